What follows belongs to an exercise in optimizing a design on an open flow for small area, a short achievable clock period and few clock cycles per item; a production flow would make more cautious choices.
At most, simulation tests tie the RTL to the original design; equivalence was not proved.
Runs are listed by start time; runs that overlapped did not see each other's results, and the first one shown may already differ from the original design.
Some runs may be left out. An edit can pass the tests and still lose a function that they never use.
Function not checked in runs 9 and 14: the RTL went through the layout flow alone.

[flow/run.sh]
#!/bin/bash
# synth_recipe.tcl (not shown) runs the flow's synth.tcl, then flattens the netlist and writes it again
# the make line also repeats each setting of config.mk as NAME=value (left out here)
make -C /OpenROAD-flow-scripts/flow DESIGN_CONFIG=/design/flow/config.mk WORK_HOME=/design/flow/orfs CLKGATE_MAP_FILE= SYNTH_SCRIPT=/design/flow/synth_recipe.tcl finish
[flow/config.mk]
export PLATFORM = sky130hd
export DESIGN_NAME = muldiv_top
export DESIGN_NICKNAME = muldiv_top
export VERILOG_FILES = /design/flow/design.v
export SDC_FILE = /design/flow/constraint.sdc
export NUM_CORES = 4
export LEC_CHECK = 0
export CAP_MARGIN = 20
export CORE_MARGIN = 2
export CORE_UTILIZATION = 40
export PLACE_DENSITY = 0.6
export SLEW_MARGIN = 20
[flow/constraint.sdc]
create_clock -name core_clock -period 14.0 [get_ports {clk}]
set_input_delay 2.8000 -clock core_clock [delete_from_list [all_inputs] [get_ports {clk}]]
set_output_delay 2.8000 -clock core_clock [all_outputs]
set_load 0.01 [all_outputs]
[flow/design.v]
typedef enum logic [16-1:0] {
    MTIME_LOW_R     = 16'hbff8,
    MTIME_HIGH_R    = 16'hbffc,
    MTIMECMP_LOW_R  = 16'h4000,
    MTIMECMP_HIGH_R = 16'h4004
} type_mtime_regs_e;
localparam int unsigned CSR_MTVEC_BASE_ALIGN_VECTOR = 6;
localparam int unsigned CSR_MTVEC_BASE_ALIGN_DIRECT = 2;
localparam int unsigned MODE_BIT = 0;
localparam int unsigned CSR_STVEC_BASE_ALIGN_VECTOR = 6;
localparam int unsigned CSR_STVEC_BASE_ALIGN_DIRECT = 2;
typedef enum logic [11:0] {
    CSR_ADDR_MVENDORID  = 12'hF11,
    CSR_ADDR_MARCHID    = 12'hF12,
    CSR_ADDR_MIMPID     = 12'hF13,
    CSR_ADDR_MHARTID    = 12'hF14,
    CSR_ADDR_MSTATUS    = 12'h300,   
    CSR_ADDR_MISA       = 12'h301,   
    CSR_ADDR_MEDELEG    = 12'h302,   
    CSR_ADDR_MIDELEG    = 12'h303,   
    CSR_ADDR_MIE        = 12'h304,   
    CSR_ADDR_MTVEC      = 12'h305,   
    CSR_ADDR_MCOUNTEREN = 12'h306,   
    CSR_ADDR_MSTATUSH   = 12'h310,   
    CSR_ADDR_MSCRATCH   = 12'h340,   
    CSR_ADDR_MEPC       = 12'h341,   
    CSR_ADDR_MCAUSE     = 12'h342,   
    CSR_ADDR_MTVAL      = 12'h343,   
    CSR_ADDR_MIP        = 12'h344,   
    CSR_ADDR_SSTATUS    = 12'h100,
    CSR_ADDR_SIE        = 12'h104,
    CSR_ADDR_STVEC      = 12'h105,
    CSR_ADDR_SCOUNTEREN = 12'h106,
    CSR_ADDR_SSCRATCH   = 12'h140,
    CSR_ADDR_SEPC       = 12'h141,
    CSR_ADDR_SCAUSE     = 12'h142,
    CSR_ADDR_STVAL      = 12'h143,
    CSR_ADDR_SIP        = 12'h144,
    CSR_ADDR_SATP       = 12'h180,
    CSR_ADDR_PMPCFG0   = 12'h3A0,
    CSR_ADDR_PMPADDR0  = 12'h3B0,
    CSR_ADDR_PMPADDR1  = 12'h3B1,
    CSR_ADDR_PMPADDR2  = 12'h3B2,
    CSR_ADDR_PMPADDR3  = 12'h3B3,
    CSR_ADDR_MCYCLE        = 12'hB00,
    CSR_ADDR_MCYCLEH       = 12'hB80,
    CSR_ADDR_MINSTRET      = 12'hB02,
    CSR_ADDR_MINSTRETH     = 12'hB82,
    CSR_ADDR_MHPMCOUNTER3  = 12'hB03,
    CSR_ADDR_MHPMCOUNTER3H = 12'hB83,
    CSR_ADDR_MCOUNTINHIBIT = 12'h320,
    CSR_ADDR_CYCLE         = 12'hC00,
    CSR_ADDR_TIME          = 12'hC01,
    CSR_ADDR_INSTRET       = 12'hC02,
    CSR_ADDR_CYCLEH        = 12'hC80,
    CSR_ADDR_TIMEH         = 12'hC81,
    CSR_ADDR_INSTRETH      = 12'hC82
} type_csr_addr_e;
localparam int unsigned EXC_CODE_WIDTH = 4;
typedef enum logic [EXC_CODE_WIDTH-1:0] {
    EXC_CODE_INSTR_MISALIGN        = 4'd0,      
    EXC_CODE_INSTR_ACCESS_FAULT    = 4'd1,      
    EXC_CODE_ILLEGAL_INSTR         = 4'd2,      
    EXC_CODE_BREAKPOINT            = 4'd3,      
    EXC_CODE_LD_ADDR_MISALIGN      = 4'd4,      
    EXC_CODE_LD_ACCESS_FAULT       = 4'd5,      
    EXC_CODE_ST_ADDR_MISALIGN      = 4'd6,      
    EXC_CODE_ST_ACCESS_FAULT       = 4'd7,      
    EXC_CODE_ECALL_UMODE           = 4'd8,      
    EXC_CODE_ECALL_SMODE           = 4'd9,      
    EXC_CODE_ECALL_MMODE           = 4'd11,     
    EXC_CODE_INST_PAGE_FAULT       = 4'd12,     
    EXC_CODE_LD_PAGE_FAULT         = 4'd13,     
    EXC_CODE_ST_PAGE_FAULT         = 4'd15,     
    EXC_CODE_NO_EXCEPTION          = 4'd14      
} type_exc_code_e;
localparam int unsigned S_SOFT_INT_IDX  = 1;
localparam int unsigned M_SOFT_INT_IDX  = 3;
localparam int unsigned S_TIMER_INT_IDX = 5;
localparam int unsigned M_TIMER_INT_IDX = 7;
localparam int unsigned S_EXT_INT_IDX   = 9;
localparam int unsigned M_EXT_INT_IDX   = 11;
localparam logic [32-1:0] MIE_SSIP = 1 << S_SOFT_INT_IDX;
localparam logic [32-1:0] MIE_MSIP = 1 << M_SOFT_INT_IDX;
localparam logic [32-1:0] MIE_STIP = 1 << S_TIMER_INT_IDX;
localparam logic [32-1:0] MIE_MTIP = 1 << M_TIMER_INT_IDX;
localparam logic [32-1:0] MIE_SEIP = 1 << S_EXT_INT_IDX;
localparam logic [32-1:0] MIE_MEIP = 1 << M_EXT_INT_IDX;
localparam logic [32-1:0] MIE_MASK = MIE_SSIP | MIE_STIP | MIE_SEIP | MIE_MSIP | MIE_MTIP | MIE_MEIP;
localparam logic [32-1:0] MIP_MASK = MIE_MASK;
localparam logic [32-1:0] SIE_MASK = MIE_SSIP | MIE_STIP | MIE_SEIP;
localparam logic [32-1:0] SIP_MASK = SIE_MASK;
localparam logic [32-1:0] SIE_SSIP = MIE_SSIP;
localparam logic [32-1:0] SIP_SSIP = SIE_SSIP;
localparam int unsigned IRQ_CODE_WIDTH = 4;
typedef enum logic [IRQ_CODE_WIDTH-1:0] {
    IRQ_CODE_NONE       = 4'd0,
    IRQ_CODE_S_SOFTWARE = 4'd1,      
    IRQ_CODE_M_SOFTWARE = 4'd3,      
    IRQ_CODE_S_TIMER    = 4'd5,      
    IRQ_CODE_M_TIMER    = 4'd7,      
    IRQ_CODE_S_EXTERNAL = 4'd9,      
    IRQ_CODE_M_EXTERNAL = 4'd11      
} type_irq_code_e;
typedef enum logic[1:0] {
    PRIV_MODE_M = 2'b11,
    PRIV_MODE_S = 2'b01,
    PRIV_MODE_U = 2'b00
} type_priv_mode_e;
 typedef struct packed {
    logic              sd;      
    logic [7:0]        wpri3;   
    logic              tsr;     
    logic              tw;      
    logic              tvm;     
    logic              mxr;     
    logic              sum;     
    logic              mprv;    
    logic [1:0]        xs;      
    logic [1:0]        fs;      
    type_priv_mode_e   mpp;     
    logic [1:0]        vs;      
    logic              spp;     
    logic              mpie;    
    logic              ube;     
    logic              spie;    
    logic              wpri2;   
    logic              mie;     
    logic              wpri1;   
    logic              sie;     
    logic              wpri0;   
} type_status_reg_s;
localparam logic [32-1:0] STATUS_SIE  = 'h00000002;
localparam logic [32-1:0] STATUS_SPIE = 'h00000020;
localparam logic [32-1:0] STATUS_UBE  = 'h00000040;
localparam logic [32-1:0] STATUS_SPP  = 'h00000100;
localparam logic [32-1:0] STATUS_VS   = 'h00000600;
localparam logic [32-1:0] STATUS_FS   = 'h00006000;
localparam logic [32-1:0] STATUS_XS   = 'h00018000;
localparam logic [32-1:0] STATUS_SUM  = 'h00040000;
localparam logic [32-1:0] STATUS_MXR  = 'h00080000;
localparam logic [32-1:0] STATUS_SD   = 'h80000000;
localparam logic [32-1:0] SSTATUS_READ_MASK  = STATUS_SIE | STATUS_SPIE
                                                | STATUS_UBE | STATUS_SPP
                                                | STATUS_VS  | STATUS_FS
                                                | STATUS_XS  | STATUS_SUM
                                                | STATUS_MXR | STATUS_SD;
localparam logic [32-1:0] SSTATUS_WRITE_MASK = STATUS_SIE | STATUS_SPIE
                                                | STATUS_SPP | STATUS_FS
                                                | STATUS_SUM | STATUS_MXR;
localparam logic [32-1:0] SATP_ASID_MASK  = 'h803FFFFF;
localparam SATP_MODE_WIDTH = 1;
localparam SATP_ASID_WIDTH = 9;
localparam SATP_PPN_WIDTH  = 22;
localparam MODE_SV32       = 1;
typedef struct packed {
    logic [SATP_MODE_WIDTH-1:0] mode;
    logic [SATP_ASID_WIDTH-1:0] asid;
    logic [SATP_PPN_WIDTH-1:0]  ppn;
} type_satp_reg_s;
localparam TVEC_MODE_WIDTH = 2;
localparam TVEC_BASE_WIDTH = 30;
typedef struct packed {
    logic [TVEC_BASE_WIDTH-1:0] base;
    logic [TVEC_MODE_WIDTH-1:0] mode;
} type_tvec_reg_s;
typedef struct packed {
    logic [14:0]                warl7;    
    logic                       uart;
    logic [3:0]                 warl6;
    logic                       meie;     
    logic                       warl5;
    logic                       seie;     
    logic                       warl4;
    logic                       mtie;     
    logic                       warl3;
    logic                       stie;     
    logic                       warl2;
    logic                       msie;     
    logic                       warl1;
    logic                       ssie;     
    logic                       warl0;
} type_mie_reg_s;
typedef struct packed {
    logic [14:0]                warl7;    
    logic                       uart;
    logic [3:0]                 warl6;
    logic                       meip;     
    logic                       warl5;
    logic                       seip;     
    logic                       warl4;
    logic                       mtip;     
    logic                       warl3;
    logic                       stip;     
    logic                       warl2;
    logic                       msip;     
    logic                       warl1;
    logic                       ssip;     
    logic                       warl0;
} type_mip_reg_s;
typedef struct packed {
    logic [14:0]                warl10;    
    logic                       uart;
    logic [3:0]                 warl9;
    logic                       warl8;   
    logic                       warl7;
    logic                       seie;     
    logic                       warl6;
    logic                       warl5;    
    logic                       warl4;
    logic                       stie;     
    logic                       warl3;
    logic                       warl2;    
    logic                       warl1;
    logic                       ssie;     
    logic                       warl0;
} type_sie_reg_s;
typedef struct packed {
    logic [14:0]                warl10;    
    logic                       uart;
    logic [3:0]                 warl9;
    logic                       warl8;   
    logic                       warl7;
    logic                       seip;     
    logic                       warl6;
    logic                       warl5;    
    logic                       warl4;
    logic                       stip;     
    logic                       warl3;
    logic                       warl2;    
    logic                       warl1;
    logic                       ssip;     
    logic                       warl0;
} type_sip_reg_s;
typedef struct packed {
    logic [27:0]               warl1;
    logic                       hpm3;
    logic                       ir;
    logic                       warl0;
    logic                       cy;
} type_mcountinhibit_reg_s;
 typedef enum logic [3:0] {
    AMO_OPS_NONE = '0,
    AMO_OPS_LR,
    AMO_OPS_SC,
    AMO_OPS_SWAP,
    AMO_OPS_ADD,
    AMO_OPS_XOR,
    AMO_OPS_AND,
    AMO_OPS_OR,
    AMO_OPS_MIN,
    AMO_OPS_MAX,
    AMO_OPS_MINU,
    AMO_OPS_MAXU
} type_amo_ops_e;
typedef enum logic [2:0] {
    AMO_IDLE  = 3'h0,
    AMO_LOAD  = 3'h1,
    AMO_OP    = 3'h2,
    AMO_ST    = 3'h3,
    AMO_DONE  = 3'h4
} type_amo_states_e;
typedef struct packed {                            
    type_amo_ops_e                   amo_ops;              
    logic                            is_amo; 
    logic                            amo_flush; 
    logic                            ack;  
} type_lsu2amo_ctrl_s;
typedef struct packed {                            
    logic [32-1:0]                lsu_addr;
    logic [32-1:0]                rs2_operand;
    logic [32-1:0]                r_data; 
} type_lsu2amo_data_s;
typedef struct packed {                      
    logic                            amo_done;      
    logic                            ld_req;     
    logic                            st_req; 
    logic                            rd_wr_req;
} type_amo2lsu_ctrl_s;
typedef struct packed {                            
    logic [32-1:0]                w_data; 
    logic [32-1:0]                amo_wrb_data; 
} type_amo2lsu_data_s;
typedef enum logic [4:0] {
    OPCODE_LOAD_INST      = 5'b00000,
    OPCODE_STORE_INST     = 5'b01000,
    OPCODE_MEM_FENCE_INST = 5'b00011,
    OPCODE_IMM_INST       = 5'b00100,
    OPCODE_AUIPC_INST     = 5'b00101,
    OPCODE_ARITH_INST     = 5'b01100,
    OPCODE_LUI_INST       = 5'b01101,
    OPCODE_BRANCH_INST    = 5'b11000,
    OPCODE_JALR_INST      = 5'b11001,
    OPCODE_JAL_INST       = 5'b11011,
    OPCODE_AMO_INST       = 5'b01011,
    OPCODE_SYSTEM_INST    = 5'b11100
} type_rv_opcode_e;
typedef enum logic {
    ALU_OPR1_PC = '0,        
    ALU_OPR1_REG             
} type_alu_opr1_sel_e;
typedef enum logic {
    ALU_OPR2_IMM = '0,      
    ALU_OPR2_REG            
} type_alu_opr2_sel_e;
typedef enum logic {
    ALU_CMP_OPR2_IMM = '0,  
    ALU_CMP_OPR2_REG        
} type_alu_cmp_opr2_sel_e;
typedef enum logic [3:0] {
    ALU_I_OPS_NONE = '0,    
    ALU_I_OPS_ADD,           
    ALU_I_OPS_SUB,           
    ALU_I_OPS_AND,           
    ALU_I_OPS_OR,            
    ALU_I_OPS_XOR,           
    ALU_I_OPS_SLT,           
    ALU_I_OPS_SLTU,          
    ALU_I_OPS_SLL,           
    ALU_I_OPS_SRL,           
    ALU_I_OPS_SRA,           
    ALU_I_OPS_COPY_OPR1,     
    ALU_I_OPS_COPY_OPR2      
} type_alu_i_ops_e;
typedef enum logic [3:0] {
    ALU_M_OPS_NONE = '0,    
    ALU_M_OPS_MUL    =  4'b0100,         
    ALU_M_OPS_MULH   =  4'b0101,         
    ALU_M_OPS_MULHSU =  4'b0110,         
    ALU_M_OPS_MULHU  =  4'b0111,         
    ALU_M_OPS_DIV    =  4'b1000,           
    ALU_M_OPS_DIVU   =  4'b1001,          
    ALU_M_OPS_REM    =  4'b1010,           
    ALU_M_OPS_REMU   =  4'b1011           
} type_alu_m_ops_e;
typedef enum logic [2:0] {
    BR_OPS_NONE = '0,   
    BR_OPS_EQ,           
    BR_OPS_NE,           
    BR_OPS_GE,           
    BR_OPS_GEU,          
    BR_OPS_LT,           
    BR_OPS_LTU           
} type_br_ops_e;
typedef enum logic [2:0] {
    LD_OPS_NONE = '0,
    LD_OPS_LB,
    LD_OPS_LBU,
    LD_OPS_LH,
    LD_OPS_LHU,
    LD_OPS_LW
} type_ld_ops_e;
typedef enum logic [1:0] {
    ST_OPS_NONE = '0,
    ST_OPS_SB,
    ST_OPS_SH,
    ST_OPS_SW
} type_st_ops_e;
typedef enum logic [2:0] {
    RD_WRB_NONE = '0,
    RD_WRB_ALU,                            
    RD_WRB_INC_PC,                         
    RD_WRB_DMEM,                           
    RD_WRB_CSR,                            
    RD_WRB_M_ALU                           
} type_rd_wrb_sel_e;
 typedef enum logic [2:0] {
    SYS_OPS_NONE = '0,
    SYS_OPS_SFENCE_VMA,
    SYS_OPS_SRET,
    SYS_OPS_MRET,
    SYS_OPS_WFI 
} type_sys_ops_e;
 typedef enum logic [1:0] {
    CSR_OPS_NONE = '0,
    CSR_OPS_WRITE,
    CSR_OPS_SET,
    CSR_OPS_CLEAR
} type_csr_ops_e;
typedef enum logic {
    CSR_OPR_REG = '0,        
    CSR_OPR_IMM              
} type_csr_opr_sel_e;
typedef struct packed {                            
    logic [32-1:0]                addr;
    logic                            req; 
} type_if2imem_s;
typedef struct packed {                            
    logic [32-1:0]                r_data;
    logic                            ack;  
} type_imem2if_s;
typedef struct packed {
    logic [32-1:0]                instr;
} type_pf2if_data_s;
typedef struct packed {
    logic       [1:0]               fifo_valid;
    logic                           stall;
    logic                           ack;
} type_pf2if_ctrl_s;
typedef struct packed {
    logic [32-1:0]               pc_ff;
    logic                           instr_req;
    logic                           is_comp;
    logic                           clear;
} type_if2pf_s;
typedef struct packed {                            
    logic [32-1:0]                instr;
    logic [32-1:0]                pc;
    logic [32-1:0]                pc_next;
    type_exc_code_e                  exc_code;
    logic                            instr_flushed;
} type_if2id_data_s;
typedef struct packed {                            
    logic                            exc_req;
} type_if2id_ctrl_s;
typedef struct packed {                            
    logic [32-1:0]                rs1_data;     
    logic [32-1:0]                rs2_data;
    logic [32-1:0]                instr;
    logic [32-1:0]                pc;
    logic [32-1:0]                pc_next;
    logic [32-1:0]                imm;  
    type_exc_code_e                  exc_code;
    logic                            instr_flushed;   
} type_id2exe_data_s;
typedef struct packed {                           
    type_alu_i_ops_e                 alu_i_ops;
    type_alu_m_ops_e                 alu_m_ops;
    type_ld_ops_e                    ld_ops;
    type_st_ops_e                    st_ops;
    type_br_ops_e                    branch_ops;
    type_csr_ops_e                   csr_ops;
    type_amo_ops_e                   amo_ops;
    type_sys_ops_e                   sys_ops;
    type_alu_opr1_sel_e              alu_opr1_sel;
    type_alu_opr2_sel_e              alu_opr2_sel;
    type_alu_cmp_opr2_sel_e          alu_cmp_opr2_sel;
    type_csr_opr_sel_e               csr_opr_sel;
    type_rd_wrb_sel_e                rd_wrb_sel;
    logic                            exc_req;
    logic                            rd_wr_req;
    logic                            jump_req;
    logic                            branch_req;
    logic                            fence_i_req;
    logic                            fence_req;
} type_id2exe_ctrl_s;
typedef struct packed {                            
    logic [32-1:0]                alu_result;
    logic [32-1:0]                pc_next;
    logic [32-1:0]                rs2_data;
} type_exe2lsu_data_s;
typedef struct packed {  
    logic [4:0]                      rd_addr;                         
    type_rd_wrb_sel_e                rd_wrb_sel;
    type_ld_ops_e                    ld_ops;
    type_st_ops_e                    st_ops;
    type_amo_ops_e                   amo_ops;
    logic                            rd_wr_req;
    logic                            jump_req;
    logic                            branch_req;
    logic                            fence_req;
} type_exe2lsu_ctrl_s;
typedef struct packed {                            
    logic [11:0]                     csr_addr;
    logic [32-1:0]                pc;
    logic [32-1:0]                instr;
    logic [32-1:0]                csr_wdata;  
    type_exc_code_e                  exc_code; 
    logic                            instr_flushed;     
} type_exe2csr_data_s;
typedef struct packed {                           
    type_csr_ops_e                   csr_ops;
    type_sys_ops_e                   sys_ops;
    logic                            exc_req;
    logic                            csr_rd_req;
    logic                            csr_wr_req;
    logic                            fence_i_req;
} type_exe2csr_ctrl_s;
typedef struct packed {                           
    type_ld_ops_e                    ld_ops;
    type_st_ops_e                    st_ops;
    logic                            ld_page_fault;
    logic                            st_page_fault;
    logic                            dcache_flush_ack;  
} type_lsu2csr_ctrl_s;
typedef struct packed {                            
    logic [32-1:0]                dbus_addr;
    logic [32-1:0]                pc_next; 
} type_lsu2csr_data_s;
typedef struct packed {                            
    logic [32-1:0]                csr_rdata;     
} type_csr2wrb_data_s;
typedef struct packed { 
    logic [32-1:0]                csr_mhartid;                           
    logic [1:0]                      ext_irq;   
    logic                            timer_irq;   
    logic                            soft_irq; 
    logic                            uart_irq;    
} type_pipe2csr_s;
typedef struct packed {                            
    logic [32-1:0]                alu_result;
    logic [32-1:0]                pc_next;
    logic [32-1:0]                r_data;  
    logic [5-1:0]           rd_addr; 
} type_lsu2wrb_data_s;
typedef struct packed {                           
    type_rd_wrb_sel_e                rd_wrb_sel;
    logic                            rd_wr_req;
} type_lsu2wrb_ctrl_s;
typedef struct packed {                            
    logic [32-1:0]                addr;
    logic [32-1:0]                w_data;
    type_st_ops_e                    st_ops;
    logic                            ld_req;  
    logic                            st_req;  
} type_lsu2dbus_s;
typedef struct packed {                            
    logic [32-1:0]                r_data;
    logic                            ack;  
} type_dbus2lsu_s;
typedef struct packed {                            
    logic [32-1:0]                addr;
    logic [32-1:0]                w_data;
    logic [3:0]                      sel_byte;  
    logic                            w_en;  
    logic                            req;
} type_dbus2peri_s;
typedef struct packed {                            
    logic [32-1:0]                r_data;
    logic                            ack;  
} type_peri2dbus_s;
typedef struct packed {                            
    logic [32-1:0]                pc_new;
} type_exe2if_fb_s;
typedef struct packed {                            
    logic [32-1:0]                pc_new;
    logic                            icache_flush;  
} type_csr2if_fb_s;
typedef struct packed {                            
    type_priv_mode_e                 priv_mode;
} type_csr2id_fb_s;
typedef struct packed {                            
    logic [32-1:0]                rd_data;
    logic [5-1:0]           rd_addr;
    logic                            rd_wr_req;  
} type_wrb2id_fb_s;
typedef struct packed {                        
    logic [5-1:0]           rd_addr;
    logic                            rd_wr_req;  
    logic                            lsu_req;
    logic                            lsu_ack;   
} type_lsu2fwd_s;
typedef struct packed {                            
    logic [5-1:0]           rd_addr;
    logic                            rd_wr_req;    
} type_wrb2fwd_s;
typedef struct packed {                            
    logic [5-1:0]           rs1_addr;
    logic [5-1:0]           rs2_addr;
    logic                            new_pc_req;  
    logic                            use_rs1;
    logic                            use_rs2; 
} type_exe2fwd_s;
typedef struct packed {                            
    logic                            new_pc_req; 
    logic                            irq_flush_lsu;
    logic                            wfi_req; 
    logic                            csr_read_req;
} type_csr2fwd_s;
typedef struct packed {  
    logic                            exe_new_pc_req;                            
    logic                            csr_new_pc_req;
    logic                            wfi_req; 
    logic                            if_stall;
} type_fwd2if_s;
typedef struct packed {                            
    logic                            fwd_wrb_rs1;
    logic                            fwd_wrb_rs2; 
    logic                            fwd_lsu_rs1;
    logic                            fwd_lsu_rs2; 
} type_fwd2exe_s;
typedef struct packed {  
    logic                            if2id_pipe_flush; 
    logic                            if2id_pipe_stall;
    logic                            id2exe_pipe_flush;  
    logic                            id2exe_pipe_stall; 
    logic                            exe2lsu_pipe_stall;
    logic                            exe2lsu_pipe_flush;
    logic                            lsu2wrb_pipe_flush; 
    logic                            pipe_fwd_wrb_rs1; 
    logic                            pipe_fwd_wrb_rs2;                          
} type_fwd2ptop_s;
typedef struct packed {  
    logic                            pipe_stall; 
    logic                            irq_stall;                           
} type_fwd2csr_s;
typedef struct packed {  
    logic                            lsu_flush;                           
} type_fwd2lsu_s;
typedef struct packed {                            
    logic [22-1:0]           satp_ppn;  
    logic                            en_vaddr;
    logic                            en_ld_st_vaddr;
    logic                            mxr; 
    logic                            lsu_flush;  
    logic                            tlb_flush;
    logic                            dcache_flush;
} type_csr2lsu_data_s;
typedef struct packed {                            
    logic [32-1:0]                timer_val;  
    logic                            flag;
} type_clint2csr_s;
typedef struct packed {                            
    logic [32-1:0]                reg_data;
    logic [5-1:0]           reg_addr;
    logic                            reg_wr_req;  
} type_debug_port_s;
typedef struct packed {                            
    logic [32-1:0]                alu_operand_1;     
    logic [32-1:0]                alu_operand_2; 
    type_alu_m_ops_e                 alu_m_ops;
} type_exe2mul_s;
typedef struct packed {                            
    logic                            mul_req;
    logic                            mul_ack;
} type_mul2fwd_s;
typedef struct packed {                            
    logic  [32-1:0]                alu_m_result;   
} type_mul2wrb_s;
typedef enum logic [1:0] {
    MULDIV_IDLE  = 2'h0,
    MULDIV_START = 2'h1,
    MULDIV_DONE  = 2'h2
} type_muldiv_states_e;
module divider (     
    input wire logic                        clk,      
    input wire logic                        rst,      
    input wire logic                        start_i,  
    input wire logic [32-1:0]            opr1_i,   
    input wire logic [32-1:0]            opr2_i,   
    output     logic                        done_o,   
    output     logic [32-1:0]            quo_o,    
    output     logic [32-1:0]            rem_o     
);
    logic                       busy_ff;
    logic                       done_ff;
    logic [32-1:0]           opr2_ff;              
    logic [32-1:0]           quo_ff, quo_next;     
    logic [32:0]             acc_ff, acc_next;     
    logic [32:0]             rem_ff;               
    logic [$clog2(32)-1:0]   counter;              
    always_comb begin
        if (acc_ff >= {1'b0, opr2_ff}) begin
            acc_next = acc_ff - opr2_ff;
            {acc_next, quo_next} = {acc_next[32-1:0], quo_ff, 1'b1};
        end else begin
            {acc_next, quo_next} = {acc_ff, quo_ff} << 1;
        end
    end
    always_ff @(posedge clk) begin
        done_ff <= 0;
        if (!rst) begin
            busy_ff <= 0;
            done_ff <= 0;
            quo_ff  <= 0;
            rem_ff  <= 0;
        end else if (busy_ff) begin
            if (counter == (32-1)) begin                 
                busy_ff <= 0;
                done_ff <= 1;
                quo_ff  <= quo_next;
                rem_ff  <= {1'b0, acc_next[32:1]};     
            end else begin                                
                counter <= counter + 1;
                acc_ff  <= acc_next;
                quo_ff  <= quo_next;
            end
        end else if (start_i) begin
            counter <= 0;
            if (opr2_i == 0) begin                        
                busy_ff <= 0;
                done_ff <= 1;
                quo_ff  <= {32{1'b1}};
                rem_ff  <= {1'b0, opr1_i};
            end else begin
                busy_ff <= 1;
                opr2_ff <= opr2_i;
                {acc_ff, quo_ff} <= {{32{1'b0}}, opr1_i, 1'b0};   
            end
        end
    end
assign rem_o  = rem_ff[32-1:0];
assign quo_o  = quo_ff;
assign done_o = done_ff;
endmodule
module muldiv (
    input   logic                        rst_n,                     
    input   logic                        clk,                       
    input  wire type_exe2mul_s           exe2mul_i,
    input wire                           fwd2mul_stall_i,
    input wire                           fwd2mul_flush_i,
    output type_mul2fwd_s                mul2fwd_o,
    output type_mul2wrb_s                mul2wrb_o
);
type_exe2mul_s                       exe2mul;
type_mul2fwd_s                       mul2fwd;
type_mul2wrb_s                       mul2wrb;
type_alu_m_ops_e                     alu_m_ops, alu_m_ops_next, alu_m_ops_ff;
logic  [32-1:0]                   alu_opr_1, alu_m_opr_1, alu_m_opr1_next, alu_m_opr1_ff;
logic  [32-1:0]                   alu_opr_2, alu_m_opr_2, alu_m_opr2_next, alu_m_opr2_ff;
logic                                alu_m_opr1_sign_next, alu_m_opr1_sign_ff;
logic                                alu_m_opr2_sign_next, alu_m_opr2_sign_ff;
logic                                alu_m_req;
logic                                alu_m_ack_next, alu_m_ack_ff;
logic  [32-1:0]                   alu_m_result_next;
logic  [2*32-1:0]                 mult;
logic  [2*32-1:0]                 mult_ss;
logic  [2*32-1:0]                 mult_su;
logic  [2*32-1:0]                 mult_su_int;
logic  [32-1:0]                   div;
logic  [32-1:0]                   div_u;
logic  [32-1:0]                   rem;
logic  [32-1:0]                   rem_u;
logic                                div_done;
logic                                div_valid;
assign exe2mul = exe2mul_i;
assign alu_m_ops = type_alu_m_ops_e'(exe2mul.alu_m_ops);
assign alu_opr_1 = exe2mul.alu_operand_1;
assign alu_opr_2 = exe2mul.alu_operand_2;
assign alu_m_req = |alu_m_ops_ff;
always_comb begin
    if (alu_m_ops == ALU_M_OPS_DIV || alu_m_ops == ALU_M_OPS_REM || alu_m_ops == ALU_M_OPS_MULHSU) begin
        alu_m_opr_1 = alu_opr_1[32-1] ? (~alu_opr_1 + 1) : alu_opr_1;
    end else begin
        alu_m_opr_1 = alu_opr_1;
    end
end
always_comb begin
    if (alu_m_ops == ALU_M_OPS_DIV || alu_m_ops == ALU_M_OPS_REM) begin
        alu_m_opr_2 = alu_opr_2[32-1] ? (~alu_opr_2+1) : alu_opr_2;
    end else begin
        alu_m_opr_2 = alu_opr_2;
    end
end
always_ff @(negedge rst_n, posedge clk ) begin
    if (~rst_n) begin
        alu_m_ops_ff       <= type_alu_m_ops_e'(0);
        alu_m_opr1_ff      <= '0;
        alu_m_opr2_ff      <= '0;
        alu_m_opr1_sign_ff <= '0;
        alu_m_opr2_sign_ff <= '0;
    end else if (fwd2mul_flush_i) begin
        alu_m_ops_ff       <= type_alu_m_ops_e'(0);
        alu_m_opr1_ff      <= '0;
        alu_m_opr2_ff      <= '0;
        alu_m_opr1_sign_ff <= '0;
        alu_m_opr2_sign_ff <= '0;
    end else begin
        alu_m_ops_ff       <= alu_m_ops_next; 
        alu_m_opr1_ff      <= alu_m_opr1_next;
        alu_m_opr2_ff      <= alu_m_opr2_next;
        alu_m_opr1_sign_ff <= alu_m_opr1_sign_next;
        alu_m_opr2_sign_ff <= alu_m_opr2_sign_next;
    end 
end
always_comb begin
    if (fwd2mul_stall_i) begin
        alu_m_ops_next       = alu_m_ops_ff; 
        alu_m_opr1_next      = alu_m_opr1_ff;
        alu_m_opr2_next      = alu_m_opr2_ff;
        alu_m_opr1_sign_next = alu_m_opr1_sign_ff;
        alu_m_opr2_sign_next = alu_m_opr2_sign_ff;
    end else begin
        alu_m_ops_next       = alu_m_ops;
        alu_m_opr1_next      = alu_m_opr_1;
        alu_m_opr2_next      = alu_m_opr_2;
        alu_m_opr1_sign_next = alu_opr_1[32-1];
        alu_m_opr2_sign_next = alu_opr_2[32-1];
    end
end
always_comb begin
    mult    = alu_m_opr1_ff          * alu_m_opr2_ff;
    mult_ss = $signed(alu_m_opr1_ff) * $signed(alu_m_opr2_ff);
end
always_comb begin
    alu_m_result_next = '0;
    alu_m_ack_next    = '0;
    mult_su_int       = alu_m_opr1_sign_ff ? (~mult + 1) : mult;
    case (alu_m_ops_ff)
        ALU_M_OPS_MUL    : begin
            alu_m_ack_next    = 1'b1;
            alu_m_result_next = mult_ss[31:0];
        end
        ALU_M_OPS_MULH   : begin
            alu_m_ack_next    = 1'b1;
            alu_m_result_next = mult_ss[63:32];
        end
        ALU_M_OPS_MULHSU : begin
            alu_m_ack_next    = 1'b1;
            alu_m_result_next = mult_su_int[63:32];
        end
        ALU_M_OPS_MULHU  : begin
            alu_m_ack_next    = 1'b1;
            alu_m_result_next = mult[63:32];
        end
        ALU_M_OPS_DIV  : begin
            alu_m_ack_next    = div_done; 
            alu_m_result_next = ((alu_m_opr1_sign_ff ^ alu_m_opr2_sign_ff) && ~div_u[32-1]) 
                              ? (~div_u+1): div_u;
        end
        ALU_M_OPS_DIVU  : begin
            alu_m_ack_next    = div_done; 
            alu_m_result_next = div_u;
        end
        ALU_M_OPS_REM  : begin
            alu_m_ack_next    = div_done; 
            alu_m_result_next = ((alu_m_opr1_sign_ff && ~alu_m_opr2_sign_ff) || (alu_m_opr1_sign_ff && alu_m_opr2_sign_ff)) 
                              ? (~rem_u+1): rem_u;
        end
        ALU_M_OPS_REMU  : begin
            alu_m_ack_next    = div_done; 
            alu_m_result_next = rem_u;
        end
        default : begin
            alu_m_ack_next    = 1'b0;
            alu_m_result_next = '0;
        end
    endcase
end
always_ff @(negedge rst_n, posedge clk ) begin
    if (~rst_n) begin
        alu_m_ack_ff <= 1'b0;       
    end else begin
        alu_m_ack_ff <= alu_m_ack_next & ~(~fwd2mul_stall_i & ~fwd2mul_flush_i & alu_m_ops[3]); 
    end
end
assign mul2fwd.mul_req = alu_m_req; 
assign mul2wrb.alu_m_result = alu_m_result_next; 
assign mul2fwd.mul_ack      = alu_m_ack_ff;
assign mul2fwd_o = mul2fwd;
assign mul2wrb_o = mul2wrb;
divider divider_module(                                                         
    .clk                (clk),                                                  
    .rst                (rst_n & ~fwd2mul_flush_i),                             
    .start_i            (alu_m_ops_ff[3] & ~(alu_m_ack_next | alu_m_ack_ff)),   
    .opr1_i             (alu_m_opr1_ff),                                        
    .opr2_i             (alu_m_opr2_ff),                                        
    .done_o             (div_done),                                             
    .quo_o              (div_u),                                                
    .rem_o              (rem_u)                                                 
);
endmodule
module muldiv_top (
    input  logic               clk,
    input  logic               rst_n,
    input  logic [3:0]         op_i,        
    input  logic [32-1:0]   opr1_i,
    input  logic [32-1:0]   opr2_i,
    input  logic               flush_i,
    output logic               busy_o,
    output logic               done_o,
    output logic [32-1:0]   result_o
);
type_exe2mul_s                 exe2mul;
type_mul2fwd_s                 mul2fwd;
type_mul2wrb_s                 mul2wrb;
logic                          mul_stall;
assign exe2mul.alu_operand_1 = opr1_i;
assign exe2mul.alu_operand_2 = opr2_i;
assign exe2mul.alu_m_ops     = type_alu_m_ops_e'(op_i);
assign mul_stall = mul2fwd.mul_req & ~mul2fwd.mul_ack;
muldiv muldiv_module (
    .rst_n           (rst_n),
    .clk             (clk),
    .exe2mul_i       (exe2mul),
    .fwd2mul_stall_i (mul_stall),
    .fwd2mul_flush_i (flush_i),
    .mul2fwd_o       (mul2fwd),
    .mul2wrb_o       (mul2wrb)
);
assign busy_o   = mul_stall;
assign done_o   = mul2fwd.mul_req & mul2fwd.mul_ack;
assign result_o = mul2wrb.alu_m_result;
endmodule
==> flow_summary_export.csv, run 1 <==
group,metric,value,unit
grt,grt_max_degree,81,
min_path,hold_path_startpoint,"muldiv_module.divider_module.rem_ff[12]$_SDFFE_PN0P_",
worst_setup_path,crit_fanout,23,
grt,grtUsageTotal,0.2710,
floorplan,core_region_area,166800,um2
final_layout,ff_latch_area,5293,um2
route,num_vias,52030,
floorplan,die_h,413.3,um
grt,grt_pass1_vias,55560,
sta,fmax,73.11,MHz
final_layout,multi_input_area,54060,um2
flow_run,maxCapViolCount,0,
placement,routabilityCongestion,0.9702,
route,drt_iter0_markers,4440,
worst_setup_path,critical-path-max-stage-delay,610,ps
worst_setup_path,r2r_end,"muldiv_module.divider_module.acc_ff[31]$_SDFFCE_PN0P_",
logic_synthesis,synthTopCellsByArea,"fa_1 44%, inv_1 9.6%, ha_1 8.0%, and2_1 5.2%, nand2_1 4.0%",
logic_synthesis,yosysWarnings,2,
final_layout,final_common_cell,"inv_1",
logic_synthesis,synth_edf_count,70,
grt,antenna_found_initial,9,
sta,hold_violations,0,
grt,grt_pass1_wl,348400,um
floorplan,io_pins,105,
status,outcome,"complete, no violations",
logic_synthesis,yosys.area.top_type,"fa_1",
sta,worst_slew_pin_slew,1085,ps
min_path,min_path_type,"flip-flop to flip-flop",
final_layout,areaGrowthSynthToFinish,7.508,%
logic_synthesis,syn_area_per_cell,8.942,um2
sta,fin_tns_setup,0,ps
worst_setup_path,crit_path_end_kind,"output port",
min_path,hold_depth,2,
cts,cts_made_buffers,29,
worst_setup_path,cp_slowest_cell,"clkdlybuf4s50_1",
floorplan,die_x,413.3,um
logic_synthesis,synth_nets,9470,
worst_setup_path,reg2reg_from,"muldiv_module.divider_module.opr2_ff[10]$_DFFE_PP_",
placement,post-dp-hpwl,190400,um
route,drtAntennaViolNets,0,
sta,slew_violations,0,
cts,cts_tree,"done",
sta,slew_headroom,0.2705,
cts,htreeDepth,1,
cts,cts.path.max_buffers,3,
sta,setup_viol,0,
cts,cts_root_buffer,"clkbuf_16",
cts,cts_num_sinks,207,
floorplan,initial_utilization,0.4017,
logic_synthesis,synth_top_area_share,0.4400,
cts,clkTransAtPathRegs,60,ps
logic_synthesis,ys_ff_latch,207,
logic_synthesis,synth.distinct_cells,101,
floorplan,row_count,150,
route,vias_per_cell,5.390,
worst_setup_path,r2r_slack,9420,ps
logic_synthesis,yosysSeqAreaShare,0.07759,
sta,min_period,13680,ps
worst_setup_path,crit_arrival,10880,ps
floorplan,die_area,170800,um2
sta,finClkSkew,45.22,ps
final_layout,nets,9399,
logic_synthesis,synth_cells,7495,
route,avgRoutedWirePerCell,23.43,um
grt,grt-ovfl-total,0,
min_path,min_to,"muldiv_module.divider_module.rem_ff[12]$_SDFFE_PN0P_",
route,drt-total-wl,226100,um
logic_synthesis,syn-cell-area,67020,um2
route,first_pass_iters,7,
logic_synthesis,async_flop_share,0.3430,
worst_setup_path,crit_path_start_kind,"flip-flop",
final_layout,layout_common_cells,"1715 x inv_1, 1473 x fa_1, 711 x nand2_1",
worst_setup_path,cp.required,11200,ps
route,route.detailed.drc,0,
worst_setup_path,crit_type,"flip-flop to output port",
cts,clock_latency,660,ps
sta,fin_crit_sh,0.9769,
worst_setup_path,crit_top_cell,"fa_1",
final_layout,n_fill_cell,16320,
logic_synthesis,synthFlopType,"dfrtp_1",
final_layout,drive_gt1_frac,0.04713,
cts,holdBufCountCts,0,
worst_setup_path,reg2regPathDepth,16,
placement,io_buffers,104,
per-layer routing:
layer  vias to the layer above  GRT usage  part of all wire
li1                      22830          -                 -
met1                     26870     0.3748              0.42
met2                      1995     0.4284              0.45
met3                       328    0.05602             0.087
met4                         2    0.08069             0.036
met5                         -          0          0.000057
kinds of logic (layout without fill, tap and decap cells):
logic type      after synthesis  after routing  synth area share
compound gates              961            961           0.09370
xor+xnor                    259            259           0.03385
fa+ha+maj                  1904           1904            0.5204
buf+inv                    2099           2051            0.1178
flops                       207            207           0.07759
mux                          36             36          0.005507
other cells                   0              1                 0
simple gates               2029           2029            0.1512
through the flow:
step	setup slack [ps]	util	area [um2]	cells	hold WS, ps
final	322.9	0.4319	72060	9652	512.4
after global routing	-8.598	0.4318	72050	9651	525.1
after CTS	1.997	0.4308	71870	9648	506.3
after detailed placement	335.5	0.4244	70810	9594	502.1
after global placement	329.7	0.4244	70810	9594	476.8
after floorplan	2204	-	67020	7495	423.1
flip-flops by register name, indices dropped and copies added (netlist names):
register and count:
muldiv_module.alu_m_opr1_ff 32, muldiv_module.divider_module.done_ff 1, muldiv_module.alu_m_ops_ff 4, muldiv_module.divider_module.quo_ff 32
muldiv_module.alu_m_opr2_sign_ff 1, muldiv_module.divider_module.acc_ff 33, muldiv_module.alu_m_ack_ff 1, muldiv_module.divider_module.opr2_ff 32
muldiv_module.alu_m_opr1_sign_ff 1, muldiv_module.divider_module.busy_ff 1, muldiv_module.alu_m_opr2_ff 32, muldiv_module.divider_module.rem_ff 32
muldiv_module.divider_module.counter 5
worst max-delay path, delay by kind of cell (launching register included):
| family | cells | cell delay (ps) |
|---|---|---|
| AO/OA/AOI/OAI | 5 | 800 |
| XOR/XNOR | 1 | 240 |
| adder cells (fa/ha/maj) | 9 | 4350 |
| buffers and inverters | 7 | 1350 |
| flip-flops | 1 | 560 |
| AND/OR/NAND/NOR | 9 | 2920 |
timing repair:
| item | CTS | global route |
|---|---|---|
| pin swaps | 1 | 3 |
| setup endpoints to repair | 18 | 23 |
| buffers inserted | 0 | 3 |
| gates cloned | 0 | 0 |
| gates resized for setup | 31 | 53 |
final cells by class:
class                      instances  share of cell area
clock inverter                    22            0.003577
antenna                            1          0.00003473
sequential                       207             0.07345
inverter                        1716             0.08939
multi-input combinational       5189              0.7502
tap                             2204             0.03827
timing repair buffer             281             0.03452
clock buffer                      32             0.01051
worst max path at each step:
stage                                                           start            to  slack, ps  cells past startpoint
after CTS                 muldiv_module.alu_m_opr2_ff[12]$_DFFE_PN0P_  result_o[26]          2                     30
after floorplan           muldiv_module.alu_m_opr2_ff[31]$_DFFE_PN0P_  result_o[26]       2200                     31
after detailed placement   muldiv_module.alu_m_opr2_ff[9]$_DFFE_PN0P_  result_o[26]        340                     29
final                      muldiv_module.alu_m_opr1_ff[5]$_DFFE_PN0P_  result_o[26]        320                     31
after global routing       muldiv_module.alu_m_opr1_ff[5]$_DFFE_PN0P_  result_o[26]         -9                     31
after global placement     muldiv_module.alu_m_opr1_ff[1]$_DFFE_PN0P_  result_o[26]        330                     29
synth_stat cells, drive strengths merged (43+ instances only):
master / n
a211oi: 75
a21o: 116
a21oi: 247
a31oi: 45
and2: 553
clkbuf: 370
dfrtp: 71
dfxtp: 66
edfxtp: 70
fa: 1473
ha: 431
inv: 1715
nand2: 712
nand3: 49
nor2: 308
nor3: 118
o21ai: 215
or3: 43
xnor2: 145
xor2: 114
Testbench counts, summed over its fixed seeds: cycles 42,244, ops 2,400.
Power of run 1 is left out: the tool's default activity adds up to more than one toggle a clock period on the data nets, which glitch-free logic cannot reach.
==> run 2, diff against run 1 <==
--- a/flow/design.v
+++ b/flow/design.v
@@ -632,253 +632,144 @@
     MULDIV_START = 2'h1,
     MULDIV_DONE  = 2'h2
 } type_muldiv_states_e;
-module divider (     
-    input wire logic                        clk,      
-    input wire logic                        rst,      
-    input wire logic                        start_i,  
-    input wire logic [32-1:0]            opr1_i,   
-    input wire logic [32-1:0]            opr2_i,   
-    output     logic                        done_o,   
-    output     logic [32-1:0]            quo_o,    
-    output     logic [32-1:0]            rem_o     
-);
-    logic                       busy_ff;
-    logic                       done_ff;
-    logic [32-1:0]           opr2_ff;              
-    logic [32-1:0]           quo_ff, quo_next;     
-    logic [32:0]             acc_ff, acc_next;     
-    logic [32:0]             rem_ff;               
-    logic [$clog2(32)-1:0]   counter;              
-    always_comb begin
-        if (acc_ff >= {1'b0, opr2_ff}) begin
-            acc_next = acc_ff - opr2_ff;
-            {acc_next, quo_next} = {acc_next[32-1:0], quo_ff, 1'b1};
-        end else begin
-            {acc_next, quo_next} = {acc_ff, quo_ff} << 1;
-        end
-    end
-    always_ff @(posedge clk) begin
-        done_ff <= 0;
-        if (!rst) begin
-            busy_ff <= 0;
-            done_ff <= 0;
-            quo_ff  <= 0;
-            rem_ff  <= 0;
-        end else if (busy_ff) begin
-            if (counter == (32-1)) begin                 
-                busy_ff <= 0;
-                done_ff <= 1;
-                quo_ff  <= quo_next;
-                rem_ff  <= {1'b0, acc_next[32:1]};     
-            end else begin                                
-                counter <= counter + 1;
-                acc_ff  <= acc_next;
-                quo_ff  <= quo_next;
-            end
-        end else if (start_i) begin
-            counter <= 0;
-            if (opr2_i == 0) begin                        
-                busy_ff <= 0;
-                done_ff <= 1;
-                quo_ff  <= {32{1'b1}};
-                rem_ff  <= {1'b0, opr1_i};
-            end else begin
-                busy_ff <= 1;
-                opr2_ff <= opr2_i;
-                {acc_ff, quo_ff} <= {{32{1'b0}}, opr1_i, 1'b0};   
-            end
-        end
-    end
-assign rem_o  = rem_ff[32-1:0];
-assign quo_o  = quo_ff;
-assign done_o = done_ff;
-endmodule
-module muldiv (
-    input   logic                        rst_n,                     
-    input   logic                        clk,                       
-    input  wire type_exe2mul_s           exe2mul_i,
-    input wire                           fwd2mul_stall_i,
-    input wire                           fwd2mul_flush_i,
-    output type_mul2fwd_s                mul2fwd_o,
-    output type_mul2wrb_s                mul2wrb_o
+module muldiv_top (
+    input  logic               clk,
+    input  logic               rst_n,
+    input  logic [3:0]         op_i,
+    input  logic [31:0]        opr1_i,
+    input  logic [31:0]        opr2_i,
+    input  logic               flush_i,
+    output logic               busy_o,
+    output logic               done_o,
+    output logic [31:0]        result_o
 );
-type_exe2mul_s                       exe2mul;
-type_mul2fwd_s                       mul2fwd;
-type_mul2wrb_s                       mul2wrb;
-type_alu_m_ops_e                     alu_m_ops, alu_m_ops_next, alu_m_ops_ff;
-logic  [32-1:0]                   alu_opr_1, alu_m_opr_1, alu_m_opr1_next, alu_m_opr1_ff;
-logic  [32-1:0]                   alu_opr_2, alu_m_opr_2, alu_m_opr2_next, alu_m_opr2_ff;
-logic                                alu_m_opr1_sign_next, alu_m_opr1_sign_ff;
-logic                                alu_m_opr2_sign_next, alu_m_opr2_sign_ff;
-logic                                alu_m_req;
-logic                                alu_m_ack_next, alu_m_ack_ff;
-logic  [32-1:0]                   alu_m_result_next;
-logic  [2*32-1:0]                 mult;
-logic  [2*32-1:0]                 mult_ss;
-logic  [2*32-1:0]                 mult_su;
-logic  [2*32-1:0]                 mult_su_int;
-logic  [32-1:0]                   div;
-logic  [32-1:0]                   div_u;
-logic  [32-1:0]                   rem;
-logic  [32-1:0]                   rem_u;
-logic                                div_done;
-logic                                div_valid;
-assign exe2mul = exe2mul_i;
-assign alu_m_ops = type_alu_m_ops_e'(exe2mul.alu_m_ops);
-assign alu_opr_1 = exe2mul.alu_operand_1;
-assign alu_opr_2 = exe2mul.alu_operand_2;
-assign alu_m_req = |alu_m_ops_ff;
+localparam int S  = 4;            
+localparam int LS = $clog2(S);
+localparam int BW = 32 + S - 1;   
+function automatic logic [5:0] clz32(input logic [31:0] x);
+    logic [5:0] n;
+    n = 6'd32;
+    for (int i = 0; i < 32; i++)
+        if (x[i]) n = 6'(31 - i);
+    clz32 = n;
+endfunction
+logic              mul_q;       
+logic              div_q;       
+logic              sh_q;        
+logic              imm_q;       
+logic              rem_q;       
+logic              bz_q;        
+logic              hi_q;        
+logic [3:0]        cnt_q;       
+logic [5:0]        clza_q, clzb_q;
+logic [32:0]       a_q;         
+logic [BW-1:0]     b_q;         
+logic [31:0]       q_q;         
+logic              done_q;
+logic              neg_q;       
+logic              oneg_q;      
+logic [31:0]       res_q;
+logic        last_iter;
+logic        take;
+logic        is_div;
+logic        sgn_a, sgn_b;      
+logic [31:0] ua, ub;
+logic [5:0]  clza, clzb;
+assign last_iter = ~sh_q & ~imm_q & (cnt_q == 4'd1);
+assign busy_o    = div_q & ~imm_q & ~last_iter;
+assign take      = ~busy_o & ~flush_i & (op_i != 4'b0000);
+assign is_div    = op_i[3];
 always_comb begin
-    if (alu_m_ops == ALU_M_OPS_DIV || alu_m_ops == ALU_M_OPS_REM || alu_m_ops == ALU_M_OPS_MULHSU) begin
-        alu_m_opr_1 = alu_opr_1[32-1] ? (~alu_opr_1 + 1) : alu_opr_1;
+    if (is_div) begin
+        sgn_a = ~op_i[0];
+        sgn_b = ~op_i[0];
     end else begin
-        alu_m_opr_1 = alu_opr_1;
+        sgn_a = (op_i[1:0] == 2'b01) | (op_i[1:0] == 2'b10);
+        sgn_b = (op_i[1:0] == 2'b01);
     end
 end
+assign ua   = (sgn_a & opr1_i[31]) ? (~opr1_i + 32'd1) : opr1_i;
+assign ub   = (sgn_b & opr2_i[31]) ? (~opr2_i + 32'd1) : opr2_i;
+assign clza = clz32(ua);
+assign clzb = clz32(ub);
+logic signed [65:0] prod;
+assign prod = $signed(a_q) * $signed(b_q[32:0]);
+logic [5:0]     dsh;
+logic [BW-1:0]  b_al;
+logic [31:0]    r_it;
+logic [S-1:0]   qb_it;
+assign dsh  = (clzb_q - clza_q) | 6'(S - 1);
+assign b_al = b_q << dsh[4:0];
 always_comb begin
-    if (alu_m_ops == ALU_M_OPS_DIV || alu_m_ops == ALU_M_OPS_REM) begin
-        alu_m_opr_2 = alu_opr_2[32-1] ? (~alu_opr_2+1) : alu_opr_2;
-    end else begin
-        alu_m_opr_2 = alu_opr_2;
+    logic [31:0]   r;
+    logic [BW-1:0] d;
+    logic [BW:0]   diff;
+    r = a_q[31:0];
+    for (int j = 0; j < S; j++) begin
+        d    = b_q >> j;
+        diff = {1'b0, {(BW-32){1'b0}}, r} - {1'b0, d};
+        qb_it[S-1-j] = ~diff[BW];
+        if (~diff[BW]) r = diff[31:0];
     end
+    r_it = r;
 end
-always_ff @(negedge rst_n, posedge clk ) begin
+always_ff @(posedge clk or negedge rst_n) begin
     if (~rst_n) begin
-        alu_m_ops_ff       <= type_alu_m_ops_e'(0);
-        alu_m_opr1_ff      <= '0;
-        alu_m_opr2_ff      <= '0;
-        alu_m_opr1_sign_ff <= '0;
-        alu_m_opr2_sign_ff <= '0;
-    end else if (fwd2mul_flush_i) begin
-        alu_m_ops_ff       <= type_alu_m_ops_e'(0);
-        alu_m_opr1_ff      <= '0;
-        alu_m_opr2_ff      <= '0;
-        alu_m_opr1_sign_ff <= '0;
-        alu_m_opr2_sign_ff <= '0;
-    end else begin
-        alu_m_ops_ff       <= alu_m_ops_next; 
-        alu_m_opr1_ff      <= alu_m_opr1_next;
-        alu_m_opr2_ff      <= alu_m_opr2_next;
-        alu_m_opr1_sign_ff <= alu_m_opr1_sign_next;
-        alu_m_opr2_sign_ff <= alu_m_opr2_sign_next;
-    end 
-end
-always_comb begin
-    if (fwd2mul_stall_i) begin
-        alu_m_ops_next       = alu_m_ops_ff; 
-        alu_m_opr1_next      = alu_m_opr1_ff;
-        alu_m_opr2_next      = alu_m_opr2_ff;
-        alu_m_opr1_sign_next = alu_m_opr1_sign_ff;
-        alu_m_opr2_sign_next = alu_m_opr2_sign_ff;
+        mul_q  <= 1'b0;
+        div_q  <= 1'b0;
+        done_q <= 1'b0;
+    end else if (flush_i) begin
+        mul_q  <= 1'b0;
+        div_q  <= 1'b0;
+        done_q <= 1'b0;
     end else begin
-        alu_m_ops_next       = alu_m_ops;
-        alu_m_opr1_next      = alu_m_opr_1;
-        alu_m_opr2_next      = alu_m_opr_2;
-        alu_m_opr1_sign_next = alu_opr_1[32-1];
-        alu_m_opr2_sign_next = alu_opr_2[32-1];
-    end
-end
-always_comb begin
-    mult    = alu_m_opr1_ff          * alu_m_opr2_ff;
-    mult_ss = $signed(alu_m_opr1_ff) * $signed(alu_m_opr2_ff);
-end
-always_comb begin
-    alu_m_result_next = '0;
-    alu_m_ack_next    = '0;
-    mult_su_int       = alu_m_opr1_sign_ff ? (~mult + 1) : mult;
-    case (alu_m_ops_ff)
-        ALU_M_OPS_MUL    : begin
-            alu_m_ack_next    = 1'b1;
-            alu_m_result_next = mult_ss[31:0];
-        end
-        ALU_M_OPS_MULH   : begin
-            alu_m_ack_next    = 1'b1;
-            alu_m_result_next = mult_ss[63:32];
-        end
-        ALU_M_OPS_MULHSU : begin
-            alu_m_ack_next    = 1'b1;
-            alu_m_result_next = mult_su_int[63:32];
-        end
-        ALU_M_OPS_MULHU  : begin
-            alu_m_ack_next    = 1'b1;
-            alu_m_result_next = mult[63:32];
-        end
-        ALU_M_OPS_DIV  : begin
-            alu_m_ack_next    = div_done; 
-            alu_m_result_next = ((alu_m_opr1_sign_ff ^ alu_m_opr2_sign_ff) && ~div_u[32-1]) 
-                              ? (~div_u+1): div_u;
-        end
-        ALU_M_OPS_DIVU  : begin
-            alu_m_ack_next    = div_done; 
-            alu_m_result_next = div_u;
-        end
-        ALU_M_OPS_REM  : begin
-            alu_m_ack_next    = div_done; 
-            alu_m_result_next = ((alu_m_opr1_sign_ff && ~alu_m_opr2_sign_ff) || (alu_m_opr1_sign_ff && alu_m_opr2_sign_ff)) 
-                              ? (~rem_u+1): rem_u;
-        end
-        ALU_M_OPS_REMU  : begin
-            alu_m_ack_next    = div_done; 
-            alu_m_result_next = rem_u;
-        end
-        default : begin
-            alu_m_ack_next    = 1'b0;
-            alu_m_result_next = '0;
+        done_q <= mul_q | (div_q & (imm_q | last_iter));
+        mul_q  <= take & ~is_div;
+        if (take)
+            div_q <= is_div;
+        else if (imm_q | last_iter)
+            div_q <= 1'b0;
+    end
+end
+always_ff @(posedge clk) begin
+    if (take) begin
+        hi_q   <= (op_i[1:0] != 2'b00);
+        rem_q  <= op_i[1];
+        bz_q   <= (opr2_i == 32'd0);
+        imm_q  <= (opr2_i == 32'd0) | (ua == 32'd0) | (clza > clzb);
+        sh_q   <= 1'b1;
+        clza_q <= clza;
+        clzb_q <= clzb;
+        if (is_div) begin
+            a_q <= {1'b0, ua};
+            b_q <= BW'(ub);
+        end else begin
+            a_q <= {sgn_a & opr1_i[31], opr1_i};
+            b_q <= BW'({sgn_b & opr2_i[31], opr2_i});
         end
-    endcase
-end
-always_ff @(negedge rst_n, posedge clk ) begin
-    if (~rst_n) begin
-        alu_m_ack_ff <= 1'b0;       
-    end else begin
-        alu_m_ack_ff <= alu_m_ack_next & ~(~fwd2mul_stall_i & ~fwd2mul_flush_i & alu_m_ops[3]); 
-    end
+    end else if (div_q & sh_q) begin
+        sh_q  <= 1'b0;
+        b_q   <= b_al;
+        q_q   <= '0;
+        cnt_q <= 4'((clzb_q - clza_q) >> LS) + 4'd1;
+    end else if (div_q & ~imm_q) begin
+        a_q   <= {1'b0, r_it};
+        b_q   <= b_q >> S;
+        q_q   <= {q_q[31-S:0], qb_it};
+        cnt_q <= cnt_q - 4'd1;
+    end
+    if (take)
+        neg_q <= is_div & (op_i[1] ? (sgn_a & opr1_i[31])
+                                   : (sgn_a & (opr1_i[31] ^ opr2_i[31]) & (opr2_i != 32'd0)));
+    if (mul_q | (div_q & (imm_q | last_iter)))
+        oneg_q <= div_q & neg_q;
+    if (mul_q)
+        res_q <= hi_q ? prod[63:32] : prod[31:0];
+    else if (div_q & imm_q)
+        res_q <= rem_q ? a_q[31:0] : {32{bz_q}};
+    else if (last_iter)
+        res_q <= rem_q ? r_it : {q_q[31-S:0], qb_it};
 end
-assign mul2fwd.mul_req = alu_m_req; 
-assign mul2wrb.alu_m_result = alu_m_result_next; 
-assign mul2fwd.mul_ack      = alu_m_ack_ff;
-assign mul2fwd_o = mul2fwd;
-assign mul2wrb_o = mul2wrb;
-divider divider_module(                                                         
-    .clk                (clk),                                                  
-    .rst                (rst_n & ~fwd2mul_flush_i),                             
-    .start_i            (alu_m_ops_ff[3] & ~(alu_m_ack_next | alu_m_ack_ff)),   
-    .opr1_i             (alu_m_opr1_ff),                                        
-    .opr2_i             (alu_m_opr2_ff),                                        
-    .done_o             (div_done),                                             
-    .quo_o              (div_u),                                                
-    .rem_o              (rem_u)                                                 
-);
-endmodule
-module muldiv_top (
-    input  logic               clk,
-    input  logic               rst_n,
-    input  logic [3:0]         op_i,        
-    input  logic [32-1:0]   opr1_i,
-    input  logic [32-1:0]   opr2_i,
-    input  logic               flush_i,
-    output logic               busy_o,
-    output logic               done_o,
-    output logic [32-1:0]   result_o
-);
-type_exe2mul_s                 exe2mul;
-type_mul2fwd_s                 mul2fwd;
-type_mul2wrb_s                 mul2wrb;
-logic                          mul_stall;
-assign exe2mul.alu_operand_1 = opr1_i;
-assign exe2mul.alu_operand_2 = opr2_i;
-assign exe2mul.alu_m_ops     = type_alu_m_ops_e'(op_i);
-assign mul_stall = mul2fwd.mul_req & ~mul2fwd.mul_ack;
-muldiv muldiv_module (
-    .rst_n           (rst_n),
-    .clk             (clk),
-    .exe2mul_i       (exe2mul),
-    .fwd2mul_stall_i (mul_stall),
-    .fwd2mul_flush_i (flush_i),
-    .mul2fwd_o       (mul2fwd),
-    .mul2wrb_o       (mul2wrb)
-);
-assign busy_o   = mul_stall;
-assign done_o   = mul2fwd.mul_req & mul2fwd.mul_ack;
-assign result_o = mul2wrb.alu_m_result;
+assign done_o   = done_q;
+assign result_o = oneg_q ? (~res_q + 32'd1) : res_q;
 endmodule
==> run 2 against run 1 <==
Net effect:
- critical path depth rose by 11
- clock skew fell by 31 ps
- die area fell by 12%
==> flow_summary_export.csv, run 2 <==
group,metric,value,unit
status,outcome,"complete, no violations",
placement,placedInstanceArea,62170,um2
final_layout,largest_registers,"b_q: 35 flops, a_q: 33 flops, res_q: 32 flops",
placement,post-dp-hpwl,174700,um
logic_synthesis,yosysMostFrequentCell,"inv_1",
cts,cts_made_buffers,17,
sta,min_period,13230,ps
worst_setup_path,crit_path_start_kind,"flip-flop",
final_layout,final_common_cell,"inv_1",
final_layout,areaGrowthSynthToFinish,6.212,%
final_layout,nets,8419,
floorplan,core_region_area,147100,um2
floorplan,die_area,150700,um2
grt,grt_max_degree,56,
worst_setup_path,crit_top_cell,"buf_4",
final_layout,layout_common_cells,"1141 x inv_1, 1129 x fa_1, 1048 x nand2_1",
worst_setup_path,crit_arrival,13480,ps
logic_synthesis,synth.distinct_cells,108,
sta,hold_violations,0,
flow_run,maxCapViolCount,0,
cts,holdBufCountCts,0,
grt,grt_pass1_wl,334400,um
worst_setup_path,crit_path_end_kind,"flip-flop",
route,first_pass_iters,8,
final_layout,drive_gt1_frac,0.04326,
sta,slew_violations,0,
route,drtAntennaViolNets,0,
logic_synthesis,ys_ff_latch,154,
cts,cts_tree,"done",
sta,fin_crit_sh,0.9447,
logic_synthesis,yosysWarnings,1,
grt,grt_pass1_vias,51320,
worst_setup_path,critical-path-max-stage-delay,550,ps
grt,grtUsageTotal,0.2973,
logic_synthesis,syn_area_per_cell,8.498,um2
grt,grt-ovfl-total,0,
cts,cts_root_buffer,"clkbuf_16",
cts,cts_num_sinks,154,
route,drt-total-wl,222000,um
floorplan,die_x,388.2,um
logic_synthesis,synthTopCellsByCount,"1141 x inv_1, 1129 x fa_1, 1049 x nand2_1, 390 x ha_1, 378 x nor2_1",
final_layout,regMostFlops,"b_q",
cts,post-cts-setup-buffer-count,0,
worst_setup_path,cp_slowest_cell,"o311ai_0",
cts,clock_latency,500,ps
logic_synthesis,synthFlopType,"edfxtp_1",
placement,routabilityCongestion,1.038,
sta,slew_headroom,0.2017,
logic_synthesis,synth_cells,6950,
floorplan,io_pins,105,
grt,antenna_found_initial,8,
sta,worst_slew_pin_slew,1167,ps
logic_synthesis,synth_edf_count,150,
worst_setup_path,crit_fanout,34,
floorplan,initial_utilization,0.4014,
worst_setup_path,reg2reg_from,"b_q[8]$_DFFE_PP_",
floorplan,die_h,388.2,um
final_layout,design_area,62730,um2
route,num_vias,50380,
min_path,min_path_type,"flip-flop to flip-flop",
route,vias_per_cell,5.741,
sta,setup_viol,0,
cts,cts_resized,0,
placement,io_buffers,104,
logic_synthesis,synthTopCellsByArea,"fa_1 38%, ha_1 8.3%, edfxtp_1 7.6%, inv_1 7.3%, nand2_1 6.7%",
logic_synthesis,syn-cell-area,59060,um2
route,drt_iter0_markers,5123,
logic_synthesis,async_flop_share,0.01948,
logic_synthesis,synth_nets,8540,
sta,fin_tns_setup,0,ps
route,avgRoutedWirePerCell,25.30,um
sta,rsz0062_at_grt,"no",
sta,finClkSkew,14.22,ps
worst_setup_path,r2r_end,"res_q[30]$_DFFE_PP_",
logic_synthesis,synth_top_area_share,0.3827,
logic_synthesis,yosys.area.top_type,"fa_1",
cts,clkTransAtPathRegs,80,ps
final_layout,n_fill_cell,14830,
worst_setup_path,cp.required,14250,ps
worst_setup_path,reg2regPathDepth,42,
route,route.detailed.drc,0,
worst_setup_path,startpoint,"b_q[8]$_DFFE_PP_",
cts,cts.path.max_buffers,2,
final_layout,largest_register_ffs,35,
floorplan,row_count,141,
worst_setup_path,crit_type,"flip-flop to flip-flop",
worst_setup_path,cp-endpoint,"res_q[30]$_DFFE_PP_",
logic_synthesis,yosysSeqAreaShare,0.07788,
worst_setup_path,r2r_slack,770,ps
cts,htreeDepth,4,
sta,fmax,75.61,MHz
## run 2: routing by layer
layer  share of wire  global-route usage  up-vias
met2            0.45              0.4640     2215
met4           0.044              0.1091        8
met3           0.084             0.05185      351
met5         0.00021                   0        -
li1                -                   -    22010
met1            0.43              0.4137    25800
## run 2: cell type report
cell class                 instances  area, um2  share of cell area
multi-input combinational       5256      48690              0.7762
sequential                       154       4599             0.07332
inverter                        1146       4302             0.06858
tap                             1930       2415             0.03850
timing repair buffer             254       2167             0.03455
clock buffer                      18      429.2            0.006842
clock inverter                    14      116.4            0.001855
antenna                            4      10.01           0.0001596
## run 2: how the worst min path moves through the flow
stage | startpoint | to | slack (ps) | cells past startpoint
2_1_floorplan | sh_q$_SDFFE_PP1P_ | sh_q$_SDFFE_PP1P_ | 490 | 2
3_3_place_gp | neg_q$_DFFE_PP_ | oneg_q$_DFFE_PN_ | 530 | 1
3_5_place_dp | q_q[2]$_SDFFCE_PP0P_ | q_q[6]$_SDFFCE_PP0P_ | 540 | 1
4_1_cts | q_q[21]$_SDFFCE_PP0P_ | q_q[25]$_SDFFCE_PP0P_ | 560 | 1
5_1_grt | neg_q$_DFFE_PP_ | oneg_q$_DFFE_PN_ | 570 | 1
6_report | neg_q$_DFFE_PP_ | oneg_q$_DFFE_PN_ | 560 | 1
## run 2: metrics by stage
| step | cells | utilization | setup WS, ps | hold slack, ps |
|---|---|---|---|---|
| floorplan | 6950 | - | 2815 | 486.3 |
| global placement | 8740 | 0.4225 | 1092 | 534.4 |
| detailed placement | 8740 | 0.4225 | 987.0 | 539.3 |
| CTS | 8772 | 0.4263 | 924.3 | 562.8 |
| global route | 8772 | 0.4263 | 174.1 | 569.1 |
| finish | 8776 | 0.4263 | 773.6 | 555.5 |
## run 2: worst max-delay path, delay by kind of cell, from the launching register on
family                   cells  cell delay [ps]
AND/OR/NAND/NOR              9             2510
multiplexers                 3             1040
flip-flops                   1              360
buffers and inverters        7             1480
AO/OA/AOI/OAI               18             5830
adder cells (fa/ha/maj)      5             1670
## run 2: cells by family (layout without fill, tap and decap cells)
| logic type | after synthesis | after routing | share of synthesized area |
|---|---|---|---|
| buf+inv | 1540 | 1432 | 0.09858 |
| simple gates | 2144 | 2144 | 0.1662 |
| other cells | 0 | 4 | 0 |
| compound gates | 1216 | 1216 | 0.1330 |
| flops | 154 | 154 | 0.07788 |
| xor+xnor | 292 | 292 | 0.04330 |
| fa+ha+maj | 1520 | 1520 | 0.4655 |
| mux | 84 | 84 | 0.01553 |
Testbench counts for the RTL of run 2, summed over its fixed seeds: cycles 4,379, ops 2,400.
Power of run 2 is left out for the same reason.
==> run 3, diff against run 2 <==
--- a/flow/design.v
+++ b/flow/design.v
@@ -644,38 +644,65 @@
     output logic [31:0]        result_o
 );
 localparam int S  = 4;            
-localparam int LS = $clog2(S);
-localparam int BW = 32 + S - 1;   
+localparam int BW = 36;           
+localparam int CW = 4;            
 function automatic logic [5:0] clz32(input logic [31:0] x);
-    logic [5:0] n;
-    n = 6'd32;
-    for (int i = 0; i < 32; i++)
-        if (x[i]) n = 6'(31 - i);
-    clz32 = n;
+    logic [15:0]      v1;
+    logic [15:0][0:0] c1;
+    logic [7:0]       v2;
+    logic [7:0][1:0]  c2;
+    logic [3:0]       v3;
+    logic [3:0][2:0]  c3;
+    logic [1:0]       v4;
+    logic [1:0][3:0]  c4;
+    logic             v5;
+    logic [4:0]       c5;
+    for (int k = 0; k < 16; k++) begin
+        v1[k] = x[2*k+1] | x[2*k];
+        c1[k] = ~x[2*k+1];
+    end
+    for (int k = 0; k < 8; k++) begin
+        v2[k] = v1[2*k+1] | v1[2*k];
+        c2[k] = v1[2*k+1] ? {1'b0, c1[2*k+1]} : {1'b1, c1[2*k]};
+    end
+    for (int k = 0; k < 4; k++) begin
+        v3[k] = v2[2*k+1] | v2[2*k];
+        c3[k] = v2[2*k+1] ? {1'b0, c2[2*k+1]} : {1'b1, c2[2*k]};
+    end
+    for (int k = 0; k < 2; k++) begin
+        v4[k] = v3[2*k+1] | v3[2*k];
+        c4[k] = v3[2*k+1] ? {1'b0, c3[2*k+1]} : {1'b1, c3[2*k]};
+    end
+    v5 = v4[1] | v4[0];
+    c5 = v4[1] ? {1'b0, c4[1]} : {1'b1, c4[0]};
+    clz32 = v5 ? {1'b0, c5} : 6'd32;
 endfunction
 logic              mul_q;       
 logic              div_q;       
-logic              sh_q;        
 logic              imm_q;       
 logic              rem_q;       
 logic              bz_q;        
 logic              hi_q;        
-logic [3:0]        cnt_q;       
-logic [5:0]        clza_q, clzb_q;
+logic              neg_q;       
+logic [CW-1:0]     cnt_q;       
 logic [32:0]       a_q;         
 logic [BW-1:0]     b_q;         
 logic [31:0]       q_q;         
 logic              done_q;
-logic              neg_q;       
 logic              oneg_q;      
 logic [31:0]       res_q;
 logic        last_iter;
 logic        take;
 logic        is_div;
 logic        sgn_a, sgn_b;      
+logic        na, nb;            
 logic [31:0] ua, ub;
-logic [5:0]  clza, clzb;
-assign last_iter = ~sh_q & ~imm_q & (cnt_q == 4'd1);
+logic [5:0]  lza, lzb;          
+logic [5:0]  clza, clzb;        
+logic [5:0]  dd;
+logic        bz, imm;
+logic [3:0]  dsh4;              
+assign last_iter = ~imm_q & (cnt_q == CW'(1));
 assign busy_o    = div_q & ~imm_q & ~last_iter;
 assign take      = ~busy_o & ~flush_i & (op_i != 4'b0000);
 assign is_div    = op_i[3];
@@ -688,31 +715,45 @@
         sgn_b = (op_i[1:0] == 2'b01);
     end
 end
-assign ua   = (sgn_a & opr1_i[31]) ? (~opr1_i + 32'd1) : opr1_i;
-assign ub   = (sgn_b & opr2_i[31]) ? (~opr2_i + 32'd1) : opr2_i;
-assign clza = clz32(ua);
-assign clzb = clz32(ub);
-logic signed [65:0] prod;
-assign prod = $signed(a_q) * $signed(b_q[32:0]);
-logic [5:0]     dsh;
-logic [BW-1:0]  b_al;
+assign na   = sgn_a & opr1_i[31];
+assign nb   = sgn_b & opr2_i[31];
+assign ua   = na ? (~opr1_i + 32'd1) : opr1_i;
+assign ub   = nb ? (~opr2_i + 32'd1) : opr2_i;
+assign lza  = clz32(na ? ~opr1_i : opr1_i);
+assign lzb  = clz32(nb ? ~opr2_i : opr2_i);
+assign clza = na ? (lza - 6'd1) : lza;
+assign clzb = lzb;
+assign bz   = (opr2_i == 32'd0);
+assign imm  = bz | (clza > clzb);
+assign dd   = clzb - clza;
+assign dsh4 = dd[5:2];
+logic [63:0] prod;
+booth33 mul_u (.a(a_q), .b(b_q[32:0]), .p(prod));
 logic [31:0]    r_it;
 logic [S-1:0]   qb_it;
-assign dsh  = (clzb_q - clza_q) | 6'(S - 1);
-assign b_al = b_q << dsh[4:0];
-always_comb begin
-    logic [31:0]   r;
-    logic [BW-1:0] d;
-    logic [BW:0]   diff;
-    r = a_q[31:0];
-    for (int j = 0; j < S; j++) begin
-        d    = b_q >> j;
-        diff = {1'b0, {(BW-32){1'b0}}, r} - {1'b0, d};
-        qb_it[S-1-j] = ~diff[BW];
-        if (~diff[BW]) r = diff[31:0];
-    end
-    r_it = r;
+localparam int DW = BW + 2;       
+logic [31:0]    r_k  [3];           
+logic [DW-1:0]  bh_k [2], bf_k [2];
+logic [DW-1:0]  d1_k [2], d2_k [2], d3_k [2];
+logic           ge1_k [2], ge2_k [2], ge3_k [2];
+assign r_k[0] = a_q[31:0];
+for (genvar k = 0; k < 2; k++) begin : g_r4
+    assign bf_k[k] = DW'(b_q >> (2*k));         
+    assign bh_k[k] = DW'(b_q >> (2*k+1));       
+    logic [DW-1:0] cs_s, cs_c;
+    assign cs_s = DW'(r_k[k]) ^ ~bf_k[k] ^ ~bh_k[k];
+    assign cs_c = (DW'(r_k[k]) & ~bf_k[k]) | (DW'(r_k[k]) & ~bh_k[k]) | (~bf_k[k] & ~bh_k[k]);
+    sub_ge #(.W(DW)) s1 (.a(DW'(r_k[k])), .b(bh_k[k]), .d(d1_k[k]), .ge(ge1_k[k]));
+    sub_ge #(.W(DW)) s2 (.a(DW'(r_k[k])), .b(bf_k[k]), .d(d2_k[k]), .ge(ge2_k[k]));
+    add_pf #(.W(DW)) s3 (.a(cs_s), .b({cs_c[DW-2:0], 1'b1}), .s(d3_k[k]));
+    assign ge3_k[k] = ~d3_k[k][DW-1];
+    assign qb_it[3-2*k] = ge2_k[k];
+    assign qb_it[2-2*k] = ge3_k[k] | (ge1_k[k] & ~ge2_k[k]);
+    assign r_k[k+1]     = ge3_k[k] ? d3_k[k][31:0] :
+                          ge2_k[k] ? d2_k[k][31:0] :
+                          ge1_k[k] ? d1_k[k][31:0] : r_k[k];
 end
+assign r_it = r_k[2];
 always_ff @(posedge clk or negedge rst_n) begin
     if (~rst_n) begin
         mul_q  <= 1'b0;
@@ -733,43 +774,106 @@
 end
 always_ff @(posedge clk) begin
     if (take) begin
-        hi_q   <= (op_i[1:0] != 2'b00);
-        rem_q  <= op_i[1];
-        bz_q   <= (opr2_i == 32'd0);
-        imm_q  <= (opr2_i == 32'd0) | (ua == 32'd0) | (clza > clzb);
-        sh_q   <= 1'b1;
-        clza_q <= clza;
-        clzb_q <= clzb;
+        hi_q  <= (op_i[1:0] != 2'b00);
+        rem_q <= op_i[1];
+        bz_q  <= bz;
+        imm_q <= ~is_div | imm;
+        cnt_q <= dsh4 + 4'd1;
+        neg_q <= op_i[1] ? na : ((na ^ nb) & ~bz);
+        q_q   <= '0;
         if (is_div) begin
             a_q <= {1'b0, ua};
-            b_q <= BW'(ub);
+            b_q <= BW'({ub, 3'b000}) << {dsh4, 2'b00};
         end else begin
-            a_q <= {sgn_a & opr1_i[31], opr1_i};
-            b_q <= BW'({sgn_b & opr2_i[31], opr2_i});
+            a_q <= {na, opr1_i};
+            b_q <= BW'({nb, opr2_i});
         end
-    end else if (div_q & sh_q) begin
-        sh_q  <= 1'b0;
-        b_q   <= b_al;
-        q_q   <= '0;
-        cnt_q <= 4'((clzb_q - clza_q) >> LS) + 4'd1;
     end else if (div_q & ~imm_q) begin
         a_q   <= {1'b0, r_it};
         b_q   <= b_q >> S;
         q_q   <= {q_q[31-S:0], qb_it};
-        cnt_q <= cnt_q - 4'd1;
+        cnt_q <= cnt_q - CW'(1);
     end
-    if (take)
-        neg_q <= is_div & (op_i[1] ? (sgn_a & opr1_i[31])
-                                   : (sgn_a & (opr1_i[31] ^ opr2_i[31]) & (opr2_i != 32'd0)));
     if (mul_q | (div_q & (imm_q | last_iter)))
         oneg_q <= div_q & neg_q;
     if (mul_q)
         res_q <= hi_q ? prod[63:32] : prod[31:0];
     else if (div_q & imm_q)
         res_q <= rem_q ? a_q[31:0] : {32{bz_q}};
-    else if (last_iter)
+    else if (div_q & last_iter)
         res_q <= rem_q ? r_it : {q_q[31-S:0], qb_it};
 end
 assign done_o   = done_q;
 assign result_o = oneg_q ? (~res_q + 32'd1) : res_q;
 endmodule
+module booth33 (
+    input  logic [32:0] a,
+    input  logic [32:0] b,
+    output logic [63:0] p
+);
+    logic [35:0] bx;
+    logic [33:0] ax;
+    logic [63:0] rows [17];
+    logic [63:0] negs;
+    logic [63:0] kconst;
+    assign bx = {b[32], b[32], b, 1'b0};
+    assign ax = {a[32], a};
+    always_comb begin
+        logic [33:0] pp;
+        logic        s1, s2, ng;
+        negs   = '0;
+        kconst = '0;
+        for (int i = 0; i < 17; i++) begin
+            s1 = bx[2*i+1] ^ bx[2*i];
+            s2 = (bx[2*i+2] & ~bx[2*i+1] & ~bx[2*i]) | (~bx[2*i+2] & bx[2*i+1] & bx[2*i]);
+            ng = bx[2*i+2];
+            for (int j = 0; j < 34; j++)
+                pp[j] = ((s1 & ax[j]) | (s2 & (j == 0 ? 1'b0 : ax[j-1]))) ^ ng;
+            rows[i]   = 64'({~pp[33], pp[32:0]}) << (2*i);
+            negs[2*i] = ng;
+            kconst    = kconst - (64'd1 << (33 + 2*i));
+        end
+    end
+    always_comb begin
+        p = negs + kconst;
+        for (int i = 0; i < 17; i++)
+            p = p + rows[i];
+    end
+endmodule
+module sub_ge #(parameter int W = 38) (
+    input  logic [W-1:0] a,
+    input  logic [W-1:0] b,
+    output logic [W-1:0] d,
+    output logic         ge
+);
+    localparam int L = $clog2(W);
+    logic [W-1:0] p0;
+    logic [W-1:0] g [L+1];
+    logic [W-1:0] p [L+1];
+    assign p0   = a ^ ~b;
+    assign p[0] = p0;
+    assign g[0] = (a & ~b) | {{(W-1){1'b0}}, p0[0]};
+    for (genvar l = 0; l < L; l++) begin : g_lvl
+        for (genvar i = 0; i < W; i++) begin : g_bit
+            if ((i >> l) & 1) begin : g_m
+                localparam int J = ((i >> l) << l) - 1;
+                assign g[l+1][i] = g[l][i] | (p[l][i] & g[l][J]);
+                assign p[l+1][i] = p[l][i] & p[l][J];
+            end else begin : g_t
+                assign g[l+1][i] = g[l][i];
+                assign p[l+1][i] = p[l][i];
+            end
+        end
+    end
+    assign d  = p0 ^ {g[L][W-2:0], 1'b1};
+    assign ge = g[L][W-1];
+endmodule
+module add_pf #(parameter int W = 38) (
+    input  logic [W-1:0] a,
+    input  logic [W-1:0] b,
+    output logic [W-1:0] s
+);
+    logic [W-1:0] d;
+    logic         ge;
+    sub_ge #(.W(W)) u (.a(a), .b(~b), .d(s), .ge(ge));
+endmodule
==> run 3 against run 2 <==
Net effect:
- via count down 7.1%
- synthesized cell count down 15%
- worst setup slack better by 2600 ps
- final cell count down 16%
- sequential cell count down 12
- critical path type unchanged
- still clean
- clock skew about the same
- die area down 16%
- register-to-register slack better by 2600 ps
- cell area down 16%
==> flow_summary_export.csv, run 3 <==
group,metric,value,unit
sta,min_period,10630,ps
grt,grt-ovfl-total,0,
min_path,min_to,"q_q[0]$_SDFFE_PP0P_",
final_layout,layout_common_cells,"674 x xnor2_1, 621 x inv_1, 543 x fa_1",
worst_setup_path,startpoint,"b_q[7]$_DFFE_PP_",
cts,clock_latency,450,ps
logic_synthesis,yosysSeqAreaShare,0.08032,
logic_synthesis,syn_area_per_cell,8.384,um2
final_layout,n_fill_cell,12300,
cts,holdBufCountCts,0,
logic_synthesis,syn-cell-area,49410,um2
sta,finClkSkew,14.01,ps
cts,cts.path.max_buffers,2,
sta,setup_viol,0,
floorplan,io_pins,105,
logic_synthesis,synth.distinct_cells,94,
cts,cts_resized,0,
worst_setup_path,cp.required,14160,ps
sta,hold_ws,462.0,ps
worst_setup_path,r2r_slack,3370,ps
placement,post-dp-hpwl,154000,um
final_layout,ff_latch_area,3970,um2
worst_setup_path,crit_path_end_kind,"flip-flop",
floorplan,row_count,128,
sta,fmax,94.08,MHz
route,route.detailed.drc,0,
worst_setup_path,cp_slowest_cell,"nor2_1",
grt,grtUsageTotal,0.3305,
final_layout,nets,6743,
final_layout,drive_gt1_frac,0.05228,
sta,fin_crit_sh,0.7592,
route,drt-total-wl,212400,um
route,avgRoutedWirePerCell,28.98,um
logic_synthesis,synth_top_area_share,0.2200,
placement,pre_cts_slack,3807,ps
final_layout,largest_register_ffs,36,
sta,hold_violations,0,
worst_setup_path,crit_top_cell,"a21oi_1",
cts,cts_num_sinks,142,
logic_synthesis,synthFlopType,"edfxtp_1",
worst_setup_path,crit_type,"flip-flop to flip-flop",
floorplan,core_region_area,122200,um2
sta,fin_tns_setup,0,ps
worst_setup_path,crit_path_start_kind,"flip-flop",
grt,grt_pass1_vias,46250,
status,outcome,"complete, no violations",
route,num_vias,46820,
final_layout,regMostFlops,"b_q",
route,first_pass_iters,6,
worst_setup_path,reg2reg_from,"b_q[7]$_DFFE_PP_",
grt,grt_pass1_wl,311500,um
logic_synthesis,synth_edf_count,111,
sta,worst_slew_pin_slew,1079,ps
route,vias_per_cell,6.388,
cts,clkTransAtPathRegs,70,ps
floorplan,initial_utilization,0.4044,
placement,routabilityCongestion,1.064,
route,drtAntennaViolNets,0,
sta,slew_violations,0,
logic_synthesis,yosys.area.top_type,"fa_1",
min_path,min_path_type,"flip-flop to flip-flop",
logic_synthesis,ys_ff_latch,142,
min_path,hold_path_startpoint,"q_q[0]$_SDFFE_PP0P_",
cts,cts_root_buffer,"clkbuf_16",
floorplan,die_x,355.5,um
logic_synthesis,synthTopCellsByCount,"674 x xnor2_1, 623 x inv_1, 543 x fa_1, 508 x a22oi_1, 442 x ha_1",
worst_setup_path,r2r_end,"res_q[15]$_DFFE_PP_",
logic_synthesis,async_flop_share,0.02113,
cts,cts_made_buffers,17,
logic_synthesis,synth_nets,6950,
worst_setup_path,critical-path-max-stage-delay,850,ps
route,drt_iter0_markers,5801,
placement,io_buffers,104,
worst_setup_path,crit_arrival,10790,ps
sta,fin_ws,3371,ps
sta,rsz0062_at_grt,"no",
final_layout,multi_input_area,41290,um2
floorplan,die_area,126400,um2
worst_setup_path,reg2regPathDepth,31,
grt,antenna_found_initial,11,
final_layout,final_common_cell,"xnor2_1",
cts,post-cts-setup-buffer-count,0,
final_layout,largest_registers,"b_q: 36 flops, a_q: 33 flops, res_q: 32 flops",
sta,slew_headroom,0.2778,
cts,cts_tree,"done",
floorplan,die_h,355.5,um
final_layout,areaGrowthSynthToFinish,6.163,%
cts,htreeDepth,4,
logic_synthesis,synth_cells,5894,
logic_synthesis,yosysMostFrequentCell,"xnor2_1",
logic_synthesis,yosysWarnings,19,
logic_synthesis,synthTopCellsByArea,"fa_1 22%, xnor2_1 12%, ha_1 11%, a22oi_1 7.7%, edfxtp_1 6.7%",
flow_run,maxCapViolCount,0,
grt,grt_max_degree,71,
min_path,hold_depth,2,
worst_setup_path,crit_fanout,33,
[run 3: cell types whose count changed in the layout (fill, tap and decap cells not counted), moves of 59 or more]
| cell | before | now |
|---|---|---|
| a22oi_1 | 16 | 507 |
| and2_1 | 269 | 14 |
| fa_1 | 1129 | 543 |
| inv_1 | 1141 | 621 |
| mux2i_1 | 35 | 94 |
| nand2_1 | 1048 | 285 |
| nor2_1 | 377 | 248 |
| xnor2_1 | 191 | 674 |
[run 3: metal layers]
layer / up-vias / GRT usage / routed length (um)
met5: - / 0 / 46
met4: 8 / 0.1839 / 14590
met3: 674 / 0.07186 / 20980
met2: 2775 / 0.5328 / 96550
met1: 23150 / 0.4095 / 80280
li1: 20220 / - / -
[run 3: logic make-up (layout without fill, tap and decap cells)]
family | count (synthesis) | in the layout | share of synthesized area
AOI/OAI and AO/OA | 1741 | 1741 | 0.2394
xor gates and xnor gates | 786 | 786 | 0.1396
adders and majority gates | 985 | 985 | 0.3319
buffers and inverters | 1118 | 924 | 0.08556
DFF | 142 | 142 | 0.08032
muxes | 126 | 126 | 0.02633
other | 0 | 5 | 0
and+or+nand+nor | 996 | 996 | 0.09685
[run 3: final cells by class]
cell class                      instances  share of cell area
Inverter                              634             0.04536
Antenna cell                            5           0.0002385
Sequential cell                       142             0.07568
Clock inverter                          9            0.001813
Multi-Input combinational cell       4634              0.7871
Timing Repair Buffer                  258             0.04188
Tap cell                             1625             0.03876
Clock buffer                           23            0.009135
[run 3: worst max path at each step]
| stage | to | slack (ps) |
|---|---|---|
| after detailed placement | res_q[28]$_DFFE_PP_ | 3810 |
| after global placement | res_q[14]$_DFFE_PP_ | 3950 |
| after CTS | res_q[28]$_DFFE_PP_ | 3750 |
| final | res_q[15]$_DFFE_PP_ | 3370 |
| after global routing | res_q[28]$_DFFE_PP_ | 2860 |
| after floorplan | res_q[24]$_DFFE_PP_ | 4970 |
[run 3: through the flow]
| stage | std cells | area, um2 | utilization |
|---|---|---|---|
| 2_1_floorplan | 5894 | 49410 | - |
| 3_3_place_gp | 7293 | 51870 | 0.4245 |
| 3_5_place_dp | 7293 | 51870 | 0.4245 |
| 4_1_cts | 7325 | 52450 | 0.4292 |
| 5_1_grt | 7325 | 52450 | 0.4292 |
| 6_report | 7330 | 52460 | 0.4293 |
[run 3: critical path: cells and delay by family (launching register included)]
| family | cells | cell delay, ps |
|---|---|---|
| adders and majority gates | 4 | 1320 |
| and+or+nand+nor | 2 | 970 |
| AOI/OAI and AO/OA | 19 | 5910 |
| buffers and inverters | 6 | 1590 |
| DFF | 1 | 360 |
Testbench counts for the RTL of run 3, summed over its fixed seeds: cycles 3,733, ops 2,400.
Power of run 3 is left out for the same reason.
==> run 4, diff against run 3 <==
--- a/flow/config.mk
+++ b/flow/config.mk
@@ -7,6 +7,8 @@
 export LEC_CHECK = 0
 export CAP_MARGIN = 20
 export CORE_MARGIN = 2
-export CORE_UTILIZATION = 40
-export PLACE_DENSITY = 0.6
+export CORE_UTILIZATION = 55
+export PLACE_DENSITY = 0.7
+export SETUP_SLACK_MARGIN = 5
 export SLEW_MARGIN = 20
+export TNS_END_PERCENT = 100
==> run 4 against run 3 <==
Net effect:
- hold slack gained 2.9 ps
- cell area grew 2.9%
- utilization grew 18 points
- largest cell class unchanged
- critical endpoint is now res_q[16]$_DFFE_PP_
==> flow_summary_export.csv, run 4 <==
group,metric,value,unit
placement,routabilityCongestion,1.060,
final_layout,drive_gt1_frac,0.08719,
floorplan,core_region_area,88650,um2
final_layout,nets,6858,
sta,setup_viol,0,
route,route.detailed.drc,0,
worst_setup_path,r2r_end,"res_q[16]$_DFFE_PP_",
floorplan,initial_utilization,0.5574,
logic_synthesis,synthTopCellsByArea,"fa_1 22%, xnor2_1 12%, ha_1 11%, a22oi_1 7.7%, edfxtp_1 6.7%",
grt,busiest_layer,"met2",
grt,grt_pass1_vias,46360,
placement,io_buffers,104,
grt,met2_usage,0.6727,
flow_run,maxCapViolCount,0,
worst_setup_path,crit_fanout,33,
grt,grtUsageTotal,0.4243,
sta,slew_headroom,0.3502,
logic_synthesis,syn_area_per_cell,8.384,um2
grt,antenna_found_initial,5,
worst_setup_path,critical-path-max-stage-delay,560,ps
logic_synthesis,yosys.area.top_type,"fa_1",
logic_synthesis,synth_edf_count,111,
route,avgRoutedWirePerCell,29.22,um
logic_synthesis,synth_nets,6950,
final_layout,layout_common_cells,"672 x xnor2_1, 607 x inv_1, 543 x fa_1",
floorplan,die_x,303.7,um
floorplan,io_pins,105,
cts,cts_num_sinks,142,
cts,clkTransAtPathRegs,70,ps
worst_setup_path,reg2reg_from,"b_q[11]$_DFFE_PP_",
sta,rsz0062_at_grt,"no",
sta,hold_ws,464.9,ps
min_path,hold_path_startpoint,"q_q[0]$_SDFFE_PP0P_",
cts,cts_tree,"done",
worst_setup_path,reg2regPathDepth,32,
worst_setup_path,crit_arrival,9200,ps
sta,fmax,111.2,MHz
logic_synthesis,synthTopCellsByCount,"674 x xnor2_1, 623 x inv_1, 543 x fa_1, 508 x a22oi_1, 442 x ha_1",
status,outcome,"complete, no violations",
sta,min_period,8992,ps
worst_setup_path,cp.required,14210,ps
min_path,min_to,"q_q[0]$_SDFFE_PP0P_",
logic_synthesis,synth_top_area_share,0.2200,
logic_synthesis,ys_ff_latch,142,
route,num_vias,47620,
final_layout,regMostFlops,"b_q",
route,vias_per_cell,6.821,
floorplan,die_area,92260,um2
final_layout,largest_registers,"b_q: 36 flops, a_q: 33 flops, res_q: 32 flops",
cts,cts.path.max_buffers,2,
sta,finClkSkew,16.49,ps
worst_setup_path,crit_top_cell,"fa_1",
route,drt-total-wl,204000,um
logic_synthesis,syn-cell-area,49410,um2
grt,grt_pass1_wl,297600,um
logic_synthesis,yosysMostFrequentCell,"xnor2_1",
worst_setup_path,crit_path_start_kind,"flip-flop",
final_layout,areaGrowthSynthToFinish,9.244,%
min_path,min_path_type,"flip-flop to flip-flop",
floorplan,row_count,109,
logic_synthesis,yosysSeqAreaShare,0.08032,
sta,worst_slew_pin_slew,974.7,ps
logic_synthesis,synth.distinct_cells,94,
worst_setup_path,r2r_slack,5010,ps
floorplan,die_h,303.7,um
cts,clock_latency,440,ps
grt,grt_max_degree,74,
grt,grt-ovfl-total,0,
final_layout,final_common_cell,"xnor2_1",
final_layout,largest_register_ffs,36,
logic_synthesis,yosysWarnings,19,
worst_setup_path,crit_type,"flip-flop to flip-flop",
grt,grt_use_met1,0.5167,
cts,cts_root_buffer,"clkbuf_16",
logic_synthesis,synthFlopType,"edfxtp_1",
grt,grt_use_met3,0.1130,
logic_synthesis,async_flop_share,0.02113,
worst_setup_path,cp_slowest_cell,"fa_1",
cts,holdBufCountCts,0,
route,drt_iter0_markers,6247,
min_path,hold_depth,2,
placement,post-dp-hpwl,148300,um
logic_synthesis,synth_cells,5894,
worst_setup_path,crit_path_end_kind,"flip-flop",
sta,hold_violations,0,
cts,cts_made_buffers,17,
sta,fin_tns_setup,0,ps
route,drtAntennaViolNets,0,
sta,slew_violations,0,
route,first_pass_iters,7,
cts,htreeDepth,4,
sta,fin_crit_sh,0.6423,
## run 4: what timing repair did
item / 4_1_cts / 5_1_grt
pin swaps: 3 / 16
setup endpoints to repair: 101 / 97
setup buffers: 27 / 87
gates cloned: 0 / 8
resized for setup: 115 / 170
## run 4: layer usage
layer	up-vias	routed length, um
met5	-	25
met4	4	15810
met3	780	24030
met2	3149	90460
met1	23230	73640
li1	20450	-
## run 4: cell type report
cell class,instances,area [um2]
repair buffers,372,3695
clock inverters,13,127.6
flip-flops and latches,142,3970
inverters,634,2460
fillers,8050,34660
diodes,1,2.502
multi-input cells,4635,41830
clock buffers,19,442.9
well taps,1165,1458
## run 4: kinds of logic after synthesis
kind of cell    count (synthesis)  synth area share
compound gates               1741            0.2394
xor+xnor                      786            0.1396
fa+ha+maj                     985            0.3319
buf+inv                      1118           0.08556
flops                         142           0.08032
mux                           126           0.02633
simple gates                  996           0.09685
## run 4: worst max-delay path, delay by kind of cell (launching register included)
kind	cells	cell delay (ps)
xor+xnor	2	660
buf+inv	10	1150
compound gates	12	2830
fa+ha+maj	7	3480
flops	1	450
simple gates	1	100
## run 4: through the flow
stage                       util  cells  cell area [um2]  worst slack, ps
final                     0.6090   6981            53980             5008
after global routing      0.6089   6980            53980             4960
after CTS                 0.5921   6885            52490             4978
after detailed placement  0.5783   6826            51260             3122
after global placement    0.5779   6824            51230             3043
after floorplan                -   5894            49420             5129
## run 4: how the worst max path moves through the flow
stage,from,end,slack [ps],cells past startpoint
final,b_q[11]$_DFFE_PP_,res_q[16]$_DFFE_PP_,5010,32
after global routing,b_q[5]$_DFFE_PP_,res_q[28]$_DFFE_PP_,4960,35
after CTS,b_q[5]$_DFFE_PP_,res_q[28]$_DFFE_PP_,4980,33
after detailed placement,b_q[3]$_DFFE_PP_,res_q[28]$_DFFE_PP_,3120,30
after global placement,b_q[3]$_DFFE_PP_,res_q[28]$_DFFE_PP_,3040,26
after floorplan,b_q[27]$_DFFE_PP_,res_q[24]$_DFFE_PP_,5130,33
Power of run 4 is left out for the same reason.
--- run 5: outline of the changes from run 4 ---
flow/design.v: 879 -> 2508 lines; modules unchanged: 2
  mul33: new, 1629 lines, shown in part
  add64: new, 23 lines
  muldiv_top: edited, 174 -> 185 lines
  removed: booth33
==> module mul33 as of run 5, first 39 of 1629 lines <==
module mul33 (
    input  logic [32:0] a,
    input  logic [16:0] sel1,
    input  logic [16:0] sel2,
    input  logic [16:0] neg,
    output logic [63:0] p
);
    logic [33:0] ax;
    assign ax = {a[32], a};
    logic [33:0] pp0;
    logic [33:0] pp1;
    logic [33:0] pp2;
    logic [33:0] pp3;
    logic [33:0] pp4;
    logic [33:0] pp5;
    logic [33:0] pp6;
    logic [33:0] pp7;
    logic [33:0] pp8;
    logic [33:0] pp9;
    logic [33:0] pp10;
    logic [33:0] pp11;
    logic [33:0] pp12;
    logic [33:0] pp13;
    logic [33:0] pp14;
    logic [33:0] pp15;
    logic [33:0] pp16;
    assign pp0 = ({34{sel1[0]}} & ax | {34{sel2[0]}} & {ax[32:0], 1'b0}) ^ {34{neg[0]}};
    assign pp1 = ({34{sel1[1]}} & ax | {34{sel2[1]}} & {ax[32:0], 1'b0}) ^ {34{neg[1]}};
    assign pp2 = ({34{sel1[2]}} & ax | {34{sel2[2]}} & {ax[32:0], 1'b0}) ^ {34{neg[2]}};
    assign pp3 = ({34{sel1[3]}} & ax | {34{sel2[3]}} & {ax[32:0], 1'b0}) ^ {34{neg[3]}};
    assign pp4 = ({34{sel1[4]}} & ax | {34{sel2[4]}} & {ax[32:0], 1'b0}) ^ {34{neg[4]}};
    assign pp5 = ({34{sel1[5]}} & ax | {34{sel2[5]}} & {ax[32:0], 1'b0}) ^ {34{neg[5]}};
    assign pp6 = ({34{sel1[6]}} & ax | {34{sel2[6]}} & {ax[32:0], 1'b0}) ^ {34{neg[6]}};
    assign pp7 = ({34{sel1[7]}} & ax | {34{sel2[7]}} & {ax[32:0], 1'b0}) ^ {34{neg[7]}};
    assign pp8 = ({34{sel1[8]}} & ax | {34{sel2[8]}} & {ax[32:0], 1'b0}) ^ {34{neg[8]}};
    assign pp9 = ({34{sel1[9]}} & ax | {34{sel2[9]}} & {ax[32:0], 1'b0}) ^ {34{neg[9]}};
    assign pp10 = ({34{sel1[10]}} & ax | {34{sel2[10]}} & {ax[32:0], 1'b0}) ^ {34{neg[10]}};
    assign pp11 = ({34{sel1[11]}} & ax | {34{sel2[11]}} & {ax[32:0], 1'b0}) ^ {34{neg[11]}};
    assign pp12 = ({34{sel1[12]}} & ax | {34{sel2[12]}} & {ax[32:0], 1'b0}) ^ {34{neg[12]}};
==> module add64 as of run 5 <==
module add64 (
    input  logic [63:0] a,
    input  logic [63:0] b,
    output logic [63:0] s
);
    logic [63:0] g [7];
    logic [63:0] p [7];
    assign g[0] = a & b;
    assign p[0] = a ^ b;
    for (genvar l = 0; l < 6; l++) begin : g_lvl
        for (genvar i = 0; i < 64; i++) begin : g_bit
            if ((i >> l) & 1) begin : g_m
                localparam int J = ((i >> l) << l) - 1;
                assign g[l+1][i] = g[l][i] | (p[l][i] & g[l][J]);
                assign p[l+1][i] = p[l][i] & p[l][J];
            end else begin : g_t
                assign g[l+1][i] = g[l][i];
                assign p[l+1][i] = p[l][i];
            end
        end
    end
    assign s = p[0] ^ {g[6][62:0], 1'b0};
endmodule
==> module muldiv_top, changes in run 5 <==
@@ -64,11 +64,10 @@
 logic        na, nb;            
 logic [31:0] ua, ub;
 logic [5:0]  lza, lzb;          
-logic [5:0]  clza, clzb;        
-logic [5:0]  dd;
+logic [6:0]  dd;                
 logic        bz, imm;
 logic [3:0]  dsh4;              
-assign last_iter = ~imm_q & (cnt_q == CW'(1));
+assign last_iter = ~imm_q & (cnt_q == CW'(0));
 assign busy_o    = div_q & ~imm_q & ~last_iter;
 assign take      = ~busy_o & ~flush_i & (op_i != 4'b0000);
 assign is_div    = op_i[3];
@@ -87,14 +86,28 @@
 assign ub   = nb ? (~opr2_i + 32'd1) : opr2_i;
 assign lza  = clz32(na ? ~opr1_i : opr1_i);
 assign lzb  = clz32(nb ? ~opr2_i : opr2_i);
-assign clza = na ? (lza - 6'd1) : lza;
-assign clzb = lzb;
 assign bz   = (opr2_i == 32'd0);
-assign imm  = bz | (clza > clzb);
-assign dd   = clzb - clza;
+assign dd   = {1'b0, lzb} - {1'b0, lza} + 7'(na);
+assign imm  = bz | dd[6];
 assign dsh4 = dd[5:2];
+logic [35:0] bx;
+logic [16:0] bsel1, bsel2, bneg;
+logic [16:0] bsel1_q, bsel2_q, bneg_q;
 logic [63:0] prod;
-booth33 mul_u (.a(a_q), .b(b_q[32:0]), .p(prod));
+assign bx = {nb, nb, opr2_i, 1'b0};
+always_comb begin
+    for (int i = 0; i < 17; i++) begin
+        bsel1[i] = bx[2*i+1] ^ bx[2*i];
+        bsel2[i] = (bx[2*i+2] & ~bx[2*i+1] & ~bx[2*i]) | (~bx[2*i+2] & bx[2*i+1] & bx[2*i]);
+        bneg[i]  = bx[2*i+2];
+    end
+end
+always_ff @(posedge clk) begin
+    bsel1_q <= bsel1;
+    bsel2_q <= bsel2;
+    bneg_q  <= bneg;
+end
+mul33 mul_u (.a(a_q), .sel1(bsel1_q), .sel2(bsel2_q), .neg(bneg_q), .p(prod));
 logic [31:0]    r_it;
 logic [S-1:0]   qb_it;
 localparam int DW = BW + 2;       
@@ -144,16 +157,14 @@
         rem_q <= op_i[1];
         bz_q  <= bz;
         imm_q <= ~is_div | imm;
-        cnt_q <= dsh4 + 4'd1;
+        cnt_q <= dsh4;
         neg_q <= op_i[1] ? na : ((na ^ nb) & ~bz);
         q_q   <= '0;
-        if (is_div) begin
+        b_q <= BW'({ub, 3'b000}) << {dsh4, 2'b00};
+        if (is_div)
             a_q <= {1'b0, ua};
-            b_q <= BW'({ub, 3'b000}) << {dsh4, 2'b00};
-        end else begin
+        else
             a_q <= {na, opr1_i};
-            b_q <= BW'({nb, opr2_i});
-        end
     end else if (div_q & ~imm_q) begin
         a_q   <= {1'b0, r_it};
         b_q   <= b_q >> S;
==> run 5 against run 4 <==
Net effect:
- still clean on timing, DRC and antenna
- utilization shrank 2.4 points
- wire length is 1.6% higher
- count of clock-buffer cells in the layout is 2 higher
- critical path depth shrank 7
- die area fell by 0.13%
- hold slack improved by 29 ps
- non-clock buffer count shrank 124
- critical endpoint is now res_q[3]$_DFFE_PP_
==> flow_summary_export.csv, run 5 <==
group,metric,value,unit
final_layout,regMostFlops,"b_q",
logic_synthesis,synth_cells,5879,
grt,grt_pass1_vias,46030,
final_layout,layout_common_cells,"738 x inv_1, 556 x fa_1, 529 x a22oi_1",
cts,cts_root_buffer,"clkbuf_16",
worst_setup_path,r2r_slack,5000,ps
min_path,hold_path_startpoint,"q_q[24]$_SDFFE_PP0P_",
final_layout,drive_gt1_frac,0.05126,
logic_synthesis,synth_fa_ha_area_frac,0.3140,
min_path,min_path_type,"flip-flop to flip-flop",
logic_synthesis,async_flop_share,0.01563,
logic_synthesis,yosys.area_share.simple,0.09819,
grt,grt_pass1_wl,301000,um
worst_setup_path,timing.critical_path.buf_inv,4,
cts,cts.path.max_buffers,2,
route,first_pass_iters,10,
grt,grt_max_degree,62,
logic_synthesis,synth_top_family_by_area,"adder cells",
cts,clkTransAtPathRegs,70,ps
cts,cts_tree,"done",
worst_setup_path,crit_path_end_kind,"flip-flop",
logic_synthesis,yosys.area.top_type,"fa_1",
logic_synthesis,ys_ff_latch,192,
logic_synthesis,synth.distinct_cells,105,
cts,clock_latency,510,ps
placement,post-dp-hpwl,146200,um
worst_setup_path,r2r_end,"res_q[3]$_DFFE_PP_",
sta,finClkSkew,22.15,ps
logic_synthesis,yosysSeqAreaShare,0.1007,
grt,antenna_found_initial,11,
grt,grtUsageTotal,0.4457,
route,route.detailed.drc,0,
sta,slew_headroom,0.2139,
logic_synthesis,syn-cell-area,49350,um2
min_path,min_to,"q_q[24]$_SDFFE_PP0P_",
worst_setup_path,cp_slowest_cell,"edfxtp_1",
sta,setup_viol,0,
final_layout,final_common_cell,"inv_1",
sta,rsz0062_at_grt,"yes",
floorplan,core_region_area,88650,um2
logic_synthesis,synth_top_area_share,0.2255,
sta,worst_slew_pin_slew,1171,ps
sta,fin_tns_setup,0,ps
flow_run,maxCapViolCount,0,
route,avgRoutedWirePerCell,30.18,um
cts,cts_made_buffers,17,
final_layout,nets,6659,
route,drtAntennaViolNets,0,
placement,io_buffers,104,
worst_setup_path,crit_path_start_kind,"flip-flop",
logic_synthesis,synth_nets,6855,
floorplan,die_x,303.6,um
route,drt_iter0_markers,6856,
worst_setup_path,crit_arrival,9160,ps
final_layout,largest_registers,"b_q: 36 flops, a_q: 33 flops, res_q: 32 flops",
worst_setup_path,crit_fanout,24,
worst_setup_path,reg2regPathDepth,25,
worst_setup_path,cp_top_family,"compound AO/OA/AOI/OAI gates",
floorplan,io_pins,105,
final_layout,largest_register_ffs,36,
status,outcome,"complete, no violations",
logic_synthesis,muxShareOfSynthArea,0.01085,
logic_synthesis,synth_compound_area_frac,0.2358,
floorplan,die_area,92140,um2
worst_setup_path,critical-path-max-stage-delay,610,ps
floorplan,row_count,109,
logic_synthesis,yosysMostFrequentCell,"inv_1",
logic_synthesis,synthFlopType,"edfxtp_1",
logic_synthesis,synthTopCellsByArea,"fa_1 23%, ha_1 8.8%, a22oi_1 8.0%, xnor2_1 7.8%, xor2_1 6.8%",
sta,fmax,111.1,MHz
worst_setup_path,cp.required,14160,ps
worst_setup_path,crit_type,"flip-flop to flip-flop",
sta,hold_ws,493.9,ps
route,drt-total-wl,207300,um
sta,min_period,8999,ps
placement,routabilityCongestion,1.047,
final_layout,areaGrowthSynthToFinish,5.121,%
logic_synthesis,synth_edf_count,111,
cts,cts_num_sinks,192,
final_layout,ff_latch_area,4995,um2
logic_synthesis,syn_area_per_cell,8.394,um2
route,num_vias,47500,
logic_synthesis,synth_xor_area_frac,0.1467,
logic_synthesis,synthTopCellsByCount,"744 x inv_1, 556 x fa_1, 529 x a22oi_1, 439 x xnor2_1, 384 x xor2_1",
floorplan,die_h,303.6,um
logic_synthesis,yosysWarnings,20,
floorplan,initial_utilization,0.5567,
grt,grt-ovfl-total,0,
final_layout,multi_input_area,39870,um2
sta,hold_violations,0,
final_layout,n_fill_cell,8192,
cts,htreeDepth,4,
sta,fin_crit_sh,0.6428,
route,vias_per_cell,6.915,
min_path,hold_depth,1,
worst_setup_path,reg2reg_from,"b_q[7]$_DFFE_PP_",
sta,slew_violations,0,
[run 5: area by class of cell]
| cell class | instances | area share |
|---|---|---|
| Antenna cell | 9 | 0.0004341 |
| Clock buffer | 21 | 0.009310 |
| Clock inverter | 11 | 0.001857 |
| Inverter | 748 | 0.05446 |
| Multi-Input combinational cell | 4476 | 0.7686 |
| Sequential cell | 192 | 0.09628 |
| Tap cell | 1165 | 0.02810 |
| Timing Repair Buffer | 248 | 0.04098 |
[run 5: metal layers]
layer  up-vias  global-route usage  routed length, um
met1     22970              0.5829              77910
met5         -            0.006211                256
met3       938              0.1570              29630
met2      3638              0.6423              85390
met4        18              0.2431              14110
li1      19940                   -                  -
[run 5: repair_timing]
item / CTS / global route
hold buffers: 0 / 0
setup buffers: 0 / 15
pin swaps: 0 / 3
gates resized for setup: 1 / 24
endpoints found under the setup margin: 5 / 73
[run 5: how the worst max path moves through the flow]
stage	start	endpoint	cells past startpoint
after floorplan	op_i[1]	b_q[34]$_SDFFCE_PP0P_	24
after global placement	op_i[3]	b_q[4]$_DFFE_PP_	23
after detailed placement	op_i[3]	b_q[10]$_DFFE_PP_	23
after CTS	b_q[5]$_DFFE_PP_	res_q[27]$_DFFE_PP_	26
after global routing	b_q[7]$_DFFE_PP_	res_q[3]$_DFFE_PP_	25
final	b_q[7]$_DFFE_PP_	res_q[3]$_DFFE_PP_	25
[run 5: cells by family after synthesis]
group / after synthesis
simple gates: 1019
flops: 192
mux: 53
buf+inv: 1211
compound gates: 1674
fa+ha+maj: 905
xor+xnor: 825
[run 5: per-stage QoR]
step           setup WS (ps)  utilization  instance area (um2)  instances
2_1_floorplan           6588            -                49350       5879
3_3_place_gp            4539       0.5759                51060       6814
3_5_place_dp            4410       0.5759                51060       6814
4_1_cts                 5137       0.5825                51640       6846
5_1_grt                 4847       0.5850                51860       6862
6_report                5001       0.5852                51880       6870
Testbench counts for the RTL of run 5, summed over its fixed seeds: cycles 3,733, ops 2,400.
Power of run 5 is left out for the same reason.
==> run 6, diff against run 5 <==
==> flow/flow/run.sh (new file) <==
#!/bin/bash
set -euo pipefail
bash standard.sh finish SETUP_SLACK_MARGIN=7 > standard_flow.log 2>&1
==> flow/standard.sh (new file) <==
#!/bin/bash
# synth_recipe.tcl (not shown) runs the flow's synth.tcl, then flattens the netlist and writes it again
# the make line also repeats each setting of config.mk as NAME=value (left out here)
make -C /OpenROAD-flow-scripts/flow DESIGN_CONFIG=/design/flow/config.mk WORK_HOME=/design/flow/orfs CLKGATE_MAP_FILE= SYNTH_SCRIPT=/design/flow/synth_recipe.tcl "${@:-finish}"
--- a/flow/config.mk
+++ b/flow/config.mk
@@ -9,6 +9,5 @@
 export CORE_MARGIN = 2
 export CORE_UTILIZATION = 55
 export PLACE_DENSITY = 0.7
-export SETUP_SLACK_MARGIN = 5
 export SLEW_MARGIN = 20
 export TNS_END_PERCENT = 100
removed: flow/run.sh
==> run 6 against run 5 <==
Net effect:
- still clean on timing, DRC and antenna
- maximum frequency is 11% higher
- sequential cell count stayed put
- critical path depth is 2 higher
- die area stayed put
- global-route usage is 2.8 points higher
- count of clock-buffer cells in the layout is 3 lower
- final cell count is 5.2% higher
- hold slack worse by 19 ps
==> flow_summary_export.csv, run 6 <==
group,metric,value,unit
sta,rsz0062_at_grt,"yes",
sta,setup_viol,0,
route,routed.top_layer,"met5",
route,route.detailed.drc,0,
route,vias_per_cell,7.003,
sta,hold_violations,0,
logic_synthesis,yosysSeqAreaShare,0.1007,
final_layout,ff_latch_area,4991,um2
worst_setup_path,crit_fanout,24,
logic_synthesis,async_flop_share,0.01563,
placement,post-dp-hpwl,148000,um
min_path,hold_path_startpoint,"q_q[2]$_SDFFE_PP0P_",
sta,slew_violations,0,
flow_run,maxCapViolCount,0,
logic_synthesis,syn-cell-area,49350,um2
final_layout,drive_gt1_frac,0.1784,
worst_setup_path,cp_top_family,"compound AO/OA/AOI/OAI gates",
worst_setup_path,crit_path_end_kind,"flip-flop",
logic_synthesis,syn_area_per_cell,8.394,um2
route,num_vias,50610,
cts,cts.path.max_buffers,2,
route,first_pass_iters,9,
grt,grtUsageTotal,0.4742,
status,outcome,"complete, no violations",
worst_setup_path,critical-path-max-stage-delay,1050,ps
logic_synthesis,synth.distinct_cells,105,
final_layout,areaGrowthSynthToFinish,20.46,%
logic_synthesis,synth_top_area_share,0.2255,
logic_synthesis,synth_cells,5879,
final_layout,largest_registers,"b_q: 36 flops, a_q: 33 flops, res_q: 32 flops",
sta,slew_headroom,0.1064,
worst_setup_path,crit_arrival,8320,ps
route,avgRoutedWirePerCell,31.45,um
logic_synthesis,yosysWarnings,20,
worst_setup_path,crit_top_cell,"buf_4",
sta,finClkSkew,20.68,ps
cts,clkTransAtPathRegs,90,ps
grt,grt_max_degree,70,
logic_synthesis,synthTopCellsByCount,"744 x inv_1, 556 x fa_1, 529 x a22oi_1, 439 x xnor2_1, 384 x xor2_1",
final_layout,layout_common_cells,"699 x inv_1, 547 x fa_1, 500 x a22oi_1",
final_layout,nets,7016,
floorplan,initial_utilization,0.5567,
logic_synthesis,synth_edf_count,111,
floorplan,io_pins,105,
cts,cts_num_sinks,192,
logic_synthesis,synth_nets,6855,
logic_synthesis,yosys.area.top_type,"fa_1",
worst_setup_path,crit_path_start_kind,"flip-flop",
worst_setup_path,cp_slowest_cell,"a31oi_1",
final_layout,largest_register_ffs,36,
route,drtAntennaViolNets,0,
final_layout,multi_input_area,42950,um2
floorplan,die_area,92140,um2
grt,grt_pass1_vias,48300,
worst_setup_path,timing.critical_path.buf_inv,7,
grt,grt-ovfl-total,0,
grt,antenna_found_initial,13,
final_layout,final_common_cell,"inv_1",
route,drt-total-wl,227300,um
final_layout,n_fill_cell,7126,
sta,min_period,8094,ps
floorplan,core_region_area,88650,um2
route,drt_iter0_markers,7418,
worst_setup_path,crit_type,"flip-flop to flip-flop",
route,wl_met1,81040,um
logic_synthesis,synthFlopType,"edfxtp_1",
placement,routabilityCongestion,1.064,
logic_synthesis,synthTopCellsByArea,"fa_1 23%, ha_1 8.8%, a22oi_1 8.0%, xnor2_1 7.8%, xor2_1 6.8%",
cts,cts_root_buffer,"clkbuf_16",
placement,io_buffers,104,
cts,cts_made_buffers,17,
final_layout,regMostFlops,"b_q",
cts,htreeDepth,4,
route,met2WireLength,93280,um
min_path,min_path_type,"flip-flop to flip-flop",
cts,cts_tree,"done",
sta,worst_slew_pin_slew,1334,ps
cts,clock_latency,500,ps
sta,fmax,123.6,MHz
logic_synthesis,ys_ff_latch,192,
sta,fin_tns_setup,0,ps
floorplan,row_count,109,
cts,holdBufCountCts,0,
floorplan,die_x,303.6,um
logic_synthesis,yosysMostFrequentCell,"inv_1",
floorplan,die_h,303.6,um
worst_setup_path,reg2reg_from,"a_q[11]$_DFFE_PP_",
worst_setup_path,cp.required,14230,ps
route,wl_met3,35840,um
sta,fin_crit_sh,0.5781,
worst_setup_path,startpoint,"a_q[11]$_DFFE_PP_",
grt,grt_pass1_wl,319600,um
run 6: cell counts after synthesis:
No cell type changed its count.
run 6: kinds of logic after synthesis:
| group | count (synthesis) | share of synthesized area |
|---|---|---|
| DFF | 192 | 0.1007 |
| AOI/OAI and AO/OA | 1674 | 0.2358 |
| muxes | 53 | 0.01085 |
| adders and majority gates | 905 | 0.3140 |
| buffers and inverters | 1211 | 0.09376 |
| and+or+nand+nor | 1019 | 0.09819 |
| xor gates and xnor gates | 825 | 0.1467 |
run 6: final timing paths:
kind / end / slack [ps] / depth (start not counted)
max in group asynchronous: mul_q$_DFF_PN0_ / 10980 / 1
min: q_q[2]$_SDFFE_PP0P_ / 470 / 2
min reg2reg: q_q[2]$_SDFFE_PP0P_ / 470 / 2
max reg2reg: res_q[27]$_DFFE_PP_ / 5910 / 27
min in group asynchronous: done_q$_DFF_PN0_ / 2650 / 1
max: res_q[27]$_DFFE_PP_ / 5910 / 27
run 6: area by class of cell:
type	instances	share of cell area
Timing Repair Buffer	600	0.1099
Sequential cell	192	0.08395
Clock buffer	18	0.007219
Tap cell	1165	0.02452
Antenna cell	9	0.0003788
Clock inverter	14	0.002420
Inverter	748	0.04902
Multi-Input combinational cell	4481	0.7225
run 6: repair_timing:
item | 4_1_cts | 5_1_grt
resized for setup | 508 | 446
setup endpoints to repair | 104 | 100
buffers inserted | 204 | 140
gates cloned | 19 | 13
pin swaps | 118 | 179
run 6: worst reg2reg max path: cells and delay by family (launching register included):
family / cells / cell delay (ps)
adder cells (fa/ha/maj): 3 / 1250
flip-flops: 1 / 680
AND/OR/NAND/NOR: 2 / 520
AO/OA/AOI/OAI: 15 / 4060
buffers and inverters: 7 / 1310
run 6: routing by layer:
metal	vias to the layer above	GRT usage
met5	-	0.02795
met4	20	0.2698
met3	1137	0.1923
met2	4198	0.6720
met1	24570	0.6072
li1	20690	-
run 6: per-stage QoR:
stage	area, um2	hold slack [ps]	instances	utilization	worst slack, ps
after floorplan	49460	435.2	5879	-	6999
after global placement	51090	454.0	6810	0.5763	4443
after detailed placement	51090	458.4	6810	0.5763	4374
after CTS	55990	470.4	7065	0.6316	6890
after global routing	59430	488.3	7219	0.6704	5845
final	59450	474.9	7227	0.6706	5906
Power of run 6 is left out for the same reason.
==> run 7, diff against run 6 <==
==> flow/run.sh (new file) <==
#!/bin/bash
# synth_recipe.tcl (not shown) runs the flow's synth.tcl, then flattens the netlist and writes it again
# the make line also repeats each setting of config.mk as NAME=value (left out here)
make -C /OpenROAD-flow-scripts/flow DESIGN_CONFIG=/design/flow/config.mk WORK_HOME=/design/flow/orfs CLKGATE_MAP_FILE= SYNTH_SCRIPT=/design/flow/synth_recipe.tcl finish
--- a/flow/config.mk
+++ b/flow/config.mk
@@ -9,5 +9,6 @@
 export CORE_MARGIN = 2
 export CORE_UTILIZATION = 55
 export PLACE_DENSITY = 0.7
+export SETUP_SLACK_MARGIN = 5
 export SLEW_MARGIN = 20
-export TNS_END_PERCENT = 100
+export TNS_END_PERCENT = 5
removed: flow/flow/run.sh
removed: flow/standard.sh
==> run 7 against run 6 <==
Net effect:
- area after synthesis unchanged
- maximum frequency down 12%
- utilization fell by 8.7 points
- count of clock-buffer cells in the layout is 3 higher
- clock skew rose by 1.1 ps
- worst setup slack worse by 1100 ps
- final cell count decreased by 5.1%
- non-clock buffer count fell by 365
- global-route usage down 2.8 points
- largest cell class unchanged
==> flow_summary_export.csv, run 7 <==
group,metric,value,unit
route,wl_met1,77160,um
cts,htreeDepth,4,
worst_setup_path,crit_fanout,45,
cts,holdBufCountCts,0,
worst_setup_path,r2r_slack,4830,ps
worst_setup_path,reg2regPathDepth,25,
grt,grtUsageTotal,0.4457,
logic_synthesis,synth_top_area_share,0.2255,
floorplan,initial_utilization,0.5567,
cts,cts_num_sinks,192,
grt,grt_pass1_wl,301000,um
route,met2WireLength,84990,um
sta,rsz0062_at_grt,"yes",
logic_synthesis,synth.distinct_cells,105,
final_layout,final_core_util,0.5833,
cts,clock_latency,510,ps
cts,cts.path.max_buffers,2,
cts,cts_made_buffers,17,
logic_synthesis,synthTopCellsByArea,"fa_1 23%, ha_1 8.8%, a22oi_1 8.0%, xnor2_1 7.8%, xor2_1 6.8%",
min_path,min_path_type,"flip-flop to flip-flop",
route,avgRoutedWirePerCell,30.24,um
final_layout,drive_gt1_frac,0.04716,
sta,fin_ws,4826,ps
logic_synthesis,yosysSeqAreaShare,0.1007,
floorplan,die_h,303.6,um
final_layout,largest_registers,"b_q: 36 flops, a_q: 33 flops, res_q: 32 flops",
logic_synthesis,synth_cells,5879,
logic_synthesis,synth_nets,6855,
logic_synthesis,ys_ff_latch,192,
placement,pre_cts_slack,4410,ps
sta,slew_headroom,0.1679,
final_layout,regMostFlops,"b_q",
cts,clkTransAtPathRegs,80,ps
route,drtAntennaViolNets,0,
grt,antenna_found_initial,11,
sta,hold_violations,0,
logic_synthesis,yosys.area.top_type,"fa_1",
grt,grt_max_degree,62,
cts,cts_tree,"done",
logic_synthesis,yosysMostFrequentCell,"inv_1",
flow_run,maxCapViolCount,0,
worst_setup_path,critical-path-max-stage-delay,720,ps
sta,setup_viol,0,
placement,io_buffers,104,
sta,min_period,9174,ps
final_layout,areaGrowthSynthToFinish,4.776,%
route,wl_met3,30720,um
final_layout,final_common_cell,"inv_1",
grt,grt_pass1_vias,46030,
floorplan,io_pins,105,
worst_setup_path,crit_top_cell,"inv_1",
sta,hold_ws,491.3,ps
final_layout,layout_common_cells,"742 x inv_1, 556 x fa_1, 529 x a22oi_1",
worst_setup_path,crit_path_start_kind,"flip-flop",
final_layout,nets,6646,
floorplan,die_x,303.6,um
floorplan,row_count,109,
status,outcome,"complete, no violations",
sta,worst_slew_pin_slew,1248,ps
logic_synthesis,async_flop_share,0.01563,
worst_setup_path,cp_slowest_cell,"o211ai_1",
route,route.detailed.drc,0,
cts,cts_root_buffer,"clkbuf_16",
worst_setup_path,crit_arrival,9370,ps
floorplan,core_region_area,88650,um2
placement,routabilityCongestion,1.047,
route,drt_iter0_markers,7033,
sta,fin_crit_sh,0.6553,
sta,slew_violations,0,
min_path,hold_depth,1,
final_layout,largest_register_ffs,36,
worst_setup_path,crit_path_end_kind,"flip-flop",
route,vias_per_cell,6.931,
logic_synthesis,yosysWarnings,20,
route,drt-total-wl,207300,um
route,first_pass_iters,9,
sta,finClkSkew,21.76,ps
logic_synthesis,synthTopCellsByCount,"744 x inv_1, 556 x fa_1, 529 x a22oi_1, 439 x xnor2_1, 384 x xor2_1",
logic_synthesis,synthFlopType,"edfxtp_1",
floorplan,die_area,92140,um2
worst_setup_path,crit_type,"flip-flop to flip-flop",
worst_setup_path,cp.required,14190,ps
logic_synthesis,synth_edf_count,111,
logic_synthesis,syn-cell-area,49350,um2
sta,fmax,109.0,MHz
placement,post-dp-hpwl,146200,um
route,routed.top_layer,"met5",
logic_synthesis,syn_area_per_cell,8.394,um2
sta,fin_tns_setup,0,ps
grt,grt-ovfl-total,0,
route,num_vias,47510,
run 7: metal layers:
metal  global-route usage  up-vias
met5             0.006211        -
met4               0.2431       14
met3               0.1570      944
met2               0.6423     3701
met1               0.5829    22950
li1                     -    19910
run 7: critical path, delay by kind of cell (launching register included):
kind | cells | cell delay (ps)
simple gates | 6 | 990
flops | 1 | 650
compound gates | 11 | 4210
buf+inv | 4 | 1230
fa+ha+maj | 4 | 1700
run 7: timing repair:
item	CTS	global route
pin swaps	0	1
hold endpoints to repair	0	0
setup endpoints to repair	5	73
resized for setup	1	9
cloned	0	0
setup buffers	0	2
run 7: logic make-up after synthesis:
family	synth area share
AOI/OAI and AO/OA	0.2358
buffers and inverters	0.09376
and+or+nand+nor	0.09819
adders and majority gates	0.3140
xor gates and xnor gates	0.1467
DFF	0.1007
muxes	0.01085
run 7: path summary, 6_finish.rpt:
| check | to | start |
|---|---|---|
| setup / recovery | res_q[23]$_DFFE_PP_ | b_q[16]$_DFFE_PP_ |
| hold / removal | q_q[24]$_SDFFE_PP0P_ | q_q[24]$_SDFFE_PP0P_ |
| setup reg to reg | res_q[23]$_DFFE_PP_ | b_q[16]$_DFFE_PP_ |
| hold reg to reg | q_q[24]$_SDFFE_PP0P_ | q_q[24]$_SDFFE_PP0P_ |
| max in group asynchronous | done_q$_DFF_PN0_ | rst_n |
| min in group asynchronous | div_q$_DFFE_PN0P_ | rst_n |
run 7: cell type report:
| cell class | count | area, um2 |
|---|---|---|
| Clock buffer | 21 | 483.0 |
| Clock inverter | 11 | 96.34 |
| Inverter | 748 | 2810 |
| Tap cell | 1165 | 1458 |
| Sequential cell | 192 | 4995 |
| Fill cell | 8202 | 36940 |
| Multi-Input combinational cell | 4476 | 39820 |
| Antenna cell | 7 | 17.52 |
| Timing Repair Buffer | 235 | 2024 |
run 7: metrics by stage:
stage / area, um2 / std cells
detailed placement: 51060 / 6814
global placement: 51060 / 6814
CTS: 51640 / 6846
global route: 51690 / 6849
floorplan: 49350 / 5879
finish: 51710 / 6855
Power of run 7 is left out for the same reason.
==> run 8, diff against run 7 <==
--- a/flow/design.v
+++ b/flow/design.v
@@ -2346,9 +2346,9 @@
 logic        last_iter;
 logic        take;
 logic        is_div;
-logic        sgn_a, sgn_b;      
+logic        nma, nmb;          
 logic        na, nb;            
-logic [31:0] ua, ub;
+logic [31:0] ua, ub;            
 logic [5:0]  lza, lzb;          
 logic [6:0]  dd;                
 logic        bz, imm;
@@ -2357,18 +2357,11 @@
 assign busy_o    = div_q & ~imm_q & ~last_iter;
 assign take      = ~busy_o & ~flush_i & (op_i != 4'b0000);
 assign is_div    = op_i[3];
-always_comb begin
-    if (is_div) begin
-        sgn_a = ~op_i[0];
-        sgn_b = ~op_i[0];
-    end else begin
-        sgn_a = (op_i[1:0] == 2'b01) | (op_i[1:0] == 2'b10);
-        sgn_b = (op_i[1:0] == 2'b01);
-    end
-end
-assign na   = sgn_a & opr1_i[31];
-assign nb   = sgn_b & opr2_i[31];
-assign ua   = na ? (~opr1_i + 32'd1) : opr1_i;
+assign nma  = ((op_i[1:0] == 2'b01) | (op_i[1:0] == 2'b10)) & opr1_i[31];
+assign nmb  = (op_i[1:0] == 2'b01) & opr2_i[31];
+assign na   = ~op_i[0] & opr1_i[31];
+assign nb   = ~op_i[0] & opr2_i[31];
+assign ua   = (na & is_div) ? (~opr1_i + 32'd1) : opr1_i;    
 assign ub   = nb ? (~opr2_i + 32'd1) : opr2_i;
 assign lza  = clz32(na ? ~opr1_i : opr1_i);
 assign lzb  = clz32(nb ? ~opr2_i : opr2_i);
@@ -2380,7 +2373,7 @@
 logic [16:0] bsel1, bsel2, bneg;
 logic [16:0] bsel1_q, bsel2_q, bneg_q;
 logic [63:0] prod;
-assign bx = {nb, nb, opr2_i, 1'b0};
+assign bx = {nmb, nmb, opr2_i, 1'b0};
 always_comb begin
     for (int i = 0; i < 17; i++) begin
         bsel1[i] = bx[2*i+1] ^ bx[2*i];
@@ -2443,27 +2436,27 @@
         rem_q <= op_i[1];
         bz_q  <= bz;
         imm_q <= ~is_div | imm;
-        cnt_q <= dsh4;
         neg_q <= op_i[1] ? na : ((na ^ nb) & ~bz);
+    end
+end
+always_ff @(posedge clk) begin
+    if (take) begin
+        a_q   <= {nma & ~is_div, ua};
+        b_q   <= BW'({ub, 3'b000}) << {dsh4, 2'b00};
         q_q   <= '0;
-        b_q <= BW'({ub, 3'b000}) << {dsh4, 2'b00};
-        if (is_div)
-            a_q <= {1'b0, ua};
-        else
-            a_q <= {na, opr1_i};
-    end else if (div_q & ~imm_q) begin
+        cnt_q <= dsh4;
+    end else begin
         a_q   <= {1'b0, r_it};
         b_q   <= b_q >> S;
         q_q   <= {q_q[31-S:0], qb_it};
         cnt_q <= cnt_q - CW'(1);
     end
-    if (mul_q | (div_q & (imm_q | last_iter)))
-        oneg_q <= div_q & neg_q;
+    oneg_q <= div_q & neg_q;
     if (mul_q)
         res_q <= hi_q ? prod[63:32] : prod[31:0];
-    else if (div_q & imm_q)
+    else if (imm_q)
         res_q <= rem_q ? a_q[31:0] : {32{bz_q}};
-    else if (div_q & last_iter)
+    else
         res_q <= rem_q ? r_it : {q_q[31-S:0], qb_it};
 end
 assign done_o   = done_q;
--- a/flow/config.mk
+++ b/flow/config.mk
@@ -11,4 +11,4 @@
 export PLACE_DENSITY = 0.7
 export SETUP_SLACK_MARGIN = 5
 export SLEW_MARGIN = 20
-export TNS_END_PERCENT = 5
+export TNS_END_PERCENT = 100
==> run 8 against run 7 <==
Net effect:
- global-route usage decreased by 1.2 points
- critical path depth decreased by 1
- cell area decreased by 3.7%
- critical endpoint is now res_q[24]$_DFF_P_
- largest cell class unchanged
- synthesized cell count decreased by 1.8%
- wire length decreased by 5.4%
- hold slack got worse by 22 ps
- die area decreased by 3.7%
- register-to-register slack improved by 400 ps
- final cell count decreased by 2.1%
- count of clock-buffer cells in the layout decreased by 3
- area after synthesis decreased by 3.7%
- maximum frequency increased by 4.5%
==> flow_summary_export.csv, run 8 <==
group,metric,value,unit
logic_synthesis,synth.distinct_cells,111,
final_layout,multi_input_area,39060,um2
final_layout,ff_latch_area,3963,um2
cts,htreeDepth,4,
floorplan,io_pins,105,
logic_synthesis,yosysWarnings,20,
floorplan,die_h,297.9,um
placement,routabilityCongestion,1.107,
logic_synthesis,synthTopCellsByCount,"739 x inv_1, 556 x fa_1, 526 x a22oi_1, 437 x xnor2_1, 414 x xor2_1",
floorplan,die_x,297.9,um
grt,antenna_found_initial,12,
grt,grt_pass1_vias,43720,
flow_run,maxCapViolCount,0,
cts,cts_num_sinks,192,
sta,fin_crit_sh,0.6269,
worst_setup_path,crit_path_start_kind,"flip-flop",
min_path,min_path_type,"flip-flop to flip-flop",
final_layout,regMostFlops,"b_q",
floorplan,core_region_area,85410,um2
floorplan,die_area,88730,um2
worst_setup_path,reg2reg_from,"b_q[5]$_DFF_P_",
worst_setup_path,startpoint,"b_q[5]$_DFF_P_",
worst_setup_path,crit_path_end_kind,"flip-flop",
route,drt_iter0_markers,6110,
worst_setup_path,cp-endpoint,"res_q[24]$_DFF_P_",
final_layout,largest_registers,"b_q: 36 flops, a_q: 33 flops, res_q: 32 flops",
logic_synthesis,synth_nets,6751,
sta,worst_slew_pin_slew,1119,ps
final_layout,largest_register_ffs,36,
worst_setup_path,critical-path-max-stage-delay,620,ps
logic_synthesis,synth_top_area_share,0.2343,
final_layout,layout_common_cells,"739 x inv_1, 556 x fa_1, 526 x a22oi_1",
final_layout,areaGrowthSynthToFinish,4.820,%
grt,grt-ovfl-total,0,
placement,io_buffers,104,
placement,post-dp-hpwl,142700,um
logic_synthesis,async_flop_share,0.01563,
logic_synthesis,yosysSeqAreaShare,0.08229,
worst_setup_path,cp_slowest_cell,"o22ai_1",
final_layout,n_fill_cell,8010,
placement,placedInstanceArea,49100,um2
route,first_pass_iters,7,
logic_synthesis,ys_ff_latch,192,
logic_synthesis,syn_area_per_cell,8.224,um2
route,route.detailed.drc,0,
grt,grt_max_degree,70,
floorplan,initial_utilization,0.5561,
cts,cts_made_buffers,17,
logic_synthesis,synth_cells,5776,
worst_setup_path,cp_cell_sequence,"inv_1 > fa_1 > ha_1 > a21oi_1 > nor3b_2 > a211oi_2 > o21ai_0 > a31o_2 > buf_4 > o21ai_0 > o22ai_1 > inv_1 > ha_1 > o211ai_1 > o211ai_1 > nand4b_1 > nand2_1 > a211o_1 > a21bo_2 > nor2_1 > a221oi_1 > o21ai_1 > nand3_1 > nand2_1",
logic_synthesis,yosysMostFrequentCell,"inv_1",
status,outcome,"complete, no violations",
final_layout,final_common_cell,"inv_1",
worst_setup_path,crit_fanout,39,
logic_synthesis,synth_edf_count,5,
logic_synthesis,syn-cell-area,47500,um2
route,vias_per_cell,6.764,
logic_synthesis,synthFlopType,"dfxtp_1",
floorplan,row_count,107,
worst_setup_path,crit_type,"flip-flop to flip-flop",
placement,placed_cells,6672,
grt,grt_pass1_wl,288100,um
sta,slew_violations,0,
sta,hold_violations,0,
final_layout,nets,6523,
sta,setup_viol,0,
logic_synthesis,synthTopCellsByArea,"fa_1 23%, ha_1 9.2%, a22oi_1 8.3%, xnor2_1 8.1%, dfxtp_1 7.8%",
sta,fin_tns_setup,0,ps
worst_setup_path,crit_arrival,9100,ps
final_layout,drive_gt1_frac,0.05233,
sta,rsz0062_at_grt,"no",
final_layout,fin_cells,6710,
cts,cts.path.max_buffers,2,
final_layout,design_area,49790,um2
worst_setup_path,r2r_end,"res_q[24]$_DFF_P_",
final_layout,final_core_util,0.5829,
cts,cts_tree,"done",
route,avgRoutedWirePerCell,29.23,um
cts,cts_root_buffer,"clkbuf_16",
route,drtAntennaViolNets,0,
cts,clock_latency,490,ps
logic_synthesis,yosys.area.top_type,"fa_1",
worst_setup_path,reg2regPathDepth,24,
cts,clkTransAtPathRegs,90,ps
route,drt-total-wl,196200,um
grt,grtUsageTotal,0.4336,
worst_setup_path,cp.required,14320,ps
cts,post-cts-setup-buffer-count,0,
sta,fmax,113.9,MHz
worst_setup_path,r2r_slack,5220,ps
route,num_vias,45390,
sta,slew_headroom,0.2484,
sta,finClkSkew,22.07,ps
sta,min_period,8777,ps
-- run 8: worst min path at each step --
stage                            start                 end  slack, ps  cells after the start
floorplan           q_q[12]$_SDFF_PP0_  q_q[16]$_SDFF_PP0_        420                      2
global placement     q_q[5]$_SDFF_PP0_   q_q[9]$_SDFF_PP0_        440                      1
CTS                 q_q[17]$_SDFF_PP0_  q_q[21]$_SDFF_PP0_        470                      1
global route        q_q[17]$_SDFF_PP0_  q_q[21]$_SDFF_PP0_        480                      1
finish                cnt_q[0]$_DFF_P_    cnt_q[0]$_DFF_P_        470                      1
detailed placement  q_q[17]$_SDFF_PP0_  q_q[21]$_SDFF_PP0_        430                      1
-- run 8: logic make-up (layout without fill, tap and decap cells) --
family,count (synthesis),count (layout),share of synthesized area
AOI/OAI and AO/OA,1594,1594,0.2314
xor gates and xnor gates,851,851,0.1569
DFF,192,192,0.08229
other,0,5,0
and+or+nand+nor,984,984,0.09678
muxes,44,44,0.009509
buffers and inverters,1207,992,0.09712
adders and majority gates,904,904,0.3260
-- run 8: timing repair --
item | 4_1_cts | 5_1_grt
gates resized for setup | 0 | 8
hold buffers | 0 | 0
setup endpoints to repair | 0 | 36
-- run 8: stage by stage --
stage	setup slack, ps	hold WS, ps
2_1_floorplan	6901	417.1
3_3_place_gp	5280	436.4
3_5_place_dp	5186	432.5
4_1_cts	5123	466.8
5_1_grt	5037	480.2
6_report	5223	469.2
-- run 8: per-layer routing --
| layer | part of all wire | global-route usage | up-vias | wire [um] |
|---|---|---|---|---|
| li1 | - | - | 19170 | - |
| met1 | 0.38 | 0.5741 | 21950 | 74420 |
| met2 | 0.40 | 0.6106 | 3443 | 79010 |
| met3 | 0.15 | 0.1604 | 813 | 29750 |
| met4 | 0.066 | 0.2350 | 12 | 12890 |
| met5 | 0.00044 | 0 | - | 86 |
-- run 8: layout make-up --
type | count | share of cell area
Antenna cell | 5 | 0.0002513
Clock buffer | 18 | 0.008820
Clock inverter | 14 | 0.003694
Inverter | 742 | 0.05594
Multi-Input combinational cell | 4377 | 0.7845
Sequential cell | 192 | 0.07958
Tap cell | 1144 | 0.02875
Timing Repair Buffer | 218 | 0.03847
-- run 8: worst max-delay path: cells and delay by family, from the launching register on --
kind | cells | cell delay [ps]
AO/OA/AOI/OAI | 12 | 4280
flip-flops | 1 | 540
AND/OR/NAND/NOR | 6 | 1590
buffers and inverters | 3 | 900
adder cells (fa/ha/maj) | 3 | 1240
Testbench counts for the RTL of run 8, summed over its fixed seeds: cycles 3,733, ops 2,400.
Power of run 8 is left out for the same reason.
==> run 9, diff against run 8 <==
--- a/flow/design.v
+++ b/flow/design.v
@@ -2339,6 +2339,7 @@
 logic [CW-1:0]     cnt_q;       
 logic [32:0]       a_q;         
 logic [BW-1:0]     b_q;         
+logic [BW+1:0]     b3_q;        
 logic [31:0]       q_q;         
 logic              done_q;
 logic              oneg_q;      
@@ -2349,6 +2350,7 @@
 logic        nma, nmb;          
 logic        na, nb;            
 logic [31:0] ua, ub;            
+logic [33:0] ub3;                
 logic [5:0]  lza, lzb;          
 logic [6:0]  dd;                
 logic        bz, imm;
@@ -2367,6 +2369,7 @@
 assign lzb  = clz32(nb ? ~opr2_i : opr2_i);
 assign bz   = (opr2_i == 32'd0);
 assign dd   = {1'b0, lzb} - {1'b0, lza} + 7'(na);
+assign ub3  = {1'b0, ub, 1'b0} + {2'b00, ub};
 assign imm  = bz | dd[6];
 assign dsh4 = dd[5:2];
 logic [35:0] bx;
@@ -2389,27 +2392,28 @@
 mul33 mul_u (.a(a_q), .sel1(bsel1_q), .sel2(bsel2_q), .neg(bneg_q), .p(prod));
 logic [31:0]    r_it;
 logic [S-1:0]   qb_it;
-localparam int DW = BW + 2;       
 logic [31:0]    r_k  [3];           
-logic [DW-1:0]  bh_k [2], bf_k [2];
-logic [DW-1:0]  d1_k [2], d2_k [2], d3_k [2];
+logic [31:0]    d1_k [2], d2_k [2], d3_k [2];
 logic           ge1_k [2], ge2_k [2], ge3_k [2];
 assign r_k[0] = a_q[31:0];
 for (genvar k = 0; k < 2; k++) begin : g_r4
-    assign bf_k[k] = DW'(b_q >> (2*k));         
-    assign bh_k[k] = DW'(b_q >> (2*k+1));       
-    logic [DW-1:0] cs_s, cs_c;
-    assign cs_s = DW'(r_k[k]) ^ ~bf_k[k] ^ ~bh_k[k];
-    assign cs_c = (DW'(r_k[k]) & ~bf_k[k]) | (DW'(r_k[k]) & ~bh_k[k]) | (~bf_k[k] & ~bh_k[k]);
-    sub_ge #(.W(DW)) s1 (.a(DW'(r_k[k])), .b(bh_k[k]), .d(d1_k[k]), .ge(ge1_k[k]));
-    sub_ge #(.W(DW)) s2 (.a(DW'(r_k[k])), .b(bf_k[k]), .d(d2_k[k]), .ge(ge2_k[k]));
-    add_pf #(.W(DW)) s3 (.a(cs_s), .b({cs_c[DW-2:0], 1'b1}), .s(d3_k[k]));
-    assign ge3_k[k] = ~d3_k[k][DW-1];
+    logic [BW-1:0] bf, bh;              
+    logic [BW+1:0] b3;                  
+    logic          c1, c2, c3;
+    assign bf = b_q >> (2*k);
+    assign bh = b_q >> (2*k+1);
+    assign b3 = b3_q >> (2*k+1);
+    sub_ge #(.W(32)) s1 (.a(r_k[k]), .b(bh[31:0]), .d(d1_k[k]), .ge(c1));
+    sub_ge #(.W(32)) s2 (.a(r_k[k]), .b(bf[31:0]), .d(d2_k[k]), .ge(c2));
+    sub_ge #(.W(32)) s3 (.a(r_k[k]), .b(b3[31:0]), .d(d3_k[k]), .ge(c3));
+    assign ge1_k[k] = c1 & ~|bh[BW-1:32];
+    assign ge2_k[k] = c2 & ~|bf[BW-1:32];
+    assign ge3_k[k] = c3 & ~|b3[BW+1:32];
     assign qb_it[3-2*k] = ge2_k[k];
     assign qb_it[2-2*k] = ge3_k[k] | (ge1_k[k] & ~ge2_k[k]);
-    assign r_k[k+1]     = ge3_k[k] ? d3_k[k][31:0] :
-                          ge2_k[k] ? d2_k[k][31:0] :
-                          ge1_k[k] ? d1_k[k][31:0] : r_k[k];
+    assign r_k[k+1]     = ge3_k[k] ? d3_k[k] :
+                          ge2_k[k] ? d2_k[k] :
+                          ge1_k[k] ? d1_k[k] : r_k[k];
 end
 assign r_it = r_k[2];
 always_ff @(posedge clk or negedge rst_n) begin
@@ -2443,11 +2447,13 @@
     if (take) begin
         a_q   <= {nma & ~is_div, ua};
         b_q   <= BW'({ub, 3'b000}) << {dsh4, 2'b00};
+        b3_q  <= (BW+2)'({ub3, 3'b000}) << {dsh4, 2'b00};
         q_q   <= '0;
         cnt_q <= dsh4;
     end else begin
         a_q   <= {1'b0, r_it};
         b_q   <= b_q >> S;
+        b3_q  <= b3_q >> S;
         q_q   <= {q_q[31-S:0], qb_it};
         cnt_q <= cnt_q - CW'(1);
     end
@@ -2490,12 +2496,3 @@
     assign d  = p0 ^ {g[L][W-2:0], 1'b1};
     assign ge = g[L][W-1];
 endmodule
-module add_pf #(parameter int W = 38) (
-    input  logic [W-1:0] a,
-    input  logic [W-1:0] b,
-    output logic [W-1:0] s
-);
-    logic [W-1:0] d;
-    logic         ge;
-    sub_ge #(.W(W)) u (.a(a), .b(~b), .d(s), .ge(ge));
-endmodule
==> flow/flow/run.sh (new file) <==
#!/bin/bash
# The standard layout (standard.sh, standard synthesis included), with
# the port buffers made from sky130_fd_sc_hd__buf_2 cells instead of the delay
# buffer cells ORFS picks by default.
set -euo pipefail
bash standard.sh finish "BUFFER_PORTS_ARGS=-buffer_cell sky130_fd_sc_hd__buf_2" > standard_flow.log 2>&1
==> flow/standard.sh (new file) <==
#!/bin/bash
# synth_recipe.tcl (not shown) runs the flow's synth.tcl, then flattens the netlist and writes it again
# the make line also repeats each setting of config.mk as NAME=value (left out here)
make -C /OpenROAD-flow-scripts/flow DESIGN_CONFIG=/design/flow/config.mk WORK_HOME=/design/flow/orfs CLKGATE_MAP_FILE= SYNTH_SCRIPT=/design/flow/synth_recipe.tcl "${@:-finish}"
removed: flow/run.sh
==> run 9 against run 8 <==
Net effect:
- non-clock buffer count up 6
- sequential cell count is 37 higher
- register-to-register slack worse by 220 ps
- synthesized cell count is 5.9% higher
==> flow_summary_export.csv, run 9 <==
group,metric,value,unit
worst_setup_path,r2r_slack,5010,ps
final_layout,fin_cells,7069,
grt,grtUsageTotal,0.4310,
route,drt_iter0_markers,7292,
route,vias_per_cell,6.804,
final_layout,drive_gt1_frac,0.06812,
logic_synthesis,yosysMostFrequentCell,"inv_1",
final_layout,n_fill_cell,8174,
sta,setup_viol,0,
cts,post-cts-setup-buffer-count,0,
placement,pre_cts_slack,4012,ps
logic_synthesis,synth_nets,7058,
placement,placed_cells,7016,
route,num_vias,48100,
worst_setup_path,crit_path_end_kind,"flip-flop",
status,outcome,"complete, no violations",
final_layout,largest_registers,"b3_q: 37 flops, b_q: 36 flops, a_q: 33 flops",
logic_synthesis,syn-cell-area,49430,um2
grt,grt_pass1_wl,301500,um
placement,routabilityCongestion,1.031,
final_layout,final_common_cell,"inv_1",
sta,hold_violations,0,
logic_synthesis,synthTopCellsByCount,"705 x inv_1, 524 x a22oi_1, 495 x fa_1, 465 x xnor2_1, 423 x clkbuf_1",
sta,fmax,111.2,MHz
floorplan,io_pins,105,
logic_synthesis,yosysWarnings,18,
min_path,min_path_type,"flip-flop to flip-flop",
cts,holdBufCountCts,0,
final_layout,nets,6819,
logic_synthesis,async_flop_share,0.01310,
final_layout,largest_register_ffs,37,
flow_run,maxCapViolCount,0,
logic_synthesis,ys_ff_latch,229,
worst_setup_path,crit_type,"flip-flop to flip-flop",
sta,slew_violations,0,
floorplan,initial_utilization,0.5567,
worst_setup_path,crit_arrival,9430,ps
final_layout,layout_common_cells,"704 x inv_1, 524 x a22oi_1, 495 x fa_1",
placement,io_buffers,104,
floorplan,core_region_area,88780,um2
sta,finClkSkew,25.58,ps
route,drt-total-wl,204100,um
final_layout,final_core_util,0.5803,
grt,grt_max_degree,69,
cts,cts_num_sinks,229,
sta,worst_slew_pin_slew,1057,ps
route,first_pass_iters,10,
sta,rsz0062_at_grt,"yes",
sta,slew_headroom,0.2867,
worst_setup_path,crit_path_start_kind,"flip-flop",
cts,clock_latency,580,ps
grt,grt-ovfl-total,0,
placement,post-dp-hpwl,144600,um
cts,cts_made_buffers,27,
logic_synthesis,synth.distinct_cells,112,
route,avgRoutedWirePerCell,28.87,um
grt,antenna_found_initial,18,
cts,cts.path.max_buffers,3,
cts,cts_root_buffer,"clkbuf_16",
final_layout,regMostFlops,"b3_q",
logic_synthesis,synthTopCellsByArea,"fa_1 20%, ha_1 9.4%, dfxtp_1 9.0%, xnor2_1 8.2%, a22oi_1 8.0%",
logic_synthesis,synth_top_area_share,0.2005,
worst_setup_path,crit_fanout,30,
sta,fin_tns_setup,0,ps
route,drtAntennaViolNets,0,
cts,cts_tree,"done",
floorplan,row_count,109,
cts,clkTransAtPathRegs,60,ps
logic_synthesis,synthFlopType,"dfxtp_1",
sta,min_period,8993,ps
final_layout,areaGrowthSynthToFinish,4.235,%
logic_synthesis,syn_area_per_cell,8.078,um2
floorplan,die_x,303.8,um
grt,grt_pass1_vias,46930,
floorplan,die_h,303.8,um
cts,htreeDepth,1,
logic_synthesis,yosys.area.top_type,"fa_1",
logic_synthesis,yosysSeqAreaShare,0.09406,
route,route.detailed.drc,0,
sta,fin_ws,5007,ps
logic_synthesis,synth_edf_count,5,
floorplan,die_area,92290,um2
logic_synthesis,synth_cells,6119,
sta,fin_crit_sh,0.6423,
worst_setup_path,cp.required,14440,ps
==> run 9: cell count changes after synthesis, moves of 32 or more <==
cell / previous run / this run
nand2_1: 367 / 399
dfxtp_1: 184 / 221
inv_1: 739 / 705
fa_1: 556 / 495
a21oi_1: 273 / 331
clkbuf_1: 391 / 423
o21ai_0: 220 / 290
==> run 9: final cells by class <==
cell class | instances | area (um2) | share of cell area
Inverter | 707 | 2655 | 0.05153
Timing Repair Buffer | 224 | 1421 | 0.02759
Tap cell | 1165 | 1458 | 0.02829
Clock inverter | 17 | 200.2 | 0.003886
Multi-Input combinational cell | 4691 | 40350 | 0.7832
Antenna cell | 3 | 7.507 | 0.0001457
Sequential cell | 229 | 4691 | 0.09104
Clock buffer | 33 | 739.5 | 0.01435
==> run 9: through the flow <==
stage                     hold slack (ps)  cell area, um2
after global routing                471.8           51520
after floorplan                     420.9           49430
after CTS                           453.8           51500
after global placement              427.8           50540
after detailed placement            440.1           50540
final                               457.2           51520
==> run 9: what timing repair did <==
item | in CTS | in global routing
gates resized for setup | 4 | 6
pin swaps | 0 | 1
endpoints found under the setup margin | 21 | 50
==> run 9: kinds of logic (layout without fill, tap and decap cells) <==
group	after synthesis	in the layout	synth area share
XOR/XNOR	871	871	0.1543
flip-flops	229	229	0.09406
AND/OR/NAND/NOR	1082	1082	0.1026
AO/OA/AOI/OAI	1787	1787	0.2441
buffers and inverters	1199	981	0.09211
other	0	3	0
multiplexers	83	83	0.01787
adder cells (fa/ha/maj)	868	868	0.2949
==> run 9: worst max-delay path, cell delays in order (launching register included) <==
cell and delay [ps]:
dfxtp_2 720, buf_4 660, a22oi_1 170, xnor2_1 210, fa_1 580, inv_1 70, fa_1 530, inv_1 50
fa_1 500, inv_1 50, fa_1 380, fa_1 510, inv_1 50, fa_1 480, ha_1 350, a21o_1 190
a21oi_1 350, o21bai_1 170, a221o_1 360, a21oi_1 350, nand2_1 330, a31oi_1 330, o21ai_0 130, xnor2_1 460
o21ai_0 490, a21o_1 330
==> run 9: worst paths after layout <==
| path | start | end | depth (start not counted) |
|---|---|---|---|
| max | a_q[19]$_DFF_P_ | res_q[27]$_DFF_P_ | 25 |
| min | q_q[11]$_SDFF_PP0_ | q_q[15]$_SDFF_PP0_ | 1 |
| max reg2reg | a_q[19]$_DFF_P_ | res_q[27]$_DFF_P_ | 25 |
| min reg2reg | q_q[11]$_SDFF_PP0_ | q_q[15]$_SDFF_PP0_ | 1 |
| max in group asynchronous | rst_n | div_q$_DFFE_PN0P_ | 1 |
| min in group asynchronous | rst_n | done_q$_DFF_PN0_ | 1 |
==> run 9: layer usage <==
layer  part of all wire  global-route usage  up-vias  wire length, um
li1                   -                   -    20570                -
met3               0.16              0.1637      821            33400
met5            0.00039                   0        -               79
met4              0.059              0.2021       12            12000
met2               0.39              0.6009     3732            80110
met1               0.38              0.5850    22960            78490
Power of run 9 is left out for the same reason.
==> run 10, diff against run 9 <==
--- a/flow/design.v
+++ b/flow/design.v
@@ -2339,7 +2339,6 @@
 logic [CW-1:0]     cnt_q;       
 logic [32:0]       a_q;         
 logic [BW-1:0]     b_q;         
-logic [BW+1:0]     b3_q;        
 logic [31:0]       q_q;         
 logic              done_q;
 logic              oneg_q;      
@@ -2350,7 +2349,6 @@
 logic        nma, nmb;          
 logic        na, nb;            
 logic [31:0] ua, ub;            
-logic [33:0] ub3;                
 logic [5:0]  lza, lzb;          
 logic [6:0]  dd;                
 logic        bz, imm;
@@ -2365,11 +2363,10 @@
 assign nb   = ~op_i[0] & opr2_i[31];
 assign ua   = (na & is_div) ? (~opr1_i + 32'd1) : opr1_i;    
 assign ub   = nb ? (~opr2_i + 32'd1) : opr2_i;
-assign lza  = clz32(na ? ~opr1_i : opr1_i);
+assign lza  = clz32(na ? {~opr1_i[30:0], 1'b1} : opr1_i);
 assign lzb  = clz32(nb ? ~opr2_i : opr2_i);
 assign bz   = (opr2_i == 32'd0);
-assign dd   = {1'b0, lzb} - {1'b0, lza} + 7'(na);
-assign ub3  = {1'b0, ub, 1'b0} + {2'b00, ub};
+assign dd   = {1'b0, lzb} - {1'b0, lza};
 assign imm  = bz | dd[6];
 assign dsh4 = dd[5:2];
 logic [35:0] bx;
@@ -2393,25 +2390,32 @@
 logic [31:0]    r_it;
 logic [S-1:0]   qb_it;
 logic [31:0]    r_k  [3];           
-logic [31:0]    d1_k [2], d2_k [2], d3_k [2];
+logic [31:0]    d1_k [2], d2_k [2];
+logic [33:0]    d3_k [2];
 logic           ge1_k [2], ge2_k [2], ge3_k [2];
 assign r_k[0] = a_q[31:0];
 for (genvar k = 0; k < 2; k++) begin : g_r4
     logic [BW-1:0] bf, bh;              
-    logic [BW+1:0] b3;                  
-    logic          c1, c2, c3;
+    logic          c1, c2, hf, hh;
+    logic [33:0]   x, yf, yh, cs_s, cs_c;
     assign bf = b_q >> (2*k);
     assign bh = b_q >> (2*k+1);
-    assign b3 = b3_q >> (2*k+1);
+    assign hf = |bf[BW-1:32];
+    assign hh = |bh[BW-1:32];
     sub_ge #(.W(32)) s1 (.a(r_k[k]), .b(bh[31:0]), .d(d1_k[k]), .ge(c1));
     sub_ge #(.W(32)) s2 (.a(r_k[k]), .b(bf[31:0]), .d(d2_k[k]), .ge(c2));
-    sub_ge #(.W(32)) s3 (.a(r_k[k]), .b(b3[31:0]), .d(d3_k[k]), .ge(c3));
-    assign ge1_k[k] = c1 & ~|bh[BW-1:32];
-    assign ge2_k[k] = c2 & ~|bf[BW-1:32];
-    assign ge3_k[k] = c3 & ~|b3[BW+1:32];
+    assign x    = {2'b00, r_k[k]};
+    assign yf   = ~{2'b00, bf[31:0]};
+    assign yh   = ~{2'b00, bh[31:0]};
+    assign cs_s = x ^ yf ^ yh;
+    assign cs_c = (x & yf) | (x & yh) | (yf & yh);
+    add_pf #(.W(34)) s3 (.a(cs_s), .b({cs_c[32:0], 1'b1}), .s(d3_k[k]));
+    assign ge1_k[k] = c1 & ~hh;
+    assign ge2_k[k] = c2 & ~hf;
+    assign ge3_k[k] = ~d3_k[k][33] & ~hf & ~hh;
     assign qb_it[3-2*k] = ge2_k[k];
     assign qb_it[2-2*k] = ge3_k[k] | (ge1_k[k] & ~ge2_k[k]);
-    assign r_k[k+1]     = ge3_k[k] ? d3_k[k] :
+    assign r_k[k+1]     = ge3_k[k] ? d3_k[k][31:0] :
                           ge2_k[k] ? d2_k[k] :
                           ge1_k[k] ? d1_k[k] : r_k[k];
 end
@@ -2447,13 +2451,11 @@
     if (take) begin
         a_q   <= {nma & ~is_div, ua};
         b_q   <= BW'({ub, 3'b000}) << {dsh4, 2'b00};
-        b3_q  <= (BW+2)'({ub3, 3'b000}) << {dsh4, 2'b00};
         q_q   <= '0;
         cnt_q <= dsh4;
     end else begin
         a_q   <= {1'b0, r_it};
         b_q   <= b_q >> S;
-        b3_q  <= b3_q >> S;
         q_q   <= {q_q[31-S:0], qb_it};
         cnt_q <= cnt_q - CW'(1);
     end
@@ -2496,3 +2498,12 @@
     assign d  = p0 ^ {g[L][W-2:0], 1'b1};
     assign ge = g[L][W-1];
 endmodule
+module add_pf #(parameter int W = 38) (
+    input  logic [W-1:0] a,
+    input  logic [W-1:0] b,
+    output logic [W-1:0] s
+);
+    logic [W-1:0] d;
+    logic         ge;
+    sub_ge #(.W(W)) u (.a(a), .b(~b), .d(s), .ge(ge));
+endmodule
==> flow/run.sh (new file) <==
#!/bin/bash
# synth_recipe.tcl (not shown) runs the flow's synth.tcl, then flattens the netlist and writes it again
# the make line also repeats each setting of config.mk as NAME=value (left out here)
make -C /OpenROAD-flow-scripts/flow DESIGN_CONFIG=/design/flow/config.mk WORK_HOME=/design/flow/orfs CLKGATE_MAP_FILE= SYNTH_SCRIPT=/design/flow/synth_recipe.tcl finish
removed: flow/flow/run.sh
removed: flow/standard.sh
==> run 10 against run 9 <==
Net effect:
- still clean on timing, DRC and antenna
- hold slack worse by 14 ps
- clock skew is 2.8 ps higher
- die area is 3.7% lower
- maximum frequency is 4.4% higher
- global-route usage hardly changed
==> flow_summary_export.csv, run 10 <==
group,metric,value,unit
worst_setup_path,crit_path_end_kind,"flip-flop",
logic_synthesis,yosys.area.top_type,"fa_1",
placement,post-dp-hpwl,140800,um
cts,clkTransAtPathRegs,100,ps
worst_setup_path,cp.required,14410,ps
logic_synthesis,synth_top_family_by_area,"adder cells",
logic_synthesis,yosys.area_share.simple,0.09978,
sta,finClkSkew,28.37,ps
logic_synthesis,synth_top_area_share,0.2338,
final_layout,nets,6489,
final_layout,fin_cells,6692,
sta,setup_viol,0,
final_layout,final_common_cell,"inv_1",
floorplan,die_h,298.2,um
sta,fmax,116.1,MHz
route,avgRoutedWirePerCell,29.01,um
logic_synthesis,muxShareOfSynthArea,0.01735,
logic_synthesis,synth_nets,6713,
logic_synthesis,ys_ff_latch,192,
logic_synthesis,synth_cells,5750,
route,num_vias,45130,
logic_synthesis,synth_compound_area_frac,0.2269,
grt,grt_max_degree,73,
logic_synthesis,synth_xor_area_frac,0.1549,
final_layout,n_fill_cell,7975,
placement,io_buffers,104,
worst_setup_path,crit_fanout,38,
sta,fin_tns_setup,0,ps
route,vias_per_cell,6.744,
cts,cts_root_buffer,"clkbuf_16",
sta,hold_violations,0,
logic_synthesis,synthTopCellsByCount,"735 x inv_1, 556 x fa_1, 528 x a22oi_1, 420 x xnor2_1, 420 x xor2_1",
status,outcome,"complete, no violations",
logic_synthesis,synth_fa_ha_area_frac,0.3222,
grt,grtUsageTotal,0.4309,
logic_synthesis,yosysWarnings,21,
grt,grt_pass1_wl,287300,um
sta,slew_headroom,0.2071,
sta,min_period,8612,ps
final_layout,ff_latch_area,3964,um2
route,drt_iter0_markers,5681,
route,drtAntennaViolNets,0,
logic_synthesis,syn_area_per_cell,8.278,um2
cts,clock_latency,510,ps
placement,placed_cells,6648,
cts,cts.path.max_buffers,2,
floorplan,io_pins,105,
grt,grt-ovfl-total,0,
worst_setup_path,crit_path_start_kind,"flip-flop",
sta,slew_violations,0,
route,first_pass_iters,13,
final_layout,areaGrowthSynthToFinish,5.102,%
sta,worst_slew_pin_slew,1156,ps
logic_synthesis,synthTopCellsByArea,"fa_1 23%, ha_1 8.8%, a22oi_1 8.3%, dfxtp_1 7.7%, xnor2_1 7.7%",
final_layout,largest_register_ffs,36,
cts,cts_made_buffers,17,
grt,antenna_found_initial,16,
logic_synthesis,synthFlopType,"dfxtp_1",
sta,fin_crit_sh,0.6152,
floorplan,initial_utilization,0.5573,
final_layout,regMostFlops,"b_q",
sta,rsz0062_at_grt,"yes",
final_layout,drive_gt1_frac,0.05434,
floorplan,core_region_area,85410,um2
route,drt-total-wl,194100,um
min_path,min_path_type,"flip-flop to flip-flop",
placement,routabilityCongestion,1.076,
worst_setup_path,crit_type,"flip-flop to flip-flop",
final_layout,largest_registers,"b_q: 36 flops, a_q: 33 flops, res_q: 32 flops",
grt,grt_pass1_vias,44720,
cts,cts_tree,"done",
flow_run,maxCapViolCount,0,
logic_synthesis,synth_edf_count,5,
final_layout,layout_common_cells,"735 x inv_1, 556 x fa_1, 527 x a22oi_1",
logic_synthesis,async_flop_share,0.01563,
floorplan,row_count,107,
final_layout,multi_input_area,39250,um2
logic_synthesis,yosysMostFrequentCell,"inv_1",
logic_synthesis,synth.distinct_cells,103,
cts,cts_num_sinks,192,
cts,htreeDepth,4,
final_layout,final_core_util,0.5857,
worst_setup_path,crit_arrival,9020,ps
route,route.detailed.drc,0,
floorplan,die_area,88910,um2
floorplan,die_x,298.2,um
logic_synthesis,syn-cell-area,47600,um2
logic_synthesis,yosysSeqAreaShare,0.08212,
==> run 10: path summary, 6_finish.rpt <==
path                                         start                 end  slack (ps)  depth (start not counted)
worst max-delay path                a_q[3]$_DFF_P_    res_q[2]$_DFF_P_        5390                         27
worst min-delay path            q_q[19]$_SDFF_PP0_  q_q[23]$_SDFF_PP0_         440                          2
worst max register to register      a_q[3]$_DFF_P_    res_q[2]$_DFF_P_        5390                         27
worst min register to register  q_q[19]$_SDFF_PP0_  q_q[23]$_SDFF_PP0_         440                          2
max in group asynchronous                    rst_n     mul_q$_DFF_PN0_       11380                          1
min in group asynchronous                    rst_n    done_q$_DFF_PN0_        2470                          1
==> run 10: per-layer routing <==
layer | track usage | vias to the layer above | wire length (um)
li1 | - | 19180 | -
met1 | 0.5576 | 21920 | 73740
met2 | 0.6305 | 3237 | 80970
met3 | 0.1537 | 781 | 27700
met4 | 0.2237 | 18 | 11590
met5 | 0 | - | 122
==> run 10: cell type report <==
cell class / instances / area share
repair buffers: 225 / 0.03934
flip-flops and latches: 192 / 0.07923
clock buffers: 17 / 0.008504
inverters: 738 / 0.05537
diodes: 9 / 0.0004502
well taps: 1144 / 0.02861
clock inverters: 15 / 0.003977
multi-input cells: 4352 / 0.7845
==> run 10: metrics by stage <==
stage | setup WS [ps] | cell area [um2] | hold WS, ps
after floorplan | 6119 | 47600 | 416.0
after global placement | 4468 | 49240 | 421.8
after detailed placement | 4403 | 49240 | 429.2
after CTS | 5109 | 49890 | 441.2
after global routing | 4980 | 50010 | 476.8
final | 5388 | 50030 | 443.0
==> run 10: worst max-delay path: stages, from the launching register on <==
cell	delay (ps)
dfxtp_2	320
buf_4	520
fa_1	520
ha_1	350
o211ai_1	110
a21o_1	200
a211o_1	350
a21oi_1	320
o2111a_1	380
a21o_1	300
o31a_1	180
buf_6	310
a211oi_1	140
or2_2	370
fa_1	510
inv_1	50
ha_1	210
or4_1	550
o2111ai_2	300
o31ai_2	150
o211a_1	310
o2111ai_2	310
a21o_1	160
buf_4	370
nand2_1	380
o221ai_1	320
a21oi_1	100
a221o_1	350
==> run 10: what timing repair did <==
| action | CTS | global route |
|---|---|---|
| endpoints found under the setup margin | 48 | 63 |
| gates resized for setup | 7 | 18 |
| setup buffers | 0 | 3 |
| hold buffers | 0 | 0 |
| pin swaps | 0 | 1 |
==> run 10: cells by family (layout without fill, tap and decap cells) <==
kind of cell	Yosys count	in the layout
AOI/OAI and AO/OA	1554	1554
buffers and inverters	1206	995
and+or+nand+nor	985	985
adders and majority gates	892	892
xor gates and xnor gates	841	841
DFF	192	192
muxes	80	80
other	0	9
Testbench counts for the RTL of run 10, summed over its fixed seeds: cycles 3,733, ops 2,400.
Power of run 10 is left out for the same reason.
==> run 11, diff against run 10 <==
==> flow/flow/run.sh (new file) <==
#!/bin/bash
# The standard layout (standard.sh, standard synthesis included), with
# the port buffers made from sky130_fd_sc_hd__buf_2 cells instead of the delay
# buffer cells ORFS picks by default.
set -euo pipefail
bash standard.sh finish "BUFFER_PORTS_ARGS=-buffer_cell sky130_fd_sc_hd__buf_2" > standard_flow.log 2>&1
==> flow/standard.sh (new file) <==
#!/bin/bash
# synth_recipe.tcl (not shown) runs the flow's synth.tcl, then flattens the netlist and writes it again
# the make line also repeats each setting of config.mk as NAME=value (left out here)
make -C /OpenROAD-flow-scripts/flow DESIGN_CONFIG=/design/flow/config.mk WORK_HOME=/design/flow/orfs CLKGATE_MAP_FILE= SYNTH_SCRIPT=/design/flow/synth_recipe.tcl "${@:-finish}"
removed: flow/run.sh
==> run 11 against run 10 <==
Net effect:
- still clean
- final cell count hardly changed
- register-to-register slack worse by 170 ps
- cell area is 1.1% lower
- count of clock-buffer cells in the layout stayed put
- critical endpoint is now res_q[23]$_DFF_P_
- largest cell class unchanged
==> flow_summary_export.csv, run 11 <==
group,metric,value,unit
logic_synthesis,synth_nets,6713,
cts,cts_tree,"done",
sta,finClkSkew,17.97,ps
placement,io_buffers,104,
sta,slew_headroom,0.2326,
placement,post-dp-hpwl,146100,um
worst_setup_path,crit_path_start_kind,"flip-flop",
sta,rsz0062_at_grt,"no",
logic_synthesis,syn_area_per_cell,8.278,um2
status,outcome,"complete, no violations",
floorplan,die_area,88910,um2
sta,worst_slew_pin_slew,1139,ps
floorplan,die_x,298.2,um
sta,min_period,8781,ps
grt,grt_pass1_vias,43820,
floorplan,io_pins,105,
route,vias_per_cell,6.771,
logic_synthesis,synth_top_area_share,0.2338,
placement,routabilityCongestion,1.067,
logic_synthesis,syn-cell-area,47600,um2
final_layout,layout_common_cells,"735 x inv_1, 556 x fa_1, 527 x a22oi_1",
logic_synthesis,synthTopCellsByCount,"735 x inv_1, 556 x fa_1, 528 x a22oi_1, 420 x xnor2_1, 420 x xor2_1",
route,route.detailed.drc,0,
sta,slew_violations,0,
worst_setup_path,critical-path-max-stage-delay,680,ps
logic_synthesis,yosysWarnings,21,
final_layout,n_fill_cell,7936,
final_layout,nets,6488,
worst_setup_path,cp.required,14400,ps
worst_setup_path,crit_path_end_kind,"flip-flop",
logic_synthesis,async_flop_share,0.01563,
cts,cts_root_buffer,"clkbuf_16",
cts,htreeDepth,4,
placement,placedInstanceArea,48710,um2
flow_run,maxCapViolCount,0,
route,drtAntennaViolNets,0,
logic_synthesis,synth_cells,5750,
worst_setup_path,timing.critical_path.buf_inv,5,
grt,grt-ovfl-total,0,
floorplan,core_region_area,85410,um2
floorplan,die_h,298.2,um
sta,fmax,113.9,MHz
logic_synthesis,yosysSeqAreaShare,0.08212,
logic_synthesis,synthTopCellsByArea,"fa_1 23%, ha_1 8.8%, a22oi_1 8.3%, dfxtp_1 7.7%, xnor2_1 7.7%",
sta,setup_viol,0,
floorplan,row_count,107,
logic_synthesis,ys_ff_latch,192,
logic_synthesis,synthFlopType,"dfxtp_1",
grt,grt_pass1_wl,293200,um
worst_setup_path,cp_slowest_cell,"nor3_1",
route,drt-total-wl,201000,um
route,drt_iter0_markers,6199,
route,first_pass_iters,8,
logic_synthesis,yosysMostFrequentCell,"inv_1",
grt,antenna_found_initial,23,
final_layout,design_area,49500,um2
cts,holdBufCountCts,0,
min_path,min_path_type,"flip-flop to flip-flop",
sta,fin_tns_setup,0,ps
floorplan,initial_utilization,0.5573,
sta,hold_violations,0,
worst_setup_path,crit_arrival,9180,ps
final_layout,areaGrowthSynthToFinish,3.996,%
route,avgRoutedWirePerCell,30.04,um
cts,cts_made_buffers,17,
logic_synthesis,synth.distinct_cells,103,
worst_setup_path,cp_top_family,"compound AO/OA/AOI/OAI gates",
logic_synthesis,synth_edf_count,5,
sta,fin_crit_sh,0.6272,
worst_setup_path,crit_fanout,39,
logic_synthesis,yosys.area.top_type,"fa_1",
final_layout,drive_gt1_frac,0.07349,
route,num_vias,45310,
final_layout,largest_register_ffs,36,
cts,cts_num_sinks,192,
grt,grtUsageTotal,0.4447,
cts,cts.path.max_buffers,2,
final_layout,largest_registers,"b_q: 36 flops, a_q: 33 flops, res_q: 32 flops",
final_layout,final_common_cell,"inv_1",
cts,clkTransAtPathRegs,80,ps
cts,clock_latency,510,ps
final_layout,regMostFlops,"b_q",
worst_setup_path,crit_type,"flip-flop to flip-flop",
worst_setup_path,crit_top_cell,"a21o_1",
grt,grt_max_degree,55,
==> run 11: cell counts after synthesis <==
No cell type changed its count.
==> run 11: logic make-up (layout without fill, tap and decap cells) <==
kind of cell	after synthesis	after routing	synth area share
AND/OR/NAND/NOR	985	985	0.09978
XOR/XNOR	841	841	0.1549
flip-flops	192	192	0.08212
other	0	9	0
multiplexers	80	80	0.01735
buffers and inverters	1206	994	0.09674
AO/OA/AOI/OAI	1554	1554	0.2269
adder cells (fa/ha/maj)	892	892	0.3222
==> run 11: timing repair <==
item | 4_1_cts | 5_1_grt
cloned | 0 | 0
pin swaps | 0 | 3
gates resized for setup | 6 | 24
endpoints found under the setup margin | 36 | 63
buffers inserted | 0 | 4
==> run 11: worst reg2reg max path: cells and delay by family (launching register included) <==
family,cells,cell delay [ps]
buf+inv,5,1310
simple gates,6,2120
flops,1,320
compound gates,13,3930
fa+ha+maj,3,970
==> run 11: final cells by class <==
| class | instances | area, um2 | area share |
|---|---|---|---|
| clock buffers | 17 | 425.4 | 0.008594 |
| diodes | 9 | 22.52 | 0.0004550 |
| clock inverters | 15 | 176.4 | 0.003564 |
| flip-flops and latches | 192 | 3968 | 0.08015 |
| multi-input cells | 4352 | 39250 | 0.7929 |
| well taps | 1144 | 1431 | 0.02892 |
| repair buffers | 224 | 1459 | 0.02947 |
| inverters | 738 | 2770 | 0.05596 |
==> run 11: worst paths after layout <==
path,from,end,slack [ps],cells past startpoint
worst max-delay path,a_q[2]$_DFF_P_,res_q[23]$_DFF_P_,5220,27
worst min-delay path,q_q[7]$_SDFF_PP0_,q_q[11]$_SDFF_PP0_,460,1
worst min register to register,q_q[7]$_SDFF_PP0_,q_q[11]$_SDFF_PP0_,460,1
worst max register to register,a_q[2]$_DFF_P_,res_q[23]$_DFF_P_,5220,27
min in group asynchronous,rst_n,done_q$_DFF_PN0_,2090,1
max in group asynchronous,rst_n,mul_q$_DFF_PN0_,11800,1
==> run 11: stage by stage <==
| step | instances | setup slack [ps] | utilization | hold slack, ps |
|---|---|---|---|---|
| after floorplan | 5750 | 6119 | - | 416.0 |
| after global placement | 6645 | 4736 | 0.5702 | 434.9 |
| after detailed placement | 6645 | 4679 | 0.5702 | 435.4 |
| after CTS | 6677 | 4992 | 0.5777 | 455.6 |
| after global routing | 6683 | 5023 | 0.5793 | 473.8 |
| final | 6691 | 5219 | 0.5795 | 457.9 |
==> run 11: metal layers <==
| metal | GRT usage | wire length, um |
|---|---|---|
| met5 | 0 | 109 |
| met4 | 0.2303 | 12240 |
| met3 | 0.1569 | 29610 |
| met2 | 0.6406 | 82880 |
| met1 | 0.5852 | 76160 |
Power of run 11 is left out for the same reason.
==> run 12, diff against run 11 <==
==> flow/flow/run.sh (replaced) <==
#!/bin/bash
# The standard layout (standard.sh, standard synthesis included), with
# the port buffers made from sky130_fd_sc_hd__buf_2 cells instead of the delay
# buffer cells ORFS picks by default, and timing repair aiming for 7 ns of
# setup slack.
set -euo pipefail
bash standard.sh finish "BUFFER_PORTS_ARGS=-buffer_cell sky130_fd_sc_hd__buf_2" SETUP_SLACK_MARGIN=7 > standard_flow.log 2>&1
--- a/flow/config.mk
+++ b/flow/config.mk
@@ -9,6 +9,5 @@
 export CORE_MARGIN = 2
 export CORE_UTILIZATION = 55
 export PLACE_DENSITY = 0.7
-export SETUP_SLACK_MARGIN = 5
 export SLEW_MARGIN = 20
 export TNS_END_PERCENT = 100
==> run 12 against run 11 <==
Net effect:
- synthesized cell count unchanged
- sequential cell count is the same
- sequential share of layout area decreased by 0.76 points
- critical endpoint is now res_q[11]$_DFF_P_
- area after synthesis did not move
- first-iteration DRC count is 18% higher
- highest routed layer unchanged
- global-route usage increased by 3.7 points
- hold slack worse by 12 ps
- cell area up 15%
- maximum frequency up 22%
- wire length increased by 11%
- final cell count rose by 4.8%
- register-to-register slack improved by 1600 ps
==> flow_summary_export.csv, run 12 <==
group,metric,value,unit
logic_synthesis,async_flop_share,0.01563,
route,route.detailed.drc,0,
worst_setup_path,cp.required,14360,ps
cts,holdBufCountCts,0,
placement,post-dp-hpwl,141800,um
logic_synthesis,synthFlopType,"dfxtp_1",
final_layout,regMostFlops,"b_q",
sta,finClkSkew,21.73,ps
logic_synthesis,synth_cells,5750,
sta,rsz0062_at_grt,"yes",
logic_synthesis,syn_area_per_cell,8.278,um2
worst_setup_path,cp_top_family,"compound AO/OA/AOI/OAI gates",
final_layout,nets,6806,
floorplan,core_region_area,85410,um2
logic_synthesis,synth_top_area_share,0.2338,
worst_setup_path,crit_arrival,7560,ps
worst_setup_path,crit_path_end_kind,"flip-flop",
sta,min_period,7206,ps
route,num_vias,48960,
logic_synthesis,synthTopCellsByCount,"735 x inv_1, 556 x fa_1, 528 x a22oi_1, 420 x xnor2_1, 420 x xor2_1",
worst_setup_path,timing.critical_path.buf_inv,5,
worst_setup_path,crit_top_cell,"buf_12",
logic_synthesis,synth_edf_count,5,
route,vias_per_cell,6.979,
cts,cts_root_buffer,"clkbuf_16",
worst_setup_path,crit_path_start_kind,"flip-flop",
worst_setup_path,cp_slowest_cell,"fa_2",
worst_setup_path,crit_type,"flip-flop to flip-flop",
sta,fmax,138.8,MHz
grt,grt_pass1_vias,46670,
logic_synthesis,yosysWarnings,21,
cts,cts_tree,"done",
grt,grt_max_degree,73,
floorplan,row_count,107,
sta,slew_violations,0,
logic_synthesis,ys_ff_latch,192,
placement,routabilityCongestion,1.081,
floorplan,initial_utilization,0.5573,
floorplan,die_area,88910,um2
route,first_pass_iters,9,
logic_synthesis,yosysSeqAreaShare,0.08212,
status,outcome,"complete, no violations",
logic_synthesis,yosysMostFrequentCell,"inv_1",
cts,cts_num_sinks,192,
route,drt_iter0_markers,7338,
logic_synthesis,synthTopCellsByArea,"fa_1 23%, ha_1 8.8%, a22oi_1 8.3%, dfxtp_1 7.7%, xnor2_1 7.7%",
sta,worst_slew_pin_slew,1314,ps
final_layout,areaGrowthSynthToFinish,19.90,%
floorplan,die_h,298.2,um
final_layout,layout_common_cells,"699 x inv_1, 541 x fa_1, 499 x a22oi_1",
cts,htreeDepth,4,
cts,clock_latency,510,ps
cts,cts.path.max_buffers,2,
logic_synthesis,syn-cell-area,47600,um2
sta,setup_viol,0,
worst_setup_path,crit_fanout,7,
grt,grtUsageTotal,0.4814,
sta,fin_tns_setup,0,ps
route,drt-total-wl,224100,um
sta,slew_headroom,0.1241,
logic_synthesis,yosys.area.top_type,"fa_1",
cts,clkTransAtPathRegs,80,ps
logic_synthesis,synth.distinct_cells,103,
floorplan,io_pins,105,
flow_run,maxCapViolCount,0,
final_layout,largest_register_ffs,36,
sta,hold_violations,0,
placement,io_buffers,104,
final_layout,largest_registers,"b_q: 36 flops, a_q: 33 flops, res_q: 32 flops",
route,avgRoutedWirePerCell,31.94,um
grt,grt_pass1_wl,314800,um
final_layout,final_common_cell,"inv_1",
cts,cts_made_buffers,17,
grt,grt-ovfl-total,0,
final_layout,drive_gt1_frac,0.1954,
logic_synthesis,synth_nets,6713,
worst_setup_path,critical-path-max-stage-delay,600,ps
sta,fin_crit_sh,0.5147,
min_path,min_path_type,"flip-flop to flip-flop",
route,drtAntennaViolNets,0,
floorplan,die_x,298.2,um
grt,antenna_found_initial,26,
-- run 12: path summary, 6_finish.rpt --
path / start / to / slack (ps) / cells after the start
hold reg to reg: q_q[19]$_SDFF_PP0_ / q_q[23]$_SDFF_PP0_ / 450 / 2
setup reg to reg: a_q[13]$_DFF_P_ / res_q[11]$_DFF_P_ / 6790 / 27
max in group asynchronous: rst_n / mul_q$_DFF_PN0_ / 11800 / 1
hold / removal: q_q[19]$_SDFF_PP0_ / q_q[23]$_SDFF_PP0_ / 450 / 2
setup / recovery: a_q[13]$_DFF_P_ / res_q[11]$_DFF_P_ / 6790 / 27
min in group asynchronous: rst_n / done_q$_DFF_PN0_ / 2090 / 1
-- run 12: final cells by class --
type	instances	area, um2
Clock buffer	17	425.4
Clock inverter	15	140.1
Antenna cell	15	37.54
Tap cell	1144	1431
Fill cell	7033	28340
Timing Repair Buffer	540	6309
Inverter	738	2865
Sequential cell	192	4143
Multi-Input combinational cell	4354	41720
-- run 12: kinds of logic (layout without fill, tap and decap cells) --
logic type	after synthesis	count (layout)	share of synthesized area
AOI/OAI and AO/OA	1554	1554	0.2269
xor gates and xnor gates	841	841	0.1549
adders and majority gates	892	892	0.3222
buffers and inverters	1206	1310	0.09674
DFF	192	192	0.08212
muxes	80	80	0.01735
other	0	15	0
and+or+nand+nor	985	987	0.09978
-- run 12: what timing repair did --
action / CTS / global route
gates resized for setup: 596 / 322
hold endpoints to repair: 0 / 0
pin swaps: 100 / 123
gates cloned: 43 / 15
endpoints found under the setup margin: 91 / 93
setup buffers: 175 / 92
-- run 12: stage by stage --
stage | area (um2) | worst slack (ps) | std cells | utilization | hold slack (ps)
4_1_cts | 54530 | 6967 | 6893 | 0.6385 | 442.6
2_1_floorplan | 47690 | 7010 | 5750 | - | 416.0
3_3_place_gp | 48710 | 4726 | 6643 | 0.5703 | 421.5
5_1_grt | 57040 | 6669 | 7003 | 0.6678 | 455.1
6_report | 57070 | 6794 | 7015 | 0.6682 | 445.7
3_5_place_dp | 48710 | 4593 | 6643 | 0.5703 | 431.5
-- run 12: tightest hold or removal path, cell delays in order (launching register included) --
cell     delay (ps)
dfxtp_1         300
inv_1            60
nor2_1           40
-- run 12: metal layers --
metal / global-route usage / vias up / part of all wire
met5: 0.005952 / - / 0.0021
met4: 0.3179 / 26 / 0.089
met2: 0.6680 / 4397 / 0.39
li1: - / 19870 / -
met1: 0.6023 / 23350 / 0.35
met3: 0.2099 / 1312 / 0.17
Power of run 12 is left out for the same reason.
==> run 13, diff against run 12 <==
==> flow/flow/run.sh (replaced) <==
#!/bin/bash
# The standard layout (standard.sh, standard synthesis included), with
# the port buffers made from sky130_fd_sc_hd__buf_2 cells instead of the delay
# buffer cells ORFS picks by default, and timing repair aiming for 6 ns of
# setup slack.
set -euo pipefail
bash standard.sh finish "BUFFER_PORTS_ARGS=-buffer_cell sky130_fd_sc_hd__buf_2" SETUP_SLACK_MARGIN=6 > standard_flow.log 2>&1
==> run 13 against run 12 <==
Net effect:
- still clean on timing, DRC and antenna
- critical path type unchanged
- final cell count down 4.1%
- highest routed layer unchanged
- critical path depth is 1 higher
- largest cell class unchanged
- via count is 7.0% lower
==> flow_summary_export.csv, run 13 <==
group,metric,value,unit
floorplan,io_pins,105,
cts,cts.path.max_buffers,2,
worst_setup_path,crit_type,"flip-flop to flip-flop",
sta,rsz0062_at_grt,"yes",
logic_synthesis,synth_compound_area_frac,0.2269,
logic_synthesis,synthTopCellsByCount,"735 x inv_1, 556 x fa_1, 528 x a22oi_1, 420 x xnor2_1, 420 x xor2_1",
grt,grt_max_degree,55,
logic_synthesis,yosysSeqAreaShare,0.08212,
logic_synthesis,muxShareOfSynthArea,0.01735,
cts,clkTransAtPathRegs,90,ps
worst_setup_path,crit_path_end_kind,"flip-flop",
logic_synthesis,yosys.area.top_type,"fa_1",
logic_synthesis,syn_area_per_cell,8.278,um2
logic_synthesis,synthFlopType,"dfxtp_1",
final_layout,final_common_cell,"inv_1",
logic_synthesis,synth_nets,6713,
placement,pre_cts_slack,4679,ps
floorplan,die_area,88910,um2
sta,fin_tns_setup,0,ps
placement,placedInstanceArea,48710,um2
floorplan,core_region_area,85410,um2
cts,cts_num_sinks,192,
final_layout,drive_gt1_frac,0.09026,
logic_synthesis,synth_top_area_share,0.2338,
worst_setup_path,crit_fanout,48,
final_layout,largest_registers,"b_q: 36 flops, a_q: 33 flops, res_q: 32 flops",
route,num_vias,45520,
logic_synthesis,yosysWarnings,21,
route,first_pass_iters,10,
logic_synthesis,yosysMostFrequentCell,"inv_1",
worst_setup_path,cp_slowest_cell,"a2111oi_2",
route,drtAntennaViolNets,0,
final_layout,areaGrowthSynthToFinish,5.936,%
worst_setup_path,crit_arrival,8380,ps
worst_setup_path,crit_top_cell,"buf_4",
logic_synthesis,synthTopCellsByArea,"fa_1 23%, ha_1 8.8%, a22oi_1 8.3%, dfxtp_1 7.7%, xnor2_1 7.7%",
sta,worst_slew_pin_slew,1124,ps
final_layout,design_area,50420,um2
logic_synthesis,synth_edf_count,5,
worst_setup_path,critical-path-max-stage-delay,550,ps
logic_synthesis,synth_cells,5750,
route,vias_per_cell,6.768,
logic_synthesis,synth_top_family_by_area,"adder cells",
final_layout,n_fill_cell,7881,
logic_synthesis,syn-cell-area,47600,um2
cts,cts_made_buffers,17,
floorplan,die_x,298.2,um
sta,fmax,125.5,MHz
floorplan,row_count,107,
cts,clock_latency,510,ps
placement,io_buffers,104,
flow_run,maxCapViolCount,0,
final_layout,nets,6523,
worst_setup_path,crit_path_start_kind,"flip-flop",
logic_synthesis,yosys.area_share.simple,0.09978,
logic_synthesis,ys_ff_latch,192,
route,drt-total-wl,203400,um
logic_synthesis,synth_fa_ha_area_frac,0.3222,
logic_synthesis,async_flop_share,0.01563,
floorplan,die_h,298.2,um
placement,routabilityCongestion,1.067,
grt,grt-ovfl-total,0,
sta,slew_headroom,0.2478,
final_layout,regMostFlops,"b_q",
worst_setup_path,cp.required,14410,ps
route,route.detailed.drc,0,
cts,cts_root_buffer,"clkbuf_16",
sta,hold_violations,0,
cts,cts_tree,"done",
sta,finClkSkew,14.11,ps
grt,grt_pass1_vias,44070,
route,drt_iter0_markers,6408,
sta,slew_violations,0,
sta,setup_viol,0,
floorplan,initial_utilization,0.5573,
placement,post-dp-hpwl,146100,um
grt,antenna_found_initial,20,
cts,htreeDepth,4,
logic_synthesis,synth_xor_area_frac,0.1549,
status,outcome,"complete, no violations",
sta,min_period,7970,ps
final_layout,layout_common_cells,"724 x inv_1, 556 x fa_1, 526 x a22oi_1",
route,avgRoutedWirePerCell,30.24,um
logic_synthesis,synth.distinct_cells,103,
final_layout,largest_register_ffs,36,
sta,fin_crit_sh,0.5693,
min_path,min_path_type,"flip-flop to flip-flop",
sta,fin_ws,6030,ps
grt,grt_pass1_wl,294700,um
grt,grtUsageTotal,0.4470,
## run 13: changes by cell type in the layout (fill, tap and decap cells not counted), sizes merged, moves of 2 or more
cell / change
bufbuf: -34
inv: +9
clkinvlp: -11
bufinv: +2
diode: -6
buf: -233
clkbuf: -14
## run 13: area by class of cell
type	count	area, um2	area share
Multi-Input combinational cell	4352	39490	0.7832
Sequential cell	192	3995	0.07923
Inverter	738	2810	0.05573
Timing Repair Buffer	259	2068	0.04102
Tap cell	1144	1431	0.02839
Clock buffer	17	425.4	0.008437
Clock inverter	15	176.4	0.003499
Antenna cell	9	22.52	0.0004466
## run 13: worst max-delay path: cells and delay by family (launching register included)
kind            cells  cell delay (ps)
compound gates     12             3450
buf+inv             6             1340
simple gates        6             1210
fa+ha+maj           2              860
flops               1              480
mux                 2              450
## run 13: cell families after synthesis
group                      after synthesis
AOI/OAI and AO/OA                     1554
xor gates and xnor gates               841
adders and majority gates              892
buffers and inverters                 1206
DFF                                    192
muxes                                   80
and+or+nand+nor                        985
## run 13: path summary, 6_finish.rpt
check / startpoint / endpoint / slack, ps / cells past startpoint
max in group asynchronous: rst_n / mul_q$_DFF_PN0_ / 11810 / 1
min: q_q[9]$_SDFF_PP0_ / q_q[13]$_SDFF_PP0_ / 460 / 1
max reg2reg: b_q[13]$_DFF_P_ / res_q[7]$_DFF_P_ / 6030 / 28
min reg2reg: q_q[9]$_SDFF_PP0_ / q_q[13]$_SDFF_PP0_ / 460 / 1
max: b_q[13]$_DFF_P_ / res_q[7]$_DFF_P_ / 6030 / 28
min in group asynchronous: rst_n / done_q$_DFF_PN0_ / 2080 / 1
## run 13: stage by stage
stage	std cells	hold slack, ps	util
CTS	6687	455.6	0.5817
global placement	6645	434.9	0.5702
floorplan	5750	416.0	-
global route	6718	476.2	0.5901
finish	6726	458.8	0.5903
detailed placement	6645	435.4	0.5702
## run 13: timing repair
action	in CTS	in global routing
buffers inserted	8	28
gates cloned	2	2
gates resized for setup	63	112
pin swaps	3	8
hold buffers	0	0
endpoints found under the setup margin	65	78
## run 13: per-layer routing
layer  part of all wire  GRT usage  vias to the layer above
li1                   -          -                    19220
met1               0.38     0.5935                    21930
met2               0.41     0.6415                     3560
met3               0.15     0.1491                      790
met4              0.064     0.2373                       18
met5            0.00066          0                        -
Power of run 13 is left out for the same reason.
==> run 14, diff against run 13 <==
--- a/flow/design.v
+++ b/flow/design.v
@@ -2339,6 +2339,7 @@
 logic [CW-1:0]     cnt_q;       
 logic [32:0]       a_q;         
 logic [BW-1:0]     b_q;         
+logic [BW+1:0]     b3_q;        
 logic [31:0]       q_q;         
 logic              done_q;
 logic              oneg_q;      
@@ -2349,6 +2350,7 @@
 logic        nma, nmb;          
 logic        na, nb;            
 logic [31:0] ua, ub;            
+logic [33:0] ub3;                
 logic [5:0]  lza, lzb;          
 logic [6:0]  dd;                
 logic        bz, imm;
@@ -2367,6 +2369,9 @@
 assign lzb  = clz32(nb ? ~opr2_i : opr2_i);
 assign bz   = (opr2_i == 32'd0);
 assign dd   = {1'b0, lzb} - {1'b0, lza};
+logic [31:0] xb;
+assign xb   = opr2_i ^ {32{nb}};
+assign ub3  = {1'b0, xb, 1'b0} + {2'b00, xb} + {32'd0, nb, nb};
 assign imm  = bz | dd[6];
 assign dsh4 = dd[5:2];
 logic [35:0] bx;
@@ -2390,32 +2395,25 @@
 logic [31:0]    r_it;
 logic [S-1:0]   qb_it;
 logic [31:0]    r_k  [3];           
-logic [31:0]    d1_k [2], d2_k [2];
-logic [33:0]    d3_k [2];
+logic [31:0]    d1_k [2], d2_k [2], d3_k [2];
 logic           ge1_k [2], ge2_k [2], ge3_k [2];
 assign r_k[0] = a_q[31:0];
 for (genvar k = 0; k < 2; k++) begin : g_r4
     logic [BW-1:0] bf, bh;              
-    logic          c1, c2, hf, hh;
-    logic [33:0]   x, yf, yh, cs_s, cs_c;
+    logic [BW+1:0] b3;                  
+    logic          c1, c2, c3;
     assign bf = b_q >> (2*k);
     assign bh = b_q >> (2*k+1);
-    assign hf = |bf[BW-1:32];
-    assign hh = |bh[BW-1:32];
+    assign b3 = b3_q >> (2*k+1);
     sub_ge #(.W(32)) s1 (.a(r_k[k]), .b(bh[31:0]), .d(d1_k[k]), .ge(c1));
     sub_ge #(.W(32)) s2 (.a(r_k[k]), .b(bf[31:0]), .d(d2_k[k]), .ge(c2));
-    assign x    = {2'b00, r_k[k]};
-    assign yf   = ~{2'b00, bf[31:0]};
-    assign yh   = ~{2'b00, bh[31:0]};
-    assign cs_s = x ^ yf ^ yh;
-    assign cs_c = (x & yf) | (x & yh) | (yf & yh);
-    add_pf #(.W(34)) s3 (.a(cs_s), .b({cs_c[32:0], 1'b1}), .s(d3_k[k]));
-    assign ge1_k[k] = c1 & ~hh;
-    assign ge2_k[k] = c2 & ~hf;
-    assign ge3_k[k] = ~d3_k[k][33] & ~hf & ~hh;
+    sub_ge #(.W(32)) s3 (.a(r_k[k]), .b(b3[31:0]), .d(d3_k[k]), .ge(c3));
+    assign ge1_k[k] = c1 & ~|bh[BW-1:32];
+    assign ge2_k[k] = c2 & ~|bf[BW-1:32];
+    assign ge3_k[k] = c3 & ~|b3[BW+1:32];
     assign qb_it[3-2*k] = ge2_k[k];
     assign qb_it[2-2*k] = ge3_k[k] | (ge1_k[k] & ~ge2_k[k]);
-    assign r_k[k+1]     = ge3_k[k] ? d3_k[k][31:0] :
+    assign r_k[k+1]     = ge3_k[k] ? d3_k[k] :
                           ge2_k[k] ? d2_k[k] :
                           ge1_k[k] ? d1_k[k] : r_k[k];
 end
@@ -2451,11 +2449,13 @@
     if (take) begin
         a_q   <= {nma & ~is_div, ua};
         b_q   <= BW'({ub, 3'b000}) << {dsh4, 2'b00};
+        b3_q  <= (BW+2)'({ub3, 3'b000}) << {dsh4, 2'b00};
         q_q   <= '0;
         cnt_q <= dsh4;
     end else begin
         a_q   <= {1'b0, r_it};
         b_q   <= b_q >> S;
+        b3_q  <= b3_q >> S;
         q_q   <= {q_q[31-S:0], qb_it};
         cnt_q <= cnt_q - CW'(1);
     end
@@ -2498,12 +2498,3 @@
     assign d  = p0 ^ {g[L][W-2:0], 1'b1};
     assign ge = g[L][W-1];
 endmodule
-module add_pf #(parameter int W = 38) (
-    input  logic [W-1:0] a,
-    input  logic [W-1:0] b,
-    output logic [W-1:0] s
-);
-    logic [W-1:0] d;
-    logic         ge;
-    sub_ge #(.W(W)) u (.a(a), .b(~b), .d(s), .ge(ge));
-endmodule
==> run 14 against run 13 <==
Net effect:
- still clean
- synthesized cell count is 6.8% higher
- clock skew up 16 ps
- count of clock-buffer cells in the layout rose by 21
- non-clock buffer count shrank 19
- area after synthesis grew 5.3%
- wire length up 5.8%
- cell area rose by 4.9%
- critical endpoint is now res_q[11]$_DFF_P_
==> flow_summary_export.csv, run 14 <==
group,metric,value,unit
status,outcome,"complete, no violations",
final_layout,drive_gt1_frac,0.08259,
grt,grtUsageTotal,0.4476,
sta,fin_tns_setup,0,ps
logic_synthesis,synth_cells,6143,
sta,fin_crit_sh,0.5667,
final_layout,final_core_util,0.5866,
sta,min_period,7934,ps
logic_synthesis,synthTopCellsByArea,"fa_1 20%, ha_1 10%, dfxtp_1 8.8%, xnor2_1 8.2%, a22oi_1 8.0%",
route,first_pass_iters,6,
grt,grt_max_degree,71,
grt,grt_pass1_wl,314600,um
flow_run,maxCapViolCount,0,
sta,slew_headroom,0.1779,
worst_setup_path,crit_path_start_kind,"flip-flop",
logic_synthesis,yosysWarnings,18,
logic_synthesis,synthTopCellsByCount,"678 x inv_1, 533 x a22oi_1, 495 x fa_1, 470 x xnor2_1, 418 x xor2_1",
placement,placed_cells,7053,
route,avgRoutedWirePerCell,30.19,um
final_layout,largest_registers,"b3_q: 37 flops, b_q: 36 flops, a_q: 33 flops",
cts,cts_root_buffer,"clkbuf_16",
logic_synthesis,yosys.area.top_type,"fa_1",
route,num_vias,49430,
sta,fin_ws,6066,ps
cts,cts_num_sinks,229,
final_layout,n_fill_cell,8183,
logic_synthesis,yosysSeqAreaShare,0.09276,
floorplan,die_h,305.9,um
worst_setup_path,cp.required,14450,ps
sta,worst_slew_pin_slew,1217,ps
logic_synthesis,synth_edf_count,5,
floorplan,core_region_area,90150,um2
worst_setup_path,crit_type,"flip-flop to flip-flop",
floorplan,io_pins,105,
floorplan,row_count,110,
sta,rsz0062_at_grt,"yes",
sta,slew_violations,0,
worst_setup_path,r2r_slack,6070,ps
sta,finClkSkew,29.90,ps
cts,cts.path.max_buffers,3,
floorplan,die_area,93560,um2
logic_synthesis,synthFlopType,"dfxtp_1",
final_layout,areaGrowthSynthToFinish,5.509,%
final_layout,largest_register_ffs,37,
placement,post-dp-hpwl,149600,um
route,vias_per_cell,6.936,
final_layout,layout_common_cells,"676 x inv_1, 533 x a22oi_1, 495 x fa_1",
cts,holdBufCountCts,0,
grt,grt-ovfl-total,0,
route,drt_iter0_markers,7209,
final_layout,nets,6898,
sta,hold_violations,0,
final_layout,regMostFlops,"b3_q",
placement,pre_cts_slack,4623,ps
grt,antenna_found_initial,12,
worst_setup_path,crit_path_end_kind,"flip-flop",
cts,cts_tree,"done",
cts,clock_latency,620,ps
logic_synthesis,synth.distinct_cells,100,
sta,setup_viol,0,
final_layout,fin_cells,7127,
placement,io_buffers,104,
logic_synthesis,async_flop_share,0.01310,
route,drt-total-wl,215200,um
route,drtAntennaViolNets,0,
min_path,min_path_type,"flip-flop to flip-flop",
logic_synthesis,syn-cell-area,50120,um2
logic_synthesis,synth_top_area_share,0.1977,
placement,routabilityCongestion,1.118,
worst_setup_path,crit_arrival,8390,ps
sta,fmax,126.0,MHz
worst_setup_path,crit_fanout,14,
grt,grt_pass1_vias,48340,
logic_synthesis,yosysMostFrequentCell,"inv_1",
logic_synthesis,synth_nets,7120,
logic_synthesis,ys_ff_latch,229,
floorplan,die_x,305.9,um
floorplan,initial_utilization,0.5560,
logic_synthesis,syn_area_per_cell,8.159,um2
cts,cts_made_buffers,30,
cts,clkTransAtPathRegs,70,ps
cts,htreeDepth,1,
route,route.detailed.drc,0,
final_layout,final_common_cell,"inv_1",
==> run 14: cell families (layout without fill, tap and decap cells) <==
| group | count (synthesis) | in the layout | share of synthesized area |
|---|---|---|---|
| buffers and inverters | 1178 | 977 | 0.09024 |
| other | 0 | 6 | 0 |
| XOR/XNOR | 889 | 889 | 0.1555 |
| multiplexers | 76 | 76 | 0.01615 |
| flip-flops | 229 | 229 | 0.09276 |
| adder cells (fa/ha/maj) | 906 | 906 | 0.3003 |
| AO/OA/AOI/OAI | 1761 | 1762 | 0.2405 |
| AND/OR/NAND/NOR | 1104 | 1106 | 0.1045 |
==> run 14: final timing paths <==
| path | from | endpoint | depth (start not counted) |
|---|---|---|---|
| max in group asynchronous | rst_n | mul_q$_DFF_PN0_ | 1 |
| setup reg to reg | bneg_q[3]$_DFF_P_ | res_q[11]$_DFF_P_ | 25 |
| setup / recovery | bneg_q[3]$_DFF_P_ | res_q[11]$_DFF_P_ | 25 |
| hold reg to reg | q_q[13]$_SDFF_PP0_ | q_q[17]$_SDFF_PP0_ | 1 |
| hold / removal | q_q[13]$_SDFF_PP0_ | q_q[17]$_SDFF_PP0_ | 1 |
| min in group asynchronous | rst_n | done_q$_DFF_PN0_ | 1 |
==> run 14: through the flow <==
step                      hold WS (ps)  instance area [um2]
final                            455.6                52880
after global routing             475.2                52870
after CTS                        459.2                52410
after detailed placement         443.4                51180
after global placement           430.9                51180
after floorplan                  424.2                50120
==> run 14: area by class of cell <==
cell class | instances | area [um2] | share of cell area
flip-flops and latches | 229 | 4716 | 0.08917
diodes | 6 | 15.01 | 0.0002839
multi-input cells | 4739 | 41460 | 0.7840
repair buffers | 240 | 1653 | 0.03125
clock buffers | 38 | 810.8 | 0.01533
well taps | 1176 | 1471 | 0.02782
inverters | 681 | 2562 | 0.04846
clock inverters | 18 | 196.4 | 0.003715
==> run 14: per-layer routing <==
layer	GRT usage	wire length, um	part of all wire	vias to the layer above
met2	0.6493	88300	0.41	3978
met5	0	110	0.00051	-
met1	0.5612	77340	0.36	23640
met3	0.1643	32570	0.15	972
met4	0.2838	16850	0.078	6
li1	-	-	-	20830
==> run 14: timing repair <==
action                     4_1_cts  5_1_grt
setup endpoints to repair      127      111
gates cloned                     1        2
pin swaps                        3       13
hold endpoints to repair         0        0
gates resized for setup         44       83
setup buffers                    3        6
==> run 14: worst max-delay path, cell delays in order, from the launching register on <==
cell and delay [ps]:
dfxtp_1 310, buf_4 370, clkinv_2 420, buf_4 380, xnor2_1 200, fa_1 540, inv_1 50, fa_1 370
inv_1 100, fa_1 430, fa_1 490, inv_1 50, fa_1 460, ha_1 380, a21o_1 200, a221oi_1 550
o31a_1 220, o21ai_1 180, o21ai_2 200, buf_4 180, o21a_1 150, nor3_1 50, a41oi_1 910, o2111ai_1 300
o221ai_1 170, a31oi_1 60
Power of run 14 is left out for the same reason.
==> run 15, diff against run 14 <==
==> flow/design.v: back to that of run 10 <==
--- a/flow/config.mk
+++ b/flow/config.mk
@@ -8,6 +8,6 @@
 export CAP_MARGIN = 20
 export CORE_MARGIN = 2
 export CORE_UTILIZATION = 55
-export PLACE_DENSITY = 0.7
+export PLACE_DENSITY = 0.8
 export SLEW_MARGIN = 20
 export TNS_END_PERCENT = 100
==> run 15 against run 14 <==
Net effect:
- die area is 5.0% lower
- register-to-register slack hardly changed
- first-iteration DRC count is 4.5% lower
- highest routed layer unchanged
- critical path depth is 9 lower
- global-route usage is 1.0 points lower
- via count is 6.1% lower
==> flow_summary_export.csv, run 15 <==
group,metric,value,unit
status,outcome,"complete, no violations",
sta,slew_violations,0,
grt,antenna_found_initial,12,
final_layout,drive_gt1_frac,0.08597,
logic_synthesis,yosys.area.top_type,"fa_1",
sta,fin_crit_sh,0.5699,
final_layout,final_common_cell,"inv_1",
final_layout,design_area,50430,um2
worst_setup_path,cp.required,14390,ps
placement,post-dp-hpwl,140300,um
final_layout,multi_input_area,39550,um2
logic_synthesis,synth_cells,5750,
worst_setup_path,crit_arrival,8360,ps
route,wl_met1,71680,um
grt,grt_pass1_vias,46040,
worst_setup_path,crit_path_start_kind,"input pin",
logic_synthesis,synthFlopType,"dfxtp_1",
placement,io_buffers,104,
placement,routabilityCongestion,1.071,
route,num_vias,46440,
sta,fmax,125.3,MHz
logic_synthesis,yosysMostFrequentCell,"inv_1",
worst_setup_path,r2r_slack,6070,ps
sta,fin_tns_setup,0,ps
logic_synthesis,yosysSeqAreaShare,0.08212,
sta,worst_slew_pin_slew,1082,ps
logic_synthesis,yosysWarnings,21,
cts,cts_made_buffers,17,
grt,grt_max_degree,71,
cts,cts_root_buffer,"clkbuf_16",
worst_setup_path,crit_fanout,31,
cts,clkTransAtPathRegs,100,ps
final_layout,regMostFlops,"b_q",
floorplan,die_area,88910,um2
final_layout,layout_common_cells,"730 x inv_1, 556 x fa_1, 527 x a22oi_1",
sta,fin_ws,6022,ps
cts,clock_latency,510,ps
sta,rsz0062_at_grt,"no",
final_layout,largest_registers,"b_q: 36 flops, a_q: 33 flops, res_q: 32 flops",
sta,slew_headroom,0.2762,
floorplan,row_count,107,
route,route.detailed.drc,0,
logic_synthesis,synth.distinct_cells,103,
route,avgRoutedWirePerCell,29.74,um
route,drt_iter0_markers,6883,
route,first_pass_iters,11,
final_layout,n_fill_cell,7633,
sta,finClkSkew,22.91,ps
route,met2WireLength,79820,um
floorplan,die_h,298.2,um
final_layout,largest_register_ffs,36,
logic_synthesis,async_flop_share,0.01563,
sta,min_period,7978,ps
worst_setup_path,reg2regPathDepth,26,
route,drtAntennaViolNets,0,
worst_setup_path,crit_type,"input pin to flip-flop",
logic_synthesis,synthTopCellsByArea,"fa_1 23%, ha_1 8.8%, a22oi_1 8.3%, dfxtp_1 7.7%, xnor2_1 7.7%",
grt,grtUsageTotal,0.4372,
sta,hold_violations,0,
cts,htreeDepth,4,
route,drt-total-wl,199600,um
logic_synthesis,synth_top_area_share,0.2338,
logic_synthesis,synthTopCellsByCount,"735 x inv_1, 556 x fa_1, 528 x a22oi_1, 420 x xnor2_1, 420 x xor2_1",
grt,grt_pass1_wl,293400,um
cts,cts_tree,"done",
route,wl_met3,33360,um
min_path,min_path_type,"flip-flop to flip-flop",
worst_setup_path,crit_path_end_kind,"flip-flop",
logic_synthesis,synth_nets,6713,
logic_synthesis,ys_ff_latch,192,
flow_run,maxCapViolCount,0,
cts,cts.path.max_buffers,2,
floorplan,initial_utilization,0.5573,
placement,placedInstanceArea,48650,um2
min_path,hold_depth,1,
cts,holdBufCountCts,0,
placement,pre_cts_slack,3488,ps
floorplan,io_pins,105,
route,vias_per_cell,6.920,
grt,grt-ovfl-total,0,
cts,cts_num_sinks,192,
logic_synthesis,syn_area_per_cell,8.278,um2
logic_synthesis,syn-cell-area,47600,um2
route,routed.top_layer,"met5",
floorplan,die_x,298.2,um
final_layout,areaGrowthSynthToFinish,5.943,%
logic_synthesis,synth_edf_count,5,
final_layout,ff_latch_area,3981,um2
floorplan,core_region_area,85410,um2
final_layout,nets,6510,
sta,setup_viol,0,
run 15: cell count changes after synthesis, sizes merged, moves of 31 or more:
cell / delta
o21ai: -83
ha: -75
fa: +61
inv: +57
nand3: -52
a21oi: -50
xnor2: -50
dfxtp: -37
nor2: -37
clkbuf: -31
run 15: kinds of logic (layout without fill, tap and decap cells):
kind of cell / count (synthesis) / count (layout) / synth area share
buf+inv: 1206 / 1015 / 0.09674
simple gates: 985 / 986 / 0.09978
xor+xnor: 841 / 841 / 0.1549
fa+ha+maj: 892 / 892 / 0.3222
compound gates: 1554 / 1554 / 0.2269
mux: 80 / 80 / 0.01735
other cells: 0 / 7 / 0
flops: 192 / 192 / 0.08212
run 15: layout make-up:
cell class	count	share of cell area
Antenna cell	7	0.0003474
Clock buffer	17	0.008436
Clock inverter	15	0.003895
Inverter	738	0.05536
Multi-Input combinational cell	4353	0.7843
Sequential cell	192	0.07895
Tap cell	1144	0.02838
Timing Repair Buffer	245	0.04029
run 15: metal layers:
layer	vias to the layer above	GRT usage
met5	-	0.008117
met4	8	0.2377
met3	1079	0.1861
met2	4020	0.6197
met1	22100	0.5585
li1	19230	-
run 15: path summary, 6_finish.rpt:
kind	startpoint	endpoint
setup / recovery	op_i[0]	b_q[13]$_DFF_P_
hold / removal	q_q[16]$_SDFF_PP0_	q_q[20]$_SDFF_PP0_
setup reg to reg	b_q[3]$_DFF_P_	res_q[11]$_DFF_P_
hold reg to reg	q_q[16]$_SDFF_PP0_	q_q[20]$_SDFF_PP0_
max in group asynchronous	rst_n	div_q$_DFFE_PN0P_
min in group asynchronous	rst_n	done_q$_DFF_PN0_
run 15: worst max-delay path: stages:
cell and delay, ps:
buf_2 380, nand2b_1 370, buf_4 380, a2bb2oi_1 200, nor2_1 300, nand2_1 90
a221oi_1 370, a311oi_1 80, nor3_1 350, ha_1 310, nand2b_1 150, o21ai_0 150
a211o_1 510, nor2_1 920, mux2i_1 590, o22ai_1 380
run 15: timing repair:
action / 4_1_cts / 5_1_grt
cloned: 3 / 4
buffers inserted: 8 / 19
setup endpoints to repair: 69 / 71
pin swaps: 3 / 10
resized for setup: 92 / 107
run 15: metrics by stage:
stage | util | std cells | hold WS, ps
after detailed placement | 0.5696 | 6638 | 442.8
after global placement | 0.5695 | 6638 | 432.7
after global routing | 0.5902 | 6705 | 471.1
after CTS | 0.5833 | 6681 | 457.2
after floorplan | - | 5750 | 416.0
final | 0.5904 | 6711 | 465.0
Testbench counts for the RTL of run 15, summed over its fixed seeds: cycles 3,733, ops 2,400.
Power of run 15 is left out for the same reason.

-- separate check: timing with driven ports --
The results above use ideal ports. As a check the final layouts listed here were re-extracted and re-timed, cells and wires unchanged.
Step 1, drivers: a clkbuf_16 drives clk and a buf_2 each remaining input, both assumed.
Step 2 adds t to the input delays and takes it off the output delays; t is the mean of the earliest and latest rising clock arrival at the registers after step 1. Input paths then give back, and output paths get back, about the clock's delay inside the block.
Slacks: ideal ports / drivers / drivers and shift; pairs: ideal ports / drivers.
run	shift t [ns]	slack for setup (ns)	hold WS [ns]	worst setup path at the end
run 1	0.712	0.323 / 0.243 / 0.955	0.512 / 0.512 / 0.512	register to output
run 2	0.554	0.774 / 0.774 / 0.774	0.556 / 0.556 / 0.556	register to register
run 3	0.516	3.371 / 3.371 / 3.371	0.462 / 0.462 / 0.462	register to register
run 4	0.490	5.008 / 5.008 / 4.832	0.465 / 0.465 / 0.465	input to register
run 5	0.552	5.001 / 5.001 / 4.979	0.494 / 0.494 / 0.494	input to register
run 6	0.550	5.906 / 5.906 / 5.906	0.475 / 0.475 / 0.475	register to register
run 7	0.552	4.826 / 4.826 / 4.826	0.491 / 0.491 / 0.491	register to register
run 8	0.550	5.223 / 5.223 / 5.054	0.469 / 0.469 / 0.469	input to register
run 9	0.643	5.007 / 5.007 / 4.595	0.457 / 0.457 / 0.457	input to register
run 10	0.565	5.388 / 5.388 / 5.058	0.443 / 0.443 / 0.443	input to register
run 11	0.573	5.219 / 5.219 / 5.219	0.458 / 0.458 / 0.458	register to register
run 12	0.569	6.794 / 6.794 / 6.447	0.446 / 0.446 / 0.446	input to register
run 13	0.574	6.030 / 6.030 / 5.643	0.459 / 0.459 / 0.459	input to register
run 14	0.676	6.066 / 6.066 / 5.523	0.456 / 0.456 / 0.456	input to register
run 15	0.558	6.022 / 6.061 / 5.503	0.465 / 0.465 / 0.465	input to register
After both steps setup and hold are still met in every run listed. For run 14, which loses most, drivers alone change the setup slack by 0.000 ns; drivers and shift together by -0.543 ns.
